Source: an optimization exercise on an open RTL-to-GDS flow (aim: small area, a short achievable clock period and few clock cycles). Production flows keep margins and buffers that such runs may drop.
RTL that was checked went through simulation tests only; none was proved equivalent to the original.
Runs are listed by start time; runs that overlapped did not see each other's results, and the first one shown may already differ from the original design.
Not every run is shown, and edits may drop behaviour that the tests do not exercise.
For run 6, only the layout was checked, not whether the RTL still works.

[flow/run.sh]
#!/bin/bash
# synth_recipe.tcl (not shown) runs the flow's synth.tcl, then flattens the netlist and writes it again
# the make line also repeats each setting of config.mk as NAME=value (left out here)
make -C /OpenROAD-flow-scripts/flow DESIGN_CONFIG=/design/flow/config.mk WORK_HOME=/design/flow/orfs CLKGATE_MAP_FILE= SYNTH_SCRIPT=/design/flow/synth_recipe.tcl finish
[flow/config.mk]
export PLATFORM = sky130hd
export DESIGN_NAME = SoftMax
export DESIGN_NICKNAME = SoftMax
export VERILOG_FILES = /design/flow/design.v
export SDC_FILE = /design/flow/constraint.sdc
export NUM_CORES = 8
export LEC_CHECK = 0
export CAP_MARGIN = 20
export CORE_MARGIN = 2
export CORE_UTILIZATION = 40
export SLEW_MARGIN = 20
[flow/constraint.sdc]
create_clock -name core_clock -period 310.0 [get_ports {clk}]
set_input_delay 62.0000 -clock core_clock [delete_from_list [all_inputs] [get_ports {clk}]]
set_output_delay 62.0000 -clock core_clock [all_outputs]
set_load 0.01 [all_outputs]
[flow/design.v]
module Counter #(parameter DATA_WIDTH = 32, VALMAX = 10)
(
	clk,
	rst_n,
	clear,
	en,
	val,
	fin
);
	input clk;
	input rst_n;
	input clear;
	input en;
	output reg [DATA_WIDTH-1:0] val;
	output fin;
	always @(posedge clk, negedge rst_n) begin
		if (~rst_n) begin
			val <= 0;
		end
		else begin
			if (clear)
				val <= 0;
			else if (en) begin
				if (fin) val <= 0;
				else val <= val + 1;
			end
		end
	end
	assign fin = (val == VALMAX);
endmodule
module Register #(parameter SIZE = 32) (
    clk, 
    rst, 
    ld,
    clr,
    dataIn,
    dataOut
);
    input clk, rst, ld, clr;
    input [SIZE-1:0] dataIn;
    output reg [SIZE-1:0] dataOut;
    always @(posedge clk or posedge rst) begin
        if (rst)
            dataOut <= {SIZE{1'b0}};
        else if (clr)
            dataOut <= {SIZE{1'b0}};
        else if (ld)
            dataOut <= dataIn;
    end
endmodule
module Buffer #(parameter 
    WORD_SIZE = 32, 
    LENGTH_SIZE = 10, 
    ADR_SIZE = 4
) (
    clk,
    wr,
    adr,
    dataIn,
    dataOut
);
    input clk, wr;
    input [ADR_SIZE-1:0] adr;
    input [WORD_SIZE-1:0] dataIn;
    output [WORD_SIZE-1:0] dataOut;
    reg [WORD_SIZE-1:0] mem [0:LENGTH_SIZE-1];
    assign dataOut = mem[adr];
    always @(posedge clk) begin
        if (wr)
            mem[adr] <= dataIn;
    end
endmodule
module Maximum
#(parameter
	DATA_WIDTH = 32
)
(
	clk,
	rst_n,
	clear,
	ld,
	dataIn,
	dataOut
);
input								clk;
input								rst_n;
input								clear;
input								ld;
input	signed	[DATA_WIDTH-1:0]	dataIn;
output			[DATA_WIDTH-1:0]	dataOut;
wire	signed	[DATA_WIDTH-1:0]	most_negative;
reg		signed	[DATA_WIDTH-1:0]	regOut;
assign most_negative	=	{1'b1, {(DATA_WIDTH-1){1'b0}}};	 
assign dataOut			=	regOut;
always @(posedge clk, negedge rst_n) begin
	if (~rst_n) begin
		regOut <= most_negative;
	end
	else begin	 
		if (clear) begin
			regOut <= most_negative;
		end
		else if (ld) begin
			if (dataIn > regOut) begin
				regOut <= dataIn;
			end
		end
	end
end
endmodule
module FixedPointMultiplier #(parameter WIDTH = 32, FRAC_SIZE = 30) (
    data0,
    data1,
    prod
);
    input   signed   [WIDTH-1:0] data0, data1;
    output  signed  [WIDTH-1:0] prod;
    localparam PARTIAL_PROD_SIZE = 2 * WIDTH;
    localparam INT_SIZE = WIDTH - FRAC_SIZE;
    wire    [PARTIAL_PROD_SIZE-1:0]     partialProd;
    assign partialProd = data0 * data1;
    assign prod = partialProd[PARTIAL_PROD_SIZE - INT_SIZE - 1 : FRAC_SIZE];
endmodule
module ExpTaylorLut
#(parameter
	DATA_WIDTH = 32,
	FRACTION_BITS = 30
)
(
	adr,
	val
);
input	[4:0]					adr;
output	[DATA_WIDTH-1:0]		val;
wire	[31:0]					mem[0:31];
wire	[2*DATA_WIDTH+32-1:0]	intermediate;
wire	[DATA_WIDTH-1:0]		zero;
assign		zero			=	{DATA_WIDTH{1'b0}};
assign		intermediate	=	{zero, mem[adr], zero};
localparam	NEW_FRAC_BITS	=	31 + DATA_WIDTH;
localparam	EXTRA_FRAC_BITS	=	NEW_FRAC_BITS - FRACTION_BITS;
assign		val				=	intermediate[DATA_WIDTH + EXTRA_FRAC_BITS - 1 : EXTRA_FRAC_BITS];
assign	mem[0]	=	32'b0_0000000000000000000000000000000;
assign	mem[1]	=	32'b1_0000000000000000000000000000000;
assign	mem[2]	=	32'b0_1000000000000000000000000000000;
assign	mem[3]	=	32'b0_0101010101010101010101010101010;
assign	mem[4]	=	32'b0_0100000000000000000000000000000;
assign	mem[5]	=	32'b0_0011001100110011001100110011001;
assign	mem[6]	=	32'b0_0010101010101010101010101010101;
assign	mem[7]	=	32'b0_0010010010010010010010010010010;
assign	mem[8]	=	32'b0_0010000000000000000000000000000;
assign	mem[9]	=	32'b0_0001110001110001110001110001110;
assign	mem[10]	=	32'b0_0001100110011001100110011001100;
assign	mem[11]	=	32'b0_0001011101000101110100010111010;
assign	mem[12]	=	32'b0_0001010101010101010101010101010;
assign	mem[13]	=	32'b0_0001001110110001001110110001001;
assign	mem[14]	=	32'b0_0001001001001001001001001001001;
assign	mem[15]	=	32'b0_0001000100010001000100010001000;
assign	mem[16]	=	32'b0_0001000000000000000000000000000;
assign	mem[17]	=	32'b0_0000111100001111000011110000111;
assign	mem[18]	=	32'b0_0000111000111000111000111000111;
assign	mem[19]	=	32'b0_0000000000000000000000000000000;
assign	mem[20]	=	32'b0_0000000000000000000000000000000;
assign	mem[21]	=	32'b0_0000000000000000000000000000000;
assign	mem[22]	=	32'b0_0000000000000000000000000000000;
assign	mem[23]	=	32'b0_0000000000000000000000000000000;
assign	mem[24]	=	32'b0_0000000000000000000000000000000;
assign	mem[25]	=	32'b0_0000000000000000000000000000000;
assign	mem[26]	=	32'b0_0000000000000000000000000000000;
assign	mem[27]	=	32'b0_0000000000000000000000000000000;
assign	mem[28]	=	32'b0_0000000000000000000000000000000;
assign	mem[29]	=	32'b0_0000000000000000000000000000000;
assign	mem[30]	=	32'b0_0000000000000000000000000000000;
assign	mem[31]	=	32'b0_0000000000000000000000000000000;
endmodule
module Exponential
#(parameter
	DATA_WIDTH=32,
	FRACTION_BITS=30
)
(
	clk,
	rst_n,
	start,
	done,
	in,
	out
);
localparam					K			=	18,
							ADR_WIDTH	=	5;
wire	signed	[DATA_WIDTH-1:0]	ZERO;
wire	signed	[DATA_WIDTH-1:0]	ONE;
wire	signed	[DATA_WIDTH-1:0]	MINUS6;
assign	ZERO	=	{DATA_WIDTH{1'b0}};
assign	ONE		=	{{(DATA_WIDTH-FRACTION_BITS-1){1'b0}}, 1'b1, {FRACTION_BITS{1'b0}}};
assign	MINUS6	=	{{(DATA_WIDTH-FRACTION_BITS-3){1'b1}}, 3'b010, {FRACTION_BITS{1'b0}}};
input								clk;
input								rst_n;
input								start;
input	signed	[DATA_WIDTH-1:0]	in;
output								done;
output			[DATA_WIDTH-1:0]	out;
wire			[ADR_WIDTH-1:0]		lut_in_adr;
wire			[DATA_WIDTH-1:0]	lut_out_val;
ExpTaylorLut #(.DATA_WIDTH(DATA_WIDTH), .FRACTION_BITS(FRACTION_BITS)) Lut
(
	.adr(lut_in_adr),
	.val(lut_out_val)
);
wire								cnt_in_clear;
wire								cnt_in_en;
wire			[ADR_WIDTH-1:0]		cnt_out_val;
wire								cnt_out_fin;
Counter #(.DATA_WIDTH(ADR_WIDTH), .VALMAX(K + 1)) Cnt
(
	.clk(clk),
	.rst_n(rst_n),
	.clear(cnt_in_clear),
	.en(cnt_in_en),
	.val(cnt_out_val),
	.fin(cnt_out_fin)
);
wire								sumReg_in_ld;
wire								sumReg_in_clr;
wire			[DATA_WIDTH-1:0]	sumReg_in_dataIn;
wire			[DATA_WIDTH-1:0]	sumReg_out_dataOut;
Register #(.SIZE(DATA_WIDTH)) SumReg
(
	.clk(clk),
	.rst(~rst_n),
	.ld(sumReg_in_ld),
	.clr(sumReg_in_clr),
	.dataIn(sumReg_in_dataIn),
	.dataOut(sumReg_out_dataOut)
);
wire								prodReg_in_ld;
wire								prodReg_in_clr;
wire			[DATA_WIDTH-1:0]	prodReg_in_dataIn;
wire			[DATA_WIDTH-1:0]	prodReg_out_dataOut;
Register #(.SIZE(DATA_WIDTH)) ProdReg
(
	.clk(clk),
	.rst(~rst_n),
	.ld(prodReg_in_ld),
	.clr(prodReg_in_clr),
	.dataIn(prodReg_in_dataIn),
	.dataOut(prodReg_out_dataOut)
);
wire	signed	[DATA_WIDTH-1:0]	mult_in_data0;
wire	signed	[DATA_WIDTH-1:0]	mult_in_data1;
wire			[DATA_WIDTH-1:0]	mult_out_prod;
FixedPointMultiplier #(.WIDTH(DATA_WIDTH), .FRAC_SIZE(FRACTION_BITS)) Mult
(
    .data0(mult_in_data0),
    .data1(mult_in_data1),
    .prod(mult_out_prod)
);
wire	signed	[DATA_WIDTH-1:0]	gtm6_in_val;
wire								gtm6_out_out;
assign	gtm6_out_out	=	(gtm6_in_val > MINUS6);
wire	cu_in_start;
wire	cu_in_gtm6;
wire	cu_in_fin;
reg		cu_out_clear;
reg		cu_out_done;
reg		cu_out_en;
reg		cu_out_sumRegLd;
reg		cu_out_prodRegLd;
reg		cu_out_timesX;
localparam	IDLE		=	0,
			INIT		=	1,
			PROD_X		=	2,
			PROD_LUT	=	3;
localparam	STATES		=	4,
			STATE_BITS	=	2;	 
reg	[STATE_BITS-1:0]	ps, ns;
always @(posedge clk, negedge rst_n) begin
	if (~rst_n)	ps <= IDLE;
	else		ps <= ns;
end
always @(*) begin
	ns = IDLE;
	case (ps)
		IDLE:		ns =	(cu_in_start)	?	INIT:
												IDLE;
		INIT:		ns =	(cu_in_gtm6)	?	PROD_X:
												IDLE;
		PROD_X:		ns =	PROD_LUT;
		PROD_LUT:	ns =	(cu_in_fin)		?	IDLE:
												PROD_X;
	endcase
end
always @(*) begin
	{
		cu_out_clear,
		cu_out_done,
		cu_out_en,
		cu_out_sumRegLd,
		cu_out_prodRegLd,
		cu_out_timesX
	} = 0;
	case (ps)
		IDLE: begin
			cu_out_done			=	1;
		end
		INIT: begin
			cu_out_clear		=	1;
		end
		PROD_X: begin
			cu_out_en			=	1;
			cu_out_sumRegLd		=	1;
			cu_out_prodRegLd	=	1;
			cu_out_timesX		=	1;
		end
		PROD_LUT: begin
			cu_out_prodRegLd	=	~cu_in_fin;
		end
	endcase
end
assign	lut_in_adr			=	cnt_out_val;
assign	cnt_in_clear		=	cu_out_clear;
assign	cnt_in_en			=	cu_out_en;
assign	sumReg_in_ld		=	cu_out_sumRegLd;
assign	sumReg_in_clr		=	cu_out_clear;
assign	sumReg_in_dataIn	=	sumReg_out_dataOut + prodReg_out_dataOut;
assign	prodReg_in_ld		=	cu_out_clear | cu_out_prodRegLd;
assign	prodReg_in_clr		=	0;
assign	prodReg_in_dataIn	=	cu_out_clear	?	ONE:
													mult_out_prod;
assign	mult_in_data0		=	prodReg_out_dataOut;
assign	mult_in_data1		=	(cu_out_timesX) ? in : lut_out_val;
assign	gtm6_in_val			=	in;
assign	cu_in_start			=	start;
assign	cu_in_gtm6			=	gtm6_out_out;
assign	cu_in_fin			=	cnt_out_fin;
assign	done				=	cu_out_done;
assign	out					=	sumReg_out_dataOut;
endmodule
module Reciprocal
#(parameter
	DATA_WIDTH=32,
	FRACTION_BITS=30
)
(
	in,
	out
);
input	[DATA_WIDTH-1:0]	in;				 
output	[DATA_WIDTH-1:0]	out;			 
wire	[2*DATA_WIDTH-1:0]	PowerOf2;
assign	PowerOf2	=	{{(2*DATA_WIDTH - 2*FRACTION_BITS - 1){1'b0}}, 1'b1, {(2*FRACTION_BITS){1'b0}}};
assign	out			=	PowerOf2 / in;
endmodule
module SoftMax
#(parameter
	DATA_WIDTH = 32,
	FRACTION_BITS = 20,
	DATA_NUM = 10,
	ADR_WIDTH = 4
)
(
	clk,
	rst_n,
	axisif_in_start,
	axisif_out_done,
	out_adrIn,
	in_dataIn,
	out_adrOut,
	out_dataOut,
	out_wr
);
input								clk;
input								rst_n;
input								axisif_in_start;
output								axisif_out_done;
output			[ADR_WIDTH-1:0]		out_adrIn;
input	signed	[DATA_WIDTH-1:0]	in_dataIn;
output			[ADR_WIDTH-1:0]		out_adrOut;
output			[DATA_WIDTH-1:0]	out_dataOut;
output								out_wr;
wire								cntAdr_in_clear;
wire								cntAdr_in_en;
wire			[ADR_WIDTH-1:0]		cntAdr_out_val;
wire								cntAdr_out_fin;
Counter #(.DATA_WIDTH(ADR_WIDTH), .VALMAX(DATA_NUM - 1)) CntAdr
(
	.clk(clk),
	.rst_n(rst_n),
	.clear(cntAdr_in_clear),
	.en(cntAdr_in_en),
	.val(cntAdr_out_val),
	.fin(cntAdr_out_fin)
);
wire								maxReg_in_clear;
wire								maxReg_in_ld;
wire			[DATA_WIDTH-1:0]	maxReg_in_dataIn;
wire			[DATA_WIDTH-1:0]	maxReg_out_dataOut;
Maximum #(.DATA_WIDTH(DATA_WIDTH)) MaxReg
(
	.clk(clk),
	.rst_n(rst_n),
	.clear(maxReg_in_clear),
	.ld(maxReg_in_ld),
	.dataIn(maxReg_in_dataIn),
	.dataOut(maxReg_out_dataOut)
);
wire								exp_in_start;
wire			[DATA_WIDTH-1:0]	exp_in_dataIn;
wire								exp_out_done;
wire			[DATA_WIDTH-1:0]	exp_out_dataOut;
Exponential #(.DATA_WIDTH(DATA_WIDTH), .FRACTION_BITS(FRACTION_BITS)) Exp
(
	.clk(clk),
	.rst_n(rst_n),
	.start(exp_in_start),
	.done(exp_out_done),
	.in(exp_in_dataIn),
	.out(exp_out_dataOut)
);
wire								expBuffer_in_wr;
wire			[ADR_WIDTH-1:0]		expBuffer_in_adr;
wire			[DATA_WIDTH-1:0]	expBuffer_in_dataIn;
wire			[DATA_WIDTH-1:0]	expBuffer_out_dataOut;
Buffer #(.WORD_SIZE(DATA_WIDTH), .LENGTH_SIZE(DATA_NUM), .ADR_SIZE(ADR_WIDTH)) ExpBuffer
(
	.clk(clk),
	.wr(expBuffer_in_wr),
	.adr(expBuffer_in_adr),
	.dataIn(expBuffer_in_dataIn),
	.dataOut(expBuffer_out_dataOut)
);
wire								sum_in_ld;
wire								sum_in_clear;
wire			[DATA_WIDTH-1:0]	sum_in_dataIn;
wire			[DATA_WIDTH-1:0]	sum_out_dataOut;
Register #(.SIZE(DATA_WIDTH)) Sum
(
    .clk(clk),
    .rst(~rst_n),
    .ld(sum_in_ld),
    .clr(sum_in_clear),
    .dataIn(sum_in_dataIn),
    .dataOut(sum_out_dataOut)
);
wire			[DATA_WIDTH-1:0]	recip_in_dataIn;
wire			[DATA_WIDTH-1:0]	recip_out_dataOut;
Reciprocal #(.DATA_WIDTH(DATA_WIDTH), .FRACTION_BITS(FRACTION_BITS)) Recip
(
	.in(recip_in_dataIn),
	.out(recip_out_dataOut)
);
wire								denom_in_ld;
wire								denom_in_clear;
wire			[DATA_WIDTH-1:0]	denom_in_dataIn;
wire			[DATA_WIDTH-1:0]	denom_out_dataOut;
Register #(.SIZE(DATA_WIDTH)) Denom
(
    .clk(clk),
    .rst(~rst_n),
    .ld(denom_in_ld),
    .clr(denom_in_clear),
    .dataIn(denom_in_dataIn),
    .dataOut(denom_out_dataOut)
);
wire			[DATA_WIDTH-1:0]	mult_in_data0;
wire			[DATA_WIDTH-1:0]	mult_in_data1;
wire			[DATA_WIDTH-1:0]	mult_out_prod;
FixedPointMultiplier #(.WIDTH(DATA_WIDTH), .FRAC_SIZE(FRACTION_BITS)) Mult
(
	.data0(mult_in_data0),
	.data1(mult_in_data1),
	.prod(mult_out_prod)
);
wire	cu_in_start;
wire	cu_in_expDone;
wire	cu_in_cntAdrFin;
reg		cu_out_cntAdrClear;
reg		cu_out_sumClear;
reg		cu_out_done;
reg		cu_out_maxRegClear;
reg		cu_out_cntAdrEn;
reg		cu_out_maxRegLd;
reg		cu_out_expStart;
reg		cu_out_expWr;
reg		cu_out_outWr;
localparam	IDLE		=	0,
			MAX			=	1,
			EXPIN		=	2,
			EXPWAIT		=	3,
			EXPCNT		=	4,
			DIV			=	5,
			OUTPUT		=	6;
localparam	STATES		=	7,
			STATE_BITS	=	3;	 
reg	[STATE_BITS-1:0]	ps, ns;
always @(posedge clk, negedge rst_n) begin
	if (~rst_n)	ps <= IDLE;
	else		ps <= ns;
end
always @(*) begin
	ns = IDLE;
	case (ps)
		IDLE:		ns	=	(cu_in_start)		?	MAX:
													IDLE;
		MAX:		ns	=	(cu_in_cntAdrFin)	?	EXPIN:
													MAX;
		EXPIN:		ns	=							EXPWAIT;
		EXPWAIT:	ns	=	(cu_in_expDone)		?	EXPCNT:
													EXPWAIT;
		EXPCNT:		ns	=	(cu_in_cntAdrFin)	?	DIV:
													EXPIN;
		DIV:		ns	=							OUTPUT;
		OUTPUT:		ns	=	(cu_in_cntAdrFin)	?	IDLE:
													OUTPUT;
	endcase
end
always @(*) begin
	{
		cu_out_cntAdrClear,
		cu_out_sumClear,
		cu_out_done,
		cu_out_maxRegClear,
		cu_out_cntAdrEn,
		cu_out_maxRegLd,
		cu_out_expStart,
		cu_out_expWr,
		cu_out_outWr
	} = 0;
	case (ps)
		IDLE: begin
			cu_out_cntAdrClear = 1;
			cu_out_sumClear = 1;
			cu_out_done = 1;
			cu_out_maxRegClear = 1;
		end
		MAX: begin
			cu_out_cntAdrEn = 1;
			cu_out_maxRegLd = 1;
		end
		EXPIN: begin
			cu_out_expStart = 1;
		end
		EXPWAIT: begin
		end
		EXPCNT: begin
			cu_out_cntAdrEn = 1;
			cu_out_expWr = 1;
		end
		DIV: begin
		end
		OUTPUT: begin
			cu_out_cntAdrEn = 1;
			cu_out_outWr = 1;
		end
	endcase
end
assign	cntAdr_in_clear		=	cu_out_cntAdrClear;
assign	cntAdr_in_en		=	cu_out_cntAdrEn;
assign	maxReg_in_clear		=	cu_out_maxRegClear;
assign	maxReg_in_ld		=	cu_out_maxRegLd;
assign	maxReg_in_dataIn	=	in_dataIn;
assign	exp_in_start		=	cu_out_expStart;
assign	exp_in_dataIn		=	in_dataIn - maxReg_out_dataOut;
assign	expBuffer_in_wr		=	cu_out_expWr;
assign	expBuffer_in_adr	=	cntAdr_out_val;
assign	expBuffer_in_dataIn	=	exp_out_dataOut;
assign	sum_in_ld			=	cu_out_expWr;
assign	sum_in_clear		=	cu_out_sumClear;
assign	sum_in_dataIn		=	sum_out_dataOut + exp_out_dataOut;
assign	recip_in_dataIn		=	sum_out_dataOut;
assign	denom_in_ld			=	1;
assign	denom_in_clear		=	0;
assign	denom_in_dataIn		=	recip_out_dataOut;
assign	mult_in_data0		=	expBuffer_out_dataOut;
assign	mult_in_data1		=	denom_out_dataOut;
assign	cu_in_start			=	axisif_in_start;
assign	cu_in_expDone		=	exp_out_done;
assign	cu_in_cntAdrFin		=	cntAdr_out_fin;
assign	axisif_out_done		=	cu_out_done;
assign	out_adrIn			=	cntAdr_out_val;
assign	out_adrOut			=	cntAdr_out_val;
assign	out_dataOut			=	mult_out_prod;
assign	out_wr				=	cu_out_outWr;
endmodule
==> flow_summary.ini, run 1 <==
[clock_network]
cts.htree.levels = 3
clock_path_buffers = 4
clock_sinks = 494
cts_tree = built
clock-root-buffer = clkbuf_16
hold_buffers = 0
insertion_delay_ps = 810
clk_pin_slew_ps = 60
cts_buffers = 73

[sta]
finalSetupViolCount = 0
worst_pin_slew_ps = 1180
max_slew_margin_pct = 20.7
min_period_ps = 291490
drv_slew = 0
clock.fmax_ghz = 0.00343
fin_tns_setup_ps = 0
finClkSkew_ps = 64.3
post-route-period-util_pct = 94.0
finalHoldViolCount = 0
worst_slack_ps = 18510

[floorplan]
die_h_um = 694
die_x_um = 694
pin_count = 77
fp.coreArea_um2 = 474000
dieArea_um2 = 481000
placementRows = 253
start_util_pct = 40.1

[layout]
nets = 27600
drive_above_1_share_pct = 6.00
final_cell_mix = nand2_1 (2545), inv_1 (2521), nor2_1 (2005)
layout_commonest_cell = nand2_1
syn2layout_area_growth_pct = 5.82
nFillCells = 48100

[route]
num_vias = 180000
drt-pass1-iter-count = 6
ant_nets = 0
wl_per_cell_um = 22.6
viasPerCell = 5.96
drt_first_iter_violations = 17500
drt-total-wl_um = 682000
drc = 0

[worst_setup_path]
crit_family = compound AO/OA/AOI/OAI gates
path_depth = 746
cp-start-kind = flip-flop
worst_path_largest_cell_delay_ps = 1010
crit-reg2reg-launch = Sum.dataOut[17]
cpMostUsedCell = o21a_1
crit_type = flip-flop to flip-flop
endpoint = Denom.dataOut[0]
slowest_stage = nor4_1
setup.worst_path.end_class = flip-flop
r2r_cells = 1369
rrSetupSlack_ps = 18510
arrival_ps = 292140
path_buf_inv = 53
crit_start = Sum.dataOut[17]
r2r-end = Denom.dataOut[0]
required_ps = 310640
cp_max_fo = 76

[global_routing]
grt.overflow.total = 0
grt_pass1_wl_um = 1040000
antenna_found_initial = 8
grt_pass1_vias = 171000
grt_max_degree = 96
grt.total_usage_pct = 27.5

[synthesis]
synth-seq-area-share_pct = 7.34
synth-seq-cells = 494
synthArstFlopShare_pct = 35.2
syn_inst = 24300
netlist_area_um2 = 190000
synthFlopType = edfxtp_1
synth_edf_count = 320
yosysWarnings = 8
synth_cell_type_count = 155
syn_area_per_cell_um2 = 7.84

[run_status]
status = finished clean

[run]
cap_violations = 0

[placed_design]
post-dp-hpwl_um = 525000
place_ws_ps = 4210
portBuffers = 76
gp_congestion = 0.985

[worst_hold_path]
holdPathStages = 1
worstHoldPathType = flip-flop to flip-flop
hp-start = Exp.ProdReg.dataOut[13]
whs_endpoint = Exp.ProdReg.dataOut[13]
-- synthesized netlist by cell type (392+ instances only) --
master	n	area share [%]
o21ai_0	811	2.1
xnor2_1	1229	5.7
a21oi_1	1747	4.6
ha_1	1926	13
and2_1	493	1.6
nor3_1	496	1.3
clkbuf_1	721	1.4
o21a_1	515	2.0
nand2_1	2547	5.0
inv_1	2553	5.0
xor2_1	418	1.9
nor2_1	2022	4.0
fa_1	1835	19
nand3_1	392	1.0
a21o_1	1170	4.6
-- layer usage --
| metal | track usage (%) | vias to the layer above | wire length, µm | share of wire (%) |
|---|---|---|---|---|
| li1 | - | 83500 | - | - |
| met1 | 41.5 | 87900 | 318000 | 47 |
| met2 | 40.9 | 7208 | 283000 | 42 |
| met3 | 3.30 | 922 | 56700 | 8.3 |
| met4 | 7.99 | 10 | 23100 | 3.4 |
| met5 | 0 | - | 62 | 0.0091 |
-- flip-flops by register name, summed over array words and instances (netlist names) --
signal               cells
CntAdr.val               4
Denom.dataOut           32
Exp.Cnt.val              5
Exp.ProdReg.dataOut     32
Exp.SumReg.dataOut      32
Exp.ps                   2
ExpBuffer.mem          320
MaxReg.regOut           32
Sum.dataOut             32
ps                       3
-- per-stage QoR --
stage / std cells / hold WS (ps) / cell area [µm²] / utilization, %
2_1_floorplan: 24300 / 475 / 190000 / -
3_3_place_gp: 29900 / 490 / 198000 / 41.7
3_5_place_dp: 29900 / 493 / 198000 / 41.7
4_1_cts: 30100 / 513 / 200000 / 42.2
5_1_grt: 30100 / 528 / 201000 / 42.4
6_report: 30100 / 513 / 201000 / 42.4
-- kinds of logic after synthesis --
group                      count (synthesis)  share of synthesized area [%]
and+or+nand+nor                         7936                           20.1
AOI/OAI and AO/OA                       6327                           22.3
adders and majority gates               3761                           32.0
buffers and inverters                   3577                           7.32
xor gates and xnor gates                1651                           7.62
muxes                                    512                           3.31
DFF                                      494                           7.34
other                                      1                        0.00197
-- area by class of cell --
cell class | count | area (µm²) | share of cell area (%)
timing repair buffer | 484 | 3870 | 1.92
clock buffer | 98 | 2000 | 0.995
inverter | 2585 | 9800 | 4.87
sequential | 494 | 14000 | 6.95
antenna | 4 | 10.0 | 0.00497
clock inverter | 26 | 269 | 0.134
tap | 6247 | 7820 | 3.88
multi-input combinational | 20200 | 163000 | 81.2
-- what timing repair did --
item	CTS	global route
setup endpoints to repair	0	4
gates resized for setup	0	154
buffers inserted	0	51
Testbench counts, summed over its fixed seeds: cycles 78,550.
Power of run 1 is not shown: the default activity estimate is doubtful for this run.
==> run 2, diff against run 1 <==
==> flow/design.v (replaced) <==
module SoftMax (
	input				clk,
	input				rst_n,
	input				axisif_in_start,
	output				axisif_out_done,
	output		[3:0]	out_adrIn,
	input		[31:0]	in_dataIn,
	output		[3:0]	out_adrOut,
	output		[31:0]	out_dataOut,
	output				out_wr
);
localparam DIVK = 6;
localparam [2:0] S_IDLE = 3'd0, S_READ = 3'd1, S_SCAN = 3'd2, S_DIV = 3'd3, S_OUT = 3'd4;
reg		[2:0]	st;
reg		[3:0]	adr;		 
reg		[3:0]	sidx;		 
reg				scan_end;	 
reg				first;		 
reg		[30:0]	xr;			 
reg		[30:0]	m;			 
reg				busy;
reg		[22:0]	D;			 
reg		[26:0]	P;			 
reg		[20:0]	s;			 
reg		[4:0]	k;
reg				kfirst;		 
reg		[3:0]	cur;
reg				wb;			 
reg		[3:0]	wbi;
reg		[20:0]	E [0:9];
reg		[23:0]	S;
reg		[4:0]	dcnt;
reg		[3:0]	oidx;
reg				owr;
reg		[3:0]	oadr;
reg		[20:0]	y;
reg				done_r;
wire signed [31:0] diff = {m[30], m} - {xr[30], xr};	 
wire		xgt = diff[31];								 
wire		inact = (diff[30:0] >= 31'h0060_0000);
wire		ismax = (diff[30:0] == 31'd0);
reg [19:0] L;
always @(*) begin
	case (k)
		5'd1:  L = 20'd524288;
		5'd2:  L = 20'd349525;
		5'd3:  L = 20'd262144;
		5'd4:  L = 20'd209715;
		5'd5:  L = 20'd174762;
		5'd6:  L = 20'd149796;
		5'd7:  L = 20'd131072;
		5'd8:  L = 20'd116508;
		5'd9:  L = 20'd104857;
		5'd10: L = 20'd95325;
		5'd11: L = 20'd87381;
		5'd12: L = 20'd80659;
		5'd13: L = 20'd74898;
		5'd14: L = 20'd69905;
		5'd15: L = 20'd65536;
		5'd16: L = 20'd61680;
		5'd17: L = 20'd58254;
		default: L = 20'd0;
	endcase
end
wire		ceilm = ~k[0] & (st != S_OUT);
wire [49:0]	prod1 = P * D + (ceilm ? 50'hFFFFF : 50'd0);
wire [28:0]	Q = prod1[48:20];
wire [48:0]	prod2 = Q * L + (ceilm ? 49'hFFFFF : 49'd0);
wire [26:0]	Pn = prod2[46:20];
wire [20:0]	s_new = (kfirst ? 21'h100000 : s) + (k[0] ? -P[20:0] : P[20:0]);
wire		last = (k == 5'd17) | (Pn == 27'd0);
wire [20:0]	e_fin = s_new + ((k == 5'd17) ? Pn[20:0] : 21'd0);
wire		sc_act = (st == S_SCAN) & ~scan_end;
wire		sc_triv = sc_act & (inact | ismax);			 
wire		sc_load = sc_act & ~inact & ~ismax;			 
wire		exp_free = ~busy | last;
wire		do_load = sc_load & exp_free;
wire		do_triv = sc_triv & ~wb;
wire		sc_adv = do_load | do_triv;
wire [20:0]	wdata = wb ? s : (ismax ? 21'h100000 : 21'd0);
wire [3:0]	widx = wb ? wbi : sidx;
wire		wen = wb | do_triv;
localparam DIVT = ((21 + DIVK - 1) / DIVK) * DIVK;	 
reg [24:0]	dr;
reg [22:0]	dq;
integer		i;
always @(*) begin
	dr = P[24:0];
	dq = D;
	for (i = 0; i < DIVK; i = i + 1) begin
		if ({dr[23:0], 1'b0} >= {1'b0, S}) begin
			dr = {dr[23:0], 1'b0} - {1'b0, S};
			dq = {dq[21:0], 1'b1};
		end else begin
			dr = {dr[23:0], 1'b0};
			dq = {dq[21:0], 1'b0};
		end
	end
end
wire [4:0]	dcnt_n = dcnt + DIVK;
wire		div_last = (dcnt_n >= DIVT);
always @(posedge clk or negedge rst_n) begin
	if (~rst_n) begin
		st <= S_IDLE;
		adr <= 4'd0;
		done_r <= 1'b1;
		busy <= 1'b0;
		wb <= 1'b0;
		owr <= 1'b0;
		scan_end <= 1'b0;
		first <= 1'b0;
		sidx <= 4'd0;
		dcnt <= 5'd0;
		oidx <= 4'd0;
		k <= 5'd0;
		kfirst <= 1'b0;
	end else begin
		owr <= 1'b0;
		case (st)
			S_IDLE: begin
				if (~done_r) done_r <= 1'b1;	 
				else if (axisif_in_start) begin
					st <= S_READ;
					adr <= 4'd1;
					done_r <= 1'b0;
					first <= 1'b1;
				end
			end
			S_READ: begin
				first <= 1'b0;
				adr <= (adr == 4'd9) ? 4'd0 : adr + 4'd1;
				if (adr == 4'd0) begin
					st <= S_SCAN;
					adr <= 4'd1;
					sidx <= 4'd0;
					scan_end <= 1'b0;
				end
			end
			S_SCAN: begin
				if (sc_adv) begin
					sidx <= sidx + 4'd1;
					adr <= adr + 4'd1;
					if (sidx == 4'd9) scan_end <= 1'b1;
				end
				if (wen) wb <= 1'b0;
				if (busy) begin
					k <= k + 5'd1;
					kfirst <= 1'b0;
					if (last) begin
						busy <= 1'b0;
						wb <= 1'b1;
					end
				end
				if (do_load) begin
					busy <= 1'b1;
					k <= 5'd1;
					kfirst <= 1'b1;
				end
				if (scan_end & ~busy & ~wb) begin
					st <= S_DIV;
					dcnt <= 5'd0;
				end
			end
			S_DIV: begin
				dcnt <= dcnt_n;
				if (div_last) begin
					st <= S_OUT;
					oidx <= 4'd1;
					oadr <= 4'd0;
				end
			end
			S_OUT: begin
				oidx <= oidx + 4'd1;
				owr <= (oidx != 4'd0) && (oidx <= 4'd10);
				if (owr) oadr <= oadr + 4'd1;
				if (oidx == 4'd10) begin
					st <= S_IDLE;
					adr <= 4'd0;
				end
			end
			default: st <= S_IDLE;
		endcase
	end
end
always @(posedge clk) begin
	if (st != S_SCAN || sc_adv) xr <= in_dataIn[30:0];	 
	if (st == S_READ && (first | xgt)) m <= xr;
	if (wen) begin
		E[widx] <= wdata;
	end
	case (st)
		S_IDLE: S <= 24'd0;
		S_SCAN: if (wen) S <= S + {3'd0, wdata};
		default: ;
	endcase
	if (st == S_SCAN) begin
		if (busy) begin
			P <= Pn;
			s <= last ? e_fin : s_new;
		end
		if (busy & last) wbi <= cur;
		if (do_load) begin
			D <= diff[22:0];
			P <= {4'd0, diff[22:0]};
			cur <= sidx;
		end
		if (scan_end & ~busy & ~wb) begin
			P <= 27'h80000 >> (DIVT - 21);
			D <= 23'd0;
		end
	end
	if (st == S_DIV) begin
		P <= {2'd0, dr};
		D <= dq;
		if (div_last) P <= {6'd0, E[0]};
	end
	if (st == S_OUT) begin
		y <= prod1[40:20];
		P <= {6'd0, E[(oidx > 4'd9) ? 4'd9 : oidx]};
	end
end
assign axisif_out_done = done_r;
assign out_adrIn = adr;
assign out_adrOut = oadr;
assign out_dataOut = {11'd0, y};
assign out_wr = owr;
endmodule
==> run 2 against run 1 <==
  * Register-to-register slack better by 270000 ps
  * Die area is 63% lower
  * Still clean
  * Flip-flop and latch count is 63 lower
  * Count of clock-buffer cells in the layout is 46 lower
  * Critical path depth is 745 lower
  * Critical path type is now flip-flop to primary output
  * First-iteration DRC count is 70% lower
  * Cell area is 62% lower
  * Global-route usage is 2.9 points lower
  * Sequential share of layout area is 9.9 points higher
  * Synthesized area is 63% lower
  * Utilization is 0.96 points higher
  * Via count is 69% lower
==> flow_summary.ini, run 2 <==
[global_routing]
grt_pass1_vias = 57000
antenna_found_initial = 0
grt_pass1_wl_um = 340000
grt_max_degree = 50
grt.overflow.total = 0
grt.total_usage_pct = 24.6

[route]
drt-pass1-iter-count = 6
wl_per_cell_um = 21.9
num_vias = 55800
drc = 0
drt-total-wl_um = 220000
drt_first_iter_violations = 5188
viasPerCell = 5.56
ant_nets = 0

[layout]
syn2layout_area_growth_pct = 7.49
regMostFlops = E
reg.largest.list = E x210, m x31, xr x31
nets = 9340
drive_above_1_share_pct = 5.63
final_cell_mix = inv_1 (1221), fa_1 (1045), nand2_1 (1037)
layout_commonest_cell = inv_1
largest_reg_flops = 210

[worst_setup_path]
crit_type = flip-flop to primary output
cp_max_fo = 7
path_buf_inv = 1
path_cells = clkdlybuf4s50_1
crit_family = buffers and inverters
slowest_stage = clkdlybuf4s50_1
required_ps = 248000
arrival_ps = 1790
worst_path_largest_cell_delay_ps = 610
setup.worst_path.end_class = primary output
cp-start-kind = flip-flop

[clock_network]
cts_tree = built
insertion_delay_ps = 660
cts_buffers = 48
clock_sinks = 431
clock_path_buffers = 3
cts.htree.levels = 2
hold_buffers = 0
cts_resized = 0
cts_setup_buffers = 0
clock-root-buffer = clkbuf_16
clk_pin_slew_ps = 60

[synthesis]
synthFlopType = edfxtp_1
yosysWarnings = 1
synthArstFlopShare_pct = 7.19
synth-seq-cells = 431
synth_edf_count = 394
synthTopCellsByArea = fa_1 (30%), edfxtp_1 (17%), ha_1 (10%)
ys_top_cells_by_count = inv_1 (1222), fa_1 (1045), nand2_1 (1038)
netlist_area_um2 = 70300
syn_inst = 7745
synth_cell_type_count = 118
synth-seq-area-share_pct = 18.1
synth_top_area_share_pct = 29.7
yosysMostFrequentCell = inv_1
syn_area_per_cell_um2 = 9.08
yosysTopAreaCell = fa_1

[sta]
finalHoldViolCount = 0
finalSetupViolCount = 0
rsz0062_at_grt = false
finClkSkew_ps = 44.4
max_slew_margin_pct = 23.4
fin_tns_setup_ps = 0
post-route-period-util_pct = 20.6
clock.fmax_ghz = 0.0157
worst_pin_slew_ps = 1140
drv_slew = 0
min_period_ps = 63790

[floorplan]
placementRows = 153
die_x_um = 423
start_util_pct = 40.4
dieArea_um2 = 179000
die_h_um = 423
pin_count = 77
fp.coreArea_um2 = 174000

[run_status]
status = finished clean

[run]
cap_violations = 0

[worst_hold_path]
worstHoldPathType = flip-flop to flip-flop

[placed_design]
gp_congestion = 0.918
post-dp-hpwl_um = 169000
portBuffers = 64
-- run 2: cell types whose count changed after synthesis, moves of 790 or more --
cell,delta
fa_1,-790
nand2_1,-1509
inv_1,-1331
a21o_1,-1019
xnor2_1,-1045
ha_1,-1347
nor2_1,-1490
a21oi_1,-1443
-- run 2: logic make-up (layout without fill, tap and decap cells) --
logic type	Yosys count	after routing	synth area share, %
adder cells (fa/ha/maj)	1624	1624	40.0
XOR/XNOR	270	270	3.41
AND/OR/NAND/NOR	2484	2484	16.4
flip-flops	431	431	18.1
buffers and inverters	1585	1550	8.59
AO/OA/AOI/OAI	1245	1245	11.8
multiplexers	105	105	1.65
other	1	12	0.00533
-- run 2: final timing paths --
path | from | end | slack, ps | depth (start not counted)
min in group asynchronous | rst_n | st[2] | 61370 | 2
worst min-delay path | cur[1] | wbi[1] | 410 | 0
worst max register to register | S[1] | P[17] | 289640 | 69
worst max-delay path | adr[0] | out_adrIn[0] | 246210 | 1
worst min register to register | cur[1] | wbi[1] | 410 | 0
max in group asynchronous | rst_n | done_r | 247940 | 3
-- run 2: per-layer routing --
layer  vias to the layer above  track usage, %  part of all wire, %
met5                         -               0                    0
met4                         0            8.64                  3.9
met3                       354            3.33                  7.5
met2                      2096            39.2                   45
met1                     28300            34.2                   43
li1                      25100               -                    -
-- run 2: per-stage QoR --
| stage | area, µm² | hold WS [ps] | setup WS (ps) | std cells | utilization, % |
|---|---|---|---|---|---|
| detailed placement | 73900 | 406 | 246120 | 9955 | 42.4 |
| finish | 75600 | 406 | 246210 | 10000 | 43.4 |
| CTS | 75600 | 415 | 246170 | 10000 | 43.4 |
| floorplan | 70400 | 400 | 246930 | 7755 | - |
| global route | 75600 | 403 | 246160 | 10000 | 43.4 |
| global placement | 73900 | 401 | 246150 | 9955 | 42.4 |
-- run 2: layout make-up --
type | instances | area (µm²)
multi-input combinational | 5739 | 51800
tap | 2325 | 2910
clock inverter | 37 | 413
sequential | 431 | 12700
inverter | 1232 | 4630
fill | 17100 | 98600
antenna | 1 | 2.50
clock buffer | 52 | 1230
timing repair buffer | 229 | 1890
Testbench counts for the RTL of run 2, summed over its fixed seeds: cycles 26,589.
Power of run 2 is left out: the tool's default activity adds up to more than one toggle a clock period on the data nets, which glitch-free logic cannot reach.
## Run 3: large edit since run 2, in outline
flow/design.v: 227 -> 3671 lines; modules unchanged: 0
  SM_RADD: new, 17 lines
  SM_M1: new, 1785 lines, shown in part
  SM_M2: new, 1619 lines, not shown
  SM_FA: new, 4 lines
  SM_MAJ: new, 3 lines
  SM_PP3: new, 3 lines
  SM_LUT: new, 23 lines
  SM_DSTEP: new, 10 lines
  SoftMax: edited, 227 -> 207 lines
==> module SM_RADD as of run 3 <==
module SM_RADD #(parameter W = 8) (
	input	[W-1:0]	a,
	input	[W-1:0]	b,
	input			ci,
	output	[W-1:0]	s,
	output			co
);
	wire [W:0] c;
	assign c[0] = ci;
	genvar i;
	generate
		for (i = 0; i < W; i = i + 1) begin : g
			SM_FA fa (.a(a[i]), .b(b[i]), .c(c[i]), .s(s[i]), .co(c[i+1]));
		end
	endgenerate
	assign co = c[W];
endmodule
==> module SM_M1 as of run 3, first 152 of 1785 lines <==
module SM_M1 (input [22:0] x, input [24:0] x3, input [26:0] yv, input rnd, output [28:0] y);
	wire e1;
	wire e2;
	wire e3;
	wire p4;
	wire w5;
	wire w6;
	wire w7;
	wire w8;
	wire w9;
	wire w10;
	wire w11;
	wire w12;
	wire w13;
	wire w14;
	wire w15;
	wire w16;
	wire w17;
	wire w18;
	wire w19;
	wire w20;
	wire w21;
	wire w22;
	wire w23;
	wire w24;
	wire w25;
	wire w26;
	wire p27;
	wire p28;
	wire e29;
	wire e30;
	wire e31;
	wire p32;
	wire w33;
	wire w34;
	wire w35;
	wire w36;
	wire w37;
	wire w38;
	wire w39;
	wire w40;
	wire w41;
	wire w42;
	wire w43;
	wire w44;
	wire w45;
	wire w46;
	wire w47;
	wire w48;
	wire w49;
	wire w50;
	wire w51;
	wire w52;
	wire w53;
	wire w54;
	wire p55;
	wire p56;
	wire e57;
	wire e58;
	wire e59;
	wire p60;
	wire w61;
	wire w62;
	wire w63;
	wire w64;
	wire w65;
	wire w66;
	wire w67;
	wire w68;
	wire w69;
	wire w70;
	wire w71;
	wire w72;
	wire w73;
	wire w74;
	wire w75;
	wire w76;
	wire w77;
	wire w78;
	wire w79;
	wire w80;
	wire w81;
	wire w82;
	wire p83;
	wire p84;
	wire e85;
	wire e86;
	wire e87;
	wire p88;
	wire w89;
	wire w90;
	wire w91;
	wire w92;
	wire w93;
	wire w94;
	wire w95;
	wire w96;
	wire w97;
	wire w98;
	wire w99;
	wire w100;
	wire w101;
	wire w102;
	wire w103;
	wire w104;
	wire w105;
	wire w106;
	wire w107;
	wire w108;
	wire w109;
	wire w110;
	wire p111;
	wire p112;
	wire e113;
	wire e114;
	wire e115;
	wire p116;
	wire w117;
	wire w118;
	wire w119;
	wire w120;
	wire w121;
	wire w122;
	wire w123;
	wire w124;
	wire w125;
	wire w126;
	wire w127;
	wire w128;
	wire w129;
	wire w130;
	wire w131;
	wire w132;
	wire w133;
	wire w134;
	wire w135;
	wire w136;
	wire w137;
	wire w138;
	wire p139;
	wire p140;
	wire e141;
	wire e142;
	wire e143;
	wire p144;
	wire w145;
	wire w146;
	wire w147;
	wire w148;
	wire w149;
	wire w150;
	wire w151;
==> module SM_FA as of run 3 <==
module SM_FA (input a, input b, input c, output s, output co);
	assign s = a ^ b ^ c;
	assign co = (a & b) | (a & c) | (b & c);
endmodule
==> module SM_MAJ as of run 3 <==
module SM_MAJ (input a, input b, input c, output y);
	assign y = (a & b) | (a & c) | (b & c);
endmodule
==> module SM_PP3 as of run 3 <==
module SM_PP3 (input s1, input x1, input s2, input x2, input s3, input x3, output pn);
	assign pn = ~((s1 & x1) | (s2 & x2) | (s3 & x3));
endmodule
==> module SM_LUT as of run 3 <==
module SM_LUT (input [4:0] k, output reg [18:0] l, output reg [20:0] l3);
	always @(*) begin
		case (k)
			5'd2: begin l = 19'd349525; l3 = 21'd1048575; end
			5'd3: begin l = 19'd262144; l3 = 21'd786432; end
			5'd4: begin l = 19'd209715; l3 = 21'd629145; end
			5'd5: begin l = 19'd174762; l3 = 21'd524286; end
			5'd6: begin l = 19'd149796; l3 = 21'd449388; end
			5'd7: begin l = 19'd131072; l3 = 21'd393216; end
			5'd8: begin l = 19'd116508; l3 = 21'd349524; end
			5'd9: begin l = 19'd104857; l3 = 21'd314571; end
			5'd10: begin l = 19'd95325; l3 = 21'd285975; end
			5'd11: begin l = 19'd87381; l3 = 21'd262143; end
			5'd12: begin l = 19'd80659; l3 = 21'd241977; end
			5'd13: begin l = 19'd74898; l3 = 21'd224694; end
			5'd14: begin l = 19'd69905; l3 = 21'd209715; end
			5'd15: begin l = 19'd65536; l3 = 21'd196608; end
			5'd16: begin l = 19'd61680; l3 = 21'd185040; end
			5'd17: begin l = 19'd58254; l3 = 21'd174762; end
			default: begin l = 19'd0; l3 = 21'd0; end
		endcase
	end
endmodule
==> module SM_DSTEP as of run 3 <==
module SM_DSTEP (
	input	[23:0]	r,
	input	[23:0]	sn,
	output			q,
	output	[23:0]	rn
);
	wire [24:0] t;
	SM_RADD #(.W(25)) Sub (.a({r, 1'b0}), .b({1'b1, sn}), .ci(1'b1), .s(t), .co(q));
	assign rn = q ? t[23:0] : {r[22:0], 1'b0};
endmodule
==> module SoftMax as of run 3 <==
module SoftMax (
	input				clk,
	input				rst_n,
	input				axisif_in_start,
	output				axisif_out_done,
	output		[3:0]	out_adrIn,
	input		[31:0]	in_dataIn,
	output		[3:0]	out_adrOut,
	output		[31:0]	out_dataOut,
	output				out_wr
);
localparam DIVK = 5;							 
localparam DIVT = ((21 + DIVK - 1) / DIVK) * DIVK;	 
localparam [2:0] S_IDLE = 3'd0, S_READ = 3'd1, S_SCAN = 3'd2, S_DIV = 3'd3, S_OUT = 3'd4;
reg		[2:0]	st;
reg		[3:0]	adr;		 
reg		[3:0]	sidx;		 
reg				scan_end;	 
reg				first;		 
reg		[30:0]	xr;			 
reg		[30:0]	m;			 
reg				busy;
reg		[22:0]	D;			 
reg		[26:0]	P;			 
reg		[20:0]	s;			 
reg		[4:0]	k;
reg				kfirst;		 
reg		[3:0]	cur;
reg				wb;			 
reg		[3:0]	wbi;
reg		[20:0]	E [0:9];
reg		[23:0]	S;
reg		[2:0]	dcnt;
reg		[3:0]	oidx;
reg				owr;
reg		[3:0]	oadr;
reg		[20:0]	y;
reg				done_r;
wire		[31:0]	diff;
SM_RADD #(.W(32)) Diff (.a({m[30], m}), .b(~{xr[30], xr}), .ci(1'b1), .s(diff), .co());
wire				xgt = diff[31];						 
wire				dzero = (diff[30:0] == 31'd0);
wire				inact = ~xgt & ((|diff[30:23]) | (&diff[22:21]));	 
wire				ismax = xgt | dzero;
wire		[24:0]	D3;
SM_RADD #(.W(25)) Triple (.a({2'd0, D}), .b({1'b0, D, 1'b0}), .ci(1'b0), .s(D3), .co());
wire		[18:0]	l;
wire		[20:0]	l3;
SM_LUT Lut (.k(k), .l(l), .l3(l3));
wire				ceilm = ~k[0] & (st == S_SCAN);
wire		[28:0]	Q;
wire		[26:0]	Pm;
SM_M1 M1 (.x(D), .x3(D3), .yv(P), .rnd(ceilm), .y(Q));
SM_M2 M2 (.x(l), .x3(l3), .yv(Q), .rnd(ceilm), .y(Pm));
wire				k1 = (k == 5'd1);
wire		[26:0]	Pn = k1 ? Q[27:1] : Pm;				 
wire		[20:0]	s_base = kfirst ? 21'h100000 : s;
wire		[20:0]	s_new;
SM_RADD #(.W(21)) SAdd (.a(s_base), .b(P[20:0] ^ {21{k[0]}}), .ci(k[0]), .s(s_new), .co());
wire				k17 = (k == 5'd17);
wire				last = k17 | (Pn == 27'd0);
wire		[20:0]	e_fin;
SM_RADD #(.W(21)) EAdd (.a(s_new), .b(Pn[20:0] & {21{k17}}), .ci(1'b0), .s(e_fin), .co());
wire				sc_act = (st == S_SCAN) & ~scan_end;
wire				sc_triv = sc_act & (inact | ismax);		 
wire				sc_load = sc_act & ~inact & ~ismax;		 
wire				exp_free = ~busy | last;
wire				do_load = sc_load & exp_free;
wire				do_triv = sc_triv & ~wb;
wire				sc_adv = do_load | do_triv;
wire		[20:0]	wdata = wb ? s : {ismax, 20'd0};
wire		[3:0]	widx = wb ? wbi : sidx;
wire				wen = wb | do_triv;
wire		[20:0]	wadd = wb ? s : {do_triv & ismax, 20'd0};	 
wire		[23:0]	S_sum;
SM_RADD #(.W(24)) SumAdd (.a(S), .b({3'd0, wadd}), .ci(1'b0), .s(S_sum), .co());
wire		[23:0]	sn = ~S;
wire		[23:0]	dr [0:DIVK];
wire		[DIVK-1:0]	dqb;
assign dr[0] = P[23:0];
genvar gi;
generate
	for (gi = 0; gi < DIVK; gi = gi + 1) begin : g_div
		SM_DSTEP Step (.r(dr[gi]), .sn(sn), .q(dqb[DIVK-1-gi]), .rn(dr[gi+1]));
	end
endgenerate
wire		[22:0]	dq = {D[22-DIVK:0], dqb};
wire				div_last = (dcnt == DIVT / DIVK - 1);
wire				scan_done = scan_end & ~busy & ~wb;
reg			[26:0]	P_nx;
always @(*) begin
	case (st)
		S_DIV:		P_nx = div_last ? {6'd0, E[0]} : {3'd0, dr[DIVK]};
		S_OUT:		P_nx = {6'd0, E[(oidx > 4'd9) ? 4'd9 : oidx]};
		default:	P_nx = do_load ? {4'd0, diff[22:0]} :
						scan_done ? (27'h80000 >> (DIVT - 21)) :	 
						Pn;
	endcase
end
always @(posedge clk or negedge rst_n) begin
	if (~rst_n) begin
		st <= S_IDLE;
		adr <= 4'd0;
		done_r <= 1'b1;
		busy <= 1'b0;
		wb <= 1'b0;
		owr <= 1'b0;
		scan_end <= 1'b0;
		first <= 1'b0;
		sidx <= 4'd0;
		dcnt <= 3'd0;
		oidx <= 4'd0;
		oadr <= 4'd0;
		k <= 5'd0;
		kfirst <= 1'b0;
	end else begin
		owr <= 1'b0;
		case (st)
			S_IDLE: begin
				if (~done_r) done_r <= 1'b1;	 
				else if (axisif_in_start) begin
					st <= S_READ;
					adr <= 4'd1;
					done_r <= 1'b0;
					first <= 1'b1;
				end
			end
			S_READ: begin
				first <= 1'b0;
				adr <= adr + 4'd1;
				if (adr == 4'd9) begin
					st <= S_SCAN;
					adr <= 4'd0;
					sidx <= 4'd9;
					scan_end <= 1'b0;
				end
			end
			S_SCAN: begin
				if (sc_adv) begin
					sidx <= (sidx == 4'd9) ? 4'd0 : sidx + 4'd1;
					adr <= adr + 4'd1;
					if (sidx == 4'd8) scan_end <= 1'b1;
				end
				if (wen) wb <= 1'b0;
				if (busy) begin
					k <= k + 5'd1;
					kfirst <= 1'b0;
					if (last) begin
						busy <= 1'b0;
						wb <= 1'b1;
					end
				end
				if (do_load) begin
					busy <= 1'b1;
					k <= 5'd1;
					kfirst <= 1'b1;
				end
				if (scan_done) begin
					st <= S_DIV;
					dcnt <= 3'd0;
				end
			end
			S_DIV: begin
				dcnt <= dcnt + 3'd1;
				if (div_last) begin
					st <= S_OUT;
					oidx <= 4'd1;
					oadr <= 4'd0;
				end
			end
			S_OUT: begin
				oidx <= oidx + 4'd1;
				owr <= 1'b1;
				if (owr) oadr <= oadr + 4'd1;
				if (oidx == 4'd10) begin
					st <= S_IDLE;
					adr <= 4'd0;
				end
			end
			default: st <= S_IDLE;
		endcase
	end
end
always @(posedge clk) begin
	if (st != S_SCAN || sc_adv) xr <= in_dataIn[30:0];	 
	if ((st == S_READ && first) || xgt) m <= xr;
	if (wen) E[widx] <= wdata;
	S <= (st == S_IDLE) ? 24'd0 : S_sum;
	y <= Q[20:0];
	P <= P_nx;
	s <= last ? e_fin : s_new;
	if (busy & last) wbi <= cur;
	case (st)
		S_SCAN: if (do_load) begin
			D <= diff[22:0];
			cur <= sidx;
		end
		S_DIV: D <= dq;
		default: ;
	endcase
end
assign axisif_out_done = done_r;
assign out_adrIn = adr;
assign out_adrOut = oadr;
assign out_dataOut = {11'd0, y};
assign out_wr = owr;
endmodule
--- a/flow/config.mk
+++ b/flow/config.mk
@@ -7,5 +7,7 @@
 export LEC_CHECK = 0
 export CAP_MARGIN = 20
 export CORE_MARGIN = 2
-export CORE_UTILIZATION = 40
+export CORE_UTILIZATION = 55
 export SLEW_MARGIN = 20
+export SYNTH_HIERARCHICAL = 1
+export SYNTH_MINIMUM_KEEP_SIZE = 0
==> run 3 against run 2 <==
  * Flip-flop and latch count decreased by 1
  * Clock skew increased by 26 ps
  * First-iteration DRC count increased by 37%
  * Critical path type unchanged
==> flow_summary.ini, run 3 <==
[worst_setup_path]
path_cells = clkdlybuf4s50_1
crit_type = flip-flop to primary output
arrival_ps = 1690
path_depth = 1
path_buf_inv = 1
r2r_cells = 135
worst_path_largest_cell_delay_ps = 540
required_ps = 248000
cp-start-kind = flip-flop
crit_family = flip-flops
cp_max_fo = 3
setup.worst_path.end_class = primary output
slowest_stage = dfstp_2

[floorplan]
dieArea_um2 = 85000
die_h_um = 292
pin_count = 77
placementRows = 105
fp.coreArea_um2 = 82000
start_util_pct = 55.5
die_x_um = 292

[layout]
postLayoutCoreUtil_pct = 61.0
regMostFlops = E
layout_commonest_cell = fa_1
nets = 4487
syn2layout_area_growth_pct = 9.87
largest_reg_flops = 210
fin_area_um2 = 50000
drive_above_1_share_pct = 16.3
reg.largest.list = E x210, m x31, xr x31
instances_no_fill = 4679
final_cell_mix = fa_1 (858), a222oi_1 (539), edfxtp_1 (303)

[placed_design]
gp_congestion = 0.973
placed_cells = 4594
placed_cell_area_um2 = 48500
post-dp-hpwl_um = 106000
portBuffers = 64

[route]
drt-total-wl_um = 160000
drc = 0
viasPerCell = 7.48
drt_first_iter_violations = 7130
num_vias = 35000
met1_length_um = 58300
met3_length_um = 21700
wl_per_cell_um = 34.1
drt-pass1-iter-count = 20
top_layer = met5
ant_nets = 0
wl_met2_um = 70300

[clock_network]
hold_buffers = 0
cts_resized = 0
clk_pin_slew_ps = 60
clock_path_buffers = 3
clock_sinks = 430
insertion_delay_ps = 640
clock-root-buffer = clkbuf_16
cts_tree = built
cts_setup_buffers = 0
cts.htree.levels = 2
cts_buffers = 47

[synthesis]
synthFlopType = edfxtp_1
synth-xor-area-share_pct = 0.578
synthAdderAreaFrac_pct = 39.2
yosysWarnings = 8
synth_top_family_by_area = adder cells
netlist_area_um2 = 45500
synth_compound_area_share_pct = 15.0
synth-seq-cells = 430
syn_inst = 3323
yosysTopAreaCell = fa_1
synthArstFlopShare_pct = 7.91
synthTopCellsByArea = fa_1 (38%), edfxtp_1 (20%), a222oi_1 (12%)
synth-seq-area-share_pct = 26.0
yosysMostFrequentCell = fa_1
synth_edf_count = 303
synth_top_area_share_pct = 37.8
syn_area_per_cell_um2 = 13.7
synthMuxAreaShare_pct = 9.11
synthSimpleGateAreaFrac_pct = 6.88
ys_top_cells_by_count = fa_1 (858), a222oi_1 (539), edfxtp_1 (303)
synth_cell_type_count = 82

[worst_hold_path]
worstHoldPathType = flip-flop to flip-flop
holdPathStages = 0

[sta]
drv_slew = 0
worst_pin_slew_ps = 1110
min_period_ps = 63690
post-route-period-util_pct = 20.5
max_slew_margin_pct = 25.9
finalSetupViolCount = 0
clock.fmax_ghz = 0.0157
finClkSkew_ps = 70.0
finalHoldViolCount = 0
rsz0062_at_grt = false
fin_tns_setup_ps = 0

[run_status]
status = finished clean

[run]
cap_violations = 0

[global_routing]
grt_max_degree = 59
grt.total_usage_pct = 38.0
grt_pass1_wl_um = 243000
grt.overflow.total = 0
antenna_found_initial = 4
grt_pass1_vias = 37900
run 3: cell types whose count changed in the layout (fill, tap and decap cells not counted), moves of 93 or more:
cell / previous run / this run
a21oi_1: 302 / 39
a222oi_1: 5 / 539
xnor2_1: 181 / 2
fa_1: 1045 / 858
nor2_1: 517 / 69
a21o_1: 151 / 11
inv_1: 1221 / 135
and2_1: 366 / 57
mux2_4: 2 / 95
o21ai_0: 259 / 15
ha_1: 579 / 19
nand2_1: 1037 / 268
run 3: modules after synthesis, one instance, submodules excluded, excerpt:
module	cell area [µm²]	flip-flops and latches	cells
SoftMax	17500	430	1249
SM_FA	20.0	0	1
SM_DSTEP	395	0	29
SM_M1	947	0	165
SM_MAJ	11.3	0	1
SM_PP3	10.0	0	1
SM_M2	977	0	167
SM_LUT	1130	0	163
run 3: metrics by stage:
step                hold WS (ps)  setup slack [ps]
finish                       421            246310
global placement             402            246610
floorplan                    400            247200
global route                 432            246260
detailed placement           405            246580
CTS                          423            246280
run 3: cell families after synthesis:
| family | Yosys count |
|---|---|
| multiplexers | 295 |
| flip-flops | 430 |
| AO/OA/AOI/OAI | 742 |
| other | 15 |
| XOR/XNOR | 30 |
| buffers and inverters | 260 |
| AND/OR/NAND/NOR | 636 |
| adder cells (fa/ha/maj) | 915 |
run 3: path summary, 6_finish.rpt:
kind / end / slack (ps) / startpoint
max: axisif_out_done / 246310 / done_r
min: wbi[0] / 420 / cur[0]
max reg2reg: P[17] / 258170 / S[0]
min reg2reg: wbi[0] / 420 / cur[0]
max in group asynchronous: k[2] / 247740 / rst_n
min in group asynchronous: adr[1] / 61560 / rst_n
run 3: layer usage:
| metal | up-vias | global-route usage (%) |
|---|---|---|
| li1 | 13600 | - |
| met1 | 17800 | 51.2 |
| met2 | 2934 | 56.3 |
| met3 | 684 | 12.2 |
| met4 | 2 | 18.2 |
| met5 | - | 0 |
run 3: layout make-up:
type,instances,area (µm²)
Clock inverter,22,225
Multi-Input combinational cell,2703,32700
Tap cell,1070,1340
Antenna cell,2,5.00
Fill cell,6525,32000
Inverter,137,517
Clock buffer,59,1260
Timing Repair Buffer,256,2080
Sequential cell,430,11800
run 3: worst register-to-register path, delay by kind of cell (launching register included):
kind,cells,cell delay (ps)
AO/OA/AOI/OAI,4,900
adder cells (fa/ha/maj),120,47210
buffers and inverters,6,1650
flip-flops,1,360
multiplexers,2,780
AND/OR/NAND/NOR,3,800
Testbench counts for the RTL of run 3, summed over its fixed seeds: cycles 26,582.
Power of run 3 is left out for the same reason.
==> run 4, diff against run 3 <==
--- a/flow/design.v
+++ b/flow/design.v
@@ -3452,15 +3452,80 @@
 		endcase
 	end
 endmodule
-module SM_DSTEP (
-	input	[23:0]	r,
-	input	[23:0]	sn,
-	output			q,
-	output	[23:0]	rn
-);
-	wire [24:0] t;
-	SM_RADD #(.W(25)) Sub (.a({r, 1'b0}), .b({1'b1, sn}), .ci(1'b1), .s(t), .co(q));
-	assign rn = q ? t[23:0] : {r[22:0], 1'b0};
+module SM_RLUT (input [23:0] s, output [22:0] r0);
+	wire [1:0] o = s[23] ? 2'd3 : s[22] ? 2'd2 : s[21] ? 2'd1 : 2'd0;
+	wire [5:0] idx = s[23] ? s[22:17] : s[22] ? s[21:16] : s[21] ? s[20:15] : s[19:14];
+	reg [7:0] mant;
+	always @(*) begin
+		case (idx)
+			6'd0: mant = 8'd252;
+			6'd1: mant = 8'd248;
+			6'd2: mant = 8'd244;
+			6'd3: mant = 8'd240;
+			6'd4: mant = 8'd237;
+			6'd5: mant = 8'd234;
+			6'd6: mant = 8'd230;
+			6'd7: mant = 8'd227;
+			6'd8: mant = 8'd224;
+			6'd9: mant = 8'd221;
+			6'd10: mant = 8'd218;
+			6'd11: mant = 8'd215;
+			6'd12: mant = 8'd212;
+			6'd13: mant = 8'd210;
+			6'd14: mant = 8'd207;
+			6'd15: mant = 8'd204;
+			6'd16: mant = 8'd202;
+			6'd17: mant = 8'd199;
+			6'd18: mant = 8'd197;
+			6'd19: mant = 8'd195;
+			6'd20: mant = 8'd192;
+			6'd21: mant = 8'd190;
+			6'd22: mant = 8'd188;
+			6'd23: mant = 8'd186;
+			6'd24: mant = 8'd184;
+			6'd25: mant = 8'd182;
+			6'd26: mant = 8'd180;
+			6'd27: mant = 8'd178;
+			6'd28: mant = 8'd176;
+			6'd29: mant = 8'd174;
+			6'd30: mant = 8'd172;
+			6'd31: mant = 8'd170;
+			6'd32: mant = 8'd168;
+			6'd33: mant = 8'd167;
+			6'd34: mant = 8'd165;
+			6'd35: mant = 8'd163;
+			6'd36: mant = 8'd162;
+			6'd37: mant = 8'd160;
+			6'd38: mant = 8'd159;
+			6'd39: mant = 8'd157;
+			6'd40: mant = 8'd156;
+			6'd41: mant = 8'd154;
+			6'd42: mant = 8'd153;
+			6'd43: mant = 8'd151;
+			6'd44: mant = 8'd150;
+			6'd45: mant = 8'd148;
+			6'd46: mant = 8'd147;
+			6'd47: mant = 8'd146;
+			6'd48: mant = 8'd144;
+			6'd49: mant = 8'd143;
+			6'd50: mant = 8'd142;
+			6'd51: mant = 8'd141;
+			6'd52: mant = 8'd140;
+			6'd53: mant = 8'd138;
+			6'd54: mant = 8'd137;
+			6'd55: mant = 8'd136;
+			6'd56: mant = 8'd135;
+			6'd57: mant = 8'd134;
+			6'd58: mant = 8'd133;
+			6'd59: mant = 8'd132;
+			6'd60: mant = 8'd131;
+			6'd61: mant = 8'd130;
+			6'd62: mant = 8'd129;
+			6'd63: mant = 8'd128;
+			default: mant = 8'd0;
+		endcase
+	end
+	assign r0 = {15'd0, mant} << (5'd15 - {3'd0, o});
 endmodule
 module SoftMax (
 	input				clk,
@@ -3473,14 +3538,15 @@
 	output		[31:0]	out_dataOut,
 	output				out_wr
 );
-localparam DIVK = 5;							 
-localparam DIVT = ((21 + DIVK - 1) / DIVK) * DIVK;	 
 localparam [2:0] S_IDLE = 3'd0, S_READ = 3'd1, S_SCAN = 3'd2, S_DIV = 3'd3, S_OUT = 3'd4;
 reg		[2:0]	st;
 reg		[3:0]	adr;		 
 reg		[3:0]	sidx;		 
-reg				scan_end;	 
-reg				first;		 
+reg				sb_ok;		 
+reg				f_ok;		 
+reg		[9:0]	todo;		 
+reg		[9:0]	zr;			 
+reg		[3:0]	imax;		 
 reg		[30:0]	xr;			 
 reg		[30:0]	m;			 
 reg				busy;
@@ -3494,28 +3560,35 @@
 reg		[3:0]	wbi;
 reg		[20:0]	E [0:9];
 reg		[23:0]	S;
-reg		[2:0]	dcnt;
-reg		[3:0]	oidx;
+reg		[1:0]	dcnt;		 
+reg		[3:0]	oc;			 
+reg		[3:0]	eidx;		 
 reg				owr;
 reg		[3:0]	oadr;
 reg		[20:0]	y;
 reg				done_r;
+wire				rd_st = (st == S_READ);
+wire				sc_st = (st == S_SCAN);
+wire				dv_st = (st == S_DIV);
+wire				ou_st = (st == S_OUT);
 wire		[31:0]	diff;
 SM_RADD #(.W(32)) Diff (.a({m[30], m}), .b(~{xr[30], xr}), .ci(1'b1), .s(diff), .co());
 wire				xgt = diff[31];						 
 wire				dzero = (diff[30:0] == 31'd0);
 wire				inact = ~xgt & ((|diff[30:23]) | (&diff[22:21]));	 
-wire				ismax = xgt | dzero;
 wire		[24:0]	D3;
 SM_RADD #(.W(25)) Triple (.a({2'd0, D}), .b({1'b0, D, 1'b0}), .ci(1'b0), .s(D3), .co());
 wire		[18:0]	l;
 wire		[20:0]	l3;
 SM_LUT Lut (.k(k), .l(l), .l3(l3));
-wire				ceilm = ~k[0] & (st == S_SCAN);
+wire				nr2 = dv_st & (dcnt == 2'd1);
+wire				chk = dv_st & (dcnt == 2'd2);
+wire				ceilm = ~k[0] & (rd_st | sc_st);
 wire		[28:0]	Q;
 wire		[26:0]	Pm;
-SM_M1 M1 (.x(D), .x3(D3), .yv(P), .rnd(ceilm), .y(Q));
-SM_M2 M2 (.x(l), .x3(l3), .yv(Q), .rnd(ceilm), .y(Pm));
+SM_M1 M1 (.x(D), .x3(D3), .yv(P), .rnd(ceilm | chk), .y(Q));
+SM_M2 M2 (.x(dv_st ? D[22:4] : l), .x3(dv_st ? D3[24:4] : l3),
+		  .yv(dv_st ? {6'd0, ~Q[22:0]} : Q), .rnd(ceilm | nr2), .y(Pm));
 wire				k1 = (k == 5'd1);
 wire		[26:0]	Pn = k1 ? Q[27:1] : Pm;				 
 wire		[20:0]	s_base = kfirst ? 21'h100000 : s;
@@ -3525,42 +3598,73 @@
 wire				last = k17 | (Pn == 27'd0);
 wire		[20:0]	e_fin;
 SM_RADD #(.W(21)) EAdd (.a(s_new), .b(Pn[20:0] & {21{k17}}), .ci(1'b0), .s(e_fin), .co());
-wire				sc_act = (st == S_SCAN) & ~scan_end;
-wire				sc_triv = sc_act & (inact | ismax);		 
-wire				sc_load = sc_act & ~inact & ~ismax;		 
+wire				act = rd_st | (sc_st & sb_ok);
+wire				newmax = rd_st & ((sidx == 4'd0) | xgt);	 
 wire				exp_free = ~busy | last;
-wire				do_load = sc_load & exp_free;
-wire				do_triv = sc_triv & ~wb;
-wire				sc_adv = do_load | do_triv;
-wire		[20:0]	wdata = wb ? s : {ismax, 20'd0};
-wire		[3:0]	widx = wb ? wbi : sidx;
-wire				wen = wb | do_triv;
-wire		[20:0]	wadd = wb ? s : {do_triv & ismax, 20'd0};	 
+wire				wbv = wb & ~newmax;					 
+wire				is_z = act & ~newmax & inact;			 
+wire				is_one = act & ~newmax & dzero;		 
+wire				is_exp = act & ~newmax & ~inact & ~dzero;
+wire				do_load = is_exp & exp_free;
+wire				do_one = is_one & ~wb;
+wire				hold = sc_st & ((is_one & wb) | (is_exp & ~exp_free));	 
+wire				defer = rd_st & ((is_one & wb) | (is_exp & ~exp_free));	 
+wire				shift = sc_st & ~hold;				 
+wire				wen = wbv | newmax | do_one;
+wire		[20:0]	wdata = wbv ? s : 21'h100000;
+wire		[3:0]	widx = wbv ? wbi : sidx;
 wire		[23:0]	S_sum;
-SM_RADD #(.W(24)) SumAdd (.a(S), .b({3'd0, wadd}), .ci(1'b0), .s(S_sum), .co());
-wire		[23:0]	sn = ~S;
-wire		[23:0]	dr [0:DIVK];
-wire		[DIVK-1:0]	dqb;
-assign dr[0] = P[23:0];
-genvar gi;
-generate
-	for (gi = 0; gi < DIVK; gi = gi + 1) begin : g_div
-		SM_DSTEP Step (.r(dr[gi]), .sn(sn), .q(dqb[DIVK-1-gi]), .rn(dr[gi+1]));
-	end
-endgenerate
-wire		[22:0]	dq = {D[22-DIVK:0], dqb};
-wire				div_last = (dcnt == DIVT / DIVK - 1);
-wire				scan_done = scan_end & ~busy & ~wb;
+SM_RADD #(.W(24)) SumAdd (.a(S), .b({3'd0, (wbv | do_one) ? wdata : 21'd0}), .ci(1'b0), .s(S_sum), .co());
+wire				fetch = (rd_st & (sidx == 4'd9)) | shift;
+wire		[9:0]	seen = (10'd1 << sidx) - 10'd1;
+reg			[9:0]	todo_nx;
+always @(*) begin
+	todo_nx = todo;
+	if (newmax) todo_nx = todo | (~zr & seen);
+	if (defer) todo_nx[sidx] = 1'b1;
+	if (fetch & f_ok) todo_nx[adr] = 1'b0;
+end
+reg			[3:0]	nx_adr;
+integer				j;
+always @(*) begin
+	nx_adr = 4'd0;
+	for (j = 9; j >= 0; j = j - 1)
+		if (todo_nx[j]) nx_adr = j[3:0];
+end
+wire				nx_ok = |todo_nx;
+wire		[22:0]	nr_s;
+wire				nr_co;
+SM_RADD #(.W(23)) NrAdd (.a(D), .b(chk ? 23'h7FFFFF : {Pm[21:0], nr2}), .ci(nr2), .s(nr_s), .co(nr_co));
+wire				accept = ~(|Q[28:21]) & (~Q[20] | ~(|Q[19:0]));
+wire		[22:0]	r0;
+SM_RLUT Rlut (.s(S_sum), .r0(r0));
+wire				scan_done = sc_st & ~sb_ok & ~f_ok & ~busy;	 
+wire		[3:0]	e_first = (imax == 4'd0) ? 4'd1 : 4'd0;
+wire		[3:0]	e_inc = eidx + 4'd1;
+wire		[3:0]	e_next = (e_inc == imax) ? eidx + 4'd2 : e_inc;
+wire		[3:0]	e_rd = dv_st ? e_first : (e_next > 4'd9) ? 4'd9 : e_next;	 
+wire		[20:0]	e_val = zr[e_rd] ? 21'd0 : E[e_rd];
 reg			[26:0]	P_nx;
+reg			[22:0]	D_nx;
 always @(*) begin
-	case (st)
-		S_DIV:		P_nx = div_last ? {6'd0, E[0]} : {3'd0, dr[DIVK]};
-		S_OUT:		P_nx = {6'd0, E[(oidx > 4'd9) ? 4'd9 : oidx]};
-		default:	P_nx = do_load ? {4'd0, diff[22:0]} :
-						scan_done ? (27'h80000 >> (DIVT - 21)) :	 
-						Pn;
-	endcase
+	P_nx = Pn;
+	D_nx = D;
+	if (do_load) begin
+		P_nx = {4'd0, diff[22:0]};
+		D_nx = diff[22:0];
+	end
+	if (scan_done) begin
+		P_nx = {3'd0, S_sum};
+		D_nx = r0;
+	end
+	if (dv_st) begin
+		P_nx = chk ? {6'd0, e_val} : P;
+		D_nx = chk ? (accept ? D : nr_s) : nr2 ? {2'd0, nr_co, nr_s[22:3]} : nr_s;
+	end
+	if (ou_st) P_nx = {6'd0, e_val};
 end
+wire				rd_end = rd_st & (sidx == 4'd9);
+wire				out_end = ou_st & (oc == 4'd9);
 always @(posedge clk or negedge rst_n) begin
 	if (~rst_n) begin
 		st <= S_IDLE;
@@ -3569,99 +3673,97 @@
 		busy <= 1'b0;
 		wb <= 1'b0;
 		owr <= 1'b0;
-		scan_end <= 1'b0;
-		first <= 1'b0;
-		sidx <= 4'd0;
-		dcnt <= 3'd0;
-		oidx <= 4'd0;
-		oadr <= 4'd0;
-		k <= 5'd0;
-		kfirst <= 1'b0;
 	end else begin
-		owr <= 1'b0;
+		if (wen) wb <= 1'b0;
+		if (busy & last) begin
+			busy <= 1'b0;
+			wb <= 1'b1;
+		end
+		if (do_load) busy <= 1'b1;
+		if (newmax) begin
+			busy <= 1'b0;
+			wb <= 1'b0;
+		end
 		case (st)
-			S_IDLE: begin
-				if (~done_r) done_r <= 1'b1;	 
-				else if (axisif_in_start) begin
-					st <= S_READ;
-					adr <= 4'd1;
-					done_r <= 1'b0;
-					first <= 1'b1;
-				end
+			S_IDLE:	if (axisif_in_start) begin
+				st <= S_READ;
+				adr <= 4'd1;
+				done_r <= 1'b0;
 			end
 			S_READ: begin
-				first <= 1'b0;
 				adr <= adr + 4'd1;
-				if (adr == 4'd9) begin
+				if (sidx == 4'd8) adr <= nx_adr;		 
+				if (rd_end) begin
 					st <= S_SCAN;
-					adr <= 4'd0;
-					sidx <= 4'd9;
-					scan_end <= 1'b0;
+					adr <= nx_adr;
 				end
 			end
 			S_SCAN: begin
-				if (sc_adv) begin
-					sidx <= (sidx == 4'd9) ? 4'd0 : sidx + 4'd1;
-					adr <= adr + 4'd1;
-					if (sidx == 4'd8) scan_end <= 1'b1;
-				end
-				if (wen) wb <= 1'b0;
-				if (busy) begin
-					k <= k + 5'd1;
-					kfirst <= 1'b0;
-					if (last) begin
-						busy <= 1'b0;
-						wb <= 1'b1;
-					end
-				end
-				if (do_load) begin
-					busy <= 1'b1;
-					k <= 5'd1;
-					kfirst <= 1'b1;
-				end
-				if (scan_done) begin
-					st <= S_DIV;
-					dcnt <= 3'd0;
-				end
+				if (shift) adr <= nx_adr;
+				if (scan_done) st <= S_DIV;
 			end
-			S_DIV: begin
-				dcnt <= dcnt + 3'd1;
-				if (div_last) begin
-					st <= S_OUT;
-					oidx <= 4'd1;
-					oadr <= 4'd0;
-				end
-			end
-			S_OUT: begin
-				oidx <= oidx + 4'd1;
+			S_DIV: if (chk) begin
+				st <= S_OUT;
 				owr <= 1'b1;
-				if (owr) oadr <= oadr + 4'd1;
-				if (oidx == 4'd10) begin
-					st <= S_IDLE;
-					adr <= 4'd0;
-				end
+			end
+			S_OUT: if (out_end) begin
+				st <= S_IDLE;
+				owr <= 1'b0;
+				done_r <= 1'b1;
+				adr <= 4'd0;
 			end
 			default: st <= S_IDLE;
 		endcase
 	end
 end
 always @(posedge clk) begin
-	if (st != S_SCAN || sc_adv) xr <= in_dataIn[30:0];	 
-	if ((st == S_READ && first) || xgt) m <= xr;
+	todo <= todo_nx;
+	if (is_z) zr[sidx] <= 1'b1;
+	if (newmax) imax <= sidx;
+	if (st == S_IDLE) begin
+		sidx <= 4'd0;
+		todo <= 10'd0;
+		zr <= 10'd0;
+	end
+	if (rd_st) sidx <= sidx + 4'd1;
+	if (rd_st & (sidx == 4'd8)) f_ok <= nx_ok;
+	if (fetch) begin
+		sidx <= adr;
+		sb_ok <= f_ok;
+		f_ok <= nx_ok;
+	end
+	if (busy) begin
+		k <= k + 5'd1;
+		kfirst <= 1'b0;
+		if (last) wbi <= cur;
+	end
+	if (do_load) begin
+		k <= 5'd1;
+		kfirst <= 1'b1;
+		cur <= sidx;
+	end
+	if (scan_done) dcnt <= 2'd0;
+	if (dv_st) dcnt <= dcnt + 2'd1;
+	if (chk) begin
+		oadr <= imax;
+		oc <= 4'd0;
+		eidx <= e_first;
+	end
+	if (ou_st) begin
+		oc <= oc + 4'd1;
+		oadr <= eidx;
+		eidx <= e_next;
+	end
+end
+always @(posedge clk) begin
+	if (~sc_st | shift) xr <= in_dataIn[30:0];			 
+	if (newmax) m <= xr;
 	if (wen) E[widx] <= wdata;
-	S <= (st == S_IDLE) ? 24'd0 : S_sum;
-	y <= Q[20:0];
+	S <= (st == S_IDLE) ? 24'd0 : newmax ? 24'h100000 : S_sum;
+	y <= chk ? D_nx[20:0] : Q[20:0];
 	P <= P_nx;
 	s <= last ? e_fin : s_new;
-	if (busy & last) wbi <= cur;
-	case (st)
-		S_SCAN: if (do_load) begin
-			D <= diff[22:0];
-			cur <= sidx;
-		end
-		S_DIV: D <= dq;
-		default: ;
-	endcase
+	D <= D_nx;
 end
 assign axisif_out_done = done_r;
 assign out_adrIn = adr;
--- a/flow/config.mk
+++ b/flow/config.mk
@@ -7,7 +7,7 @@
 export LEC_CHECK = 0
 export CAP_MARGIN = 20
 export CORE_MARGIN = 2
-export CORE_UTILIZATION = 55
+export CORE_UTILIZATION = 40
 export SLEW_MARGIN = 20
 export SYNTH_HIERARCHICAL = 1
 export SYNTH_MINIMUM_KEEP_SIZE = 0
==> run 4 against run 3 <==
  * Count of clock-buffer cells in the layout is 13 higher
  * Clock skew shrank 23 ps
  * Synthesized cell count rose by 17%
  * Largest cell class unchanged
  * Via count up 8.9%
  * Still clean on timing, DRC and antenna
  * Cell area up 3.9%
  * Die area up 41%
  * Final cell count up 21%
  * Critical path type unchanged
==> flow_summary.ini, run 4 <==
[run_status]
status = finished clean

[synthesis]
synth_top_area_share_pct = 32.3
synthArstFlopShare_pct = 2.41
synthTopCellsByArea = fa_1 (32%), edfxtp_1 (21%), a222oi_1 (12%)
synthFlopType = edfxtp_1
yosysMostFrequentCell = fa_1
synth-seq-cells = 457
syn_area_per_cell_um2 = 12.0
netlist_area_um2 = 46800
synth-seq-area-share_pct = 26.7
yosysTopAreaCell = fa_1
syn_inst = 3896
yosysWarnings = 9
ys_top_cells_by_count = fa_1 (756), a222oi_1 (539), nand2_1 (446)
synth_cell_type_count = 112
synth_edf_count = 327

[sta]
rsz0062_at_grt = false
finalHoldViolCount = 0
worst_pin_slew_ps = 1130
max_slew_margin_pct = 24.6
finalSetupViolCount = 0
holdWs_ps = 419
fin_tns_setup_ps = 0
post-route-period-util_pct = 20.6
clock.fmax_ghz = 0.0157
finClkSkew_ps = 46.9
drv_slew = 0
min_period_ps = 63840

[placed_design]
portBuffers = 64
placed_cell_area_um2 = 50000
gp_congestion = 0.971
post-dp-hpwl_um = 112000

[route]
drt_first_iter_violations = 8492
viasPerCell = 6.75
drt-total-wl_um = 165000
drt-pass1-iter-count = 20
ant_nets = 0
wl_per_cell_um = 29.2
drc = 0
num_vias = 38100

[floorplan]
pin_count = 77
start_util_pct = 40.3
fp.coreArea_um2 = 116000
dieArea_um2 = 120000
die_h_um = 346
placementRows = 125
die_x_um = 346

[worst_setup_path]
slowest_stage = clkdlybuf4s50_1
r2r_cells = 93
worst_path_largest_cell_delay_ps = 640
cp_max_fo = 10
cp-start-kind = flip-flop
crit-reg2reg-launch = D[1]
path_cells = clkdlybuf4s50_1
rrSetupSlack_ps = 272770
path_buf_inv = 1
setup.worst_path.end_class = primary output
crit_type = flip-flop to primary output
r2r-end = P[3]
arrival_ps = 1840
crit_family = buffers and inverters
required_ps = 248000

[global_routing]
grt_pass1_wl_um = 250000
grt.total_usage_pct = 27.2
grt.overflow.total = 0
antenna_found_initial = 5
grt_max_degree = 71
grt_pass1_vias = 38900

[worst_hold_path]
holdPathStages = 0
worstHoldPathType = flip-flop to flip-flop
hp-start = cur[3]
whs_endpoint = wbi[3]

[clock_network]
cts_tree = built
insertion_delay_ps = 650
clk_pin_slew_ps = 60
clock_sinks = 457
clock-root-buffer = clkbuf_16
hold_buffers = 0
cts_resized = 0
cts_buffers = 51
cts_setup_buffers = 0
cts.htree.levels = 2
clock_path_buffers = 3

[layout]
layout_commonest_cell = fa_1
syn2layout_area_growth_pct = 10.9
seq_area_um2 = 12500
diodes = 0
regMostFlops = E
reg.largest.list = E x210, m x31, xr x31
nFillCells = 10700
nets = 4905
fin_area_um2 = 51900
largest_reg_flops = 210
drive_above_1_share_pct = 11.8
multi_input_area_um2 = 33300
final_cell_mix = fa_1 (756), a222oi_1 (539), nand2_1 (441)

[run]
cap_violations = 0
[run 4: cell count changes in the layout (fill, tap and decap cells not counted), moves of 44 or more]
cell,before,now
nor2_1,69,117
mux2_4,95,0
o22ai_1,1,49
nand2b_1,12,56
mux2i_1,55,125
nand2_1,268,441
o21ai_0,15,121
fa_1,858,756
[run 4: layer usage]
metal / vias to the layer above / global-route usage (%) / routed length (µm)
li1: 15600 / - / -
met4: 11 / 11.0 / 7990
met2: 2921 / 40.0 / 71000
met5: - / 1.44 / 308
met1: 19100 / 36.5 / 62600
met3: 535 / 9.57 / 23000
[run 4: logic make-up (layout without fill, tap and decap cells)]
group | Yosys count | in the layout | share of synthesized area, %
xor+xnor | 70 | 70 | 1.34
flops | 457 | 457 | 26.7
other cells | 6 | 82 | 0.0481
mux | 259 | 259 | 6.53
compound gates | 989 | 989 | 18.0
buf+inv | 310 | 460 | 3.18
simple gates | 976 | 976 | 10.0
fa+ha+maj | 829 | 829 | 34.2
[run 4: per-stage QoR]
stage / utilization, % / std cells / setup WS (ps)
after floorplan: - / 3972 / 247290
after global placement: 43.1 / 5550 / 246640
after detailed placement: 43.1 / 5550 / 246640
after CTS: 44.6 / 5646 / 246110
after global routing: 44.7 / 5646 / 246080
final: 44.7 / 5646 / 246160
[run 4: worst max-delay path by stage]
stage                    start            to  depth (start not counted)
2_1_floorplan  axisif_in_start        adr[2]                          5
3_3_place_gp   axisif_in_start        adr[2]                          6
3_5_place_dp   axisif_in_start        adr[2]                          6
4_1_cts                 adr[2]  out_adrIn[2]                          1
5_1_grt                 adr[2]  out_adrIn[2]                          1
6_report                adr[2]  out_adrIn[2]                          1
[run 4: final cells by class]
class,count,share of cell area [%]
multi-input cells,3205,64.1
flip-flops and latches,457,24.0
repair buffers,236,3.72
well taps,1524,3.67
clock buffers,72,2.80
inverters,128,0.940
clock inverters,24,0.752
[run 4: Yosys stat by module (local to each module, per instance), a selection]
module	area [µm²]	flip-flops and latches	cells
SM_FA	20.0	0	1
SM_LUT	1130	0	163
SM_M1	947	0	165
SM_M2	977	0	167
SM_MAJ	11.3	0	1
SM_PP3	10.0	0	1
SM_RLUT	1170	0	170
SoftMax	21600	457	1899
Testbench counts for the RTL of run 4, summed over its fixed seeds: cycles 23,987.
Power of run 4 is left out for the same reason.
==> run 5, diff against run 4 <==
--- a/flow/design.v
+++ b/flow/design.v
@@ -3561,8 +3561,8 @@
 reg		[20:0]	E [0:9];
 reg		[23:0]	S;
 reg		[1:0]	dcnt;		 
-reg		[3:0]	oc;			 
 reg		[3:0]	eidx;		 
+reg				ef;			 
 reg				owr;
 reg		[3:0]	oadr;
 reg		[20:0]	y;
@@ -3624,26 +3624,26 @@
 	if (defer) todo_nx[sidx] = 1'b1;
 	if (fetch & f_ok) todo_nx[adr] = 1'b0;
 end
+wire		[9:0]	omask = ~zr & ~(10'd1 << imax);		 
+wire		[9:0]	pe_in = dv_st ? omask : ou_st ? todo : todo_nx;
 reg			[3:0]	nx_adr;
 integer				j;
 always @(*) begin
 	nx_adr = 4'd0;
 	for (j = 9; j >= 0; j = j - 1)
-		if (todo_nx[j]) nx_adr = j[3:0];
+		if (pe_in[j]) nx_adr = j[3:0];
 end
-wire				nx_ok = |todo_nx;
+wire				nx_ok = |pe_in;
+wire		[9:0]	pe_rest = pe_in & (pe_in - 10'd1);		 
 wire		[22:0]	nr_s;
 wire				nr_co;
-SM_RADD #(.W(23)) NrAdd (.a(D), .b(chk ? 23'h7FFFFF : {Pm[21:0], nr2}), .ci(nr2), .s(nr_s), .co(nr_co));
+SM_RADD #(.W(23)) NrAdd (.a(D), .b(chk ? 23'h7FFFFF : {Pm[21:0], nr2}), .ci(1'b0), .s(nr_s), .co(nr_co));
+wire				div_fin = chk | (nr2 & (nr_s[2:0] >= 3'd3));	 
 wire				accept = ~(|Q[28:21]) & (~Q[20] | ~(|Q[19:0]));
 wire		[22:0]	r0;
 SM_RLUT Rlut (.s(S_sum), .r0(r0));
 wire				scan_done = sc_st & ~sb_ok & ~f_ok & ~busy;	 
-wire		[3:0]	e_first = (imax == 4'd0) ? 4'd1 : 4'd0;
-wire		[3:0]	e_inc = eidx + 4'd1;
-wire		[3:0]	e_next = (e_inc == imax) ? eidx + 4'd2 : e_inc;
-wire		[3:0]	e_rd = dv_st ? e_first : (e_next > 4'd9) ? 4'd9 : e_next;	 
-wire		[20:0]	e_val = zr[e_rd] ? 21'd0 : E[e_rd];
+wire		[20:0]	e_val = E[nx_adr];					 
 reg			[26:0]	P_nx;
 reg			[22:0]	D_nx;
 always @(*) begin
@@ -3658,21 +3658,18 @@
 		D_nx = r0;
 	end
 	if (dv_st) begin
-		P_nx = chk ? {6'd0, e_val} : P;
+		P_nx = div_fin ? {6'd0, e_val} : P;
 		D_nx = chk ? (accept ? D : nr_s) : nr2 ? {2'd0, nr_co, nr_s[22:3]} : nr_s;
 	end
 	if (ou_st) P_nx = {6'd0, e_val};
 end
 wire				rd_end = rd_st & (sidx == 4'd9);
-wire				out_end = ou_st & (oc == 4'd9);
+wire				out_end = ou_st & ~ef;			 
 always @(posedge clk or negedge rst_n) begin
 	if (~rst_n) begin
 		st <= S_IDLE;
-		adr <= 4'd0;
-		done_r <= 1'b1;
 		busy <= 1'b0;
 		wb <= 1'b0;
-		owr <= 1'b0;
 	end else begin
 		if (wen) wb <= 1'b0;
 		if (busy & last) begin
@@ -3685,39 +3682,45 @@
 			wb <= 1'b0;
 		end
 		case (st)
-			S_IDLE:	if (axisif_in_start) begin
-				st <= S_READ;
-				adr <= 4'd1;
-				done_r <= 1'b0;
-			end
-			S_READ: begin
-				adr <= adr + 4'd1;
-				if (sidx == 4'd8) adr <= nx_adr;		 
-				if (rd_end) begin
-					st <= S_SCAN;
-					adr <= nx_adr;
-				end
-			end
-			S_SCAN: begin
-				if (shift) adr <= nx_adr;
-				if (scan_done) st <= S_DIV;
-			end
-			S_DIV: if (chk) begin
-				st <= S_OUT;
-				owr <= 1'b1;
-			end
-			S_OUT: if (out_end) begin
-				st <= S_IDLE;
-				owr <= 1'b0;
+			S_IDLE:		if (axisif_in_start) st <= S_READ;
+			S_READ:		if (rd_end) st <= S_SCAN;
+			S_SCAN:		if (scan_done) st <= S_DIV;
+			S_DIV:		if (div_fin) st <= S_OUT;
+			S_OUT:		if (out_end) st <= S_IDLE;
+			default:	st <= S_IDLE;
+		endcase
+	end
+end
+always @(posedge clk) begin
+	owr <= 1'b0;
+	case (st)
+		S_IDLE: begin
+			adr <= axisif_in_start ? 4'd1 : 4'd0;
+			done_r <= ~axisif_in_start;
+		end
+		S_READ: begin
+			adr <= (sidx == 4'd8 || rd_end) ? nx_adr : sidx + 4'd2;
+			owr <= is_z;
+		end
+		S_SCAN: begin
+			if (shift) adr <= nx_adr;
+			owr <= is_z;
+		end
+		S_DIV:	owr <= div_fin;
+		S_OUT:	begin
+			owr <= ef;
+			if (out_end) begin
 				done_r <= 1'b1;
 				adr <= 4'd0;
 			end
-			default: st <= S_IDLE;
-		endcase
-	end
+		end
+		default: ;
+	endcase
+	oadr <= (rd_st | sc_st) ? sidx : dv_st ? imax : eidx;
+	y <= div_fin ? D_nx[20:0] : ou_st ? Q[20:0] : 21'd0;
 end
 always @(posedge clk) begin
-	todo <= todo_nx;
+	todo <= (dv_st | ou_st) ? pe_rest : todo_nx;
 	if (is_z) zr[sidx] <= 1'b1;
 	if (newmax) imax <= sidx;
 	if (st == S_IDLE) begin
@@ -3744,15 +3747,9 @@
 	end
 	if (scan_done) dcnt <= 2'd0;
 	if (dv_st) dcnt <= dcnt + 2'd1;
-	if (chk) begin
-		oadr <= imax;
-		oc <= 4'd0;
-		eidx <= e_first;
-	end
-	if (ou_st) begin
-		oc <= oc + 4'd1;
-		oadr <= eidx;
-		eidx <= e_next;
+	if ((dv_st & div_fin) | ou_st) begin
+		eidx <= nx_adr;
+		ef <= nx_ok;
 	end
 end
 always @(posedge clk) begin
@@ -3760,7 +3757,6 @@
 	if (newmax) m <= xr;
 	if (wen) E[widx] <= wdata;
 	S <= (st == S_IDLE) ? 24'd0 : newmax ? 24'h100000 : S_sum;
-	y <= chk ? D_nx[20:0] : Q[20:0];
 	P <= P_nx;
 	s <= last ? e_fin : s_new;
 	D <= D_nx;
--- a/flow/config.mk
+++ b/flow/config.mk
@@ -8,6 +8,8 @@
 export CAP_MARGIN = 20
 export CORE_MARGIN = 2
 export CORE_UTILIZATION = 40
+export CTS_CLUSTER_DIAMETER = 100
+export CTS_CLUSTER_SIZE = 20
 export SLEW_MARGIN = 20
 export SYNTH_HIERARCHICAL = 1
 export SYNTH_MINIMUM_KEEP_SIZE = 0
==> run 5 against run 4 <==
  * Still clean
  * Non-clock buffer count increased by 13
  * Cell area decreased by 1.2%
  * Synthesized area increased by 0.78%
  * Final cell count increased by 1.6%
  * Setup slack got worse by 100 ps
  * Via count increased by 4.4%
  * Utilization decreased by 0.99 points
  * Hold slack got worse by 6.8 ps
==> flow_summary.ini, run 5 <==
[run_status]
status = finished clean

[global_routing]
grt.overflow.total = 0
grt.total_usage_pct = 28.8
grt_pass1_vias = 40600
grt_max_degree = 71
antenna_found_initial = 8
grt_pass1_wl_um = 265000

[layout]
syn2layout_area_growth_pct = 8.71
layout_commonest_cell = fa_1
drive_above_1_share_pct = 10.4
reg.largest.list = E x210, m x31, xr x31
largest_reg_flops = 210
regMostFlops = E
nFillCells = 11000
nets = 5003
fin_area_um2 = 51300
postLayoutCoreUtil_pct = 43.7
instances_no_fill = 5739
final_cell_mix = fa_1 (756), a222oi_1 (538), nand2_1 (445)

[worst_setup_path]
arrival_ps = 1950
crit-reg2reg-launch = D[1]
cp-start-kind = flip-flop
r2r_cells = 99
slowest_stage = clkdlybuf4s50_1
crit_start = adr[3]
crit_family = buffers and inverters
cp_max_fo = 8
required_ps = 248000
worst_path_largest_cell_delay_ps = 700
path_buf_inv = 1
crit_type = flip-flop to primary output
path_cells = clkdlybuf4s50_1
path_depth = 1
setup.worst_path.end_class = primary output

[clock_network]
clock-root-buffer = clkbuf_16
hold_buffers = 0
clk_pin_slew_ps = 90
cts_resized = 0
clock_sinks = 454
cts_setup_buffers = 0
cts_tree = built
clock_path_buffers = 3
insertion_delay_ps = 650
cts_buffers = 28
cts.htree.levels = 1

[sta]
post-route-period-util_pct = 20.6
finalHoldViolCount = 0
finClkSkew_ps = 62.1
drv_slew = 0
finalSetupViolCount = 0
worst_pin_slew_ps = 1110
max_slew_margin_pct = 26.1
fin_tns_setup_ps = 0
rsz0062_at_grt = false
min_period_ps = 63950
clock.fmax_ghz = 0.0156

[run]
cap_violations = 0

[route]
drt-pass1-iter-count = 17
num_vias = 39800
wl_per_cell_um = 30.8
drt_first_iter_violations = 9131
ant_nets = 0
drt-total-wl_um = 177000
drc = 0
viasPerCell = 6.94

[synthesis]
yosysTopAreaCell = fa_1
syn_inst = 4033
synth-seq-cells = 454
synth-seq-area-share_pct = 26.2
yosysMostFrequentCell = fa_1
synthTopCellsByArea = fa_1 (32%), edfxtp_1 (21%), a222oi_1 (11%)
synth_top_area_share_pct = 32.1
synthArstFlopShare_pct = 1.10
syn_area_per_cell_um2 = 11.7
synthFlopType = edfxtp_1
synth_edf_count = 325
synth_cell_type_count = 111
yosysWarnings = 9
netlist_area_um2 = 47200
ys_top_cells_by_count = fa_1 (756), a222oi_1 (538), nand2_1 (446)

[worst_hold_path]
holdPathStages = 0
hp-start = cur[1]
worstHoldPathType = flip-flop to flip-flop

[placed_design]
portBuffers = 64
post-dp-hpwl_um = 120000
placed_cell_area_um2 = 50400
gp_congestion = 0.964
placed_cells = 5683

[floorplan]
die_h_um = 347
fp.coreArea_um2 = 117000
start_util_pct = 40.2
pin_count = 77
placementRows = 126
dieArea_um2 = 121000
die_x_um = 347
run 5: cell count changes after synthesis, moves of 11 or more:
cell | before | now
o22ai_1 | 49 | 23
a21oi_1 | 72 | 90
a32o_1 | 3 | 21
nand2b_1 | 56 | 43
a21boi_0 | 1 | 12
nand3_1 | 46 | 96
and3_1 | 23 | 54
mux4_2 | 25 | 0
clkbuf_1 | 73 | 104
o21ai_0 | 121 | 109
and2_1 | 71 | 57
nor2_1 | 128 | 139
a311o_1 | 0 | 17
run 5: worst paths after layout:
check                               end  slack [ps]
max in group asynchronous         st[0]      248040
hold reg to reg                  wbi[1]         410
setup reg to reg                   P[0]      270780
setup / recovery           out_adrIn[3]      246050
hold / removal                   wbi[1]         410
min in group asynchronous            wb       61660
run 5: kinds of logic (layout without fill, tap and decap cells):
group | count (synthesis) | count (layout) | synth area share [%]
buffers and inverters | 336 | 426 | 3.49
adders and majority gates | 828 | 828 | 33.9
and+or+nand+nor | 1058 | 1058 | 10.8
other | 6 | 86 | 0.0477
xor gates and xnor gates | 59 | 59 | 1.10
muxes | 232 | 232 | 5.22
AOI/OAI and AO/OA | 1060 | 1060 | 19.3
DFF | 454 | 454 | 26.2
run 5: routing by layer:
| metal | GRT usage, % | vias to the layer above | part of all wire, % |
|---|---|---|---|
| met5 | 0.520 | - | 0.10 |
| met4 | 12.1 | 12 | 5.5 |
| met3 | 9.44 | 635 | 14 |
| met2 | 41.5 | 3228 | 42 |
| met1 | 39.7 | 19900 | 39 |
| li1 | - | 16000 | - |
run 5: Yosys stat by module, one instance, submodules excluded, excerpt:
module   cell area [µm²]  cells
SM_M2                977    167
SM_RLUT             1300    171
SM_M1                947    165
SM_MAJ              11.3      1
SM_FA               20.0      1
SM_LUT              1140    169
SoftMax            21900   2029
SM_PP3              10.0      1
run 5: final cells by class:
type                    count  area (µm²)  area share, %
multi-input cells        3320       33600           65.5
flip-flops and latches    454       12400           24.1
inverters                 125         470          0.917
repair buffers            249        2050           4.00
well taps                1536        1920           3.75
clock buffers              45         764           1.49
diodes                      3        7.51         0.0146
clock inverters             7         110          0.215
run 5: through the flow:
step	setup WS [ps]	hold WS (ps)
CTS	246040	422
global route	246010	427
finish	246050	412
global placement	246420	402
detailed placement	246410	405
floorplan	247180	400
Testbench counts for the RTL of run 5, summed over its fixed seeds: cycles 22,133.
Power of run 5 is left out for the same reason.
==> run 6, diff against run 5 <==
--- a/flow/design.v
+++ b/flow/design.v
@@ -15,6 +15,23 @@
 	endgenerate
 	assign co = c[W];
 endmodule
+module SM_RINC #(parameter W = 8) (
+	input	[W-1:0]	a,
+	output	[W-1:0]	s
+);
+	wire [W:0] c;
+	assign c[0] = 1'b1;
+	genvar i;
+	generate
+		for (i = 0; i < W; i = i + 1) begin : g
+			SM_HA ha (.a(a[i]), .b(c[i]), .s(s[i]), .co(c[i+1]));
+		end
+	endgenerate
+endmodule
+module SM_HA (input a, input b, output s, output co);
+	assign s = a ^ b;
+	assign co = a & b;
+endmodule
 module SM_M1 (input [22:0] x, input [24:0] x3, input [26:0] yv, input rnd, output [28:0] y);
 	wire e1;
 	wire e2;
@@ -3602,6 +3619,11 @@
 wire				newmax = rd_st & ((sidx == 4'd0) | xgt);	 
 wire				exp_free = ~busy | last;
 wire				wbv = wb & ~newmax;					 
+wire				nm2 = rd_st & xgt & (sidx != 4'd0);
+wire		[23:0]	negd;								 
+SM_RINC #(.W(24)) Neg (.a(~diff[23:0]), .s(negd));
+wire				old_act = nm2 & (&diff[31:23]) & ~negd[23] & ~(negd[22] & negd[21]);
+wire				old_z = nm2 & ~old_act;				 
 wire				is_z = act & ~newmax & inact;			 
 wire				is_one = act & ~newmax & dzero;		 
 wire				is_exp = act & ~newmax & ~inact & ~dzero;
@@ -3620,7 +3642,7 @@
 reg			[9:0]	todo_nx;
 always @(*) begin
 	todo_nx = todo;
-	if (newmax) todo_nx = todo | (~zr & seen);
+	if (newmax) todo_nx = todo | (~zr & seen & ~(10'd1 << imax));
 	if (defer) todo_nx[sidx] = 1'b1;
 	if (fetch & f_ok) todo_nx[adr] = 1'b0;
 end
@@ -3653,6 +3675,10 @@
 		P_nx = {4'd0, diff[22:0]};
 		D_nx = diff[22:0];
 	end
+	if (old_act) begin
+		P_nx = {4'd0, negd[22:0]};
+		D_nx = negd[22:0];
+	end
 	if (scan_done) begin
 		P_nx = {3'd0, S_sum};
 		D_nx = r0;
@@ -3678,7 +3704,7 @@
 		end
 		if (do_load) busy <= 1'b1;
 		if (newmax) begin
-			busy <= 1'b0;
+			busy <= old_act;
 			wb <= 1'b0;
 		end
 		case (st)
@@ -3700,7 +3726,7 @@
 		end
 		S_READ: begin
 			adr <= (sidx == 4'd8 || rd_end) ? nx_adr : sidx + 4'd2;
-			owr <= is_z;
+			owr <= is_z | old_z;
 		end
 		S_SCAN: begin
 			if (shift) adr <= nx_adr;
@@ -3716,12 +3742,13 @@
 		end
 		default: ;
 	endcase
-	oadr <= (rd_st | sc_st) ? sidx : dv_st ? imax : eidx;
+	oadr <= old_z ? imax : (rd_st | sc_st) ? sidx : dv_st ? imax : eidx;
 	y <= div_fin ? D_nx[20:0] : ou_st ? Q[20:0] : 21'd0;
 end
 always @(posedge clk) begin
 	todo <= (dv_st | ou_st) ? pe_rest : todo_nx;
 	if (is_z) zr[sidx] <= 1'b1;
+	if (old_z) zr[imax] <= 1'b1;
 	if (newmax) imax <= sidx;
 	if (st == S_IDLE) begin
 		sidx <= 4'd0;
@@ -3740,10 +3767,10 @@
 		kfirst <= 1'b0;
 		if (last) wbi <= cur;
 	end
-	if (do_load) begin
+	if (do_load | old_act) begin
 		k <= 5'd1;
 		kfirst <= 1'b1;
-		cur <= sidx;
+		cur <= old_act ? imax : sidx;
 	end
 	if (scan_done) dcnt <= 2'd0;
 	if (dv_st) dcnt <= dcnt + 2'd1;
--- a/flow/config.mk
+++ b/flow/config.mk
@@ -6,6 +6,7 @@
 export NUM_CORES = 8
 export LEC_CHECK = 0
 export CAP_MARGIN = 20
+export CELL_PAD_IN_SITES_DETAIL_PLACEMENT = 1
 export CORE_MARGIN = 2
 export CORE_UTILIZATION = 40
 export CTS_CLUSTER_DIAMETER = 100
==> run 6 against run 5 <==
  * Still clean
  * Wire length is 4.1% higher
  * Die area rose by 0.99%
  * Final cell count grew 1.5%
  * Synthesized cell count up 2.1%
  * Register-to-register slack got worse by 60 ps
  * Flip-flop and latch count stayed put
  * Sequential share of layout area fell by 0.31 points
  * Count of clock-buffer cells in the layout rose by 5
  * Largest cell class unchanged
==> flow_summary.ini, run 6 <==
[floorplan]
pin_count = 77
die_h_um = 349
die_x_um = 349
dieArea_um2 = 122000
fp.coreArea_um2 = 118000
start_util_pct = 40.4
placementRows = 126

[synthesis]
netlist_area_um2 = 47700
synthArstFlopShare_pct = 1.10
synth-seq-cells = 454
syn_inst = 4116
ys_top_cells_by_count = fa_1 (756), a222oi_1 (538), nand2_1 (427)
synth_top_area_share_pct = 31.8
yosysWarnings = 9
syn_area_per_cell_um2 = 11.6
yosysMostFrequentCell = fa_1
synthFlopType = edfxtp_1
synthTopCellsByArea = fa_1 (32%), edfxtp_1 (20%), a222oi_1 (11%)
synth-seq-area-share_pct = 25.9
synth_edf_count = 325
yosysTopAreaCell = fa_1
synth_cell_type_count = 116

[sta]
rsz0062_at_grt = false
clock.fmax_ghz = 0.0157
finalSetupViolCount = 0
drv_slew = 0
min_period_ps = 63740
finClkSkew_ps = 72.0
worst_pin_slew_ps = 1200
finalHoldViolCount = 0
post-route-period-util_pct = 20.6
fin_tns_setup_ps = 0
max_slew_margin_pct = 19.9

[placed_design]
portBuffers = 64
gp_congestion = 0.941
post-dp-hpwl_um = 131000

[clock_network]
insertion_delay_ps = 640
clock-root-buffer = clkbuf_16
clk_pin_slew_ps = 80
clock_sinks = 454
cts_buffers = 34
cts_setup_buffers = 0
cts_tree = built
cts.htree.levels = 2
clock_path_buffers = 3
hold_buffers = 0
cts_resized = 0

[layout]
postLayoutCoreUtil_pct = 44.0
regMostFlops = E
drive_above_1_share_pct = 9.70
final_cell_mix = fa_1 (755), a222oi_1 (538), nand2_1 (427)
syn2layout_area_growth_pct = 9.03
reg.largest.list = E x210, m x31, xr x31
layout_commonest_cell = fa_1
largest_reg_flops = 210
nets = 5117

[worst_setup_path]
path_buf_inv = 1
slowest_stage = clkdlybuf4s50_1
cp_max_fo = 8
cp-start-kind = flip-flop
arrival_ps = 1740
setup.worst_path.end_class = primary output
crit-reg2reg-launch = D[1]
crit_family = buffers and inverters
crit_type = flip-flop to primary output
crit_start = adr[0]
worst_path_largest_cell_delay_ps = 610
path_cells = clkdlybuf4s50_1
required_ps = 248000

[route]
drt_first_iter_violations = 9136
wl_per_cell_um = 31.6
num_vias = 40900
drt-pass1-iter-count = 15
drc = 0
drt-total-wl_um = 184000
viasPerCell = 7.02
ant_nets = 0

[global_routing]
grt.overflow.total = 0
antenna_found_initial = 12
grt_pass1_wl_um = 279000
grt.total_usage_pct = 30.0
grt_max_degree = 91
grt_pass1_vias = 43000

[run]
cap_violations = 0

[worst_hold_path]
hp-start = cur[3]
worstHoldPathType = flip-flop to flip-flop

[run_status]
status = finished clean
run 6: cell count changes after synthesis, moves of 30 or more:
cell	delta
a21oi_1	+67
nor2_1	+59
ha_1	+30
nand3_1	-73
mux2_2	-30
run 6: area by class of cell:
cell class	count	area, µm²
Fill cell	12600	66100
Multi-Input combinational cell	3377	34000
Sequential cell	454	12400
Timing Repair Buffer	243	2000
Tap cell	1536	1920
Clock buffer	50	942
Inverter	152	572
Clock inverter	12	161
Antenna cell	1	2.50
run 6: metrics by stage:
step                      cell area (µm²)  setup slack (ps)  std cells  hold WS [ps]
after CTS                           51900            246210       5823           426
after global placement              50800            246730       5761           405
after floorplan                     47900            247310       4193           400
final                               52000            246260       5825           423
after global routing                52000            246180       5825           430
after detailed placement            50800            246710       5761           421
run 6: layer usage:
| metal | up-vias | wire (µm) | GRT usage, % |
|---|---|---|---|
| met1 | 20900 | 69500 | 39.5 |
| li1 | 16300 | - | - |
| met3 | 669 | 22700 | 8.21 |
| met4 | 14 | 11400 | 15.5 |
| met5 | - | 92 | 0 |
| met2 | 2957 | 80500 | 45.1 |
run 6: logic make-up (layout without fill, tap and decap cells):
logic type      Yosys count  count (layout)  synth area share [%]
compound gates         1119            1119                  19.8
simple gates           1068            1068                  11.0
fa+ha+maj               858             858                  34.3
flops                   454             454                  25.9
buf+inv                 362             457                  3.60
mux                     188             188                  4.17
xor+xnor                 60              60                  1.10
other cells               7              85                0.0551
run 6: path summary, 6_finish.rpt:
path	cells after the start	slack, ps	to
worst max register to register	95	270720	P[5]
min in group asynchronous	1	61610	busy
worst min register to register	0	420	wbi[3]
max in group asynchronous	1	248150	st[0]
worst max-delay path	1	246260	out_adrIn[0]
worst min-delay path	0	420	wbi[3]
run 6: worst register-to-register path: cells and delay by family, from the launching register on:
family                     cells  cell delay, ps
AOI/OAI and AO/OA              8            2600
xor gates and xnor gates       1             420
adders and majority gates     76           32260
buffers and inverters          3             980
DFF                            1             340
muxes                          2             730
and+or+nand+nor                5            1660
run 6: Yosys stat by module, one instance, submodules excluded, excerpt:
module,flops+latches,cells
SM_M2,0,167
SM_HA,0,1
SM_RLUT,0,171
SM_FA,0,1
SM_PP3,0,1
SM_M1,0,165
SM_MAJ,0,1
SoftMax,454,2087
SM_LUT,0,169
Power of run 6 is left out for the same reason.
==> run 7, diff against run 6 <==
--- a/flow/design.v
+++ b/flow/design.v
@@ -3721,8 +3721,8 @@
 	owr <= 1'b0;
 	case (st)
 		S_IDLE: begin
-			adr <= axisif_in_start ? 4'd1 : 4'd0;
-			done_r <= ~axisif_in_start;
+			adr <= (axisif_in_start & rst_n) ? 4'd1 : 4'd0;
+			done_r <= ~(axisif_in_start & rst_n);
 		end
 		S_READ: begin
 			adr <= (sidx == 4'd8 || rd_end) ? nx_adr : sidx + 4'd2;
--- a/flow/config.mk
+++ b/flow/config.mk
@@ -6,7 +6,6 @@
 export NUM_CORES = 8
 export LEC_CHECK = 0
 export CAP_MARGIN = 20
-export CELL_PAD_IN_SITES_DETAIL_PLACEMENT = 1
 export CORE_MARGIN = 2
 export CORE_UTILIZATION = 40
 export CTS_CLUSTER_DIAMETER = 100
==> run 7 against run 6 <==
  * Setup slack got worse by 9.0 ps
  * Critical path type unchanged
  * Non-clock buffer count increased by 12
  * First-iteration DRC count increased by 0.43%
  * Via count increased by 0.53%
  * Die area increased by 0.27%
==> flow_summary.ini, run 7 <==
[synthesis]
synth_edf_count = 325
synthArstFlopShare_pct = 1.10
syn_inst = 4212
synth_cell_type_count = 116
synth_top_area_share_pct = 31.7
ys_top_cells_by_count = fa_1 (756), a222oi_1 (538), nand2_1 (519)
synthTopCellsByArea = fa_1 (32%), edfxtp_1 (20%), a222oi_1 (11%)
synth-seq-area-share_pct = 25.9
yosysMostFrequentCell = fa_1
yosysWarnings = 9
yosysTopAreaCell = fa_1
syn_area_per_cell_um2 = 11.3
synth-seq-cells = 454
synthFlopType = edfxtp_1
netlist_area_um2 = 47800

[global_routing]
grt_pass1_wl_um = 273000
grt.total_usage_pct = 29.6
met1_usage_pct = 39.9
use_met2_pct = 42.8
grt.busiest_layer = met2
antenna_found_initial = 6
use_met3_pct = 9.83
grt_pass1_vias = 41900
grt.overflow.total = 0
grt_max_degree = 91

[floorplan]
die_x_um = 350
placementRows = 126
start_util_pct = 40.4
die_h_um = 350
fp.coreArea_um2 = 118000
pin_count = 77
dieArea_um2 = 122000

[route]
drc = 0
drt-pass1-iter-count = 17
drt_first_iter_violations = 9175
ant_nets = 0
wl_per_cell_um = 30.7
num_vias = 41100
viasPerCell = 6.93
drt-total-wl_um = 182000

[sta]
finalSetupViolCount = 0
min_period_ps = 63750
finalHoldViolCount = 0
drv_slew = 0
finClkSkew_ps = 44.2
max_slew_margin_pct = 24.9
worst_pin_slew_ps = 1120
post-route-period-util_pct = 20.6
clock.fmax_ghz = 0.0157
fin_tns_setup_ps = 0
rsz0062_at_grt = false

[worst_setup_path]
arrival_ps = 1750
path_cells = clkdlybuf4s50_1
required_ps = 248000
rrSetupSlack_ps = 270100
crit_family = buffers and inverters
setup.worst_path.end_class = primary output
cp_max_fo = 6
crit_type = flip-flop to primary output
worst_path_largest_cell_delay_ps = 600
path_buf_inv = 1
cp-start-kind = flip-flop
slowest_stage = clkdlybuf4s50_1

[layout]
layout_commonest_cell = fa_1
largest_reg_flops = 210
final_cell_mix = fa_1 (756), a222oi_1 (538), nand2_1 (519)
drive_above_1_share_pct = 9.74
reg.largest.list = E x210, m x31, xr x31
regMostFlops = E
nets = 5220
syn2layout_area_growth_pct = 9.28
nFillCells = 11200

[run_status]
status = finished clean

[clock_network]
clk_pin_slew_ps = 90
insertion_delay_ps = 640
cts.htree.levels = 2
clock-root-buffer = clkbuf_16
hold_buffers = 0
cts_tree = built
clock_sinks = 454
cts_buffers = 35
cts_resized = 0
clock_path_buffers = 3
cts_setup_buffers = 0

[placed_design]
portBuffers = 64
post-dp-hpwl_um = 123000
gp_congestion = 0.975

[worst_hold_path]
worstHoldPathType = flip-flop to flip-flop

[run]
cap_violations = 0
[run 7: cell count changes in the layout (fill, tap and decap cells not counted), moves of 19 or more]
cell	before	now
a21o_1	6	33
a21oi_1	155	207
a221o_1	3	23
a311oi_1	22	2
mux2i_1	106	19
nand2_1	427	519
nor2_1	191	133
nor3_1	37	61
o32ai_1	24	3
or4_1	22	3
[run 7: kinds of logic after synthesis]
logic type      after synthesis  share of synthesized area [%]
compound gates             1198                           20.7
xor+xnor                     60                           1.10
fa+ha+maj                   858                           34.2
buf+inv                     374                           3.68
flops                       454                           25.9
mux                         104                           2.41
other cells                   7                         0.0550
simple gates               1157                           11.9
[run 7: area by class of cell]
cell class / instances / area, µm² / area share [%]
clock inverters: 14 / 277 / 0.530
well taps: 1536 / 1920 / 3.68
multi-input cells: 3461 / 34000 / 65.2
inverters: 158 / 597 / 1.14
flip-flops and latches: 454 / 12400 / 23.7
diodes: 1 / 2.50 / 0.00479
repair buffers: 255 / 2070 / 3.97
clock buffers: 50 / 932 / 1.78
[run 7: per-layer routing]
layer | share of wire (%) | routed length (µm)
met1 | 38 | 69500
met5 | 0 | 0
met4 | 5.8 | 10600
met3 | 14 | 25100
met2 | 42 | 76700
[run 7: path summary, 6_finish.rpt]
check | start | end | depth (start not counted)
min | cur[3] | wbi[3] | 0
min reg2reg | cur[3] | wbi[3] | 0
max reg2reg | D[1] | P[5] | 97
min in group asynchronous | rst_n | wb | 1
max | adr[2] | out_adrIn[2] | 1
max in group asynchronous | rst_n | st[0] | 1
[run 7: per-stage QoR]
| stage | worst slack, ps | area, µm² | instances | util, % | hold WS [ps] |
|---|---|---|---|---|---|
| floorplan | 247390 | 48100 | 4289 | - | 400 |
| global placement | 246660 | 51000 | 5863 | 43.1 | 404 |
| detailed placement | 246720 | 51000 | 5863 | 43.1 | 406 |
| CTS | 246210 | 52200 | 5927 | 44.2 | 424 |
| global route | 246190 | 52200 | 5928 | 44.2 | 435 |
| finish | 246250 | 52200 | 5929 | 44.2 | 415 |
[run 7: per-module statistics from Yosys (local to each module, per instance), a selection]
module / cell area [µm²] / flops+latches
SM_M1: 947 / 0
SM_PP3: 10.0 / 0
SM_MAJ: 11.3 / 0
SM_HA: 12.5 / 0
SM_LUT: 1140 / 0
SM_RLUT: 1300 / 0
SM_M2: 977 / 0
SoftMax: 22200 / 454
SM_FA: 20.0 / 0
Testbench counts for the RTL of run 7, summed over its fixed seeds: cycles 21,626.
Power of run 7 is left out for the same reason.
==> run 8, diff against run 7 <==
==> flow/flow/run.sh (new file) <==
#!/bin/bash
# Layout: the standard flow (standard.sh), with one change: the port buffers that
# buffer_ports inserts are the smallest plain buffer, sky130_fd_sc_hd__buf_1, instead of its
# default clkdlybuf4s50_1, a delay cell.  Every port still gets its buffer.
set -euo pipefail
export BUFFER_PORTS_ARGS="-buffer_cell sky130_fd_sc_hd__buf_1"
bash standard.sh > standard.log 2>&1
==> flow/standard.sh (new file) <==
#!/bin/bash
# synth_recipe.tcl (not shown) runs the flow's synth.tcl, then flattens the netlist and writes it again
# the make line also repeats each setting of config.mk as NAME=value (left out here)
make -C /OpenROAD-flow-scripts/flow DESIGN_CONFIG=/design/flow/config.mk WORK_HOME=/design/flow/orfs CLKGATE_MAP_FILE= SYNTH_SCRIPT=/design/flow/synth_recipe.tcl "${@:-finish}"
removed: flow/run.sh
==> run 8 against run 7 <==
  * Via count grew 0.33%
  * Die area is the same
  * Clock skew grew 31 ps
  * Largest cell class unchanged
  * Hold slack gained 16 ps
  * Register-to-register slack gained 100 ps
==> flow_summary.ini, run 8 <==
[layout]
syn2layout_area_growth_pct = 8.26
nets = 5223
largest_reg_flops = 210
drive_above_1_share_pct = 9.81
fin_area_um2 = 51700
regMostFlops = E
layout_commonest_cell = fa_1
nFillCells = 11100
reg.largest.list = E x210, m x31, xr x31
final_cell_mix = fa_1 (756), a222oi_1 (538), nand2_1 (519)

[clock_network]
clock_path_buffers = 3
cts_buffers = 34
insertion_delay_ps = 650
clk_pin_slew_ps = 90
cts_setup_buffers = 0
hold_buffers = 0
clock_sinks = 454
clock-root-buffer = clkbuf_16
cts_resized = 0
cts.htree.levels = 2
cts_tree = built

[sta]
fin_tns_setup_ps = 0
post-route-period-util_pct = 20.4
max_slew_margin_pct = 22.0
rsz0062_at_grt = false
worst_slack_ps = 246650
min_period_ps = 63350
finalSetupViolCount = 0
finClkSkew_ps = 75.4
finalHoldViolCount = 0
worst_pin_slew_ps = 1170
drv_slew = 0
clock.fmax_ghz = 0.0158

[synthesis]
synth_top_area_share_pct = 31.7
yosysTopAreaCell = fa_1
yosysWarnings = 9
synthFlopType = edfxtp_1
syn_inst = 4212
ys_top_cells_by_count = fa_1 (756), a222oi_1 (538), nand2_1 (519)
synthTopCellsByArea = fa_1 (32%), edfxtp_1 (20%), a222oi_1 (11%)
synth-seq-area-share_pct = 25.9
synth_cell_type_count = 116
syn_area_per_cell_um2 = 11.3
synth-seq-cells = 454
netlist_area_um2 = 47800
synth_edf_count = 325
synthArstFlopShare_pct = 1.10
yosysMostFrequentCell = fa_1

[route]
drt_first_iter_violations = 9086
ant_nets = 0
drt-pass1-iter-count = 17
num_vias = 41200
viasPerCell = 6.95
wl_per_cell_um = 30.6
drc = 0
drt-total-wl_um = 182000

[floorplan]
die_h_um = 350
start_util_pct = 40.4
fp.coreArea_um2 = 118000
placementRows = 126
dieArea_um2 = 122000
die_x_um = 350
pin_count = 77

[worst_setup_path]
r2r_cells = 97
slowest_stage = edfxtp_1
rrSetupSlack_ps = 270200
required_ps = 248000
path_cells = buf_1
cp-start-kind = flip-flop
r2r-end = P[6]
crit_type = flip-flop to primary output
setup.worst_path.end_class = primary output
path_buf_inv = 1
crit_family = flip-flops
worst_path_largest_cell_delay_ps = 540
arrival_ps = 1350
cp_max_fo = 6
crit-reg2reg-launch = D[1]

[placed_design]
place_ws_ps = 246970
gp_congestion = 0.977
post-dp-hpwl_um = 124000
portBuffers = 64
placed_cell_area_um2 = 50600

[worst_hold_path]
worstHoldPathType = flip-flop to flip-flop
hp-start = cur[1]
whs_endpoint = wbi[1]
holdPathStages = 0

[global_routing]
grt.total_usage_pct = 29.5
grt_max_degree = 84
grt_pass1_vias = 41300
grt_pass1_wl_um = 273000
grt.overflow.total = 0
antenna_found_initial = 5

[run]
cap_violations = 0

[run_status]
status = finished clean
## run 8: modules after synthesis (local to each module, per instance), excerpt
module | area (µm²) | flip-flops and latches | times used
SM_HA | 12.5 | 0 | 24
SM_MAJ | 11.3 | 0 | 38
SoftMax | 22200 | 454 | 1
SM_M2 | 977 | 0 | 1
SM_LUT | 1140 | 0 | 1
SM_RLUT | 1300 | 0 | 1
## run 8: worst max path at each step
stage                     cells past startpoint            start           end  slack (ps)
after floorplan                               4  axisif_in_start         st[0]      247390
after global placement                        3            rst_n        adr[0]      247000
after detailed placement                      3            rst_n        adr[0]      246970
after CTS                                     1           adr[2]  out_adrIn[2]      246620
after global routing                          1           adr[2]  out_adrIn[2]      246610
final                                         1           adr[2]  out_adrIn[2]      246650
## run 8: cell type report
| class | instances | area (µm²) | share of cell area, % |
|---|---|---|---|
| Multi-Input combinational cell | 3461 | 34000 | 65.8 |
| Sequential cell | 454 | 12400 | 23.9 |
| Tap cell | 1536 | 1920 | 3.71 |
| Timing Repair Buffer | 259 | 1700 | 3.29 |
| Clock buffer | 48 | 903 | 1.75 |
| Inverter | 158 | 597 | 1.15 |
| Clock inverter | 13 | 188 | 0.363 |
| Antenna cell | 3 | 7.51 | 0.0145 |
## run 8: cells by family after synthesis
family	Yosys count	synth area share (%)
adders and majority gates	858	34.2
other	7	0.0550
AOI/OAI and AO/OA	1198	20.7
DFF	454	25.9
buffers and inverters	374	3.68
muxes	104	2.41
xor gates and xnor gates	60	1.10
and+or+nand+nor	1157	11.9
## run 8: worst reg2reg max path: cells and delay by family, from the launching register on
kind,cells,cell delay (ps)
muxes,1,200
xor gates and xnor gates,1,500
AOI/OAI and AO/OA,7,2650
and+or+nand+nor,8,2960
DFF,1,340
buffers and inverters,5,1370
adders and majority gates,75,31540
## run 8: through the flow
stage	hold WS (ps)	utilization, %	instances
5_1_grt	451	43.7	5929
2_1_floorplan	400	-	4289
6_report	431	43.8	5932
3_5_place_dp	407	42.8	5868
3_3_place_gp	404	42.8	5868
4_1_cts	432	43.7	5929
## run 8: metal layers
metal,vias up,routed length (µm),GRT usage [%],part of all wire [%]
li1,16700,-,-,-
met1,20800,69800,40.3,38
met2,3222,77700,43.3,43
met3,570,24800,9.23,14
met4,2,9290,12.7,5.1
met5,-,13,0,0.0072
Power of run 8 is left out for the same reason.
--- run 9: outline of the changes from run 8 ---
flow/design.v: 3796 -> 4063 lines; modules unchanged: 6
  SM_TRIPLE: new, 50 lines
  SM_DIFF: new, 67 lines
  SM_SUMADD: new, 50 lines
  SM_EADD: new, 44 lines
  SM_NRADD: new, 49 lines
  SM_SADD: new, 44 lines
  SM_INC24: new, 49 lines
  SM_M1: edited, 1785 -> 1697 lines, shown in part
  SM_M2: edited, 1619 -> 1642 lines
  SM_XNOR2: new, 3 lines
  SM_OR2: new, 3 lines
  SM_PP4: new, 3 lines
  SoftMax: edited, 250 -> 250 lines
  removed: SM_RADD, SM_RINC
==> module SM_TRIPLE as of run 9 <==
module SM_TRIPLE (input [22:0] d, output [24:0] s);
	wire c2;
	wire c3;
	wire c4;
	wire c5;
	wire c6;
	wire c7;
	wire c8;
	wire c9;
	wire c10;
	wire c11;
	wire c12;
	wire c13;
	wire c14;
	wire c15;
	wire c16;
	wire c17;
	wire c18;
	wire c19;
	wire c20;
	wire c21;
	wire c22;
	wire c23;
	wire c24;
	assign s[0] = d[0];
	SM_HA h1 (.a(d[1]), .b(d[0]), .s(s[1]), .co(c2));
	SM_FA f2 (.a(d[2]), .b(d[1]), .c(c2), .s(s[2]), .co(c3));
	SM_FA f3 (.a(d[3]), .b(d[2]), .c(c3), .s(s[3]), .co(c4));
	SM_FA f4 (.a(d[4]), .b(d[3]), .c(c4), .s(s[4]), .co(c5));
	SM_FA f5 (.a(d[5]), .b(d[4]), .c(c5), .s(s[5]), .co(c6));
	SM_FA f6 (.a(d[6]), .b(d[5]), .c(c6), .s(s[6]), .co(c7));
	SM_FA f7 (.a(d[7]), .b(d[6]), .c(c7), .s(s[7]), .co(c8));
	SM_FA f8 (.a(d[8]), .b(d[7]), .c(c8), .s(s[8]), .co(c9));
	SM_FA f9 (.a(d[9]), .b(d[8]), .c(c9), .s(s[9]), .co(c10));
	SM_FA f10 (.a(d[10]), .b(d[9]), .c(c10), .s(s[10]), .co(c11));
	SM_FA f11 (.a(d[11]), .b(d[10]), .c(c11), .s(s[11]), .co(c12));
	SM_FA f12 (.a(d[12]), .b(d[11]), .c(c12), .s(s[12]), .co(c13));
	SM_FA f13 (.a(d[13]), .b(d[12]), .c(c13), .s(s[13]), .co(c14));
	SM_FA f14 (.a(d[14]), .b(d[13]), .c(c14), .s(s[14]), .co(c15));
	SM_FA f15 (.a(d[15]), .b(d[14]), .c(c15), .s(s[15]), .co(c16));
	SM_FA f16 (.a(d[16]), .b(d[15]), .c(c16), .s(s[16]), .co(c17));
	SM_FA f17 (.a(d[17]), .b(d[16]), .c(c17), .s(s[17]), .co(c18));
	SM_FA f18 (.a(d[18]), .b(d[17]), .c(c18), .s(s[18]), .co(c19));
	SM_FA f19 (.a(d[19]), .b(d[18]), .c(c19), .s(s[19]), .co(c20));
	SM_FA f20 (.a(d[20]), .b(d[19]), .c(c20), .s(s[20]), .co(c21));
	SM_FA f21 (.a(d[21]), .b(d[20]), .c(c21), .s(s[21]), .co(c22));
	SM_FA f22 (.a(d[22]), .b(d[21]), .c(c22), .s(s[22]), .co(c23));
	SM_HA h23 (.a(d[22]), .b(c23), .s(s[23]), .co(c24));
	assign s[24] = c24;
endmodule
==> module SM_DIFF as of run 9 <==
module SM_DIFF (input [31:0] a, input [31:0] bn, output [31:0] s);
	wire c1;
	wire c2;
	wire c3;
	wire c4;
	wire c5;
	wire c6;
	wire c7;
	wire c8;
	wire c9;
	wire c10;
	wire c11;
	wire c12;
	wire c13;
	wire c14;
	wire c15;
	wire c16;
	wire c17;
	wire c18;
	wire c19;
	wire c20;
	wire c21;
	wire c22;
	wire c23;
	wire c24;
	wire c25;
	wire c26;
	wire c27;
	wire c28;
	wire c29;
	wire c30;
	wire c31;
	wire c32;
	SM_XNOR2 x0 (.a(a[0]), .b(bn[0]), .y(s[0]));
	SM_OR2 o0 (.a(a[0]), .b(bn[0]), .y(c1));
	SM_FA f1 (.a(a[1]), .b(bn[1]), .c(c1), .s(s[1]), .co(c2));
	SM_FA f2 (.a(a[2]), .b(bn[2]), .c(c2), .s(s[2]), .co(c3));
	SM_FA f3 (.a(a[3]), .b(bn[3]), .c(c3), .s(s[3]), .co(c4));
	SM_FA f4 (.a(a[4]), .b(bn[4]), .c(c4), .s(s[4]), .co(c5));
	SM_FA f5 (.a(a[5]), .b(bn[5]), .c(c5), .s(s[5]), .co(c6));
	SM_FA f6 (.a(a[6]), .b(bn[6]), .c(c6), .s(s[6]), .co(c7));
	SM_FA f7 (.a(a[7]), .b(bn[7]), .c(c7), .s(s[7]), .co(c8));
	SM_FA f8 (.a(a[8]), .b(bn[8]), .c(c8), .s(s[8]), .co(c9));
	SM_FA f9 (.a(a[9]), .b(bn[9]), .c(c9), .s(s[9]), .co(c10));
	SM_FA f10 (.a(a[10]), .b(bn[10]), .c(c10), .s(s[10]), .co(c11));
	SM_FA f11 (.a(a[11]), .b(bn[11]), .c(c11), .s(s[11]), .co(c12));
	SM_FA f12 (.a(a[12]), .b(bn[12]), .c(c12), .s(s[12]), .co(c13));
	SM_FA f13 (.a(a[13]), .b(bn[13]), .c(c13), .s(s[13]), .co(c14));
	SM_FA f14 (.a(a[14]), .b(bn[14]), .c(c14), .s(s[14]), .co(c15));
	SM_FA f15 (.a(a[15]), .b(bn[15]), .c(c15), .s(s[15]), .co(c16));
	SM_FA f16 (.a(a[16]), .b(bn[16]), .c(c16), .s(s[16]), .co(c17));
	SM_FA f17 (.a(a[17]), .b(bn[17]), .c(c17), .s(s[17]), .co(c18));
	SM_FA f18 (.a(a[18]), .b(bn[18]), .c(c18), .s(s[18]), .co(c19));
	SM_FA f19 (.a(a[19]), .b(bn[19]), .c(c19), .s(s[19]), .co(c20));
	SM_FA f20 (.a(a[20]), .b(bn[20]), .c(c20), .s(s[20]), .co(c21));
	SM_FA f21 (.a(a[21]), .b(bn[21]), .c(c21), .s(s[21]), .co(c22));
	SM_FA f22 (.a(a[22]), .b(bn[22]), .c(c22), .s(s[22]), .co(c23));
	SM_FA f23 (.a(a[23]), .b(bn[23]), .c(c23), .s(s[23]), .co(c24));
	SM_FA f24 (.a(a[24]), .b(bn[24]), .c(c24), .s(s[24]), .co(c25));
	SM_FA f25 (.a(a[25]), .b(bn[25]), .c(c25), .s(s[25]), .co(c26));
	SM_FA f26 (.a(a[26]), .b(bn[26]), .c(c26), .s(s[26]), .co(c27));
	SM_FA f27 (.a(a[27]), .b(bn[27]), .c(c27), .s(s[27]), .co(c28));
	SM_FA f28 (.a(a[28]), .b(bn[28]), .c(c28), .s(s[28]), .co(c29));
	SM_FA f29 (.a(a[29]), .b(bn[29]), .c(c29), .s(s[29]), .co(c30));
	SM_FA f30 (.a(a[30]), .b(bn[30]), .c(c30), .s(s[30]), .co(c31));
	SM_FA f31 (.a(a[31]), .b(bn[31]), .c(c31), .s(s[31]), .co(c32));
endmodule
==> module SM_SUMADD as of run 9 <==
module SM_SUMADD (input [23:0] a, input [20:0] b, output [23:0] s);
	wire c1;
	wire c2;
	wire c3;
	wire c4;
	wire c5;
	wire c6;
	wire c7;
	wire c8;
	wire c9;
	wire c10;
	wire c11;
	wire c12;
	wire c13;
	wire c14;
	wire c15;
	wire c16;
	wire c17;
	wire c18;
	wire c19;
	wire c20;
	wire c21;
	wire c22;
	wire c23;
	wire c24;
	SM_HA h0 (.a(a[0]), .b(b[0]), .s(s[0]), .co(c1));
	SM_FA f1 (.a(a[1]), .b(b[1]), .c(c1), .s(s[1]), .co(c2));
	SM_FA f2 (.a(a[2]), .b(b[2]), .c(c2), .s(s[2]), .co(c3));
	SM_FA f3 (.a(a[3]), .b(b[3]), .c(c3), .s(s[3]), .co(c4));
	SM_FA f4 (.a(a[4]), .b(b[4]), .c(c4), .s(s[4]), .co(c5));
	SM_FA f5 (.a(a[5]), .b(b[5]), .c(c5), .s(s[5]), .co(c6));
	SM_FA f6 (.a(a[6]), .b(b[6]), .c(c6), .s(s[6]), .co(c7));
	SM_FA f7 (.a(a[7]), .b(b[7]), .c(c7), .s(s[7]), .co(c8));
	SM_FA f8 (.a(a[8]), .b(b[8]), .c(c8), .s(s[8]), .co(c9));
	SM_FA f9 (.a(a[9]), .b(b[9]), .c(c9), .s(s[9]), .co(c10));
	SM_FA f10 (.a(a[10]), .b(b[10]), .c(c10), .s(s[10]), .co(c11));
	SM_FA f11 (.a(a[11]), .b(b[11]), .c(c11), .s(s[11]), .co(c12));
	SM_FA f12 (.a(a[12]), .b(b[12]), .c(c12), .s(s[12]), .co(c13));
	SM_FA f13 (.a(a[13]), .b(b[13]), .c(c13), .s(s[13]), .co(c14));
	SM_FA f14 (.a(a[14]), .b(b[14]), .c(c14), .s(s[14]), .co(c15));
	SM_FA f15 (.a(a[15]), .b(b[15]), .c(c15), .s(s[15]), .co(c16));
	SM_FA f16 (.a(a[16]), .b(b[16]), .c(c16), .s(s[16]), .co(c17));
	SM_FA f17 (.a(a[17]), .b(b[17]), .c(c17), .s(s[17]), .co(c18));
	SM_FA f18 (.a(a[18]), .b(b[18]), .c(c18), .s(s[18]), .co(c19));
	SM_FA f19 (.a(a[19]), .b(b[19]), .c(c19), .s(s[19]), .co(c20));
	SM_FA f20 (.a(a[20]), .b(b[20]), .c(c20), .s(s[20]), .co(c21));
	SM_HA h21 (.a(a[21]), .b(c21), .s(s[21]), .co(c22));
	SM_HA h22 (.a(a[22]), .b(c22), .s(s[22]), .co(c23));
	SM_HA h23 (.a(a[23]), .b(c23), .s(s[23]), .co(c24));
endmodule
==> module SM_EADD as of run 9 <==
module SM_EADD (input [20:0] a, input [14:0] b, output [20:0] s);
	wire c1;
	wire c2;
	wire c3;
	wire c4;
	wire c5;
	wire c6;
	wire c7;
	wire c8;
	wire c9;
	wire c10;
	wire c11;
	wire c12;
	wire c13;
	wire c14;
	wire c15;
	wire c16;
	wire c17;
	wire c18;
	wire c19;
	wire c20;
	wire c21;
	SM_HA h0 (.a(a[0]), .b(b[0]), .s(s[0]), .co(c1));
	SM_FA f1 (.a(a[1]), .b(b[1]), .c(c1), .s(s[1]), .co(c2));
	SM_FA f2 (.a(a[2]), .b(b[2]), .c(c2), .s(s[2]), .co(c3));
	SM_FA f3 (.a(a[3]), .b(b[3]), .c(c3), .s(s[3]), .co(c4));
	SM_FA f4 (.a(a[4]), .b(b[4]), .c(c4), .s(s[4]), .co(c5));
	SM_FA f5 (.a(a[5]), .b(b[5]), .c(c5), .s(s[5]), .co(c6));
	SM_FA f6 (.a(a[6]), .b(b[6]), .c(c6), .s(s[6]), .co(c7));
	SM_FA f7 (.a(a[7]), .b(b[7]), .c(c7), .s(s[7]), .co(c8));
	SM_FA f8 (.a(a[8]), .b(b[8]), .c(c8), .s(s[8]), .co(c9));
	SM_FA f9 (.a(a[9]), .b(b[9]), .c(c9), .s(s[9]), .co(c10));
	SM_FA f10 (.a(a[10]), .b(b[10]), .c(c10), .s(s[10]), .co(c11));
	SM_FA f11 (.a(a[11]), .b(b[11]), .c(c11), .s(s[11]), .co(c12));
	SM_FA f12 (.a(a[12]), .b(b[12]), .c(c12), .s(s[12]), .co(c13));
	SM_FA f13 (.a(a[13]), .b(b[13]), .c(c13), .s(s[13]), .co(c14));
	SM_FA f14 (.a(a[14]), .b(b[14]), .c(c14), .s(s[14]), .co(c15));
	SM_HA h15 (.a(a[15]), .b(c15), .s(s[15]), .co(c16));
	SM_HA h16 (.a(a[16]), .b(c16), .s(s[16]), .co(c17));
	SM_HA h17 (.a(a[17]), .b(c17), .s(s[17]), .co(c18));
	SM_HA h18 (.a(a[18]), .b(c18), .s(s[18]), .co(c19));
	SM_HA h19 (.a(a[19]), .b(c19), .s(s[19]), .co(c20));
	SM_HA h20 (.a(a[20]), .b(c20), .s(s[20]), .co(c21));
endmodule
==> module SM_NRADD as of run 9 <==
module SM_NRADD (input [22:0] a, input [22:0] b, output [22:0] s, output co);
	wire c1;
	wire c2;
	wire c3;
	wire c4;
	wire c5;
	wire c6;
	wire c7;
	wire c8;
	wire c9;
	wire c10;
	wire c11;
	wire c12;
	wire c13;
	wire c14;
	wire c15;
	wire c16;
	wire c17;
	wire c18;
	wire c19;
	wire c20;
	wire c21;
	wire c22;
	wire c23;
	SM_HA h0 (.a(a[0]), .b(b[0]), .s(s[0]), .co(c1));
	SM_FA f1 (.a(a[1]), .b(b[1]), .c(c1), .s(s[1]), .co(c2));
	SM_FA f2 (.a(a[2]), .b(b[2]), .c(c2), .s(s[2]), .co(c3));
	SM_FA f3 (.a(a[3]), .b(b[3]), .c(c3), .s(s[3]), .co(c4));
	SM_FA f4 (.a(a[4]), .b(b[4]), .c(c4), .s(s[4]), .co(c5));
	SM_FA f5 (.a(a[5]), .b(b[5]), .c(c5), .s(s[5]), .co(c6));
	SM_FA f6 (.a(a[6]), .b(b[6]), .c(c6), .s(s[6]), .co(c7));
	SM_FA f7 (.a(a[7]), .b(b[7]), .c(c7), .s(s[7]), .co(c8));
	SM_FA f8 (.a(a[8]), .b(b[8]), .c(c8), .s(s[8]), .co(c9));
	SM_FA f9 (.a(a[9]), .b(b[9]), .c(c9), .s(s[9]), .co(c10));
	SM_FA f10 (.a(a[10]), .b(b[10]), .c(c10), .s(s[10]), .co(c11));
	SM_FA f11 (.a(a[11]), .b(b[11]), .c(c11), .s(s[11]), .co(c12));
	SM_FA f12 (.a(a[12]), .b(b[12]), .c(c12), .s(s[12]), .co(c13));
	SM_FA f13 (.a(a[13]), .b(b[13]), .c(c13), .s(s[13]), .co(c14));
	SM_FA f14 (.a(a[14]), .b(b[14]), .c(c14), .s(s[14]), .co(c15));
	SM_FA f15 (.a(a[15]), .b(b[15]), .c(c15), .s(s[15]), .co(c16));
	SM_FA f16 (.a(a[16]), .b(b[16]), .c(c16), .s(s[16]), .co(c17));
	SM_FA f17 (.a(a[17]), .b(b[17]), .c(c17), .s(s[17]), .co(c18));
	SM_FA f18 (.a(a[18]), .b(b[18]), .c(c18), .s(s[18]), .co(c19));
	SM_FA f19 (.a(a[19]), .b(b[19]), .c(c19), .s(s[19]), .co(c20));
	SM_FA f20 (.a(a[20]), .b(b[20]), .c(c20), .s(s[20]), .co(c21));
	SM_FA f21 (.a(a[21]), .b(b[21]), .c(c21), .s(s[21]), .co(c22));
	SM_FA f22 (.a(a[22]), .b(b[22]), .c(c22), .s(s[22]), .co(c23));
	assign co = c23;
endmodule
==> module SM_SADD as of run 9 <==
module SM_SADD (input [20:0] a, input [20:0] b, input ci, output [20:0] s);
	wire c1;
	wire c2;
	wire c3;
	wire c4;
	wire c5;
	wire c6;
	wire c7;
	wire c8;
	wire c9;
	wire c10;
	wire c11;
	wire c12;
	wire c13;
	wire c14;
	wire c15;
	wire c16;
	wire c17;
	wire c18;
	wire c19;
	wire c20;
	wire c21;
	SM_FA f0 (.a(a[0]), .b(b[0]), .c(ci), .s(s[0]), .co(c1));
	SM_FA f1 (.a(a[1]), .b(b[1]), .c(c1), .s(s[1]), .co(c2));
	SM_FA f2 (.a(a[2]), .b(b[2]), .c(c2), .s(s[2]), .co(c3));
	SM_FA f3 (.a(a[3]), .b(b[3]), .c(c3), .s(s[3]), .co(c4));
	SM_FA f4 (.a(a[4]), .b(b[4]), .c(c4), .s(s[4]), .co(c5));
	SM_FA f5 (.a(a[5]), .b(b[5]), .c(c5), .s(s[5]), .co(c6));
	SM_FA f6 (.a(a[6]), .b(b[6]), .c(c6), .s(s[6]), .co(c7));
	SM_FA f7 (.a(a[7]), .b(b[7]), .c(c7), .s(s[7]), .co(c8));
	SM_FA f8 (.a(a[8]), .b(b[8]), .c(c8), .s(s[8]), .co(c9));
	SM_FA f9 (.a(a[9]), .b(b[9]), .c(c9), .s(s[9]), .co(c10));
	SM_FA f10 (.a(a[10]), .b(b[10]), .c(c10), .s(s[10]), .co(c11));
	SM_FA f11 (.a(a[11]), .b(b[11]), .c(c11), .s(s[11]), .co(c12));
	SM_FA f12 (.a(a[12]), .b(b[12]), .c(c12), .s(s[12]), .co(c13));
	SM_FA f13 (.a(a[13]), .b(b[13]), .c(c13), .s(s[13]), .co(c14));
	SM_FA f14 (.a(a[14]), .b(b[14]), .c(c14), .s(s[14]), .co(c15));
	SM_FA f15 (.a(a[15]), .b(b[15]), .c(c15), .s(s[15]), .co(c16));
	SM_FA f16 (.a(a[16]), .b(b[16]), .c(c16), .s(s[16]), .co(c17));
	SM_FA f17 (.a(a[17]), .b(b[17]), .c(c17), .s(s[17]), .co(c18));
	SM_FA f18 (.a(a[18]), .b(b[18]), .c(c18), .s(s[18]), .co(c19));
	SM_FA f19 (.a(a[19]), .b(b[19]), .c(c19), .s(s[19]), .co(c20));
	SM_FA f20 (.a(a[20]), .b(b[20]), .c(c20), .s(s[20]), .co(c21));
endmodule
==> module SM_INC24 as of run 9 <==
module SM_INC24 (input [23:0] a, output [23:0] s);
	wire c2;
	wire c3;
	wire c4;
	wire c5;
	wire c6;
	wire c7;
	wire c8;
	wire c9;
	wire c10;
	wire c11;
	wire c12;
	wire c13;
	wire c14;
	wire c15;
	wire c16;
	wire c17;
	wire c18;
	wire c19;
	wire c20;
	wire c21;
	wire c22;
	wire c23;
	wire c24;
	assign s[0] = ~a[0];
	SM_HA h1 (.a(a[1]), .b(a[0]), .s(s[1]), .co(c2));
	SM_HA h2 (.a(a[2]), .b(c2), .s(s[2]), .co(c3));
	SM_HA h3 (.a(a[3]), .b(c3), .s(s[3]), .co(c4));
	SM_HA h4 (.a(a[4]), .b(c4), .s(s[4]), .co(c5));
	SM_HA h5 (.a(a[5]), .b(c5), .s(s[5]), .co(c6));
	SM_HA h6 (.a(a[6]), .b(c6), .s(s[6]), .co(c7));
	SM_HA h7 (.a(a[7]), .b(c7), .s(s[7]), .co(c8));
	SM_HA h8 (.a(a[8]), .b(c8), .s(s[8]), .co(c9));
	SM_HA h9 (.a(a[9]), .b(c9), .s(s[9]), .co(c10));
	SM_HA h10 (.a(a[10]), .b(c10), .s(s[10]), .co(c11));
	SM_HA h11 (.a(a[11]), .b(c11), .s(s[11]), .co(c12));
	SM_HA h12 (.a(a[12]), .b(c12), .s(s[12]), .co(c13));
	SM_HA h13 (.a(a[13]), .b(c13), .s(s[13]), .co(c14));
	SM_HA h14 (.a(a[14]), .b(c14), .s(s[14]), .co(c15));
	SM_HA h15 (.a(a[15]), .b(c15), .s(s[15]), .co(c16));
	SM_HA h16 (.a(a[16]), .b(c16), .s(s[16]), .co(c17));
	SM_HA h17 (.a(a[17]), .b(c17), .s(s[17]), .co(c18));
	SM_HA h18 (.a(a[18]), .b(c18), .s(s[18]), .co(c19));
	SM_HA h19 (.a(a[19]), .b(c19), .s(s[19]), .co(c20));
	SM_HA h20 (.a(a[20]), .b(c20), .s(s[20]), .co(c21));
	SM_HA h21 (.a(a[21]), .b(c21), .s(s[21]), .co(c22));
	SM_HA h22 (.a(a[22]), .b(c22), .s(s[22]), .co(c23));
	SM_HA h23 (.a(a[23]), .b(c23), .s(s[23]), .co(c24));
endmodule
==> module SM_M1, changes in run 9, first 132 of 904 lines <==
@@ -339,7 +339,7 @@
 	wire e338;
 	wire e339;
 	wire p340;
-	wire w341;
+	wire p341;
 	wire w342;
 	wire w343;
 	wire w344;
@@ -363,30 +363,30 @@
 	wire w362;
 	wire p363;
 	wire p364;
-	wire p365;
-	wire p366;
-	wire p367;
-	wire p368;
-	wire p369;
-	wire p370;
-	wire p371;
-	wire p372;
-	wire p373;
-	wire p374;
-	wire p375;
-	wire p376;
-	wire p377;
-	wire p378;
-	wire p379;
-	wire p380;
-	wire p381;
-	wire p382;
-	wire p383;
-	wire p384;
-	wire p385;
-	wire p386;
-	wire p387;
-	wire r388;
+	wire r365;
+	wire w366;
+	wire w367;
+	wire w368;
+	wire w369;
+	wire w370;
+	wire w371;
+	wire w372;
+	wire w373;
+	wire w374;
+	wire w375;
+	wire w376;
+	wire w377;
+	wire w378;
+	wire w379;
+	wire w380;
+	wire w381;
+	wire w382;
+	wire w383;
+	wire w384;
+	wire w385;
+	wire w386;
+	wire w387;
+	wire w388;
 	wire w389;
 	wire w390;
 	wire w391;
@@ -984,73 +984,6 @@
 	wire w983;
 	wire w984;
 	wire w985;
-	wire w986;
-	wire w987;
-	wire w988;
-	wire w989;
-	wire w990;
-	wire w991;
-	wire w992;
-	wire w993;
-	wire w994;
-	wire w995;
-	wire w996;
-	wire w997;
-	wire w998;
-	wire w999;
-	wire w1000;
-	wire w1001;
-	wire w1002;
-	wire w1003;
-	wire w1004;
-	wire w1005;
-	wire w1006;
-	wire w1007;
-	wire w1008;
-	wire w1009;
-	wire w1010;
-	wire w1011;
-	wire w1012;
-	wire w1013;
-	wire w1014;
-	wire w1015;
-	wire w1016;
-	wire w1017;
-	wire w1018;
-	wire w1019;
-	wire w1020;
-	wire w1021;
-	wire w1022;
-	wire w1023;
-	wire w1024;
-	wire w1025;
-	wire w1026;
-	wire w1027;
-	wire w1028;
-	wire w1029;
-	wire w1030;
-	wire w1031;
-	wire w1032;
-	wire w1033;
-	wire w1034;
-	wire w1035;
-	wire w1036;
-	wire w1037;
-	wire w1038;
-	wire w1039;
-	wire w1040;
-	wire w1041;
-	wire w1042;
-	wire w1043;
-	wire w1044;
-	wire w1045;
-	wire w1046;
-	wire w1047;
-	wire w1048;
-	wire w1049;
==> module SM_M2, changes in run 9 <==
@@ -1307,45 +1307,57 @@
 	assign p354 = ~((yv[28] & x[17]));
 	assign p355 = ~((yv[28] & x[18]));
 	assign r356 = ~rnd;
-	SM_FA u358(.a(w20), .b(w42), .c(1'b1), .s(w357), .co(w358));
+	SM_XNOR2 u357(.a(w20), .b(w42), .y(w357));
+	SM_OR2 u358(.a(w20), .b(w42), .y(w358));
 	SM_FA u360(.a(w21), .b(w43), .c(w65), .s(w359), .co(w360));
 	SM_FA u362(.a(w22), .b(w44), .c(w66), .s(w361), .co(w362));
-	SM_FA u364(.a(w88), .b(w110), .c(1'b1), .s(w363), .co(w364));
+	SM_XNOR2 u363(.a(w88), .b(w110), .y(w363));
+	SM_OR2 u364(.a(w88), .b(w110), .y(w364));
 	SM_FA u366(.a(p23), .b(w45), .c(w67), .s(w365), .co(w366));
 	SM_FA u368(.a(w89), .b(w111), .c(w133), .s(w367), .co(w368));
 	SM_FA u370(.a(p24), .b(w46), .c(w68), .s(w369), .co(w370));
 	SM_FA u372(.a(w90), .b(w112), .c(w134), .s(w371), .co(w372));
 	SM_FA u374(.a(p47), .b(w69), .c(w91), .s(w373), .co(w374));
-	SM_FA u376(.a(w113), .b(w135), .c(1'b1), .s(w375), .co(w376));
+	SM_XNOR2 u375(.a(w113), .b(w135), .y(w375));
+	SM_OR2 u376(.a(w113), .b(w135), .y(w376));
 	SM_FA u378(.a(p48), .b(w70), .c(w92), .s(w377), .co(w378));
 	SM_FA u380(.a(w114), .b(w136), .c(w158), .s(w379), .co(w380));
 	SM_FA u382(.a(p71), .b(w93), .c(w115), .s(w381), .co(w382));
-	SM_FA u384(.a(w137), .b(w159), .c(1'b1), .s(w383), .co(w384));
+	SM_XNOR2 u383(.a(w137), .b(w159), .y(w383));
+	SM_OR2 u384(.a(w137), .b(w159), .y(w384));
 	SM_FA u386(.a(p72), .b(w94), .c(w116), .s(w385), .co(w386));
 	SM_FA u388(.a(w138), .b(w160), .c(w182), .s(w387), .co(w388));
 	SM_FA u390(.a(p95), .b(w117), .c(w139), .s(w389), .co(w390));
-	SM_FA u392(.a(w161), .b(w183), .c(1'b1), .s(w391), .co(w392));
+	SM_XNOR2 u391(.a(w161), .b(w183), .y(w391));
+	SM_OR2 u392(.a(w161), .b(w183), .y(w392));
 	SM_FA u394(.a(p96), .b(w118), .c(w140), .s(w393), .co(w394));
 	SM_FA u396(.a(w162), .b(w184), .c(w206), .s(w395), .co(w396));
 	SM_FA u398(.a(p119), .b(w141), .c(w163), .s(w397), .co(w398));
-	SM_FA u400(.a(w185), .b(w207), .c(1'b1), .s(w399), .co(w400));
+	SM_XNOR2 u399(.a(w185), .b(w207), .y(w399));
+	SM_OR2 u400(.a(w185), .b(w207), .y(w400));
 	SM_FA u402(.a(p120), .b(w142), .c(w164), .s(w401), .co(w402));
 	SM_FA u404(.a(w186), .b(w208), .c(w230), .s(w403), .co(w404));
 	SM_FA u406(.a(p143), .b(w165), .c(w187), .s(w405), .co(w406));
-	SM_FA u408(.a(w209), .b(w231), .c(1'b1), .s(w407), .co(w408));
+	SM_XNOR2 u407(.a(w209), .b(w231), .y(w407));
+	SM_OR2 u408(.a(w209), .b(w231), .y(w408));
 	SM_FA u410(.a(p144), .b(w166), .c(w188), .s(w409), .co(w410));
-	SM_FA u412(.a(w210), .b(w232), .c(1'b1), .s(w411), .co(w412));
+	SM_XNOR2 u411(.a(w210), .b(w232), .y(w411));
+	SM_OR2 u412(.a(w210), .b(w232), .y(w412));
 	SM_FA u414(.a(p167), .b(w189), .c(w211), .s(w413), .co(w414));
-	SM_FA u416(.a(p168), .b(w190), .c(1'b1), .s(w415), .co(w416));
-	SM_FA u418(.a(w14), .b(w36), .c(1'b1), .s(w417), .co(w418));
+	SM_XNOR2 u415(.a(p168), .b(w190), .y(w415));
+	SM_OR2 u416(.a(p168), .b(w190), .y(w416));
+	SM_XNOR2 u417(.a(w14), .b(w36), .y(w417));
+	SM_OR2 u418(.a(w14), .b(w36), .y(w418));
 	SM_FA u420(.a(w15), .b(w37), .c(w59), .s(w419), .co(w420));
 	SM_FA u422(.a(w16), .b(w38), .c(w60), .s(w421), .co(w422));
-	SM_FA u424(.a(w82), .b(w104), .c(1'b1), .s(w423), .co(w424));
+	SM_XNOR2 u423(.a(w82), .b(w104), .y(w423));
+	SM_OR2 u424(.a(w82), .b(w104), .y(w424));
 	SM_FA u426(.a(w17), .b(w39), .c(w61), .s(w425), .co(w426));
 	SM_FA u428(.a(w83), .b(w105), .c(w127), .s(w427), .co(w428));
 	SM_FA u430(.a(w18), .b(w40), .c(w62), .s(w429), .co(w430));
 	SM_FA u432(.a(w84), .b(w106), .c(w128), .s(w431), .co(w432));
-	SM_FA u434(.a(w150), .b(p172), .c(1'b1), .s(w433), .co(w434));
+	SM_XNOR2 u433(.a(w150), .b(p172), .y(w433));
+	SM_OR2 u434(.a(w150), .b(p172), .y(w434));
 	SM_FA u436(.a(w19), .b(w41), .c(w63), .s(w435), .co(w436));
 	SM_FA u438(.a(w85), .b(w107), .c(w129), .s(w437), .co(w438));
 	SM_FA u440(.a(w151), .b(w173), .c(r356), .s(w439), .co(w440));
@@ -1405,17 +1417,22 @@
 	SM_FA u548(.a(w301), .b(w323), .c(p342), .s(w547), .co(w548));
 	SM_FA u550(.a(p192), .b(w214), .c(w236), .s(w549), .co(w550));
 	SM_FA u552(.a(w258), .b(w280), .c(w302), .s(w551), .co(w552));
-	SM_FA u554(.a(w324), .b(p343), .c(1'b1), .s(w553), .co(w554));
+	SM_XNOR2 u553(.a(w324), .b(p343), .y(w553));
+	SM_OR2 u554(.a(w324), .b(p343), .y(w554));
 	SM_FA u556(.a(p215), .b(w237), .c(w259), .s(w555), .co(w556));
 	SM_FA u558(.a(w281), .b(w303), .c(w325), .s(w557), .co(w558));
 	SM_FA u560(.a(p216), .b(w238), .c(w260), .s(w559), .co(w560));
-	SM_FA u562(.a(w282), .b(w304), .c(1'b1), .s(w561), .co(w562));
+	SM_XNOR2 u561(.a(w282), .b(w304), .y(w561));
+	SM_OR2 u562(.a(w282), .b(w304), .y(w562));
 	SM_FA u564(.a(p239), .b(w261), .c(w283), .s(w563), .co(w564));
-	SM_FA u566(.a(p240), .b(w262), .c(1'b1), .s(w565), .co(w566));
-	SM_FA u568(.a(w10), .b(w32), .c(1'b1), .s(w567), .co(w568));
+	SM_XNOR2 u565(.a(p240), .b(w262), .y(w565));
+	SM_OR2 u566(.a(p240), .b(w262), .y(w566));
+	SM_XNOR2 u567(.a(w10), .b(w32), .y(w567));
+	SM_OR2 u568(.a(w10), .b(w32), .y(w568));
 	SM_FA u570(.a(w11), .b(w33), .c(w55), .s(w569), .co(w570));
 	SM_FA u572(.a(w12), .b(w34), .c(w56), .s(w571), .co(w572));
-	SM_FA u574(.a(w78), .b(p100), .c(1'b1), .s(w573), .co(w574));
+	SM_XNOR2 u573(.a(w78), .b(p100), .y(w573));
+	SM_OR2 u574(.a(w78), .b(p100), .y(w574));
 	SM_FA u576(.a(w13), .b(w35), .c(w57), .s(w575), .co(w576));
 	SM_FA u578(.a(w79), .b(w101), .c(r356), .s(w577), .co(w578));
 	SM_FA u580(.a(w417), .b(w58), .c(w80), .s(w579), .co(w580));
@@ -1479,10 +1496,13 @@
 	SM_FA u696(.a(w566), .b(p263), .c(w285), .s(w695), .co(w696));
 	SM_FA u698(.a(w307), .b(w329), .c(p348), .s(w697), .co(w698));
 	SM_FA u700(.a(p264), .b(w286), .c(w308), .s(w699), .co(w700));
-	SM_FA u702(.a(w330), .b(p349), .c(1'b1), .s(w701), .co(w702));
+	SM_XNOR2 u701(.a(w330), .b(p349), .y(w701));
+	SM_OR2 u702(.a(w330), .b(p349), .y(w702));
 	SM_FA u704(.a(p287), .b(w309), .c(w331), .s(w703), .co(w704));
-	SM_FA u706(.a(p288), .b(w310), .c(1'b1), .s(w705), .co(w706));
-	SM_FA u708(.a(w8), .b(w30), .c(1'b1), .s(w707), .co(w708));
+	SM_XNOR2 u705(.a(p288), .b(w310), .y(w705));
+	SM_OR2 u706(.a(p288), .b(w310), .y(w706));
+	SM_XNOR2 u707(.a(w8), .b(w30), .y(w707));
+	SM_OR2 u708(.a(w8), .b(w30), .y(w708));
 	SM_FA u710(.a(w9), .b(w31), .c(w53), .s(w709), .co(w710));
 	SM_FA u712(.a(w567), .b(w54), .c(p76), .s(w711), .co(w712));
 	SM_FA u714(.a(w568), .b(w569), .c(w77), .s(w713), .co(w714));
@@ -1522,8 +1542,10 @@
 	SM_FA u782(.a(w700), .b(w702), .c(w703), .s(w781), .co(w782));
 	SM_FA u784(.a(w704), .b(w705), .c(w332), .s(w783), .co(w784));
 	SM_FA u786(.a(w706), .b(p311), .c(w333), .s(w785), .co(w786));
-	SM_FA u788(.a(p312), .b(w334), .c(1'b1), .s(w787), .co(w788));
-	SM_FA u790(.a(w6), .b(p28), .c(1'b1), .s(w789), .co(w790));
+	SM_XNOR2 u787(.a(p312), .b(w334), .y(w787));
+	SM_OR2 u788(.a(p312), .b(w334), .y(w788));
+	SM_XNOR2 u789(.a(w6), .b(p28), .y(w789));
+	SM_OR2 u790(.a(w6), .b(p28), .y(w790));
 	SM_FA u792(.a(w7), .b(w29), .c(r356), .s(w791), .co(w792));
 	SM_FA u794(.a(w707), .b(p52), .c(r356), .s(w793), .co(w794));
 	SM_FA u796(.a(w708), .b(w709), .c(r356), .s(w795), .co(w796));
@@ -1567,7 +1589,8 @@
 	SM_FA u872(.a(w784), .b(w785), .c(p352), .s(w871), .co(w872));
 	SM_FA u874(.a(w786), .b(w787), .c(p353), .s(w873), .co(w874));
 	SM_FA u876(.a(w788), .b(p335), .c(p354), .s(w875), .co(w876));
-	SM_FA u878(.a(p336), .b(p355), .c(1'b1), .s(w877), .co(w878));
+	SM_XNOR2 u877(.a(p336), .b(p355), .y(w877));
+	SM_OR2 u878(.a(p336), .b(p355), .y(w878));
 	assign w879 = p4 | r356;
 	SM_MAJ u880(.a(w5), .b(r356), .c(w879), .y(w880));
 	SM_MAJ u881(.a(w789), .b(r356), .c(w880), .y(w881));
==> module SM_XNOR2 as of run 9 <==
module SM_XNOR2 (input a, input b, output y);
	assign y = ~(a ^ b);
endmodule
==> module SM_OR2 as of run 9 <==
module SM_OR2 (input a, input b, output y);
	assign y = a | b;
endmodule
==> module SM_PP4 as of run 9 <==
module SM_PP4 (input s1, input x1, input s2, input x2, input s3, input x3, input s4, input x4, output pn);
	assign pn = ~((s1 & x1) | (s2 & x2) | (s3 & x3) | (s4 & x4));
endmodule
==> module SoftMax, changes in run 9 <==
@@ -43,12 +43,12 @@
 wire				dv_st = (st == S_DIV);
 wire				ou_st = (st == S_OUT);
 wire		[31:0]	diff;
-SM_RADD #(.W(32)) Diff (.a({m[30], m}), .b(~{xr[30], xr}), .ci(1'b1), .s(diff), .co());
+SM_DIFF Diff (.a({m[30], m}), .bn(~{xr[30], xr}), .s(diff));
 wire				xgt = diff[31];						 
 wire				dzero = (diff[30:0] == 31'd0);
 wire				inact = ~xgt & ((|diff[30:23]) | (&diff[22:21]));	 
 wire		[24:0]	D3;
-SM_RADD #(.W(25)) Triple (.a({2'd0, D}), .b({1'b0, D, 1'b0}), .ci(1'b0), .s(D3), .co());
+SM_TRIPLE Triple (.d(D), .s(D3));
 wire		[18:0]	l;
 wire		[20:0]	l3;
 SM_LUT Lut (.k(k), .l(l), .l3(l3));
@@ -64,18 +64,18 @@
 wire		[26:0]	Pn = k1 ? Q[27:1] : Pm;				 
 wire		[20:0]	s_base = kfirst ? 21'h100000 : s;
 wire		[20:0]	s_new;
-SM_RADD #(.W(21)) SAdd (.a(s_base), .b(P[20:0] ^ {21{k[0]}}), .ci(k[0]), .s(s_new), .co());
+SM_SADD SAdd (.a(s_base), .b(P[20:0] ^ {21{k[0]}}), .ci(k[0]), .s(s_new));
 wire				k17 = (k == 5'd17);
 wire				last = k17 | (Pn == 27'd0);
 wire		[20:0]	e_fin;
-SM_RADD #(.W(21)) EAdd (.a(s_new), .b(Pn[20:0] & {21{k17}}), .ci(1'b0), .s(e_fin), .co());
+SM_EADD EAdd (.a(s_new), .b(Pn[14:0] & {15{k17}}), .s(e_fin));	 
 wire				act = rd_st | (sc_st & sb_ok);
 wire				newmax = rd_st & ((sidx == 4'd0) | xgt);	 
 wire				exp_free = ~busy | last;
 wire				wbv = wb & ~newmax;					 
 wire				nm2 = rd_st & xgt & (sidx != 4'd0);
 wire		[23:0]	negd;								 
-SM_RINC #(.W(24)) Neg (.a(~diff[23:0]), .s(negd));
+SM_INC24 Neg (.a(~diff[23:0]), .s(negd));
 wire				old_act = nm2 & (&diff[31:23]) & ~negd[23] & ~(negd[22] & negd[21]);
 wire				old_z = nm2 & ~old_act;				 
 wire				is_z = act & ~newmax & inact;			 
@@ -90,7 +90,7 @@
 wire		[20:0]	wdata = wbv ? s : 21'h100000;
 wire		[3:0]	widx = wbv ? wbi : sidx;
 wire		[23:0]	S_sum;
-SM_RADD #(.W(24)) SumAdd (.a(S), .b({3'd0, (wbv | do_one) ? wdata : 21'd0}), .ci(1'b0), .s(S_sum), .co());
+SM_SUMADD SumAdd (.a(S), .b((wbv | do_one) ? wdata : 21'd0), .s(S_sum));
 wire				fetch = (rd_st & (sidx == 4'd9)) | shift;
 wire		[9:0]	seen = (10'd1 << sidx) - 10'd1;
 reg			[9:0]	todo_nx;
@@ -113,7 +113,7 @@
 wire		[9:0]	pe_rest = pe_in & (pe_in - 10'd1);		 
 wire		[22:0]	nr_s;
 wire				nr_co;
-SM_RADD #(.W(23)) NrAdd (.a(D), .b(chk ? 23'h7FFFFF : {Pm[21:0], nr2}), .ci(1'b0), .s(nr_s), .co(nr_co));
+SM_NRADD NrAdd (.a(D), .b(chk ? 23'h7FFFFF : {Pm[21:0], nr2}), .s(nr_s), .co(nr_co));
 wire				div_fin = chk | (nr2 & (nr_s[2:0] >= 3'd3));	 
 wire				accept = ~(|Q[28:21]) & (~Q[20] | ~(|Q[19:0]));
 wire		[22:0]	r0;
--- a/flow/config.mk
+++ b/flow/config.mk
@@ -6,6 +6,7 @@
 export NUM_CORES = 8
 export LEC_CHECK = 0
 export CAP_MARGIN = 20
+export CELL_PAD_IN_SITES_DETAIL_PLACEMENT = 1
 export CORE_MARGIN = 2
 export CORE_UTILIZATION = 40
 export CTS_CLUSTER_DIAMETER = 100
==> run 9 against run 8 <==
  * Still clean
  * Non-clock buffer count decreased by 14
  * Via count is 1.7% lower
  * Clock skew down 14 ps
  * Highest routed layer unchanged
==> flow_summary.ini, run 9 <==
[floorplan]
die_x_um = 347
die_h_um = 347
pin_count = 77
placementRows = 125
dieArea_um2 = 120000
start_util_pct = 40.4
fp.coreArea_um2 = 116000

[layout]
largest_reg_flops = 210
reg.largest.list = E x210, m x31, xr x31
nets = 4962
drive_above_1_share_pct = 10.2
final_cell_mix = fa_1 (670), a222oi_1 (516), nand2_1 (410)
diodes = 0
regMostFlops = E
fin_area_um2 = 50400
layout_commonest_cell = fa_1
syn2layout_area_growth_pct = 7.28

[synthesis]
yosysTopAreaCell = fa_1
netlist_area_um2 = 47000
synthTopCellsByArea = fa_1 (29%), edfxtp_1 (21%), a222oi_1 (11%)
synthArstFlopShare_pct = 1.10
synth-seq-area-share_pct = 26.3
syn_inst = 4083
synth_edf_count = 325
syn_area_per_cell_um2 = 11.5
synthFlopType = edfxtp_1
synth_top_area_share_pct = 28.6
synth_cell_type_count = 122
yosysMostFrequentCell = fa_1
yosysWarnings = 9
synth-seq-cells = 454
ys_top_cells_by_count = fa_1 (670), a222oi_1 (516), nand2_1 (411)

[worst_hold_path]
worstHoldPathType = flip-flop to flip-flop
holdPathStages = 0
hp-start = cur[3]

[global_routing]
grt.busiest_layer = met2
grt_pass1_wl_um = 279000
use_met3_pct = 8.87
met1_usage_pct = 40.2
antenna_found_initial = 4
use_met2_pct = 45.8
grt_max_degree = 103
grt.overflow.total = 0
grt.total_usage_pct = 30.4
grt_pass1_vias = 42500

[sta]
fin_tns_setup_ps = 0
finalHoldViolCount = 0
rsz0062_at_grt = false
min_period_ps = 63340
worst_pin_slew_ps = 1290
finalSetupViolCount = 0
finClkSkew_ps = 61.3
drv_slew = 0
max_slew_margin_pct = 14.1
clock.fmax_ghz = 0.0158
post-route-period-util_pct = 20.4

[clock_network]
clock-root-buffer = clkbuf_16
insertion_delay_ps = 630
cts_buffers = 27
hold_buffers = 0
clock_path_buffers = 3
clock_sinks = 454
cts_resized = 0
cts_tree = built
cts.htree.levels = 1
cts_setup_buffers = 0
clk_pin_slew_ps = 100

[route]
num_vias = 40500
ant_nets = 0
drt-total-wl_um = 186000
drt_first_iter_violations = 9008
wl_per_cell_um = 32.5
drt-pass1-iter-count = 16
drc = 0
viasPerCell = 7.08

[placed_design]
portBuffers = 64
placed_cell_area_um2 = 49600
gp_congestion = 0.978
post-dp-hpwl_um = 127000

[worst_setup_path]
crit_start = adr[0]
worst_path_largest_cell_delay_ps = 530
arrival_ps = 1340
crit_family = flip-flops
path_depth = 1
endpoint = out_adrIn[0]
rrSetupSlack_ps = 270650
path_cells = buf_1
r2r-end = P[9]
cp-start-kind = flip-flop
crit_type = flip-flop to primary output
cp_max_fo = 8
setup.worst_path.end_class = primary output
slowest_stage = edfxtp_1
required_ps = 248000
crit-reg2reg-launch = D[1]
r2r_cells = 98
path_buf_inv = 1

[run_status]
status = finished clean

[run]
cap_violations = 0
-- run 9: cell types whose count changed in the layout (fill, tap and decap cells not counted), sizes merged, moves of 45 or more --
cell    change
conb       -60
xnor2      +45
mux2i     +125
or2        +47
fa         -86
a21oi      -75
a211oi     -46
nand2     -107
-- run 9: area by class of cell --
type / count / area [µm²]
clock buffers: 46 / 757
inverters: 148 / 557
well taps: 1524 / 1910
flip-flops and latches: 454 / 12400
repair buffers: 245 / 1610
multi-input cells: 3304 / 33100
fillers: 12700 / 66000
clock inverters: 4 / 42.5
-- run 9: how the worst min path moves through the flow --
stage          endpoint  slack [ps]
3_5_place_dp     wbi[2]         410
4_1_cts          wbi[3]         430
6_report         wbi[3]         430
3_3_place_gp     wbi[0]         400
2_1_floorplan    wbi[0]         400
5_1_grt          wbi[3]         440
-- run 9: cells by family after synthesis --
group / after synthesis / synth area share (%)
AO/OA/AOI/OAI: 1096 / 19.8
AND/OR/NAND/NOR: 1063 / 11.7
adder cells (fa/ha/maj): 785 / 31.5
flip-flops: 454 / 26.3
buffers and inverters: 346 / 3.51
multiplexers: 229 / 5.13
XOR/XNOR: 107 / 2.00
other: 3 / 0.0240
-- run 9: worst register-to-register path, delay by kind of cell, from the launching register on --
| kind | cells | cell delay (ps) |
|---|---|---|
| DFF | 1 | 530 |
| muxes | 2 | 740 |
| and+or+nand+nor | 7 | 2120 |
| buffers and inverters | 6 | 1870 |
| adders and majority gates | 76 | 31440 |
| xor gates and xnor gates | 1 | 440 |
| AOI/OAI and AO/OA | 6 | 1980 |
-- run 9: per-stage QoR --
stage          std cells  hold slack [ps]  util [%]  worst slack, ps
5_1_grt             5725              444      43.3           246590
3_5_place_dp        5675              409      42.6           246970
3_3_place_gp        5675              403      42.6           246980
2_1_floorplan       4104              400         -           247310
6_report            5725              432      43.3           246660
4_1_cts             5725              431      43.3           246640
-- run 9: Yosys stat by module (local to each module, per instance), excerpt --
| module | copies in the design | flip-flops and latches | area [µm²] |
|---|---|---|---|
| SM_TRIPLE | 1 | 0 | 15.0 |
| SM_INC24 | 1 | 0 | 3.75 |
| SM_M1 | 1 | 0 | 881 |
| SM_MAJ | 38 | 0 | 11.3 |
| SM_OR2 | 46 | 0 | 6.26 |
| SoftMax | 1 | 454 | 22000 |
| SM_M2 | 1 | 0 | 973 |
| SM_PP4 | 21 | 0 | 23.8 |
| SM_RLUT | 1 | 0 | 1300 |
| SM_PP3 | 516 | 0 | 10.0 |
| SM_FA | 670 | 0 | 20.0 |
-- run 9: routing by layer --
layer	vias to the layer above	wire, µm	part of all wire [%]
met5	-	61	0.033
met4	4	11000	5.9
met3	636	25100	13
li1	16200	-	-
met2	3129	80600	43
met1	20600	69500	37
Testbench counts for the RTL of run 9, summed over its fixed seeds: cycles 21,626.
Power of run 9 is left out for the same reason.
## Run 10: large edit since run 9, in outline
flow/design.v: 4063 -> 4125 lines; modules unchanged: 16
  SM_M1: edited, 1697 -> 1723 lines, shown in part
  SM_M2: edited, 1642 -> 1670 lines, not shown
  SM_DEC: new, 5 lines
  SoftMax: edited, 250 -> 253 lines
==> module SM_M1, changes in run 10, first 138 of 1853 lines <==
@@ -1,11 +1,11 @@
 module SM_M1 (input [22:0] x, input [24:0] x3, input [26:0] yv, input rnd, output [28:0] y);
-	wire e1;
-	wire e2;
-	wire e3;
-	wire p4;
+	wire w1;
+	wire w2;
+	wire w3;
+	wire w4;
 	wire w5;
 	wire w6;
-	wire w7;
+	wire p7;
 	wire w8;
 	wire w9;
 	wire w10;
@@ -25,18 +25,18 @@
 	wire w24;
 	wire w25;
 	wire w26;
-	wire p27;
-	wire p28;
-	wire e29;
-	wire e30;
-	wire e31;
-	wire p32;
+	wire w27;
+	wire w28;
+	wire w29;
+	wire p30;
+	wire p31;
+	wire w32;
 	wire w33;
 	wire w34;
 	wire w35;
 	wire w36;
 	wire w37;
-	wire w38;
+	wire p38;
 	wire w39;
 	wire w40;
 	wire w41;
@@ -53,21 +53,21 @@
 	wire w52;
 	wire w53;
 	wire w54;
-	wire p55;
-	wire p56;
-	wire e57;
-	wire e58;
-	wire e59;
-	wire p60;
-	wire w61;
-	wire w62;
+	wire w55;
+	wire w56;
+	wire w57;
+	wire w58;
+	wire w59;
+	wire w60;
+	wire p61;
+	wire p62;
 	wire w63;
 	wire w64;
 	wire w65;
 	wire w66;
 	wire w67;
 	wire w68;
-	wire w69;
+	wire p69;
 	wire w70;
 	wire w71;
 	wire w72;
@@ -81,24 +81,24 @@
 	wire w80;
 	wire w81;
 	wire w82;
-	wire p83;
-	wire p84;
-	wire e85;
-	wire e86;
-	wire e87;
-	wire p88;
+	wire w83;
+	wire w84;
+	wire w85;
+	wire w86;
+	wire w87;
+	wire w88;
 	wire w89;
 	wire w90;
 	wire w91;
-	wire w92;
-	wire w93;
+	wire p92;
+	wire p93;
 	wire w94;
 	wire w95;
 	wire w96;
 	wire w97;
 	wire w98;
 	wire w99;
-	wire w100;
+	wire p100;
 	wire w101;
 	wire w102;
 	wire w103;
@@ -109,27 +109,27 @@
 	wire w108;
 	wire w109;
 	wire w110;
-	wire p111;
-	wire p112;
-	wire e113;
-	wire e114;
-	wire e115;
-	wire p116;
+	wire w111;
+	wire w112;
+	wire w113;
+	wire w114;
+	wire w115;
+	wire w116;
 	wire w117;
 	wire w118;
 	wire w119;
 	wire w120;
 	wire w121;
 	wire w122;
-	wire w123;
-	wire w124;
+	wire p123;
+	wire p124;
 	wire w125;
 	wire w126;
 	wire w127;
 	wire w128;
==> module SM_DEC as of run 10 <==
module SM_DEC (input b1, input b0, output s1, output s2, output s3);
	assign s1 = ~b1 & b0;
	assign s2 = b1 & ~b0;
	assign s3 = b1 & b0;
endmodule
==> module SoftMax, changes in run 10 <==
@@ -29,7 +29,7 @@
 reg		[3:0]	cur;
 reg				wb;			 
 reg		[3:0]	wbi;
-reg		[20:0]	E [0:9];
+reg		[20:0]	E [0:8];	 
 reg		[23:0]	S;
 reg		[1:0]	dcnt;		 
 reg		[3:0]	eidx;		 
@@ -86,11 +86,12 @@
 wire				hold = sc_st & ((is_one & wb) | (is_exp & ~exp_free));	 
 wire				defer = rd_st & ((is_one & wb) | (is_exp & ~exp_free));	 
 wire				shift = sc_st & ~hold;				 
-wire				wen = wbv | newmax | do_one;
+wire				wen = wbv | do_one;
 wire		[20:0]	wdata = wbv ? s : 21'h100000;
-wire		[3:0]	widx = wbv ? wbi : sidx;
+wire		[3:0]	wi = wbv ? wbi : sidx;
+wire		[3:0]	widx = (wi == 4'd9) ? imax : wi;		 
 wire		[23:0]	S_sum;
-SM_SUMADD SumAdd (.a(S), .b((wbv | do_one) ? wdata : 21'd0), .s(S_sum));
+SM_SUMADD SumAdd (.a(S), .b(wen ? wdata : 21'd0), .s(S_sum));
 wire				fetch = (rd_st & (sidx == 4'd9)) | shift;
 wire		[9:0]	seen = (10'd1 << sidx) - 10'd1;
 reg			[9:0]	todo_nx;
@@ -119,7 +120,8 @@
 wire		[22:0]	r0;
 SM_RLUT Rlut (.s(S_sum), .r0(r0));
 wire				scan_done = sc_st & ~sb_ok & ~f_ok & ~busy;	 
-wire		[20:0]	e_val = E[nx_adr];					 
+wire				fast = scan_done & (S_sum == 24'h100000);	 
+wire		[20:0]	e_val = E[(nx_adr == 4'd9) ? imax : nx_adr];	 
 reg			[26:0]	P_nx;
 reg			[22:0]	D_nx;
 always @(*) begin
@@ -164,7 +166,7 @@
 		case (st)
 			S_IDLE:		if (axisif_in_start) st <= S_READ;
 			S_READ:		if (rd_end) st <= S_SCAN;
-			S_SCAN:		if (scan_done) st <= S_DIV;
+			S_SCAN:		if (scan_done) st <= fast ? S_OUT : S_DIV;
 			S_DIV:		if (div_fin) st <= S_OUT;
 			S_OUT:		if (out_end) st <= S_IDLE;
 			default:	st <= S_IDLE;
@@ -184,7 +186,7 @@
 		end
 		S_SCAN: begin
 			if (shift) adr <= nx_adr;
-			owr <= is_z;
+			owr <= is_z | fast;
 		end
 		S_DIV:	owr <= div_fin;
 		S_OUT:	begin
@@ -196,8 +198,8 @@
 		end
 		default: ;
 	endcase
-	oadr <= old_z ? imax : (rd_st | sc_st) ? sidx : dv_st ? imax : eidx;
-	y <= div_fin ? D_nx[20:0] : ou_st ? Q[20:0] : 21'd0;
+	oadr <= (old_z | fast) ? imax : (rd_st | sc_st) ? sidx : dv_st ? imax : eidx;
+	y <= fast ? 21'h100000 : div_fin ? D_nx[20:0] : ou_st ? Q[20:0] : 21'd0;
 end
 always @(posedge clk) begin
 	todo <= (dv_st | ou_st) ? pe_rest : todo_nx;
@@ -228,6 +230,7 @@
 	end
 	if (scan_done) dcnt <= 2'd0;
 	if (dv_st) dcnt <= dcnt + 2'd1;
+	if (fast) ef <= 1'b0;					 
 	if ((dv_st & div_fin) | ou_st) begin
 		eidx <= nx_adr;
 		ef <= nx_ok;
==> run 10 against run 9 <==
  * Register-to-register slack improved by 80 ps
  * Cell area decreased by 0.10%
  * Synthesized area increased by 0.18%
  * Sequential share of layout area decreased by 1.2 points
  * Flip-flop and latch count decreased by 21
  * Hold slack got worse by 6.9 ps
  * Utilization about the same
  * Via count increased by 0.45%
  * Maximum frequency about the same
  * Global-route usage decreased by 0.96 points
  * Clock skew decreased by 25 ps
  * Critical path depth unchanged
  * Critical endpoint is now out_adrIn[1]
==> flow_summary.ini, run 10 <==
[clock_network]
clock_sinks = 433
cts_setup_buffers = 0
clock-root-buffer = clkbuf_16
cts.htree.levels = 2
clk_pin_slew_ps = 90
hold_buffers = 0
clock_path_buffers = 3
cts_buffers = 34
cts_resized = 0
cts_tree = built
insertion_delay_ps = 620

[floorplan]
dieArea_um2 = 120000
pin_count = 77
die_x_um = 347
placementRows = 125
fp.coreArea_um2 = 116000
start_util_pct = 40.4
die_h_um = 347

[layout]
reg.largest.list = E x189, m x31, xr x31
regMostFlops = E
multi_input_area_um2 = 33800
syn2layout_area_growth_pct = 6.98
nFillCells = 12600
nets = 4970
largest_reg_flops = 189
seq_area_um2 = 11700
layout_commonest_cell = fa_1
drive_above_1_share_pct = 12.1
instances_no_fill = 5740
final_cell_mix = fa_1 (670), a222oi_1 (521), nand2_1 (323)

[synthesis]
synthArstFlopShare_pct = 1.15
synth-seq-cells = 433
synthFlopType = edfxtp_1
synth_edf_count = 304
synth-xor-area-share_pct = 2.05
ys_top_cells_by_count = fa_1 (670), a222oi_1 (521), nand2_1 (325)
synth_cell_type_count = 120
synthTopCellsByArea = fa_1 (29%), edfxtp_1 (19%), a222oi_1 (11%)
synthAdderAreaFrac_pct = 31.5
synthMuxAreaShare_pct = 3.13
yosysMostFrequentCell = fa_1
netlist_area_um2 = 47100
syn_area_per_cell_um2 = 11.3
synth-seq-area-share_pct = 24.9
yosysTopAreaCell = fa_1
yosysWarnings = 9
syn_inst = 4151
synthSimpleGateAreaFrac_pct = 12.5
synth_top_area_share_pct = 28.5
synth_compound_area_share_pct = 22.2
synth_top_family_by_area = adder cells

[sta]
worst_pin_slew_ps = 1230
finClkSkew_ps = 36.0
max_slew_margin_pct = 17.8
post-route-period-util_pct = 20.4
rsz0062_at_grt = false
clock.fmax_ghz = 0.0158
drv_slew = 0
holdWs_ps = 425
finalHoldViolCount = 0
finalSetupViolCount = 0
min_period_ps = 63330
fin_tns_setup_ps = 0
worst_slack_ps = 246670

[worst_setup_path]
r2r_cells = 95
cp-start-kind = flip-flop
crit_family = flip-flops
path_depth = 1
path_cells = buf_1
setup.worst_path.end_class = primary output
slowest_stage = edfxtp_1
required_ps = 248000
cp_max_fo = 7
arrival_ps = 1330
worst_path_largest_cell_delay_ps = 520
crit_type = flip-flop to primary output
path_buf_inv = 1

[placed_design]
place_ws_ps = 246530
post-dp-hpwl_um = 131000
placed_cells = 5675
portBuffers = 64
gp_congestion = 0.967

[global_routing]
grt_pass1_vias = 42100
grt_pass1_wl_um = 272000
antenna_found_initial = 8
grt.overflow.total = 0
grt_max_degree = 86
grt.total_usage_pct = 29.4

[route]
drt-total-wl_um = 181000
wl_per_cell_um = 31.5
viasPerCell = 7.09
num_vias = 40700
ant_nets = 0
drt-pass1-iter-count = 20
drt_first_iter_violations = 8605
drc = 0

[run_status]
status = finished clean

[worst_hold_path]
holdPathStages = 0
worstHoldPathType = flip-flop to flip-flop

[run]
cap_violations = 0
==> run 10: cell count changes in the layout (fill, tap and decap cells not counted), moves of 23 or more <==
| cell | previous run | this run |
|---|---|---|
| mux2i_1 | 144 | 20 |
| nand2_1 | 410 | 323 |
| and2_2 | 0 | 55 |
| buf_4 | 180 | 125 |
| and2b_2 | 0 | 54 |
| a22oi_1 | 15 | 63 |
| nor2_1 | 101 | 146 |
| a211oi_1 | 16 | 54 |
| and2_1 | 78 | 48 |
| a21oi_1 | 129 | 153 |
| a32o_1 | 26 | 3 |
| o211ai_1 | 27 | 4 |
==> run 10: final timing paths <==
path                            startpoint            to  slack, ps
worst min register to register      cur[0]        wbi[0]        420
max in group asynchronous            rst_n         st[0]     248160
worst max register to register        D[1]          P[4]     270730
worst max-delay path                adr[1]  out_adrIn[1]     246670
worst min-delay path                cur[0]        wbi[0]        420
min in group asynchronous            rst_n         st[2]      61400
==> run 10: metrics by stage <==
| step | area (µm²) | utilization, % |
|---|---|---|
| 6_report | 50300 | 43.3 |
| 5_1_grt | 50300 | 43.3 |
| 4_1_cts | 50300 | 43.2 |
| 3_5_place_dp | 49200 | 42.3 |
| 3_3_place_gp | 49200 | 42.3 |
| 2_1_floorplan | 47100 | - |
==> run 10: cell families (layout without fill, tap and decap cells) <==
family	Yosys count	count (layout)
flops	433	433
fa+ha+maj	785	785
simple gates	1086	1086
xor+xnor	110	110
compound gates	1236	1236
buf+inv	365	406
other cells	3	27
mux	133	133
==> run 10: metal layers <==
metal | wire [µm] | GRT usage [%] | vias up
met5 | 28 | 0 | -
met4 | 8960 | 12.6 | 4
met3 | 23300 | 9.25 | 517
met2 | 78400 | 44.0 | 2967
met1 | 70300 | 39.3 | 20800
li1 | - | - | 16400
==> run 10: Yosys stat by module (local to each module, per instance), excerpt <==
module   flops+latches  cells inside  cell area (µm²)  copies in the design
SM_RLUT              0           171             1300                     1
SM_DEC               0             3             22.5                    54
SM_HA                0             1             12.5                    37
SM_MAJ               0             1             11.3                    38
SoftMax            433          2076            21800                     1
SM_LUT               0           169             1140                     1
SM_OR2               0             1             6.26                    46
SM_PP3               0             1             10.0                   516
==> run 10: final cells by class <==
type / instances / area share, %
Antenna cell: 3 / 0.0149
Clock buffer: 49 / 1.84
Sequential cell: 433 / 23.3
Multi-Input combinational cell: 3374 / 67.1
Timing Repair Buffer: 191 / 2.43
Inverter: 154 / 1.15
Tap cell: 1524 / 3.79
Clock inverter: 12 / 0.368
Testbench counts for the RTL of run 10, summed over its fixed seeds: cycles 21,458.
Power of run 10 is left out for the same reason.
==> run 11, diff against run 10 <==
--- a/flow/config.mk
+++ b/flow/config.mk
@@ -9,8 +9,8 @@
 export CELL_PAD_IN_SITES_DETAIL_PLACEMENT = 1
 export CORE_MARGIN = 2
 export CORE_UTILIZATION = 40
-export CTS_CLUSTER_DIAMETER = 100
-export CTS_CLUSTER_SIZE = 20
+export CTS_CLUSTER_DIAMETER = 150
+export CTS_CLUSTER_SIZE = 25
 export SLEW_MARGIN = 20
 export SYNTH_HIERARCHICAL = 1
 export SYNTH_MINIMUM_KEEP_SIZE = 0
==> run 11 against run 10 <==
  * Wire length shrank 0.46%
  * Largest cell class unchanged
  * Maximum frequency is essentially flat
  * Sequential share of layout area grew 0.16 points
  * Setup slack lost 50 ps
  * Non-clock buffer count is the same
  * Synthesized area is the same
  * Critical path depth is the same
  * Flip-flop and latch count is the same
  * Utilization shrank 0.29 points
  * Final cell count shrank 0.30%
==> flow_summary.ini, run 11 <==
[run_status]
status = finished clean

[clock_network]
clock-root-buffer = clkbuf_16
insertion_delay_ps = 660
clock_sinks = 433
cts_tree = built
cts.htree.levels = 1
cts_buffers = 24
cts_setup_buffers = 0
clock_path_buffers = 3
hold_buffers = 0
clk_pin_slew_ps = 110
cts_resized = 0

[sta]
post-route-period-util_pct = 20.4
worst_pin_slew_ps = 1240
finalSetupViolCount = 0
holdWs_ps = 431
clock.fmax_ghz = 0.0158
max_slew_margin_pct = 17.2
worst_slack_ps = 246620
min_period_ps = 63380
rsz0062_at_grt = false
finalHoldViolCount = 0
fin_tns_setup_ps = 0
drv_slew = 0
finClkSkew_ps = 51.1

[synthesis]
netlist_area_um2 = 47100
ys_top_cells_by_count = fa_1 (670), a222oi_1 (521), nand2_1 (325)
synth_cell_type_count = 120
synthArstFlopShare_pct = 1.15
yosysTopAreaCell = fa_1
synthTopCellsByArea = fa_1 (29%), edfxtp_1 (19%), a222oi_1 (11%)
synth-seq-area-share_pct = 24.9
yosysWarnings = 9
synthFlopType = edfxtp_1
yosysMostFrequentCell = fa_1
synth_edf_count = 304
syn_area_per_cell_um2 = 11.3
synth-seq-cells = 433
syn_inst = 4151
synth_top_area_share_pct = 28.5

[worst_setup_path]
cp_max_fo = 7
r2r-end = P[4]
r2r_cells = 96
crit_family = flip-flops
required_ps = 248000
path_buf_inv = 1
worst_path_largest_cell_delay_ps = 540
arrival_ps = 1380
slowest_stage = edfxtp_1
rrSetupSlack_ps = 270760
path_cells = buf_1
cp-start-kind = flip-flop
crit_type = flip-flop to primary output
crit-reg2reg-launch = D[1]
setup.worst_path.end_class = primary output

[route]
drt-pass1-iter-count = 17
drt-total-wl_um = 180000
ant_nets = 0
drc = 0
viasPerCell = 7.09
wl_per_cell_um = 31.5
drt_first_iter_violations = 8359
num_vias = 40600

[worst_hold_path]
holdPathStages = 0
worstHoldPathType = flip-flop to flip-flop
whs_endpoint = wbi[0]
hp-start = cur[0]

[layout]
drive_above_1_share_pct = 11.8
largest_reg_flops = 189
reg.largest.list = E x189, m x31, xr x31
final_cell_mix = fa_1 (670), a222oi_1 (521), nand2_1 (323)
layout_commonest_cell = fa_1
nets = 4960
instances_no_fill = 5723
regMostFlops = E
syn2layout_area_growth_pct = 6.27

[global_routing]
grt.overflow.total = 0
grt_pass1_vias = 42100
grt_pass1_wl_um = 271000
antenna_found_initial = 3
grt.total_usage_pct = 29.3
grt_max_degree = 86

[floorplan]
dieArea_um2 = 120000
pin_count = 77
start_util_pct = 40.4
die_x_um = 347
fp.coreArea_um2 = 116000
die_h_um = 347
placementRows = 125

[run]
cap_violations = 0

[placed_design]
placed_cells = 5675
portBuffers = 64
place_ws_ps = 246530
post-dp-hpwl_um = 131000
gp_congestion = 0.967
run 11: area by class of cell:
class | instances | area (µm²)
Tap cell | 1524 | 1910
Clock buffer | 35 | 642
Multi-Input combinational cell | 3374 | 33800
Clock inverter | 9 | 136
Inverter | 154 | 581
Antenna cell | 3 | 7.51
Timing Repair Buffer | 191 | 1220
Sequential cell | 433 | 11700
Fill cell | 12700 | 66400
run 11: routing by layer:
| layer | up-vias | global-route usage, % | wire [µm] |
|---|---|---|---|
| li1 | 16400 | - | - |
| met1 | 20900 | 39.6 | 71000 |
| met2 | 2817 | 43.9 | 78100 |
| met3 | 458 | 8.31 | 22200 |
| met4 | 4 | 12.4 | 8740 |
| met5 | - | 0.320 | 58 |
run 11: cell families (layout without fill, tap and decap cells):
| logic type | after synthesis | after routing | share of synthesized area (%) |
|---|---|---|---|
| buf+inv | 365 | 389 | 3.73 |
| compound gates | 1236 | 1236 | 22.2 |
| simple gates | 1086 | 1086 | 12.5 |
| mux | 133 | 133 | 3.13 |
| fa+ha+maj | 785 | 785 | 31.5 |
| flops | 433 | 433 | 24.9 |
| xor+xnor | 110 | 110 | 2.05 |
| other cells | 3 | 27 | 0.0239 |
run 11: Yosys stat by module (local to each module, per instance), excerpt:
module,times used,cells inside,flip-flops and latches
SoftMax,1,2076,433
SM_M2,1,97,0
SM_TRIPLE,1,2,0
SM_DEC,54,3,0
SM_M1,1,76,0
SM_INC24,1,1,0
SM_XNOR2,48,1,0
SM_PP3,516,1,0
SM_HA,37,1,0
SM_FA,670,1,0
SM_MAJ,38,1,0
SM_RLUT,1,171,0
run 11: worst max-delay path by stage:
| stage | start | end | cells past startpoint |
|---|---|---|---|
| finish | adr[1] | out_adrIn[1] | 1 |
| global route | adr[1] | out_adrIn[1] | 1 |
| CTS | adr[1] | out_adrIn[1] | 1 |
| detailed placement | rst_n | adr[0] | 4 |
| global placement | rst_n | adr[0] | 4 |
| floorplan | axisif_in_start | owr | 4 |
run 11: metrics by stage:
stage               utilization, %  cell area [µm²]
floorplan                        -            47100
global placement              42.3            49200
detailed placement            42.3            49200
CTS                           42.9            50000
global route                  43.0            50000
finish                        43.0            50000
Power of run 11 is left out for the same reason.
==> run 12, diff against run 11 <==
==> flow/flow/run.sh (replaced) <==
#!/bin/bash
# Layout: the standard flow (standard.sh) with two changes:
#  - the port buffers that buffer_ports inserts are the smallest plain buffer,
#    sky130_fd_sc_hd__buf_1, instead of its default clkdlybuf4s50_1 (a delay cell);
#    every port still gets its buffer;
#  - clock tree synthesis without dummy loads (the clock tree is built with the same
#    clustering settings as in config.mk, CTS_CLUSTER_SIZE / CTS_CLUSTER_DIAMETER).
set -euo pipefail
export BUFFER_PORTS_ARGS="-buffer_cell sky130_fd_sc_hd__buf_1"
export CTS_ARGS="-sink_clustering_enable -repair_clock_nets -sink_clustering_size 25 -sink_clustering_max_diameter 150 -dont_use_dummy_load"
bash standard.sh > standard.log 2>&1
==> run 12 against run 11 <==
  * Setup slack improved by 8.0 ps
  * Utilization is 0.15 points lower
  * Critical path depth unchanged
  * Wire length down 0.24%
  * Global-route usage about the same
  * Clock skew is 14 ps higher
  * Hold slack better by 0.58 ps
  * Synthesized cell count unchanged
  * Via count is 0.26% lower
  * Cell area is 0.36% lower
  * Die area unchanged
  * Critical path type unchanged
  * Largest cell class unchanged
  * Highest routed layer is now met4
==> flow_summary.ini, run 12 <==
[run_status]
status = finished clean

[synthesis]
yosysMostFrequentCell = fa_1
synth_top_area_share_pct = 28.5
syn_inst = 4151
syn_area_per_cell_um2 = 11.3
netlist_area_um2 = 47100
synthTopCellsByArea = fa_1 (29%), edfxtp_1 (19%), a222oi_1 (11%)
synth-seq-area-share_pct = 24.9
yosysWarnings = 9
synth_edf_count = 304
yosysTopAreaCell = fa_1
synth_cell_type_count = 120
synth-seq-cells = 433
synthArstFlopShare_pct = 1.15
ys_top_cells_by_count = fa_1 (670), a222oi_1 (521), nand2_1 (325)
synthFlopType = edfxtp_1

[worst_setup_path]
cp_max_fo = 7
cp-start-kind = flip-flop
required_ps = 248000
setup.worst_path.end_class = primary output
r2r_cells = 96
slowest_stage = edfxtp_1
path_cells = buf_1
path_depth = 1
worst_path_largest_cell_delay_ps = 540
path_buf_inv = 1
arrival_ps = 1370
crit-reg2reg-launch = D[1]
crit_type = flip-flop to primary output
r2r-end = P[4]
crit_family = flip-flops
rrSetupSlack_ps = 270780

[sta]
finClkSkew_ps = 64.9
max_slew_margin_pct = 18.9
finalSetupViolCount = 0
post-route-period-util_pct = 20.4
worst_pin_slew_ps = 1210
min_period_ps = 63370
finalHoldViolCount = 0
rsz0062_at_grt = false
clock.fmax_ghz = 0.0158
fin_tns_setup_ps = 0
drv_slew = 0

[layout]
regMostFlops = E
nets = 4960
syn2layout_area_growth_pct = 5.88
instances_no_fill = 5702
final_cell_mix = fa_1 (670), a222oi_1 (521), nand2_1 (323)
layout_commonest_cell = fa_1
largest_reg_flops = 189
postLayoutCoreUtil_pct = 42.8
drive_above_1_share_pct = 11.7
reg.largest.list = E x189, m x31, xr x31

[run]
cap_violations = 0

[route]
drc = 0
num_vias = 40500
viasPerCell = 7.10
wl_per_cell_um = 31.5
drt-total-wl_um = 180000
drt_first_iter_violations = 8644
ant_nets = 0
drt-pass1-iter-count = 22

[clock_network]
cts_setup_buffers = 0
insertion_delay_ps = 640
cts_buffers = 24
clock-root-buffer = clkbuf_16
clock_path_buffers = 3
hold_buffers = 0
cts_resized = 0
clock_sinks = 433
clk_pin_slew_ps = 110
cts_tree = built
cts.htree.levels = 1

[global_routing]
grt_pass1_wl_um = 271000
grt.total_usage_pct = 29.2
grt.overflow.total = 0
antenna_found_initial = 3
grt_pass1_vias = 41900
grt_max_degree = 86

[floorplan]
start_util_pct = 40.4
dieArea_um2 = 120000
die_h_um = 347
die_x_um = 347
pin_count = 77
placementRows = 125
fp.coreArea_um2 = 116000

[worst_hold_path]
holdPathStages = 0
hp-start = cur[1]
whs_endpoint = wbi[1]
worstHoldPathType = flip-flop to flip-flop

[placed_design]
portBuffers = 64
gp_congestion = 0.967
post-dp-hpwl_um = 131000
placed_cells = 5675
## run 12: cell types whose count changed in the layout (fill, tap and decap cells not counted), sizes merged
cell,before,now
clkinv,7,3
clkbuf,35,24
diode,3,2
inv,156,151
## run 12: how the worst max path moves through the flow
stage               startpoint           end  slack, ps
2_1_floorplan  axisif_in_start           owr     247250
3_3_place_gp             rst_n        adr[0]     246600
3_5_place_dp             rst_n        adr[0]     246530
4_1_cts                 adr[1]  out_adrIn[1]     246610
5_1_grt                 adr[1]  out_adrIn[1]     246590
6_report                adr[1]  out_adrIn[1]     246630
## run 12: Yosys stat by module, one instance, submodules excluded, excerpt
module	cell area, µm²	cells	flops+latches	times used
SM_RLUT	1300	171	0	1
SM_PP3	10.0	1	0	516
SM_XNOR2	8.76	1	0	48
SoftMax	21800	2076	433	1
SM_M1	408	76	0	1
SM_TRIPLE	15.0	2	0	1
SM_PP4	23.8	2	0	21
SM_LUT	1140	169	0	1
SM_FA	20.0	1	0	670
SM_OR2	6.26	1	0	46
SM_INC24	3.75	1	0	1
SM_M2	509	97	0	1
SM_MAJ	11.3	1	0	38
## run 12: metal layers
layer / share of wire [%] / vias up / track usage (%)
li1: - / 16400 / -
met1: 39 / 20800 / 39.3
met2: 43 / 2805 / 43.9
met3: 12 / 469 / 8.71
met4: 4.7 / 0 / 12.0
met5: 0 / - / 0.0400
## run 12: kinds of logic after synthesis
group	count (synthesis)	synth area share (%)
muxes	133	3.13
buffers and inverters	365	3.73
DFF	433	24.9
adders and majority gates	785	31.5
AOI/OAI and AO/OA	1236	22.2
and+or+nand+nor	1086	12.5
xor gates and xnor gates	110	2.05
other	3	0.0239
## run 12: layout make-up
type | count | area (µm²)
sequential | 433 | 11700
multi-input combinational | 3374 | 33800
fill | 12700 | 66500
clock buffer | 24 | 601
timing repair buffer | 191 | 1220
antenna | 2 | 5.00
inverter | 154 | 581
tap | 1524 | 1910
## run 12: through the flow
step | hold WS [ps] | setup WS, ps | cell area (µm²)
after detailed placement | 405 | 246530 | 49200
final | 431 | 246630 | 49800
after floorplan | 400 | 247250 | 47100
after global placement | 401 | 246600 | 49200
after CTS | 429 | 246610 | 49800
after global routing | 435 | 246590 | 49800
Power of run 12 is left out for the same reason.
==> run 13, diff against run 12 <==
--- a/flow/design.v
+++ b/flow/design.v
@@ -3930,7 +3930,7 @@
 wire		[28:0]	Q;
 wire		[26:0]	Pm;
 SM_M1 M1 (.x(D), .x3(D3), .yv(P), .rnd(ceilm | chk), .y(Q));
-SM_M2 M2 (.x(dv_st ? D[22:4] : l), .x3(dv_st ? D3[24:4] : l3),
+SM_M2 M2 (.x(l | ({19{dv_st}} & D[22:4])), .x3(l3 | ({21{dv_st}} & D3[24:4])),
 		  .yv(dv_st ? {6'd0, ~Q[22:0]} : Q), .rnd(ceilm | nr2), .y(Pm));
 wire				k1 = (k == 5'd1);
 wire		[26:0]	Pn = k1 ? Q[27:1] : Pm;				 
@@ -4100,7 +4100,10 @@
 		kfirst <= 1'b1;
 		cur <= old_act ? imax : sidx;
 	end
-	if (scan_done) dcnt <= 2'd0;
+	if (scan_done) begin
+		dcnt <= 2'd0;
+		k <= 5'd0;							 
+	end
 	if (dv_st) dcnt <= dcnt + 2'd1;
 	if (fast) ef <= 1'b0;					 
 	if ((dv_st & div_fin) | ou_st) begin
==> flow/flow/run.sh (replaced) <==
#!/bin/bash
# Layout: the standard flow (standard.sh), with one change: the port buffers that
# buffer_ports inserts are the smallest plain buffer, sky130_fd_sc_hd__buf_1, instead of its
# default clkdlybuf4s50_1, a delay cell.  Every port still gets its buffer.
set -euo pipefail
export BUFFER_PORTS_ARGS="-buffer_cell sky130_fd_sc_hd__buf_1"
bash standard.sh > standard.log 2>&1
==> run 13 against run 12 <==
  * Still clean
  * Critical path depth is the same
  * Synthesized cell count shrank 1.6%
  * Register-to-register slack lost 520 ps
  * Critical path type unchanged
  * Critical endpoint unchanged
==> flow_summary.ini, run 13 <==
[run_status]
status = finished clean

[route]
drc = 0
drt-total-wl_um = 179000
drt_first_iter_violations = 8085
wl_per_cell_um = 31.6
num_vias = 40400
viasPerCell = 7.15
ant_nets = 0
drt-pass1-iter-count = 17

[floorplan]
dieArea_um2 = 120000
placementRows = 125
pin_count = 77
fp.coreArea_um2 = 116000
die_h_um = 346
die_x_um = 346
start_util_pct = 40.3

[worst_hold_path]
worstHoldPathType = flip-flop to flip-flop

[sta]
clock.fmax_ghz = 0.0158
max_slew_margin_pct = 16.0
finalHoldViolCount = 0
min_period_ps = 63320
finalSetupViolCount = 0
drv_slew = 0
worst_pin_slew_ps = 1250
fin_tns_setup_ps = 0
rsz0062_at_grt = false
finClkSkew_ps = 41.4
post-route-period-util_pct = 20.4
worst_slack_ps = 246680

[synthesis]
synth_cell_type_count = 118
synth-seq-cells = 433
syn_area_per_cell_um2 = 11.4
ys_top_cells_by_count = fa_1 (670), a222oi_1 (524), edfxtp_1 (304)
syn_inst = 4085
synthTopCellsByArea = fa_1 (29%), edfxtp_1 (20%), a222oi_1 (11%)
yosysTopAreaCell = fa_1
synthFlopType = edfxtp_1
synth-seq-area-share_pct = 25.1
synthArstFlopShare_pct = 1.15
synth_edf_count = 304
synth_top_area_share_pct = 28.7
yosysMostFrequentCell = fa_1
yosysWarnings = 9
netlist_area_um2 = 46700

[global_routing]
grt.busiest_layer = met2
grt_max_degree = 85
grt.total_usage_pct = 29.1
use_met3_pct = 8.66
use_met2_pct = 44.4
antenna_found_initial = 4
grt.overflow.total = 0
grt_pass1_wl_um = 270000
met1_usage_pct = 37.9
grt_pass1_vias = 42400

[layout]
nets = 4897
layout_commonest_cell = fa_1
nFillCells = 12600
reg.largest.list = E x189, m x31, xr x31
diodes = 0
final_cell_mix = fa_1 (670), a222oi_1 (524), edfxtp_1 (304)
largest_reg_flops = 189
drive_above_1_share_pct = 10.6
syn2layout_area_growth_pct = 6.24
regMostFlops = E

[worst_setup_path]
path_cells = buf_1
worst_path_largest_cell_delay_ps = 530
cp_max_fo = 7
setup.worst_path.end_class = primary output
crit_family = flip-flops
required_ps = 248000
cp-start-kind = flip-flop
path_buf_inv = 1
crit_type = flip-flop to primary output
slowest_stage = edfxtp_1
arrival_ps = 1320

[clock_network]
cts_resized = 0
clock_path_buffers = 3
clock-root-buffer = clkbuf_16
cts_tree = built
cts_buffers = 22
hold_buffers = 0
clock_sinks = 433
cts.htree.levels = 1
cts_setup_buffers = 0
clk_pin_slew_ps = 110
insertion_delay_ps = 610

[placed_design]
place_ws_ps = 246940
post-dp-hpwl_um = 129000
gp_congestion = 0.961
portBuffers = 64

[run]
cap_violations = 0
-- run 13: changes by cell type in the layout (fill, tap and decap cells not counted), sizes merged, moves of 21 or more --
cell / delta
nand2: -97
mux2: -86
mux2i: +59
nand3: +49
o21ai: -45
a21o: +37
and2: -35
and3: +32
o2111ai: +23
xor2: -22
o221ai: -21
-- run 13: cell type report --
type | count | area (µm²) | share of cell area [%]
timing repair buffer | 201 | 1290 | 2.59
sequential | 433 | 11700 | 23.6
tap | 1524 | 1910 | 3.84
clock buffer | 35 | 599 | 1.21
multi-input combinational | 3298 | 33400 | 67.3
inverter | 159 | 601 | 1.21
clock inverter | 5 | 104 | 0.209
-- run 13: Yosys stat by module, one instance, submodules excluded, excerpt --
module | copies in the design | flip-flops and latches
SM_LUT | 1 | 0
SM_M2 | 1 | 0
SM_HA | 37 | 0
SM_FA | 670 | 0
SM_INC24 | 1 | 0
SM_MAJ | 38 | 0
SM_RLUT | 1 | 0
SM_PP4 | 21 | 0
SM_PP3 | 516 | 0
SM_OR2 | 46 | 0
-- run 13: cells by family after synthesis --
kind of cell	after synthesis	share of synthesized area, %
AND/OR/NAND/NOR	1035	12.1
AO/OA/AOI/OAI	1240	22.9
other	3	0.0241
buffers and inverters	375	3.80
XOR/XNOR	108	2.02
flip-flops	433	25.1
multiplexers	106	2.35
adder cells (fa/ha/maj)	785	31.7
-- run 13: stage by stage --
step,cell area [µm²],utilization (%),hold WS [ps],std cells
CTS,49600,42.7,436,5652
global route,49600,42.8,440,5655
global placement,48900,42.1,402,5612
finish,49600,42.8,433,5655
floorplan,46800,-,400,4106
detailed placement,48900,42.1,411,5612
-- run 13: final timing paths --
kind	start	endpoint	slack, ps	cells after the start
max in group asynchronous	rst_n	st[0]	248380	1
worst min-delay path	cur[0]	wbi[0]	430	0
worst max register to register	D[1]	P[6]	270260	98
worst max-delay path	adr[1]	out_adrIn[1]	246680	1
min in group asynchronous	rst_n	busy	61300	1
worst min register to register	cur[0]	wbi[0]	430	0
-- run 13: metal layers --
layer / wire (µm) / vias up / share of wire [%]
met4: 9930 / 8 / 5.6
met3: 22100 / 580 / 12
li1: - / 16300 / -
met5: 68 / - / 0.038
met2: 78700 / 2905 / 44
met1: 68000 / 20700 / 38
Testbench counts for the RTL of run 13, summed over its fixed seeds: cycles 21,458.
Power of run 13 is left out for the same reason.
==> run 14, diff against run 13 <==
==> flow/flow/run.sh (replaced) <==
#!/bin/bash
# Layout: the standard flow (standard.sh) with two changes:
#  - the port buffers that buffer_ports inserts are the smallest plain buffer,
#    sky130_fd_sc_hd__buf_1, instead of its default clkdlybuf4s50_1 (a delay cell);
#    every port still gets its buffer;
#  - clock tree synthesis without dummy loads (the clock tree is built with the same
#    clustering settings as in config.mk, CTS_CLUSTER_SIZE / CTS_CLUSTER_DIAMETER).
set -euo pipefail
export BUFFER_PORTS_ARGS="-buffer_cell sky130_fd_sc_hd__buf_1"
export CTS_ARGS="-sink_clustering_enable -repair_clock_nets -sink_clustering_size 25 -sink_clustering_max_diameter 150 -dont_use_dummy_load"
bash standard.sh > standard.log 2>&1
==> run 14 against run 13 <==
  * Non-clock buffer count fell by 1
  * Critical path type unchanged
  * Hold slack got worse by 3.1 ps
  * Highest routed layer unchanged
  * Critical path depth unchanged
  * Synthesized area stayed put
  * Global-route usage barely moved
  * Final cell count is 0.34% lower
==> flow_summary.ini, run 14 <==
[layout]
nets = 4896
drive_above_1_share_pct = 10.5
regMostFlops = E
nFillCells = 12600
syn2layout_area_growth_pct = 5.89
layout_commonest_cell = fa_1
reg.largest.list = E x189, m x31, xr x31
final_cell_mix = fa_1 (670), a222oi_1 (524), edfxtp_1 (304)
largest_reg_flops = 189
diodes = 0

[worst_setup_path]
r2r-end = P[6]
arrival_ps = 1310
cp-start-kind = flip-flop
crit_family = flip-flops
rrSetupSlack_ps = 270320
path_cells = buf_1
path_buf_inv = 1
crit-reg2reg-launch = D[1]
slowest_stage = edfxtp_1
setup.worst_path.end_class = primary output
required_ps = 248000
crit_type = flip-flop to primary output
worst_path_largest_cell_delay_ps = 530
cp_max_fo = 7
r2r_cells = 98

[clock_network]
cts_resized = 0
cts_buffers = 22
cts_setup_buffers = 0
clock-root-buffer = clkbuf_16
cts.htree.levels = 1
hold_buffers = 0
clock_path_buffers = 3
insertion_delay_ps = 610
cts_tree = built
clock_sinks = 433
clk_pin_slew_ps = 100

[synthesis]
synth_top_family_by_area = adder cells
synth-xor-area-share_pct = 2.02
synthTopCellsByArea = fa_1 (29%), edfxtp_1 (20%), a222oi_1 (11%)
synthFlopType = edfxtp_1
yosysMostFrequentCell = fa_1
synth_compound_area_share_pct = 22.9
synth-seq-cells = 433
synth_edf_count = 304
syn_inst = 4085
synthAdderAreaFrac_pct = 31.7
synthMuxAreaShare_pct = 2.35
yosysTopAreaCell = fa_1
synthSimpleGateAreaFrac_pct = 12.1
synth_top_area_share_pct = 28.7
ys_top_cells_by_count = fa_1 (670), a222oi_1 (524), edfxtp_1 (304)
yosysWarnings = 9
synth_cell_type_count = 118
synthArstFlopShare_pct = 1.15
synth-seq-area-share_pct = 25.1
syn_area_per_cell_um2 = 11.4
netlist_area_um2 = 46700

[route]
drt-total-wl_um = 179000
ant_nets = 0
drt-pass1-iter-count = 17
wl_per_cell_um = 31.7
drc = 0
num_vias = 40500
viasPerCell = 7.19
drt_first_iter_violations = 8418

[sta]
clock.fmax_ghz = 0.0158
min_period_ps = 63310
post-route-period-util_pct = 20.4
rsz0062_at_grt = false
drv_slew = 0
worst_pin_slew_ps = 1230
finClkSkew_ps = 107
finalSetupViolCount = 0
fin_tns_setup_ps = 0
finalHoldViolCount = 0
max_slew_margin_pct = 17.1

[worst_hold_path]
holdPathStages = 0
hp-start = cur[0]
worstHoldPathType = flip-flop to flip-flop
whs_endpoint = wbi[0]

[global_routing]
antenna_found_initial = 2
grt.overflow.total = 0
grt.total_usage_pct = 29.1
grt_pass1_vias = 42400
grt_pass1_wl_um = 269000
grt_max_degree = 85

[floorplan]
fp.coreArea_um2 = 116000
dieArea_um2 = 120000
start_util_pct = 40.3
placementRows = 125
pin_count = 77
die_x_um = 346
die_h_um = 346

[run_status]
status = finished clean

[placed_design]
gp_congestion = 0.961
post-dp-hpwl_um = 129000
portBuffers = 64

[run]
cap_violations = 0
==> run 14: cell counts after synthesis <==
No cell type changed its count.
==> run 14: area by class of cell <==
type | instances | area, µm² | share of cell area, %
multi-input combinational | 3298 | 33400 | 67.5
sequential | 433 | 11700 | 23.7
tap | 1524 | 1910 | 3.85
timing repair buffer | 200 | 1280 | 2.58
inverter | 159 | 601 | 1.21
clock buffer | 22 | 551 | 1.11
==> run 14: modules after synthesis (local to each module, per instance), excerpt <==
module     cells  cell area [µm²]  flops+latches  times used
SM_MAJ         1             11.3              0          38
SM_INC24       1             3.75              0           1
SM_XNOR2       1             8.76              0          48
SM_TRIPLE      2             15.0              0           1
SM_M2         97              509              0           1
SM_PP4         2             23.8              0          21
SM_M1         76              408              0           1
SM_PP3         1             10.0              0         516
SM_OR2         1             6.26              0          46
SM_LUT       169             1140              0           1
SM_DEC         3             22.5              0          54
==> run 14: cell families after synthesis <==
| family | after synthesis |
|---|---|
| AND/OR/NAND/NOR | 1035 |
| adder cells (fa/ha/maj) | 785 |
| XOR/XNOR | 108 |
| other | 3 |
| buffers and inverters | 375 |
| flip-flops | 433 |
| multiplexers | 106 |
| AO/OA/AOI/OAI | 1240 |
==> run 14: layer usage <==
metal / GRT usage (%) / part of all wire [%] / up-vias
li1: - / - / 16300
met1: 38.1 / 38 / 20700
met2: 44.1 / 44 / 2979
met3: 8.58 / 12 / 594
met4: 14.1 / 5.6 / 4
met5: 0.120 / 0.012 / -
==> run 14: worst max path at each step <==
stage                          from      endpoint  slack (ps)  cells after the start
floorplan           axisif_in_start         st[1]      247250                      4
global placement              rst_n        adr[0]      246980                      5
detailed placement            rst_n        adr[0]      246940                      5
CTS                          adr[1]  out_adrIn[1]      246670                      1
global route                 adr[1]  out_adrIn[1]      246650                      1
finish                       adr[1]  out_adrIn[1]      246690                      1
==> run 14: stage by stage <==
step	hold slack (ps)	setup slack, ps	util [%]	std cells	instance area, µm²
final	430	246690	42.6	5636	49500
after global routing	439	246650	42.6	5636	49500
after CTS	435	246670	42.6	5634	49400
after detailed placement	411	246940	42.1	5612	48900
after global placement	402	246980	42.1	5612	48900
after floorplan	400	247250	-	4106	46800
Power of run 14 is left out for the same reason.

[port drivers added, routing unchanged]
Ports are ideal in the flow. The routed layouts listed here were re-timed in OpenROAD.
Step 1 (the two cells are an assumption about what drives the block):
set clk [get_ports {clk}]
set_driving_cell -lib_cell sky130_fd_sc_hd__clkbuf_16 $clk
set_driving_cell -lib_cell sky130_fd_sc_hd__buf_2 [delete_from_list [all_inputs] $clk]
Step 2 also shifts input and output timing later by t, the mid clock arrival at the registers, as if the neighbouring blocks saw the same clock.
a / b / c = ideal ports / drivers / drivers and shift; a / b = the first two.
run	shift t [ns]	setup WS [ns]	hold WS [ns]
run 1	0.854	18.505 / 18.505 / 18.505	0.513 / 0.513 / 0.513
run 2	0.716	246.210 / 246.135 / 246.080	0.406 / 0.406 / 0.406
run 3	0.672	246.311 / 246.239 / 246.565	0.421 / 0.421 / 0.421
run 4	0.702	246.156 / 246.086 / 246.586	0.419 / 0.419 / 0.419
run 5	0.679	246.052 / 245.993 / 246.340	0.412 / 0.412 / 0.412
run 6	0.656	246.256 / 246.199 / 246.719	0.423 / 0.423 / 0.423
run 7	0.690	246.247 / 246.178 / 246.705	0.415 / 0.415 / 0.415
run 8	0.681	246.649 / 246.584 / 246.969	0.431 / 0.431 / 0.431
run 9	0.678	246.659 / 246.584 / 246.887	0.432 / 0.432 / 0.432
run 10	0.668	246.672 / 246.607 / 246.540	0.425 / 0.425 / 0.425
run 11	0.703	246.622 / 246.558 / 246.565	0.431 / 0.431 / 0.431
run 12	0.670	246.630 / 246.563 / 246.557	0.431 / 0.431 / 0.431
run 13	0.655	246.680 / 246.616 / 246.886	0.433 / 0.433 / 0.433
run 14	0.621	246.691 / 246.625 / 246.877	0.430 / 0.430 / 0.430
After both steps setup and hold are still met in every run listed. For run 10, which loses most, drivers alone change the setup slack by -0.065 ns; drivers and shift together by -0.132 ns.
